Background: an optimization exercise with open tools, aiming at small area. Do not read the settings as production practice. Where RTL was checked, it was by simulation tests only, not by an equivalence proof against the original. Runs are listed by start time; runs that overlapped did not see each other's results, and the first one shown may already differ from the original design. Some runs may be left out. An edit can pass the tests and still lose a function that they never use. For run 1, only the layout was checked, not whether the RTL still works.

==> design.v <==
module SPI_cmd(
    input wire       i_rst,
    input wire       i_clk,
    input wire [7:0] i_cmd,
    input wire       i_we,
    input wire       i_need_delay,
    output wire o_cmd,
    output wire o_cs,
    output wire o_done
);
    parameter CNT   = 8;
    parameter DELAY = 2_700_000; 
    reg [2:0]  r_state;
    reg [7:0]  r_cmd;
    reg        r_cs;
    reg [2:0]  r_cnt;
    reg [21:0] r_wait;
    reg r_done;
    wire [31:0] WAIT;
    assign o_cmd = r_cmd[7];
    assign o_cs   = r_cs;
    assign o_done = r_done;
    assign WAIT = i_need_delay ? DELAY : 10;
    always @(posedge i_clk or posedge i_rst) begin
        if (i_rst == 1'b1) begin
            r_state <= 0;
            r_cmd <= 0;
            r_cs <= 1;
            r_cnt <= 0;
            r_wait <= 0;
            r_done <= 0;
            r_state <= 0;
            r_cmd  <= 0;
            r_cnt   <= 0;
            r_wait  <= 0;
            r_cs    <= 1;
            r_done <= 0;
        end else begin
            r_done <= 0;
            case (r_state)
                0: begin
                    if (i_we == 1) begin
                        r_cs <= 0;
                        r_cmd <= i_cmd;
                        r_cnt <= 0;
                        r_wait <= 0;
                        r_state <= 1;
                    end
                end
                1: begin
                    if (r_cnt == CNT-1) begin
                        r_cmd <= {r_cmd[6:0], 1'b0};
                        r_cnt <= 0;
                        r_cs <= 1;
                        r_state <= 2;
                    end else begin
                        r_cnt <= r_cnt + 1'b1;
                        r_cmd <= {r_cmd[6:0], 1'b0};
                    end
                end
                2: begin
                    if (r_wait == WAIT-1) begin
                        r_wait <= 0;
                        r_state <= 3;
                    end else begin
                        r_wait <= r_wait + 1'b1;
                    end
                end
                3: begin
                    r_state <= 0;
                    r_done <= 1;
                end
            endcase
        end
    end
endmodule
module SPI_data(
    input wire        i_rst,
    input wire        i_clk,
    input wire [15:0] i_data,
    input wire        i_we,
    output wire o_data,
    output wire o_cs,
    output wire o_done
);
    parameter CNT  = 16;
    parameter WAIT = 10;
    reg [2:0]   r_state;
    reg [15:0]  r_data;
    reg         r_cs;
    reg [3:0]   r_cnt;
    reg [18:0]  r_wait;
    reg r_done;
    assign o_data  = r_data[15];
    assign o_cs    = r_cs;
    assign o_done = r_done;
    always @(posedge i_clk or posedge i_rst) begin
        if (i_rst == 1'b1) begin
            r_state <= 0;
            r_data <= 0;
            r_cs <= 1;
            r_cnt <= 0;
            r_wait <= 0;
            r_done <= 0;
            r_state <= 0;
            r_data  <= 0;
            r_cnt   <= 0;
            r_wait  <= 0;
            r_cs    <= 1;
            r_done <= 0;
        end else begin
            r_done <= 0;
            case (r_state)
                0: begin
                    if (i_we == 1) begin
                        r_cs <= 0;
                        r_data <= i_data;
                        r_cnt  <= 0;
                        r_wait <= 0;
                        r_state <= 1;
                    end
                end
                1: begin
                    if (r_cnt == CNT-1) begin
                        r_data <= {r_data[14:0], 1'b0};
                        r_cnt <= 0;
                        r_cs <= 1;
                        r_state <= 2;
                    end else begin
                        r_cnt <= r_cnt + 1'b1;
                        r_data <= {r_data[14:0], 1'b0};
                    end
                end
                2: begin
                    if (r_wait == WAIT-1) begin
                        r_wait <= 0;
                        r_state <= 3;
                    end else begin
                        r_wait <= r_wait + 1'b1;
                    end
                end
                3: begin
                    r_state <= 0;
                    r_done <= 1;
                end
            endcase
        end
    end
endmodule
module SPI_data_8(
    input wire        i_rst,
    input wire        i_clk,
    input wire [7:0] i_data,
    input wire        i_we,
    output wire o_data,
    output wire o_cs,
    output wire o_done
);
    parameter CNT  = 8;
    parameter WAIT = 10;
    reg [2:0]   r_state;
    reg [7:0]  r_data;
    reg         r_cs;
    reg [2:0]   r_cnt;
    reg [18:0]  r_wait;
    reg r_done;
    assign o_data  = r_data[7];
    assign o_cs    = r_cs;
    assign o_done = r_done;
    always @(posedge i_clk or posedge i_rst) begin
        if (i_rst == 1'b1) begin
            r_state <= 0;
            r_data <= 0;
            r_cs <= 1;
            r_cnt <= 0;
            r_wait <= 0;
            r_done <= 0;
            r_state <= 0;
            r_data  <= 0;
            r_cnt   <= 0;
            r_wait  <= 0;
            r_cs    <= 1;
            r_done <= 0;
        end else begin
            r_done <= 0;
            case (r_state)
                0: begin
                    if (i_we == 1) begin
                        r_cs <= 0;
                        r_data <= i_data;
                        r_cnt  <= 0;
                        r_wait <= 0;
                        r_state <= 1;
                    end
                end
                1: begin
                    if (r_cnt == CNT-1) begin
                        r_data <= {r_data[6:0], 1'b0};
                        r_cnt <= 0;
                        r_cs <= 1;
                        r_state <= 2;
                    end else begin
                        r_cnt <= r_cnt + 1'b1;
                        r_data <= {r_data[6:0], 1'b0};
                    end
                end
                2: begin
                    if (r_wait == WAIT-1) begin
                        r_wait <= 0;
                        r_state <= 3;
                    end else begin
                        r_wait <= r_wait + 1'b1;
                    end
                end
                3: begin
                    r_state <= 0;
                    r_done <= 1;
                end
            endcase
        end
    end
endmodule
module SPI_init (
    input wire i_rst,
    input wire i_clk,
    input wire i_start,
    output wire o_mosi,
    output wire o_dc,
    output wire o_cs,
    output wire o_done
);
    parameter SWREST     = 8'h01;
    parameter SLPOUT     = 8'h11;
    parameter DISPLAY_ON = 8'h29;
    parameter MADCTL     = 8'h36;
    parameter PIXFMT     = 8'h3A;
    parameter PWCTR1     = 8'hC0;
    parameter PWCTR2     = 8'hC1;
    parameter VMCTR1     = 8'hC5;
    parameter VMCTR2     = 8'hC7;
    reg [3:0]  r_state;
    reg        r_we_cmd;
    reg        r_we_data;
    reg [7:0]  r_cmd;
    reg [15:0] r_data;
    reg        r_dc;
    reg        r_done;
    reg        r_need_delay;
    wire w_done_cmd;
    wire w_done_data;
    wire o_cmd;
    wire o_data;
    wire o_cs_cmd;
    wire o_cs_data;
    parameter DELAY = 2_700_000; 
    SPI_cmd # (
        .DELAY (DELAY)
    ) spi_cmd (
        .i_rst          (i_rst       ),
        .i_clk          (i_clk       ),
        .i_cmd          (r_cmd       ),
        .i_we           (r_we_cmd    ),
        .i_need_delay   (r_need_delay),
        .o_cmd          (o_cmd       ),
        .o_cs           (o_cs_cmd    ),
        .o_done         (w_done_cmd  )
    );
    SPI_data spi_data (
        .i_rst          (i_rst      ),
        .i_clk          (i_clk      ),
        .i_data         (r_data     ),
        .i_we           (r_we_data  ),
        .o_data         (o_data     ),
        .o_cs           (o_cs_data  ),
        .o_done         (w_done_data)
    );
    assign o_dc = r_dc;
    assign o_done = r_done;
    assign o_mosi = r_dc ? o_data : o_cmd;
    assign o_cs   = r_dc ? o_cs_data : o_cs_cmd;
    always @(posedge i_clk or posedge i_rst) begin
        if (i_rst) begin
            r_state <= 0;
            r_we_cmd <= 0;
            r_we_data <= 0;
            r_dc <= 0;
            r_done <= 0;
            r_need_delay <= 0;
            r_state   <= 0;
            r_done    <= 0;
            r_we_cmd  <= 0;
            r_we_data <= 0;
            r_need_delay <= 0;
        end else begin
            case (r_state)
                0: begin
                    r_we_cmd     <= 0;
                    r_we_data    <= 0;
                    r_need_delay <= 0;
                    r_done       <= 0;
                    if (i_start) begin
                        r_dc         <= 0;
                        r_we_cmd     <= 1;
                        r_we_data    <= 0;
                        r_need_delay <= 1;
                        r_cmd        <= SWREST;
                        r_state      <= 1;
                    end
                end
                1: begin
                    r_we_cmd    <= 0;
                    r_we_data   <= 0;
                    if (w_done_cmd) begin
                        r_dc         <= 0;
                        r_we_cmd     <= 1;
                        r_we_data    <= 0;
                        r_need_delay <= 0;
                        r_cmd        <= PWCTR1;
                        r_state      <= 2;
                    end
                end
                2: begin
                    r_we_cmd    <= 0;
                    r_we_data   <= 0;
                    if (w_done_cmd) begin
                        r_dc        <= 1;
                        r_we_cmd    <= 0;
                        r_we_data   <= 1;
                        r_data      <= {8'b0, 8'h23};
                        r_state     <= 3;
                    end
                end
                3: begin
                    r_we_cmd    <= 0;
                    r_we_data   <= 0;
                    if (w_done_data) begin
                        r_dc         <= 0;
                        r_we_cmd     <= 1;
                        r_we_data    <= 0;
                        r_need_delay <= 0;
                        r_cmd        <= PWCTR2;
                        r_state      <= 4;
                    end
                end
                4: begin
                    r_we_cmd    <= 0;
                    r_we_data   <= 0;
                    if (w_done_cmd) begin
                        r_dc        <= 1;
                        r_we_cmd    <= 0;
                        r_we_data   <= 1;
                        r_data      <= {8'b0, 8'h10};
                        r_state     <= 5;
                    end
                end
                5: begin
                    r_we_cmd    <= 0;
                    r_we_data   <= 0;
                    if (w_done_data) begin
                        r_dc         <= 0;
                        r_we_cmd     <= 1;
                        r_we_data    <= 0;
                        r_need_delay <= 0;
                        r_cmd        <= VMCTR1;
                        r_state      <= 6;
                    end
                end
                6: begin
                    r_we_cmd    <= 0;
                    r_we_data   <= 0;
                    if (w_done_cmd) begin
                        r_dc        <= 1;    
                        r_we_cmd    <= 0;
                        r_we_data   <= 1;
                        r_data      <= {8'h3E, 8'h28};
                        r_state     <= 7;
                    end
                end
                7: begin
                    r_we_cmd    <= 0;
                    r_we_data   <= 0;
                    if (w_done_data) begin
                        r_dc         <= 0;
                        r_we_cmd     <= 1;
                        r_we_data    <= 0;
                        r_need_delay <= 0;
                        r_cmd        <= VMCTR2;
                        r_state      <= 8;
                    end
                end
                8: begin
                    r_we_cmd    <= 0;
                    r_we_data   <= 0;
                    if (w_done_cmd) begin
                        r_dc        <= 1;
                        r_we_cmd    <= 0;
                        r_we_data   <= 1;
                        r_data      <= {8'b0, 8'h86};
                        r_state     <= 9;
                    end
                end 
                9: begin
                    r_we_cmd    <= 0;
                    r_we_data   <= 0;
                    if (w_done_data) begin
                        r_dc         <= 0;
                        r_we_cmd     <= 1;
                        r_we_data    <= 0;
                        r_need_delay <= 0;
                        r_cmd        <= MADCTL;
                        r_state      <= 10;
                    end
                end
                10: begin
                    r_we_cmd    <= 0;
                    r_we_data   <= 0;
                    if (w_done_cmd) begin
                        r_dc        <= 1;
                        r_we_cmd    <= 0;
                        r_we_data   <= 1;
                        r_data      <= {8'b0, 8'h88};
                        r_state     <= 11;
                    end
                end
                11: begin
                    r_we_cmd    <= 0;
                    r_we_data   <= 0;
                    if (w_done_data) begin
                        r_dc         <= 0;
                        r_we_cmd     <= 1;
                        r_we_data    <= 0;
                        r_need_delay <= 0;
                        r_cmd        <= PIXFMT;
                        r_state      <= 12;
                    end
                end
                12: begin
                    r_we_cmd    <= 0;
                    r_we_data   <= 0;
                    if (w_done_cmd) begin
                        r_dc        <= 1;
                        r_we_cmd    <= 0;
                        r_we_data   <= 1;
                        r_data      <= {8'b0, 8'h55};
                        r_state     <= 13;
                    end
                end
                13: begin
                    r_we_cmd    <= 0;
                    r_we_data   <= 0;
                    if (w_done_data) begin
                        r_dc         <= 0;
                        r_we_cmd     <= 1;
                        r_we_data    <= 0;
                        r_need_delay <= 1;
                        r_cmd        <= SLPOUT;
                        r_state      <= 14;
                    end
                end
                14:  begin
                    r_we_cmd    <= 0;
                    r_we_data   <= 0;
                    if (w_done_cmd) begin
                        r_dc         <= 0;
                        r_we_cmd     <= 1;
                        r_we_data    <= 0;
                        r_need_delay <= 1;
                        r_cmd        <= DISPLAY_ON;
                        r_state      <= 15;
                    end
                end
                15: begin
                    r_we_cmd    <= 0;
                    r_we_data   <= 0;
                    if (w_done_cmd) begin
                        r_done  <= 1;
                        r_state <= 0;
                    end
                end
            endcase
        end
    end
endmodule
module SPI_clear (
    input wire i_rst,
    input wire i_clk,
    input wire i_start,
    output wire o_mosi,
    output wire o_dc,
    output wire o_cs,
    output wire o_done
);
    parameter WIDTH         = 240;
    parameter HEIGHT        = 320;
    parameter SET_COLUMN    = 8'h2A;
    parameter SET_PAGE      = 8'h2B;
    parameter WRITE_RAM     = 8'h2C;
    reg [3:0]  r_state;
    reg        r_we_cmd;
    reg        r_we_data;
    reg [7:0]  r_cmd;
    reg [7:0]  r_data;
    reg        r_dc;
    reg        r_done;
    reg        r_need_delay; 
    reg [8:0]  r_ycnt;
    reg [12:0] r_rcnt;
    reg [2:0]  r_state_column;
    reg [2:0]  r_state_page;
    wire w_done_cmd;
    wire w_done_data;
    wire o_cmd;
    wire o_data;
    wire o_cs_cmd;
    wire o_cs_data;
    parameter DELAY = 2_700_000; 
    SPI_cmd # (
        .DELAY (DELAY)
    ) spi_cmd (
        .i_rst          (i_rst       ),
        .i_clk          (i_clk       ),
        .i_cmd          (r_cmd       ),
        .i_we           (r_we_cmd    ),
        .i_need_delay   (r_need_delay),
        .o_cmd          (o_cmd       ),
        .o_cs           (o_cs_cmd    ),
        .o_done         (w_done_cmd  )
    );
    SPI_data_8 spi_data_8 (
        .i_rst          (i_rst      ),
        .i_clk          (i_clk      ),
        .i_data         (r_data     ),
        .i_we           (r_we_data  ),
        .o_data         (o_data     ),
        .o_cs           (o_cs_data  ),
        .o_done         (w_done_data)
    );
    assign o_dc = r_dc;
    assign o_done = r_done;
    assign o_mosi = r_dc ? o_data : o_cmd;
    assign o_cs   = r_dc ? o_cs_data : o_cs_cmd;
    always @(posedge i_clk or posedge i_rst) begin
        if (i_rst) begin
            r_state <= 0;
            r_we_cmd <= 0;
            r_we_data <= 0;
            r_dc <= 0;
            r_done <= 0;
            r_need_delay <= 0;
            r_ycnt <= 0;
            r_rcnt <= 0;
            r_state_column <= 0;
            r_state_page <= 0;
            r_state   <= 0;
            r_dc <= 0;
            r_done    <= 0;
            r_rcnt    <= 0;
            r_ycnt    <= 0;
            r_we_cmd  <= 0;
            r_we_data <= 0;
            r_state_column <= 0;
            r_state_page <= 0;
            r_need_delay = 0; 
        end else begin
                r_done    <= 0;
                if (r_ycnt == HEIGHT) begin
                    r_state <= 0;
                    r_done <= 1;
                    r_ycnt <= 0;
                    r_dc <= 0;
                end else begin
                    case (r_state)
                        0: begin
                            r_we_cmd     <= 0;
                            r_we_data    <= 0;
                            r_done       <= 0;
                            if (i_start) begin
                                r_dc         <= 0;
                                r_we_cmd     <= 1;
                                r_we_data    <= 0;
                                r_cmd        <= SET_COLUMN;
                                r_state      <= 1;
                            end
                        end
                        1: begin
                            r_we_cmd    <= 0;
                            r_we_data   <= 0;
                            case (r_state_column)
                                0: begin
                                    if (w_done_cmd) begin
                                        r_dc        <= 1;
                                        r_state_column <= 1;
                                    end
                                end
                                1: begin
                                    r_we_cmd        <= 0;
                                    r_we_data       <= 1;
                                    r_data          <= 0 >> 8;
                                    r_state_column  <= 2;
                                end
                                2: begin
                                    r_we_cmd  <= 0;
                                    r_we_data <= 0;
                                    if (w_done_data) begin
                                        r_we_cmd        <= 0;
                                        r_we_data       <= 1;
                                        r_data          <= 0 & 8'hff;
                                        r_state_column  <= 3;
                                    end
                                end
                                3: begin 
                                    r_we_cmd  <= 0;
                                    r_we_data <= 0;
                                    if (w_done_data) begin
                                        r_we_cmd        <= 0;
                                        r_we_data       <= 1;
                                        r_data          <= (WIDTH-1) >> 8;
                                        r_state_column  <= 4;
                                    end
                                end
                                4: begin
                                    r_we_cmd  <= 0;
                                    r_we_data <= 0;
                                    if (w_done_data) begin
                                        r_we_cmd        <= 0;
                                        r_we_data       <= 1;
                                        r_data          <= (WIDTH-1) & 8'hff;
                                        r_state_column  <= 5;
                                    end
                                end
                                5: begin
                                    r_we_cmd    <= 0;
                                    r_we_data   <= 0;
                                    if (w_done_data) begin
                                        r_state_column <= 0;
                                        r_state <= 2;
                                    end
                                end
                            endcase
                        end
                        2: begin
                            r_dc        <= 0;
                            r_we_cmd    <= 1;
                            r_we_data   <= 0;
                            r_cmd       <= SET_PAGE;
                            r_state     <= 3;
                        end
                        3: begin
                            r_we_cmd    <= 0;
                            r_we_data   <= 0;
                            case (r_state_page)
                                0: begin
                                    if (w_done_cmd) begin
                                        r_dc        <= 1;
                                        r_state_page <= 1;
                                    end
                                end
                                1: begin
                                    r_we_cmd      <= 0;
                                    r_we_data     <= 1;
                                    r_data        <= r_ycnt >> 8;
                                    r_state_page  <= 2;
                                end
                                2: begin
                                    r_we_cmd  <= 0;
                                    r_we_data <= 0;
                                    if (w_done_data) begin
                                        r_we_cmd      <= 0;
                                        r_we_data     <= 1;
                                        r_data        <= r_ycnt & 8'hff;
                                        r_state_page  <= 3;
                                    end
                                end
                                3: begin 
                                    r_we_cmd  <= 0;
                                    r_we_data <= 0;
                                    if (w_done_data) begin
                                        r_we_cmd      <= 0;
                                        r_we_data     <= 1;
                                        r_data        <= (r_ycnt + 8) >> 8;
                                        r_state_page  <= 4;
                                    end
                                end
                                4: begin
                                    r_we_cmd  <= 0;
                                    r_we_data <= 0;
                                    if (w_done_data) begin
                                        r_we_cmd      <= 0;
                                        r_we_data     <= 1;
                                        r_data        <= (r_ycnt + 8) & 8'hff;
                                        r_state_page  <= 5;
                                    end
                                end
                                5: begin
                                    r_we_cmd    <= 0;
                                    r_we_data   <= 0;
                                    if (w_done_data) begin
                                        r_state_page <= 0;
                                        r_state <= 4;
                                    end
                                end
                        endcase
                    end
                    4: begin
                        r_dc        <= 0;
                        r_we_cmd    <= 1;
                        r_we_data   <= 0;
                        r_cmd       <= WRITE_RAM;
                        r_state     <= 5;
                    end
                    5: begin
                        r_we_cmd    <= 0;
                        r_we_data   <= 0;
                        if (w_done_cmd) begin
                            r_dc          <= 1;
                            r_we_cmd      <= 0;
                            r_we_data     <= 1;
                            r_data        <= 8'b00000000;
                            r_rcnt        <= r_rcnt + 1'b1;
                            r_state       <= 6;
                        end
                    end
                    6: begin
                        r_we_cmd    <= 0;
                        r_we_data   <= 0;
                        if (r_rcnt == (WIDTH*2*13) - 1) begin
                            if (w_done_data) begin
                                r_we_cmd    <= 0;
                                r_we_data   <= 0;
                                r_rcnt      <= 0;
                                r_state     <= 7;
                            end
                        end else begin
                            if (w_done_data) begin
                                r_dc          <= 1;
                                r_we_cmd      <= 0;
                                r_we_data     <= 1;
                                r_data        <= 8'b00000000;
                                r_rcnt        <= r_rcnt + 1'b1;
                            end
                        end
                    end
                    7: begin
                        r_state <= 8;
                        r_ycnt <= r_ycnt + 9'd8;
                    end
                    8: begin
                            r_dc         <= 0;
                            r_we_cmd     <= 1;
                            r_we_data    <= 0;
                            r_cmd        <= SET_COLUMN;
                            r_state      <= 1;
                    end
                    endcase
                end
        end
    end
endmodule
module SPI_horizontal (
    input wire i_rst,
    input wire i_clk,
    input wire i_start,
    input wire [8:0] i_x1,
    input wire [8:0] i_x2,
    input wire [8:0] i_y,
    output wire o_mosi,
    output wire o_dc,
    output wire o_cs,
    output wire o_done
);
    parameter SET_COLUMN    = 8'h2A;
    parameter SET_PAGE      = 8'h2B;
    parameter WRITE_RAM     = 8'h2C;
    reg [3:0]  r_state;
    reg        r_we_cmd;
    reg        r_we_data;
    reg [7:0]  r_cmd;
    reg [7:0]  r_data;
    reg        r_dc;
    reg        r_done;
    reg        r_need_delay; 
    reg [11:0] r_rcnt;
    reg [2:0]  r_state_column;
    reg [2:0]  r_state_page;
    reg [8:0]  r_x1;
    reg [8:0]  r_x2;
    reg [8:0]  r_y; 
    wire w_done_cmd;
    wire w_done_data;
    wire o_cmd;
    wire o_data;
    wire o_cs_cmd;
    wire o_cs_data;
    parameter DELAY = 2_700_000; 
    SPI_cmd # (
        .DELAY (DELAY)
    ) spi_cmd (
        .i_rst          (i_rst       ),
        .i_clk          (i_clk       ),
        .i_cmd          (r_cmd       ),
        .i_we           (r_we_cmd    ),
        .i_need_delay   (r_need_delay),
        .o_cmd          (o_cmd       ),
        .o_cs           (o_cs_cmd    ),
        .o_done         (w_done_cmd  )
    );
    SPI_data_8 spi_data_8 (
        .i_rst          (i_rst      ),
        .i_clk          (i_clk      ),
        .i_data         (r_data     ),
        .i_we           (r_we_data  ),
        .o_data         (o_data     ),
        .o_cs           (o_cs_data  ),
        .o_done         (w_done_data)
    );
    assign o_dc = r_dc;
    assign o_done = r_done;
    assign o_mosi = r_dc ? o_data : o_cmd;
    assign o_cs   = r_dc ? o_cs_data : o_cs_cmd;
    always @(posedge i_clk or posedge i_rst) begin
        if (i_rst) begin
            r_state <= 0;
            r_we_cmd <= 0;
            r_we_data <= 0;
            r_dc <= 0;
            r_done <= 0;
            r_need_delay <= 0;
            r_rcnt <= 0;
            r_state_column <= 0;
            r_state_page <= 0;
            r_state   <= 0;
            r_dc <= 0;
            r_done    <= 0;
            r_rcnt    <= 0;
            r_we_cmd  <= 0;
            r_we_data <= 0;
            r_state_column <= 0;
            r_state_page <= 0;
            r_need_delay = 0; 
            r_x1 <= 0;
            r_x2 <= 0;
            r_y  <= 0; 
        end else begin
            r_done    <= 0;
            case (r_state)
                0: begin
                    r_we_cmd     <= 0;
                    r_we_data    <= 0;
                    r_done       <= 0;
                    if (i_start) begin
                        r_dc         <= 0;
                        r_we_cmd     <= 1;
                        r_we_data    <= 0;
                        r_cmd        <= SET_COLUMN;
                        r_state      <= 1;
                        r_x1 <= i_x1;
                        r_x2 <= i_x2;
                        r_y  <= i_y;
                    end
                end
                1: begin
                    r_we_cmd    <= 0;
                    r_we_data   <= 0;
                    case (r_state_column)
                        0: begin
                            if (w_done_cmd) begin
                                r_dc        <= 1;
                                r_state_column <= 1;
                            end
                        end
                        1: begin
                            r_we_cmd        <= 0;
                            r_we_data       <= 1;
                            r_data          <= r_x1 >> 8;
                            r_state_column  <= 2;
                        end
                        2: begin
                            r_we_cmd  <= 0;
                            r_we_data <= 0;
                            if (w_done_data) begin
                                r_we_cmd        <= 0;
                                r_we_data       <= 1;
                                r_data          <= r_x1 & 8'hff;
                                r_state_column  <= 3;
                            end
                        end
                        3: begin 
                            r_we_cmd  <= 0;
                            r_we_data <= 0;
                            if (w_done_data) begin
                                r_we_cmd        <= 0;
                                r_we_data       <= 1;
                                r_data          <= r_x2 >> 8;
                                r_state_column  <= 4;
                            end
                        end
                        4: begin
                            r_we_cmd  <= 0;
                            r_we_data <= 0;
                            if (w_done_data) begin
                                r_we_cmd        <= 0;
                                r_we_data       <= 1;
                                r_data          <= r_x2 & 8'hff;
                                r_state_column  <= 5;
                            end
                        end
                        5: begin
                            r_we_cmd    <= 0;
                            r_we_data   <= 0;
                            if (w_done_data) begin
                                r_state_column <= 0;
                                r_state <= 2;
                            end
                        end
                    endcase
                end
                2: begin
                    r_dc        <= 0;
                    r_we_cmd    <= 1;
                    r_we_data   <= 0;
                    r_cmd       <= SET_PAGE;
                    r_state     <= 3;
                end
                3: begin
                    r_we_cmd    <= 0;
                    r_we_data   <= 0;
                    case (r_state_page)
                        0: begin
                            if (w_done_cmd) begin
                                r_dc        <= 1;
                                r_state_page <= 1;
                            end
                        end
                        1: begin
                            r_we_cmd      <= 0;
                            r_we_data     <= 1;
                            r_data        <= r_y >> 8;
                            r_state_page  <= 2;
                        end
                        2: begin
                            r_we_cmd  <= 0;
                            r_we_data <= 0;
                            if (w_done_data) begin
                                r_we_cmd      <= 0;
                                r_we_data     <= 1;
                                r_data        <= r_y & 8'hff;
                                r_state_page  <= 3;
                            end
                        end
                        3: begin 
                            r_we_cmd  <= 0;
                            r_we_data <= 0;
                            if (w_done_data) begin
                                r_we_cmd      <= 0;
                                r_we_data     <= 1;
                                r_data        <= r_y >> 8;
                                r_state_page  <= 4;
                            end
                        end
                        4: begin
                            r_we_cmd  <= 0;
                            r_we_data <= 0;
                            if (w_done_data) begin
                                r_we_cmd      <= 0;
                                r_we_data     <= 1;
                                r_data        <= r_y & 8'hff;
                                r_state_page  <= 5;
                            end
                        end
                        5: begin
                            r_we_cmd    <= 0;
                            r_we_data   <= 0;
                            if (w_done_data) begin
                                r_state_page <= 0;
                                r_state <= 4;
                            end
                        end
                    endcase
                end
                4: begin
                    r_dc        <= 0;
                    r_we_cmd    <= 1;
                    r_we_data   <= 0;
                    r_cmd       <= WRITE_RAM;
                    r_state     <= 5;
                end
                5: begin
                    r_we_cmd    <= 0;
                    r_we_data   <= 0;
                    if (w_done_cmd) begin
                        r_dc          <= 1;
                        r_we_cmd      <= 0;
                        r_we_data     <= 1;
                        r_data        <= 8'b11111111;
                        r_rcnt        <= r_rcnt + 1'b1;
                        r_state       <= 6;
                    end
                end
                6: begin
                    r_we_cmd    <= 0;
                    r_we_data   <= 0;
                    if (r_rcnt == 8*2*(r_x2 - r_x1 + 1) - 1) begin
                        if (w_done_data) begin
                            r_we_cmd    <= 0;
                            r_we_data   <= 0;
                            r_rcnt      <= 0;
                            r_state     <= 7;
                        end
                    end else begin
                        if (w_done_data) begin
                            r_dc          <= 1;
                            r_we_cmd      <= 0;
                            r_we_data     <= 1;
                            r_data        <= 8'b11111111;
                            r_rcnt        <= r_rcnt + 1'b1;
                        end
                    end
                end
                7: begin
                    r_state <= 0;
                    r_done <= 1;
                    r_dc <= 0;
                end
            endcase
        end
    end
endmodule
module SPI_vertical (
    input wire i_rst,
    input wire i_clk,
    input wire i_start,
    input wire [8:0] i_x,
    input wire [8:0] i_y1,
    input wire [8:0] i_y2,
    output wire o_mosi,
    output wire o_dc,
    output wire o_cs,
    output wire o_done
);
    parameter SET_COLUMN    = 8'h2A;
    parameter SET_PAGE      = 8'h2B;
    parameter WRITE_RAM     = 8'h2C;
    reg [3:0]  r_state;
    reg        r_we_cmd;
    reg        r_we_data;
    reg [7:0]  r_cmd;
    reg [7:0]  r_data;
    reg        r_dc;
    reg        r_done;
    reg        r_need_delay; 
    reg [11:0] r_rcnt;
    reg [2:0]  r_state_column;
    reg [2:0]  r_state_page;
    reg [8:0]  r_x;
    reg [8:0]  r_y1;
    reg [8:0]  r_y2; 
    wire w_done_cmd;
    wire w_done_data;
    wire o_cmd;
    wire o_data;
    wire o_cs_cmd;
    wire o_cs_data;
    parameter DELAY = 2_700_000; 
    SPI_cmd # (
        .DELAY (DELAY)
    ) spi_cmd (
        .i_rst          (i_rst       ),
        .i_clk          (i_clk       ),
        .i_cmd          (r_cmd       ),
        .i_we           (r_we_cmd    ),
        .i_need_delay   (r_need_delay),
        .o_cmd          (o_cmd       ),
        .o_cs           (o_cs_cmd    ),
        .o_done         (w_done_cmd  )
    );
    SPI_data_8 spi_data_8 (
        .i_rst          (i_rst      ),
        .i_clk          (i_clk      ),
        .i_data         (r_data     ),
        .i_we           (r_we_data  ),
        .o_data         (o_data     ),
        .o_cs           (o_cs_data  ),
        .o_done         (w_done_data)
    );
    assign o_dc = r_dc;
    assign o_done = r_done;
    assign o_mosi = r_dc ? o_data : o_cmd;
    assign o_cs   = r_dc ? o_cs_data : o_cs_cmd;
    always @(posedge i_clk or posedge i_rst) begin
        if (i_rst) begin
            r_state <= 0;
            r_we_cmd <= 0;
            r_we_data <= 0;
            r_dc <= 0;
            r_done <= 0;
            r_need_delay <= 0;
            r_rcnt <= 0;
            r_state_column <= 0;
            r_state_page <= 0;
            r_state   <= 0;
            r_dc <= 0;
            r_done    <= 0;
            r_rcnt    <= 0;
            r_we_cmd  <= 0;
            r_we_data <= 0;
            r_state_column <= 0;
            r_state_page <= 0;
            r_need_delay = 0; 
            r_x   <= 0;
            r_y1  <= 0;
            r_y2  <= 0; 
        end else begin
            r_done    <= 0;
            case (r_state)
                0: begin
                    r_we_cmd     <= 0;
                    r_we_data    <= 0;
                    r_done       <= 0;
                    if (i_start) begin
                        r_dc         <= 0;
                        r_we_cmd     <= 1;
                        r_we_data    <= 0;
                        r_cmd        <= SET_COLUMN;
                        r_state      <= 1;
                        r_x   <= i_x;
                        r_y1  <= i_y1;
                        r_y2  <= i_y2; 
                    end
                end
                1: begin
                    r_we_cmd    <= 0;
                    r_we_data   <= 0;
                    case (r_state_column)
                        0: begin
                            if (w_done_cmd) begin
                                r_dc        <= 1;
                                r_state_column <= 1;
                            end
                        end
                        1: begin
                            r_we_cmd        <= 0;
                            r_we_data       <= 1;
                            r_data          <= r_x >> 8;
                            r_state_column  <= 2;
                        end
                        2: begin
                            r_we_cmd  <= 0;
                            r_we_data <= 0;
                            if (w_done_data) begin
                                r_we_cmd        <= 0;
                                r_we_data       <= 1;
                                r_data          <= r_x & 8'hff;
                                r_state_column  <= 3;
                            end
                        end
                        3: begin 
                            r_we_cmd  <= 0;
                            r_we_data <= 0;
                            if (w_done_data) begin
                                r_we_cmd        <= 0;
                                r_we_data       <= 1;
                                r_data          <= r_x >> 8;
                                r_state_column  <= 4;
                            end
                        end
                        4: begin
                            r_we_cmd  <= 0;
                            r_we_data <= 0;
                            if (w_done_data) begin
                                r_we_cmd        <= 0;
                                r_we_data       <= 1;
                                r_data          <= r_x & 8'hff;
                                r_state_column  <= 5;
                            end
                        end
                        5: begin
                            r_we_cmd    <= 0;
                            r_we_data   <= 0;
                            if (w_done_data) begin
                                r_state_column <= 0;
                                r_state <= 2;
                            end
                        end
                    endcase
                end
                2: begin
                    r_dc        <= 0;
                    r_we_cmd    <= 1;
                    r_we_data   <= 0;
                    r_cmd       <= SET_PAGE;
                    r_state     <= 3;
                end
                3: begin
                    r_we_cmd    <= 0;
                    r_we_data   <= 0;
                    case (r_state_page)
                        0: begin
                            if (w_done_cmd) begin
                                r_dc        <= 1;
                                r_state_page <= 1;
                            end
                        end
                        1: begin
                            r_we_cmd      <= 0;
                            r_we_data     <= 1;
                            r_data        <= r_y1 >> 8;
                            r_state_page  <= 2;
                        end
                        2: begin
                            r_we_cmd  <= 0;
                            r_we_data <= 0;
                            if (w_done_data) begin
                                r_we_cmd      <= 0;
                                r_we_data     <= 1;
                                r_data        <= r_y1 & 8'hff;
                                r_state_page  <= 3;
                            end
                        end
                        3: begin 
                            r_we_cmd  <= 0;
                            r_we_data <= 0;
                            if (w_done_data) begin
                                r_we_cmd      <= 0;
                                r_we_data     <= 1;
                                r_data        <= r_y2 >> 8;
                                r_state_page  <= 4;
                            end
                        end
                        4: begin
                            r_we_cmd  <= 0;
                            r_we_data <= 0;
                            if (w_done_data) begin
                                r_we_cmd      <= 0;
                                r_we_data     <= 1;
                                r_data        <= r_y2 & 8'hff;
                                r_state_page  <= 5;
                            end
                        end
                        5: begin
                            r_we_cmd    <= 0;
                            r_we_data   <= 0;
                            if (w_done_data) begin
                                r_state_page <= 0;
                                r_state <= 4;
                            end
                        end
                    endcase
                end
                4: begin
                    r_dc        <= 0;
                    r_we_cmd    <= 1;
                    r_we_data   <= 0;
                    r_cmd       <= WRITE_RAM;
                    r_state     <= 5;
                end
                5: begin
                    r_we_cmd    <= 0;
                    r_we_data   <= 0;
                    if (w_done_cmd) begin
                        r_dc          <= 1;
                        r_we_cmd      <= 0;
                        r_we_data     <= 1;
                        r_data        <= 8'b11111111;
                        r_rcnt        <= r_rcnt + 1'b1;
                        r_state       <= 6;
                    end
                end
                6: begin
                    r_we_cmd    <= 0;
                    r_we_data   <= 0;
                    if (r_rcnt == 8*2*(r_y2 - r_y1 + 1) - 1) begin
                        if (w_done_data) begin
                            r_we_cmd    <= 0;
                            r_we_data   <= 0;
                            r_rcnt      <= 0;
                            r_state     <= 7;
                        end
                    end else begin
                        if (w_done_data) begin
                            r_dc          <= 1;
                            r_we_cmd      <= 0;
                            r_we_data     <= 1;
                            r_data        <= 8'b11111111;
                            r_rcnt        <= r_rcnt + 1'b1;
                        end
                    end
                end
                7: begin
                    r_state <= 0;
                    r_done <= 1;
                    r_dc <= 0;
                end
            endcase
        end
    end
endmodule
module SPI_line (
    input wire i_rst,
    input wire i_clk,
    input wire i_start,
    input wire [8:0] i_x1,
    input wire [8:0] i_x2,
    input wire [8:0] i_y1,
    input wire [8:0] i_y2,
    output wire o_mosi,
    output wire o_dc,
    output wire o_cs,
    output wire o_done
);
    parameter SET_COLUMN    = 8'h2A;
    parameter SET_PAGE      = 8'h2B;
    parameter WRITE_RAM     = 8'h2C;
    parameter DELAY = 2_700_000; 
    parameter RST_X1 = 9'd120;
    parameter RST_Y1 = 9'd46;
    parameter RST_X2 = 9'd225;
    parameter RST_Y2 = 9'd122;
    wire [8:0] w_rst_dx = RST_X2 - RST_X1;
    wire [8:0] w_rst_dy = RST_Y2 - RST_Y1;
    reg [3:0]  r_state;
    reg        r_we_cmd;
    reg        r_we_data;
    reg [7:0]  r_cmd;
    reg [7:0]  r_data;
    reg        r_dc;
    reg        r_done;
    reg        r_need_delay; 
    reg [8:0]  r_xcnt;
    reg [8:0]  r_ycnt;
    reg [12:0] r_rcnt;
    reg [2:0]  r_state_column;
    reg [2:0]  r_state_page;
    reg [8:0]  r_dx;
    reg signed [8:0]  r_dy;
    reg signed [9:0]  r_error;
    reg r_a;
    reg [8:0] r_x1;
    reg [8:0] r_x2;
    reg [8:0] r_y1;
    reg [8:0] r_y2;
    wire w_done_cmd;
    wire w_done_data;
    wire o_cmd;
    wire o_data;
    wire o_cs_cmd;
    wire o_cs_data; 
    SPI_cmd # (
        .DELAY (DELAY)
    ) spi_cmd (
        .i_rst          (i_rst       ),
        .i_clk          (i_clk       ),
        .i_cmd          (r_cmd       ),
        .i_we           (r_we_cmd    ),
        .i_need_delay   (r_need_delay),
        .o_cmd          (o_cmd       ),
        .o_cs           (o_cs_cmd    ),
        .o_done         (w_done_cmd  )
    );
    SPI_data_8 spi_data_8 (
        .i_rst          (i_rst      ),
        .i_clk          (i_clk      ),
        .i_data         (r_data     ),
        .i_we           (r_we_data  ),
        .o_data         (o_data     ),
        .o_cs           (o_cs_data  ),
        .o_done         (w_done_data)
    );
    assign o_dc = r_dc;
    assign o_done = r_done;
    assign o_mosi = r_dc ? o_data : o_cmd;
    assign o_cs   = r_dc ? o_cs_data : o_cs_cmd;
    always @(posedge i_clk or posedge i_rst) begin
        if (i_rst) begin
            r_state <= 0;
            r_we_cmd <= 0;
            r_we_data <= 0;
            r_dc <= 0;
            r_done <= 0;
            r_need_delay <= 0;
            r_rcnt <= 0;
            r_state_column <= 0;
            r_state_page <= 0;
            r_a <= 0;
            r_state   <= 0;
            r_dc <= 0;
            r_done    <= 0;
            r_rcnt    <= 0;
            r_we_cmd  <= 0;
            r_we_data <= 0;
            r_state_column <= 0;
            r_state_page <= 0;
            r_need_delay <= 0; 
            r_error <= w_rst_dx >> 1;
            r_dx <= w_rst_dx;
            r_dy <= w_rst_dy;
            r_xcnt <= RST_X1;
            r_ycnt <= RST_Y1;
            r_x1   <= RST_X1;
            r_x2   <= RST_X2;
            r_y1   <= RST_Y1;
            r_y2   <= RST_Y2;
        end else begin
                r_dx <= r_x2 - r_x1;
                r_dy <= r_y2 - r_y1;
                r_done    <= 0;
                if (r_xcnt == r_x2 + 1) begin
                    r_state <= 0;
                    r_done <= 1;
                    r_xcnt <= r_x1;
                    r_ycnt <= r_y1;
                    r_dc <= 0;
                    r_error <= r_dx >> 1;
                end else begin
                    case (r_state)
                        0: begin
                            r_we_cmd     <= 0;
                            r_we_data    <= 0;
                            r_done       <= 0;
                            r_error <= r_dx >> 1;
                            if (i_start) begin
                                r_dc         <= 0;
                                r_we_cmd     <= 1;
                                r_we_data    <= 0;
                                r_cmd        <= SET_COLUMN;
                                r_state      <= 1;
                                r_xcnt <= i_x1;
                                r_ycnt <= i_y1;
                                r_x1   <= i_x1;
                                r_x2   <= i_x2;
                                r_y1   <= i_y1;
                                r_y2   <= i_y2;
                            end
                        end
                        1: begin
                            r_we_cmd    <= 0;
                            r_we_data   <= 0;
                            case (r_state_column)
                                0: begin
                                    if (w_done_cmd) begin
                                        r_dc        <= 1;
                                        r_state_column <= 1;
                                    end
                                end
                                1: begin
                                    r_we_cmd        <= 0;
                                    r_we_data       <= 1;
                                    r_data          <= r_xcnt >> 8;
                                    r_state_column  <= 2;
                                end
                                2: begin
                                    r_we_cmd  <= 0;
                                    r_we_data <= 0;
                                    if (w_done_data) begin
                                        r_we_cmd        <= 0;
                                        r_we_data       <= 1;
                                        r_data          <= r_xcnt & 8'hff;
                                        r_state_column  <= 3;
                                    end
                                end
                                3: begin 
                                    r_we_cmd  <= 0;
                                    r_we_data <= 0;
                                    if (w_done_data) begin
                                        r_we_cmd        <= 0;
                                        r_we_data       <= 1;
                                        r_data          <= r_xcnt >> 8;
                                        r_state_column  <= 4;
                                    end
                                end
                                4: begin
                                    r_we_cmd  <= 0;
                                    r_we_data <= 0;
                                    if (w_done_data) begin
                                        r_we_cmd        <= 0;
                                        r_we_data       <= 1;
                                        r_data          <= r_xcnt & 8'hff;
                                        r_state_column  <= 5;
                                    end
                                end
                                5: begin
                                    r_we_cmd    <= 0;
                                    r_we_data   <= 0;
                                    if (w_done_data) begin
                                        r_state_column <= 0;
                                        r_state <= 2;
                                    end
                                end
                            endcase
                        end
                        2: begin
                            r_dc        <= 0;
                            r_we_cmd    <= 1;
                            r_we_data   <= 0;
                            r_cmd       <= SET_PAGE;
                            r_state     <= 3;
                        end
                        3: begin
                            r_we_cmd    <= 0;
                            r_we_data   <= 0;
                            case (r_state_page)
                                0: begin
                                    if (w_done_cmd) begin
                                        r_dc        <= 1;
                                        r_state_page <= 1;
                                    end
                                end
                                1: begin
                                    r_we_cmd      <= 0;
                                    r_we_data     <= 1;
                                    r_data        <= r_ycnt >> 8;
                                    r_state_page  <= 2;
                                end
                                2: begin
                                    r_we_cmd  <= 0;
                                    r_we_data <= 0;
                                    if (w_done_data) begin
                                        r_we_cmd      <= 0;
                                        r_we_data     <= 1;
                                        r_data        <= r_ycnt & 8'hff;
                                        r_state_page  <= 3;
                                    end
                                end
                                3: begin 
                                    r_we_cmd  <= 0;
                                    r_we_data <= 0;
                                    if (w_done_data) begin
                                        r_we_cmd      <= 0;
                                        r_we_data     <= 1;
                                        r_data        <= r_ycnt >> 8;
                                        r_state_page  <= 4;
                                    end
                                end
                                4: begin
                                    r_we_cmd  <= 0;
                                    r_we_data <= 0;
                                    if (w_done_data) begin
                                        r_we_cmd      <= 0;
                                        r_we_data     <= 1;
                                        r_data        <= r_ycnt & 8'hff;
                                        r_state_page  <= 5;
                                    end
                                end
                                5: begin
                                    r_we_cmd    <= 0;
                                    r_we_data   <= 0;
                                    if (w_done_data) begin
                                        r_state_page <= 0;
                                        r_state <= 4;
                                    end
                                end
                        endcase
                    end
                    4: begin
                        r_dc        <= 0;
                        r_we_cmd    <= 1;
                        r_we_data   <= 0;
                        r_cmd       <= WRITE_RAM;
                        r_state     <= 5;
                    end
                    5: begin
                        r_we_cmd    <= 0;
                        r_we_data   <= 0;
                        if (w_done_cmd) begin
                            r_dc          <= 1;
                            r_we_cmd      <= 0;
                            r_we_data     <= 1;
                            r_data        <= 8'b11111111;
                            r_rcnt        <= r_rcnt + 1'b1;
                            r_state       <= 6;
                        end
                    end
                    6: begin
                        r_we_cmd    <= 0;
                        r_we_data   <= 0;
                        if (r_rcnt == 16) begin
                            if (w_done_data) begin
                                r_we_cmd    <= 0;
                                r_we_data   <= 0;
                                r_rcnt      <= 0;
                                r_state     <= 7;
                            end
                        end else begin
                            if (w_done_data) begin
                                r_dc          <= 1;
                                r_we_cmd      <= 0;
                                r_we_data     <= 1;
                                r_data        <= 8'b11111111;
                                r_rcnt        <= r_rcnt + 1'b1;
                            end
                        end
                    end
                    7: begin
                        r_state <= 8;
                        r_xcnt <= r_xcnt + 1'b1;
                        r_error <= r_error - (r_dy[8] ? -r_dy : r_dy);
                    end
                    8: begin
                        if (r_error[9] == 1) begin
                            if (r_y1 < r_y2) begin
                                r_ycnt <= r_ycnt + 1'b1;
                            end else if (r_y1 > r_y2) begin
                               r_ycnt <= r_ycnt - 1'b1;
                            end
                            r_error <= r_error + r_dx;
                        end
                        r_state <= 9;
                    end
                    9: begin
                        r_dc         <= 0;
                        r_we_cmd     <= 1;
                        r_we_data    <= 0;
                        r_cmd        <= SET_COLUMN;
                        r_state      <= 1;
                    end
                    endcase
                end
        end
    end
endmodule
module SPI_line2 (
    input wire i_rst,
    input wire i_clk,
    input wire i_start,
    input wire [8:0] i_x1,
    input wire [8:0] i_x2,
    input wire [8:0] i_y1,
    input wire [8:0] i_y2,
    output wire o_mosi,
    output wire o_dc,
    output wire o_cs,
    output wire o_done
);
    parameter SET_COLUMN    = 8'h2A;
    parameter SET_PAGE      = 8'h2B;
    parameter WRITE_RAM     = 8'h2C;
    parameter DELAY = 2_700_000; 
    parameter RST_X1 = 9'd120;
    parameter RST_Y1 = 9'd46;
    parameter RST_X2 = 9'd225;
    parameter RST_Y2 = 9'd122;
    wire [8:0] w_rst_dx = RST_X2 - RST_X1;
    wire [8:0] w_rst_dy = RST_Y2 - RST_Y1;
    reg [3:0]  r_state;
    reg        r_we_cmd;
    reg        r_we_data;
    reg [7:0]  r_cmd;
    reg [7:0]  r_data;
    reg        r_dc;
    reg        r_done;
    reg        r_need_delay; 
    reg [8:0]  r_xcnt;
    reg [8:0]  r_ycnt;
    reg [12:0] r_rcnt;
    reg [2:0]  r_state_column;
    reg [2:0]  r_state_page;
    reg signed [8:0]  r_dx;
    reg [8:0]  r_dy;
    reg signed [9:0]  r_error;
    reg r_a;
    reg [8:0] r_x1;
    reg [8:0] r_x2;
    reg [8:0] r_y1;
    reg [8:0] r_y2;
    wire w_done_cmd;
    wire w_done_data;
    wire o_cmd;
    wire o_data;
    wire o_cs_cmd;
    wire o_cs_data; 
    SPI_cmd # (
        .DELAY (DELAY)
    ) spi_cmd (
        .i_rst          (i_rst       ),
        .i_clk          (i_clk       ),
        .i_cmd          (r_cmd       ),
        .i_we           (r_we_cmd    ),
        .i_need_delay   (r_need_delay),
        .o_cmd          (o_cmd       ),
        .o_cs           (o_cs_cmd    ),
        .o_done         (w_done_cmd  )
    );
    SPI_data_8 spi_data_8 (
        .i_rst          (i_rst      ),
        .i_clk          (i_clk      ),
        .i_data         (r_data     ),
        .i_we           (r_we_data  ),
        .o_data         (o_data     ),
        .o_cs           (o_cs_data  ),
        .o_done         (w_done_data)
    );
    assign o_dc = r_dc;
    assign o_done = r_done;
    assign o_mosi = r_dc ? o_data : o_cmd;
    assign o_cs   = r_dc ? o_cs_data : o_cs_cmd;
    always @(posedge i_clk or posedge i_rst) begin
        if (i_rst) begin
            r_state <= 0;
            r_we_cmd <= 0;
            r_we_data <= 0;
            r_dc <= 0;
            r_done <= 0;
            r_need_delay <= 0;
            r_rcnt <= 0;
            r_state_column <= 0;
            r_state_page <= 0;
            r_a <= 0;
            r_state   <= 0;
            r_dc <= 0;
            r_done    <= 0;
            r_rcnt    <= 0;
            r_we_cmd  <= 0;
            r_we_data <= 0;
            r_state_column <= 0;
            r_state_page <= 0;
            r_need_delay <= 0; 
            r_error <= w_rst_dy >> 1;
            r_dx <= w_rst_dx;
            r_dy <= w_rst_dy;
            r_xcnt <= RST_X1;
            r_ycnt <= RST_Y1;
            r_x1   <= RST_X1;
            r_x2   <= RST_X2;
            r_y1   <= RST_Y1;
            r_y2   <= RST_Y2;
        end else begin
                r_dx <= r_x2 - r_x1;
                r_dy <= r_y2 - r_y1;
                r_done    <= 0;
                if (r_ycnt == r_y2 + 1) begin
                    r_state <= 0;
                    r_done <= 1;
                    r_xcnt <= r_x1;
                    r_ycnt <= r_y1;
                    r_dc <= 0;
                    r_error <= r_dy >> 1;
                end else begin
                    case (r_state)
                        0: begin
                            r_we_cmd     <= 0;
                            r_we_data    <= 0;
                            r_done       <= 0;
                            r_error <= r_dy >> 1;
                            if (i_start) begin
                                r_dc         <= 0;
                                r_we_cmd     <= 1;
                                r_we_data    <= 0;
                                r_cmd        <= SET_COLUMN;
                                r_state      <= 1;
                                r_xcnt <= i_x1;
                                r_ycnt <= i_y1;
                                r_x1   <= i_x1;
                                r_x2   <= i_x2;
                                r_y1   <= i_y1;
                                r_y2   <= i_y2;
                            end
                        end
                        1: begin
                            r_we_cmd    <= 0;
                            r_we_data   <= 0;
                            case (r_state_column)
                                0: begin
                                    if (w_done_cmd) begin
                                        r_dc        <= 1;
                                        r_state_column <= 1;
                                    end
                                end
                                1: begin
                                    r_we_cmd        <= 0;
                                    r_we_data       <= 1;
                                    r_data          <= r_xcnt >> 8;
                                    r_state_column  <= 2;
                                end
                                2: begin
                                    r_we_cmd  <= 0;
                                    r_we_data <= 0;
                                    if (w_done_data) begin
                                        r_we_cmd        <= 0;
                                        r_we_data       <= 1;
                                        r_data          <= r_xcnt & 8'hff;
                                        r_state_column  <= 3;
                                    end
                                end
                                3: begin 
                                    r_we_cmd  <= 0;
                                    r_we_data <= 0;
                                    if (w_done_data) begin
                                        r_we_cmd        <= 0;
                                        r_we_data       <= 1;
                                        r_data          <= r_xcnt >> 8;
                                        r_state_column  <= 4;
                                    end
                                end
                                4: begin
                                    r_we_cmd  <= 0;
                                    r_we_data <= 0;
                                    if (w_done_data) begin
                                        r_we_cmd        <= 0;
                                        r_we_data       <= 1;
                                        r_data          <= r_xcnt & 8'hff;
                                        r_state_column  <= 5;
                                    end
                                end
                                5: begin
                                    r_we_cmd    <= 0;
                                    r_we_data   <= 0;
                                    if (w_done_data) begin
                                        r_state_column <= 0;
                                        r_state <= 2;
                                    end
                                end
                            endcase
                        end
                        2: begin
                            r_dc        <= 0;
                            r_we_cmd    <= 1;
                            r_we_data   <= 0;
                            r_cmd       <= SET_PAGE;
                            r_state     <= 3;
                        end
                        3: begin
                            r_we_cmd    <= 0;
                            r_we_data   <= 0;
                            case (r_state_page)
                                0: begin
                                    if (w_done_cmd) begin
                                        r_dc        <= 1;
                                        r_state_page <= 1;
                                    end
                                end
                                1: begin
                                    r_we_cmd      <= 0;
                                    r_we_data     <= 1;
                                    r_data        <= r_ycnt >> 8;
                                    r_state_page  <= 2;
                                end
                                2: begin
                                    r_we_cmd  <= 0;
                                    r_we_data <= 0;
                                    if (w_done_data) begin
                                        r_we_cmd      <= 0;
                                        r_we_data     <= 1;
                                        r_data        <= r_ycnt & 8'hff;
                                        r_state_page  <= 3;
                                    end
                                end
                                3: begin 
                                    r_we_cmd  <= 0;
                                    r_we_data <= 0;
                                    if (w_done_data) begin
                                        r_we_cmd      <= 0;
                                        r_we_data     <= 1;
                                        r_data        <= r_ycnt >> 8;
                                        r_state_page  <= 4;
                                    end
                                end
                                4: begin
                                    r_we_cmd  <= 0;
                                    r_we_data <= 0;
                                    if (w_done_data) begin
                                        r_we_cmd      <= 0;
                                        r_we_data     <= 1;
                                        r_data        <= r_ycnt & 8'hff;
                                        r_state_page  <= 5;
                                    end
                                end
                                5: begin
                                    r_we_cmd    <= 0;
                                    r_we_data   <= 0;
                                    if (w_done_data) begin
                                        r_state_page <= 0;
                                        r_state <= 4;
                                    end
                                end
                        endcase
                    end
                    4: begin
                        r_dc        <= 0;
                        r_we_cmd    <= 1;
                        r_we_data   <= 0;
                        r_cmd       <= WRITE_RAM;
                        r_state     <= 5;
                    end
                    5: begin
                        r_we_cmd    <= 0;
                        r_we_data   <= 0;
                        if (w_done_cmd) begin
                            r_dc          <= 1;
                            r_we_cmd      <= 0;
                            r_we_data     <= 1;
                            r_data        <= 8'b11111111;
                            r_rcnt        <= r_rcnt + 1'b1;
                            r_state       <= 6;
                        end
                    end
                    6: begin
                        r_we_cmd    <= 0;
                        r_we_data   <= 0;
                        if (r_rcnt == 16) begin
                            if (w_done_data) begin
                                r_we_cmd    <= 0;
                                r_we_data   <= 0;
                                r_rcnt      <= 0;
                                r_state     <= 7;
                            end
                        end else begin
                            if (w_done_data) begin
                                r_dc          <= 1;
                                r_we_cmd      <= 0;
                                r_we_data     <= 1;
                                r_data        <= 8'b11111111;
                                r_rcnt        <= r_rcnt + 1'b1;
                            end
                        end
                    end
                    7: begin
                        r_state <= 8;
                        r_ycnt <= r_ycnt + 1'b1;
                        r_error <= r_error - (r_dx[8] ? -r_dx : r_dx);
                    end
                    8: begin
                        if (r_error[9] == 1) begin
                            if (r_x1 < r_x2) begin
                                r_xcnt <= r_xcnt + 1'b1;
                            end else if (r_x1 > r_x2) begin
                               r_xcnt <= r_xcnt - 1'b1;
                            end
                            r_error <= r_error + r_dy;
                        end
                        r_state <= 9;
                    end
                    9: begin
                        r_dc         <= 0;
                        r_we_cmd     <= 1;
                        r_we_data    <= 0;
                        r_cmd        <= SET_COLUMN;
                        r_state      <= 1;
                    end
                    endcase
                end
        end
    end
endmodule
module SPI_pentagon(
    input wire i_rst,
    input wire i_clk,
    input wire i_start,
    output wire o_mosi,
    output wire o_dc,
    output wire o_cs,
    output wire o_done
);
    parameter DELAY  = 2_700_000; 
    parameter X1 = 9'd120;
    parameter Y1 = 9'd46;
    parameter X2 = 9'd225;
    parameter Y2 = 9'd122;
    parameter X3 = 9'd185;
    parameter Y3 = 9'd245;
    parameter X4 = 9'd55;
    parameter Y4 = 9'd245;
    parameter X5 = 9'd15;
    parameter Y5 = 9'd122;
    reg [2:0] r_state;
    reg       r_line_start;
    reg       r_line2_start;
    reg       r_horizontal_start;
    reg r_done;
    reg [8:0] r_x1;
    reg [8:0] r_y1;
    reg [8:0] r_x2;
    reg [8:0] r_y2;
    reg [8:0] r_x1_2;
    reg [8:0] r_y1_2;
    reg [8:0] r_x2_2;
    reg [8:0] r_y2_2;
    wire w_line_done;
    wire w_line_mosi;
    wire w_line_dc;
    wire w_line_cs;
    wire w_line2_done;
    wire w_line2_mosi;
    wire w_line2_dc;
    wire w_line2_cs;
    wire w_horizontal_done;
    wire w_horizontal_mosi;
    wire w_horizontal_dc;
    wire w_horizontal_cs;
    assign o_mosi = (r_state == 3) ? w_horizontal_mosi :
                    (r_state == 1  || r_state == 5) ? w_line_mosi :
                    (r_state == 2 || r_state == 4) ? w_line2_mosi : 0; 
    assign o_dc =   (r_state == 3) ? w_horizontal_dc :
                    (r_state == 1 || r_state == 5) ? w_line_dc :
                    (r_state == 2 || r_state == 4) ? w_line2_dc : 0; 
    assign o_cs =   (r_state == 3) ? w_horizontal_cs :
                    (r_state == 1 || r_state == 5) ? w_line_cs :
                    (r_state == 2 || r_state == 4) ? w_line2_cs : 1; 
    assign o_done = r_done;
    SPI_horizontal # (
        .DELAY (DELAY)
    ) spi_horizontal (
        .i_rst      (i_rst),
        .i_clk      (i_clk),
        .i_start    (r_horizontal_start),
        .i_x1       (r_x1),
        .i_x2       (r_x2),
        .i_y        (r_y1),
        .o_mosi     (w_horizontal_mosi),
        .o_dc       (w_horizontal_dc),
        .o_cs       (w_horizontal_cs),
        .o_done     (w_horizontal_done)
    );
    SPI_line # (
        .DELAY (DELAY)
    ) spi_line (
        .i_rst      (i_rst),
        .i_clk      (i_clk),
        .i_start    (r_line_start),
        .i_x1 (r_x1),
        .i_x2 (r_x2),
        .i_y1 (r_y1),
        .i_y2 (r_y2),
        .o_mosi     (w_line_mosi),
        .o_dc       (w_line_dc),
        .o_cs       (w_line_cs),
        .o_done     (w_line_done)
    );
    SPI_line2 # (
        .DELAY (DELAY)
    ) spi_line2 (
        .i_rst      (i_rst),
        .i_clk      (i_clk),
        .i_start    (r_line2_start),
        .i_x1 (r_x1_2),
        .i_x2 (r_x2_2),
        .i_y1 (r_y1_2),
        .i_y2 (r_y2_2),
        .o_mosi     (w_line2_mosi),
        .o_dc       (w_line2_dc),
        .o_cs       (w_line2_cs),
        .o_done     (w_line2_done)
    );
    always @(posedge i_clk or posedge i_rst) begin
        if (i_rst) begin
            r_state <= 0;
            r_line_start <= 0;
            r_line2_start <= 0;
            r_horizontal_start <= 0;
            r_done <= 0;
            r_state <= 0;
            r_line_start <= 0;
            r_horizontal_start <= 0;
            r_done <= 0;
            r_x1 <= X1;
            r_y1 <= Y1;
            r_x2 <= X2;
            r_y2 <= Y2;
            r_x1_2 <= X1;
            r_y1_2 <= Y1;
            r_x2_2 <= X2;
            r_y2_2 <= Y2;
        end else begin
            case (r_state)
                0: begin
                    r_done <= 0;
                    if (i_start) begin
                        r_state <= 1;
                        r_line_start <= 1;
                        r_x1 <= X1;
                        r_y1 <= Y1;
                        r_x2 <= X2;
                        r_y2 <= Y2;
                    end
                end
                1: begin
                    r_line_start <= 0;
                    if (w_line_done) begin
                        r_state <= 2;
                        r_line2_start <= 1;
                        r_x1_2 <= X2;
                        r_y1_2 <= Y2;
                        r_x2_2 <= X3;
                        r_y2_2 <= Y3;
                    end 
                end
                2: begin
                    r_line2_start <= 0;
                    if (w_line2_done) begin
                        r_state <= 3;
                        r_horizontal_start <= 1;
                        r_x1 <= X4;
                        r_x2 <= X3;
                        r_y1 <= Y3;
                    end 
                end
                3: begin
                    r_horizontal_start <= 0;
                    if (w_horizontal_done) begin
                        r_state <= 4;
                        r_line2_start <= 1;
                        r_x1_2 <= X5;
                        r_y1_2 <= Y5;
                        r_x2_2 <= X4;
                        r_y2_2 <= Y4;
                    end 
                end
                4: begin
                    r_line2_start <= 0;
                    if (w_line2_done) begin
                        r_state <= 5;
                        r_line_start <= 1;
                        r_x1 <= X5;
                        r_y1 <= Y5;
                        r_x2 <= X1;
                        r_y2 <= Y1;
                    end 
                end
                5: begin
                    r_line_start <= 0;
                    if (w_line_done) begin
                        r_state <= 0;
                        r_done <= 1;
                    end 
                end
            endcase
        end
    end
endmodule
module SPI_star(
    input wire i_rst,
    input wire i_clk,
    input wire i_start,
    output wire o_mosi,
    output wire o_dc,
    output wire o_cs,
    output wire o_done
);
    parameter DELAY  = 2_700_000; 
    parameter X1 = 120;
    parameter Y1 = 90;
    parameter X2 = 177;
    parameter Y2 = 131;
    parameter X3 = 155;
    parameter Y3 = 198;
    parameter X4 = 84;
    parameter Y4 = 198;
    parameter X5 = 62;
    parameter Y5 = 131;
    reg [2:0] r_state;
    reg       r_line_start;
    reg       r_line2_start;
    reg       r_horizontal_start;
    reg r_done;
    reg [8:0] r_x1;
    reg [8:0] r_y1;
    reg [8:0] r_x2;
    reg [8:0] r_y2;
    reg [8:0] r_x1_2;
    reg [8:0] r_y1_2;
    reg [8:0] r_x2_2;
    reg [8:0] r_y2_2;
    wire w_line_done;
    wire w_line_mosi;
    wire w_line_dc;
    wire w_line_cs;
    wire w_line2_done;
    wire w_line2_mosi;
    wire w_line2_dc;
    wire w_line2_cs;
    wire w_horizontal_done;
    wire w_horizontal_mosi;
    wire w_horizontal_dc;
    wire w_horizontal_cs;
    assign o_mosi = (r_state == 3) ? w_horizontal_mosi :
                    (r_state == 2  || r_state == 4) ? w_line_mosi :
                    (r_state == 1 || r_state == 5) ? w_line2_mosi : 0; 
    assign o_dc =   (r_state == 3) ? w_horizontal_dc :
                    (r_state == 2 || r_state == 4) ? w_line_dc :
                    (r_state == 1 || r_state == 5) ? w_line2_dc : 0; 
    assign o_cs =   (r_state == 3) ? w_horizontal_cs :
                    (r_state == 2 || r_state == 4) ? w_line_cs :
                    (r_state == 1 || r_state == 5) ? w_line2_cs : 1; 
    assign o_done = r_done;
    SPI_horizontal # (
        .DELAY (DELAY)
    ) spi_horizontal (
        .i_rst      (i_rst),
        .i_clk      (i_clk),
        .i_start    (r_horizontal_start),
        .i_x1       (r_x1),
        .i_x2       (r_x2),
        .i_y        (r_y1),
        .o_mosi     (w_horizontal_mosi),
        .o_dc       (w_horizontal_dc),
        .o_cs       (w_horizontal_cs),
        .o_done     (w_horizontal_done)
    );
    SPI_line # (
        .DELAY (DELAY),
        .RST_X1 (X1),
        .RST_Y1 (Y1),
        .RST_X2 (X2),
        .RST_Y2 (Y2)
    ) spi_line (
        .i_rst      (i_rst),
        .i_clk      (i_clk),
        .i_start    (r_line_start),
        .i_x1 (r_x1),
        .i_x2 (r_x2),
        .i_y1 (r_y1),
        .i_y2 (r_y2),
        .o_mosi     (w_line_mosi),
        .o_dc       (w_line_dc),
        .o_cs       (w_line_cs),
        .o_done     (w_line_done)
    );
    SPI_line2 # (
        .DELAY (DELAY),
        .RST_X1 (X1),
        .RST_Y1 (Y1),
        .RST_X2 (X2),
        .RST_Y2 (Y2)
    ) spi_line2 (
        .i_rst      (i_rst),
        .i_clk      (i_clk),
        .i_start    (r_line2_start),
        .i_x1 (r_x1_2),
        .i_x2 (r_x2_2),
        .i_y1 (r_y1_2),
        .i_y2 (r_y2_2),
        .o_mosi     (w_line2_mosi),
        .o_dc       (w_line2_dc),
        .o_cs       (w_line2_cs),
        .o_done     (w_line2_done)
    );
    always @(posedge i_clk or posedge i_rst) begin
        if (i_rst) begin
            r_state <= 0;
            r_line_start <= 0;
            r_line2_start <= 0;
            r_horizontal_start <= 0;
            r_done <= 0;
            r_state <= 0;
            r_line_start <= 0;
            r_horizontal_start <= 0;
            r_done <= 0;
            r_x1 <= X1;
            r_y1 <= Y1;
            r_x2 <= X2;
            r_y2 <= Y2;
            r_x1_2 <= X1;
            r_y1_2 <= Y1;
            r_x2_2 <= X2;
            r_y2_2 <= Y2;
        end else begin
            case (r_state)
                0: begin
                    r_done <= 0;
                    if (i_start) begin
                        r_state <= 1;
                        r_line2_start <= 1;
                        r_x1_2 <= X1;
                        r_y1_2 <= Y1;
                        r_x2_2 <= X3;
                        r_y2_2 <= Y3;
                    end
                end
                1: begin
                    r_line2_start <= 0;
                    if (w_line2_done) begin
                        r_state <= 2;
                        r_line_start <= 1;
                        r_x1 <= X5;
                        r_y1 <= Y5;
                        r_x2 <= X3;
                        r_y2 <= Y3;
                    end 
                end
                2: begin
                    r_line_start <= 0;
                    if (w_line_done) begin
                        r_state <= 3;
                        r_horizontal_start <= 1;
                        r_x1 <= X5;
                        r_x2 <= X2;
                        r_y1 <= Y5;
                    end 
                end
                3: begin
                    r_horizontal_start <= 0;
                    if (w_horizontal_done) begin
                        r_state <= 4;
                        r_line_start <= 1;
                        r_x1 <= X4;
                        r_y1 <= Y4;
                        r_x2 <= X2;
                        r_y2 <= Y2;
                    end 
                end
                4: begin
                    r_line_start <= 0;
                    if (w_line_done) begin
                        r_state <= 5;
                        r_line2_start <= 1;
                        r_x1_2 <= X1;
                        r_y1_2 <= Y1;
                        r_x2_2 <= X4;
                        r_y2_2 <= Y4;
                    end 
                end
                5: begin
                    r_line2_start <= 0;
                    if (w_line2_done) begin
                        r_state <= 0;
                        r_done <= 1;
                    end 
                end
            endcase
        end
    end
endmodule
module SPI_connect(
    input wire i_rst,
    input wire i_clk,
    input wire i_start,
    output wire o_mosi,
    output wire o_dc,
    output wire o_cs,
    output wire o_done
);
    parameter DELAY  = 2_700_000; 
    parameter X1 = 120;
    parameter Y1 = 46;
    parameter X1_2 = 120;
    parameter Y1_2 = 90;
    parameter X2 = 225;
    parameter Y2 = 122;
    parameter X2_2 = 177;
    parameter Y2_2 = 131;
    parameter X3 = 185;
    parameter Y3 = 245;
    parameter X3_2 = 155;
    parameter Y3_2 = 198;
    parameter X4 = 55;
    parameter Y4 = 245;
    parameter X4_2 = 84;
    parameter Y4_2 = 198;
    parameter X5 = 15;
    parameter Y5 = 122;
    parameter X5_2 = 62;
    parameter Y5_2 = 131;
    reg [2:0] r_state;
    reg       r_line_start;
    reg       r_line2_start;
    reg       r_vertical_start;
    reg r_done;
    reg [8:0] r_x1;
    reg [8:0] r_y1;
    reg [8:0] r_x2;
    reg [8:0] r_y2;
    reg [8:0] r_x1_2;
    reg [8:0] r_y1_2;
    reg [8:0] r_x2_2;
    reg [8:0] r_y2_2;
    reg [8:0] r_x1_3;
    reg [8:0] r_y1_3;
    reg [8:0] r_x2_3;
    reg [8:0] r_y2_3;
    wire w_line_done;
    wire w_line_mosi;
    wire w_line_dc;
    wire w_line_cs;
    wire w_line2_done;
    wire w_line2_mosi;
    wire w_line2_dc;
    wire w_line2_cs;
    wire w_vertical_done;
    wire w_vertical_mosi;
    wire w_vertical_dc;
    wire w_vertical_cs;
    assign o_mosi = (r_state == 1) ? w_vertical_mosi :
                    (r_state == 2  || r_state == 5) ? w_line_mosi :
                    (r_state == 3 || r_state == 4) ? w_line2_mosi : 0; 
    assign o_dc =   (r_state == 1) ? w_vertical_dc :
                    (r_state == 2 || r_state == 5) ? w_line_dc :
                    (r_state == 3 || r_state == 4) ? w_line2_dc : 0; 
    assign o_cs =   (r_state == 1) ? w_vertical_cs :
                    (r_state == 2 || r_state == 5) ? w_line_cs :
                    (r_state == 3 || r_state == 4) ? w_line2_cs : 1; 
    assign o_done = r_done;
    SPI_vertical # (
        .DELAY (DELAY)
    ) spi_vertical (
        .i_rst      (i_rst),
        .i_clk      (i_clk),
        .i_start    (r_vertical_start),
        .i_x        (r_x1_3),
        .i_y1       (r_y1_3),
        .i_y2       (r_y2_3),
        .o_mosi     (w_vertical_mosi),
        .o_dc       (w_vertical_dc),
        .o_cs       (w_vertical_cs),
        .o_done     (w_vertical_done)
    );
    SPI_line # (
        .DELAY (DELAY)
    ) spi_line (
        .i_rst      (i_rst),
        .i_clk      (i_clk),
        .i_start    (r_line_start),
        .i_x1 (r_x1),
        .i_x2 (r_x2),
        .i_y1 (r_y1),
        .i_y2 (r_y2),
        .o_mosi     (w_line_mosi),
        .o_dc       (w_line_dc),
        .o_cs       (w_line_cs),
        .o_done     (w_line_done)
    );
    SPI_line2 # (
        .DELAY (DELAY)
    ) spi_line2 (
        .i_rst      (i_rst),
        .i_clk      (i_clk),
        .i_start    (r_line2_start),
        .i_x1 (r_x1_2),
        .i_x2 (r_x2_2),
        .i_y1 (r_y1_2),
        .i_y2 (r_y2_2),
        .o_mosi     (w_line2_mosi),
        .o_dc       (w_line2_dc),
        .o_cs       (w_line2_cs),
        .o_done     (w_line2_done)
    );
    always @(posedge i_clk or posedge i_rst) begin
        if (i_rst) begin
            r_state <= 0;
            r_line_start <= 0;
            r_line2_start <= 0;
            r_vertical_start <= 0;
            r_done <= 0;
            r_state <= 0;
            r_line_start <= 0;
            r_vertical_start <= 0;
            r_done <= 0;
            r_x1 <= X1;
            r_y1 <= Y1;
            r_x2 <= X2;
            r_y2 <= Y2;
            r_x1_2 <= X1;
            r_y1_2 <= Y1;
            r_x2_2 <= X2;
            r_y2_2 <= Y2;
        end else begin
            case (r_state)
                0: begin
                    r_done <= 0;
                    r_x1 <= X1;
                    r_y1 <= Y1;
                    r_x2 <= X2;
                    r_y2 <= Y2;
                    if (i_start) begin
                        r_state <= 1;
                        r_vertical_start <= 1;
                        r_x1_3 <= X1;
                        r_y1_3 <= Y1;
                        r_y2_3 <= Y1_2;
                    end
                end
                1: begin
                    r_vertical_start <= 0;
                    if (w_vertical_done) begin
                        r_state <= 2;
                        r_line_start <= 1;
                        r_x1 <= X2_2;
                        r_y1 <= Y2_2;
                        r_x2 <= X2;
                        r_y2 <= Y2;
                    end 
                end
                2: begin
                    r_line_start <= 0;
                    if (w_line_done) begin
                        r_state <= 3;
                        r_line2_start <= 1;
                        r_x1_2 <= X3_2;
                        r_y1_2 <= Y3_2;
                        r_x2_2 <= X3;
                        r_y2_2 <= Y3;
                    end 
                end
                3: begin
                    r_line2_start <= 0;
                    if (w_line2_done) begin
                        r_state <= 4;
                        r_line2_start <= 1;
                        r_x1_2 <= X4_2;
                        r_y1_2 <= Y4_2;
                        r_x2_2 <= X4;
                        r_y2_2 <= Y4;
                    end 
                end
                4: begin
                    r_line2_start <= 0;
                    if (w_line2_done) begin
                        r_state <= 5;
                        r_line_start <= 1;
                        r_x1 <= X5;
                        r_y1 <= Y5;
                        r_x2 <= X5_2;
                        r_y2 <= Y5_2;
                    end 
                end
                5: begin
                    r_line_start <= 0;
                    if (w_line_done) begin
                        r_state <= 0;
                        r_done <= 1;
                    end 
                end
            endcase
        end
    end
endmodule
module SPI_top(
    input wire i_clk,
    input wire i_rst,
    output wire o_mosi,
    output wire o_cs,
    output wire o_dc,
    output wire o_rst
);
    parameter DELAY  = 27_000; 
    parameter WIDTH  = 240;
    parameter HEIGHT = 320;
    reg [2:0] r_state;
    wire      w_rst;
    reg       r_init_start;
    reg       r_clear_start;
    reg       r_pentagon_start;
    reg       r_star_start;
    reg       r_connect_start;
    wire w_init_done;
    wire w_init_mosi;
    wire w_init_dc;
    wire w_init_cs;
    wire w_clear_done;
    wire w_clear_mosi;
    wire w_clear_dc;
    wire w_clear_cs;
    wire w_pentagon_done;
    wire w_pentagon_mosi;
    wire w_pentagon_dc;
    wire w_pentagon_cs;
    wire w_star_done;
    wire w_star_mosi;
    wire w_star_dc;
    wire w_star_cs;
    wire w_connect_done;
    wire w_connect_mosi;
    wire w_connect_dc;
    wire w_connect_cs;
    assign w_rst = ~i_rst;
    assign o_rst = i_rst;
    assign o_mosi = (r_state == 1) ? w_init_mosi :
                    (r_state == 2) ? w_clear_mosi :
                    (r_state == 3) ? w_pentagon_mosi :
                    (r_state == 4) ? w_star_mosi :
                    (r_state == 5) ? w_connect_mosi : 0; 
    assign o_dc =   (r_state == 1) ? w_init_dc :
                    (r_state == 2) ? w_clear_dc :
                    (r_state == 3) ? w_pentagon_dc : 
                    (r_state == 4) ? w_star_dc : 
                    (r_state == 5) ? w_connect_dc : 0; 
    assign o_cs =   (r_state == 1) ? w_init_cs :
                    (r_state == 2) ? w_clear_cs :
                    (r_state == 3) ? w_pentagon_cs :  
                    (r_state == 4) ? w_star_cs :  
                    (r_state == 5) ? w_connect_cs : 1; 
    SPI_init # (
        .DELAY (DELAY)
    )spi_init(
        .i_rst      (w_rst),
        .i_clk      (i_clk),
        .i_start    (r_init_start),
        .o_mosi     (w_init_mosi),
        .o_dc       (w_init_dc),
        .o_cs       (w_init_cs),
        .o_done     (w_init_done)
    );
    SPI_clear # (
        .DELAY  (DELAY),
        .WIDTH  (WIDTH),
        .HEIGHT (HEIGHT)
    ) spi_clear(
        .i_rst      (w_rst),
        .i_clk      (i_clk),
        .i_start    (r_clear_start),
        .o_mosi     (w_clear_mosi),
        .o_dc       (w_clear_dc),
        .o_cs       (w_clear_cs),
        .o_done     (w_clear_done)
    );
    SPI_pentagon # (
        .DELAY (DELAY)
    ) SPI_pentagon (
        .i_rst      (w_rst),
        .i_clk      (i_clk),
        .i_start    (r_pentagon_start),
        .o_mosi     (w_pentagon_mosi),
        .o_dc       (w_pentagon_dc),
        .o_cs       (w_pentagon_cs),
        .o_done     (w_pentagon_done)
    );
    SPI_star # (
        .DELAY (DELAY)
    ) SPI_star (
        .i_rst      (w_rst),
        .i_clk      (i_clk),
        .i_start    (r_star_start),
        .o_mosi     (w_star_mosi),
        .o_dc       (w_star_dc),
        .o_cs       (w_star_cs),
        .o_done     (w_star_done)
    );
    SPI_connect # (
        .DELAY (DELAY)
    ) SPI_connect (
        .i_rst      (w_rst),
        .i_clk      (i_clk),
        .i_start    (r_connect_start),
        .o_mosi     (w_connect_mosi),
        .o_dc       (w_connect_dc),
        .o_cs       (w_connect_cs),
        .o_done     (w_connect_done)
    );
    always @(posedge i_clk or posedge w_rst) begin
        if (w_rst) begin
            r_state <= 0;
            r_init_start <= 0;
            r_clear_start <= 0;
            r_pentagon_start <= 0;
            r_star_start <= 0;
            r_connect_start <= 0;
        end else begin
            case (r_state)
                0:begin
                    r_init_start <= 1;
                    r_state <= 1;
                end
                1: begin
                    r_init_start <= 0;
                    if (w_init_done) begin
                        r_state <= 2;
                        r_clear_start <= 1;
                    end
                end
                2: begin
                    r_clear_start <= 0;
                    if (w_clear_done) begin
                        r_state <= 3;
                        r_pentagon_start <= 1;
                    end 
                end
                3: begin
                    r_pentagon_start <= 0;
                    if (w_pentagon_done) begin
                        r_state <= 4;
                        r_star_start <= 1;
                    end 
                end
                4: begin
                    r_star_start <= 0;
                    if (w_star_done) begin
                        r_state <= 5;
                        r_connect_start <= 1;
                    end 
                end
                5: begin
                    r_connect_start <= 0;
                    if (w_connect_done) begin
                        r_state <= 6;
                    end 
                end
                6: begin
                end
            endcase
        end
    end
endmodule
==> run.sh <==
#!/bin/bash
# synth_recipe.tcl (not shown) runs the flow's synth.tcl, then flattens the netlist and writes it again
# the make line also repeats each setting of config.mk as NAME=value (left out here)
make -C /OpenROAD-flow-scripts/flow DESIGN_CONFIG=/design/flow/config.mk WORK_HOME=/design/flow/orfs CLKGATE_MAP_FILE= SYNTH_SCRIPT=/design/flow/synth_recipe.tcl finish
==> config.mk <==
export PLATFORM = sky130hd
export DESIGN_NAME = SPI_top
export DESIGN_NICKNAME = SPI_top
export VERILOG_FILES = /design/flow/design.v
export SDC_FILE = /design/flow/constraint.sdc
export NUM_CORES = 4
export LEC_CHECK = 0
export CAP_MARGIN = 20
export CORE_MARGIN = 2
export CORE_UTILIZATION = 40
export SLEW_MARGIN = 20
==> constraint.sdc <==
create_clock -name core_clock -period 10.0 [get_ports {i_clk}]
set_input_delay 2.0000 -clock core_clock [delete_from_list [all_inputs] [get_ports {i_clk}]]
set_output_delay 2.0000 -clock core_clock [all_outputs]
set_load 0.01 [all_outputs]
==> results by group, run 1 <==
Status
  – Status: timing/DRC/antenna clean

Routing
  – Drt drc: 0
  – Pre-antenna DRT Iters: 8
  – Drt total wl: 207000 um
  – Vias per cell: 5.57
  – Detail Route Antenna Nets: 0
  – WL per Instance: 16.2 um
  – DR vias: 71100
  – Starting DRT DRC Count: 5095

Clocking
  – TritonCTS Buffers: 181
  – Post-CTS Hold Buffers: 0
  – Later-pin clock latency in the skew report: 0.84 ns
  – CTS resizes: 0
  – CTS tree: built
  – H-Tree Level Count: 4
  – Clk buf depth: 3
  – CTS Sinks: 1579
  – CTS root buf: clkbuf_16
  – Setup Fix Bufs, Post-CTS: 0
  – Reg clk slew, reported paths: 0.06 ns

Logic synthesis
  – EDFF count, synth: 124
  – Asr flop ratio synth: 0.921
  – Syn nets: 10200
  – Cells after Synth: 9806
  – Synthesized flop and latch total: 1579
  – Area share of the largest cell type after synthesis: 0.358
  – Area contributors post-synth: dfrtp_1 36%, ha_1 5.7%, dfstp_2 4.9%
  – Avg Cell Area, Syn: 9.19 sq um
  – YS warnings: 15
  – Top cell type by total area after synthesis: dfrtp_1
  – Register area share after synthesis: 0.448
  – Most common library cells after synthesis: 1288 x dfrtp_1, 1041 x nor2_1, 897 x nand2_1, 813 x o21ai_0, 666 x a21oi_1
  – Mapped cell area: 90100 sq um
  – Top FF cell, synth: dfrtp_1
  – Netlist cell types: 98
  – Top-count cell post-synth: dfrtp_1

Worst setup path
  – CP max stage cell: a2111oi_0
  – Bufs and invs on worst path: 2
  – Worst R2R Path Depth: 11
  – Setup crit end kind: output pin
  – Worst flop-to-flop path endpoint: SPI_pentagon.spi_horizontal.r_data[1]
  – Top fanout value on the critical path: 13
  – Most common cell on crit path: o21ai_0
  – Worst Setup EP: o_mosi
  – Reg2Reg Setup Slack: 5.26 ns
  – CP max stage delay: 0.80 ns
  – Startpoint Class: flop
  – Worst EP arrival: 4.47 ns
  – Worst setup path startpoint: r_state[2]
  – Family with the most delay on the worst path: compound AO/OA/AOI/OAI gates
  – Setup CP Type: reg2out
  – Critical path, cell by cell: inv_1, a2111oi_0, o21ai_0, a21oi_1, o21ai_0, o21ai_0, a31oi_1, a32oi_1, clkdlybuf4s50_1
  – Levels on crit path: 9
  – Critical path data required time: 8.00 ns
  – Critical R2R Launch: SPI_pentagon.spi_horizontal.r_y[2]

Finish
  – Non-filler cells, final: 12800
  – Layout Nets: 10100
  – Share of cells above drive strength 1: 0.0762
  – Area delta synth->final: 10.1%
  – Final instance area: 99200 sq um

Global route
  – First-pass GRT wire length: 351000 um
  – Gr usage total: 0.178
  – Antenna violations before repair: 1
  – Largest net degree at the start of global routing: 149
  – Remaining Overflow, GRT: 0
  – Vias in the first global route: 69400

Timing
  – Setup TNS: 0 ns
  – Slew of the pin with the lowest slew margin: 1.06 ns
  – Final Critical Period: 6.47 ns
  – Max transition margin: 0.287
  – Hold Worst Slack: 0.393 ns
  – Final-report hold violation count: 0
  – Fmax: 155 MHz
  – Unrepaired setup endpoints after global routing: false
  – Worst-case clock skew: 0.0314 ns
  – Slew Limit Fails: 0
  – Fin crit share: 0.647
  – Final setup violation count: 0

Placed design
  – Post-DP HPWL: 143000 um
  – Dpl cells: 12400
  – Final Wtd Congestion: 0.876
  – Number of buffers added on ports: 5
  – DP Area: 92900 sq um

Die
  – Top Ports: 6
  – Die Wd: 479 um
  – Die Area: 229000 sq um
  – Core Footprint: 224000 sq um
  – Vert. Die Dim: 479 um
  – Num rows: 174
  – Initial Util: 0.401

Worst hold path
  – Worst min path class: reg2reg
  – Hold path startpoint: SPI_star.spi_line2.r_x2[0]

Flow run
  – Max Cap Viol: 0
how the worst min path moves through the flow:
stage	to	slack, ns	depth (start not counted)
floorplan	SPI_star.spi_line2.r_dx[0]	0.38	0
global placement	SPI_star.spi_line2.r_dx[0]	0.39	0
detailed placement	SPI_star.spi_line2.r_dx[0]	0.39	0
CTS	SPI_star.spi_line2.r_dx[0]	0.38	0
global route	SPI_star.spi_line2.r_dx[0]	0.39	0
finish	SPI_star.spi_line2.r_dx[0]	0.39	0
cells in the final DEF (no fill, tap or decap), types with 155 or more instances in the layout:
cell	count
nand2_1	897
o22ai_1	233
nand3_1	311
xnor2_1	273
inv_1	406
nor2b_1	167
and3_1	155
ha_1	413
dfrtp_1	1288
o21ai_0	812
clkbuf_16	187
xor2_1	355
dfstp_2	167
nor3_1	169
nor2_1	1037
a21oi_1	665
area by class of cell:
cell class / instances / area, sq um
multi-input combinational: 7399 / 46800
clock inverter: 74 / 958
inverter: 410 / 1540
sequential: 1579 / 40300
clock buffer: 264 / 5310
tap: 2992 / 3740
fill: 21200 / 125000
antenna: 2 / 5.00
timing repair buffer: 58 / 528
kinds of logic after synthesis:
kind of cell / count (synthesis) / share of synthesized area
AOI/OAI and AO/OA: 2604 / 0.178
xor gates and xnor gates: 632 / 0.0621
adders and majority gates: 437 / 0.0627
buffers and inverters: 828 / 0.0347
DFF: 1579 / 0.448
muxes: 238 / 0.0284
and+or+nand+nor: 3488 / 0.186
stage by stage:
step / util / setup WS (ns)
after floorplan: - / 5.77
after global routing: 0.442 / 3.28
after detailed placement: 0.414 / 4.34
after CTS: 0.442 / 3.42
final: 0.442 / 3.53
after global placement: 0.414 / 4.35
sequential cells by signal, indices dropped and copies added (netlist names), 22 cells and up:
name,cells
SPI_connect.spi_line.spi_cmd.r_wait,22
SPI_connect.spi_line2.spi_cmd.r_wait,22
SPI_connect.spi_vertical.spi_cmd.r_wait,22
SPI_pentagon.spi_horizontal.spi_cmd.r_wait,22
SPI_pentagon.spi_line.spi_cmd.r_wait,22
SPI_pentagon.spi_line2.spi_cmd.r_wait,22
SPI_star.spi_horizontal.spi_cmd.r_wait,22
SPI_star.spi_line.spi_cmd.r_wait,22
SPI_star.spi_line2.spi_cmd.r_wait,22
spi_clear.spi_cmd.r_wait,22
spi_init.spi_cmd.r_wait,22
worst register-to-register path, cell delays in order, from the launching register on:
cell,delay [ns]
dfrtp_1,0.51
inv_1,0.38
ha_1,0.66
nor2b_1,0.14
or4b_2,0.65
a41oi_1,0.31
a311o_1,0.16
o21ai_1,0.10
xor2_1,0.19
mux2i_1,0.50
a2111oi_2,0.20
nor2b_1,0.57
layer usage:
metal | up-vias | track usage | wire, um
met1 | 34600 | 0.250 | 98700
met5 | - | 0 | 0
met2 | 1330 | 0.289 | 95900
met4 | 0 | 0.0450 | 4380
li1 | 34800 | - | -
met3 | 321 | 0.0237 | 8020
Power of run 1 is not shown: the default activity estimate is doubtful for this run.
==> inputs of run 2 (changes only) <==
==> design.v (replaced) <==
module SPI_top(
    input wire i_clk,
    input wire i_rst,
    output wire o_mosi,
    output wire o_cs,
    output wire o_dc,
    output wire o_rst
);
    localparam K_L  = 2'd0;    
    localparam K_L2 = 2'd1;    
    localparam K_H  = 2'd2;    
    localparam K_V  = 2'd3;    
    wire w_rst = ~i_rst;
    assign o_rst = i_rst;
    reg        r_cs;
    reg        r_dc;
    reg [4:0]  r_t;
    reg [4:0]  r_seg;    
    reg [3:0]  r_step;
    reg        r_new;
    reg [3:0]  r_bc;
    reg [8:0]  r_x;
    reg [8:0]  r_y;
    reg [7:0]  r_err;
    reg [1:0] s_kind;
    reg [7:0] s_xs;
    reg [7:0] s_ys;
    reg [7:0] s_end;
    reg [7:0] s_m;
    reg [7:0] s_d;
    reg [7:0] s_e0;
    reg s_dec;
    reg [4:0] s_gap;
    reg s_afthv;
    always @(*) begin
        s_kind = 0; s_xs = 0; s_ys = 0; s_end = 0; s_m = 0; s_d = 0; s_e0 = 0;
        s_dec = 0; s_gap = 17; s_afthv = 0;
        case (r_seg)
            5'd2: begin s_kind=0; s_xs=120; s_ys=46; s_end=225; s_m=34; s_d=47; s_e0=22; s_dec=0; s_gap=18; s_afthv=0; end
            5'd3: begin s_kind=1; s_xs=225; s_ys=122; s_end=245; s_m=27; s_d=83; s_e0=26; s_dec=1; s_gap=17; s_afthv=0; end
            5'd4: begin s_kind=2; s_xs=55; s_ys=245; s_end=185; s_m=0; s_d=0; s_e0=0; s_dec=0; s_gap=17; s_afthv=0; end
            5'd5: begin s_kind=1; s_xs=15; s_ys=122; s_end=245; s_m=13; s_d=40; s_e0=19; s_dec=0; s_gap=16; s_afthv=1; end
            5'd6: begin s_kind=0; s_xs=15; s_ys=122; s_end=120; s_m=34; s_d=47; s_e0=22; s_dec=1; s_gap=17; s_afthv=0; end
            5'd7: begin s_kind=1; s_xs=120; s_ys=90; s_end=198; s_m=12; s_d=37; s_e0=7; s_dec=0; s_gap=19; s_afthv=0; end
            5'd8: begin s_kind=0; s_xs=62; s_ys=131; s_end=155; s_m=49; s_d=68; s_e0=21; s_dec=0; s_gap=17; s_afthv=0; end
            5'd9: begin s_kind=2; s_xs=62; s_ys=131; s_end=177; s_m=0; s_d=0; s_e0=0; s_dec=0; s_gap=17; s_afthv=0; end
            5'd10: begin s_kind=0; s_xs=84; s_ys=198; s_end=177; s_m=31; s_d=43; s_e0=22; s_dec=1; s_gap=16; s_afthv=1; end
            5'd11: begin s_kind=1; s_xs=120; s_ys=90; s_end=198; s_m=1; s_d=3; s_e0=1; s_dec=1; s_gap=17; s_afthv=0; end
            5'd12: begin s_kind=3; s_xs=120; s_ys=46; s_end=90; s_m=0; s_d=0; s_e0=0; s_dec=0; s_gap=19; s_afthv=0; end
            5'd13: begin s_kind=0; s_xs=177; s_ys=131; s_end=225; s_m=3; s_d=16; s_e0=17; s_dec=1; s_gap=16; s_afthv=1; end
            5'd14: begin s_kind=1; s_xs=155; s_ys=198; s_end=245; s_m=7; s_d=11; s_e0=8; s_dec=0; s_gap=17; s_afthv=0; end
            5'd15: begin s_kind=1; s_xs=84; s_ys=198; s_end=245; s_m=13; s_d=21; s_e0=11; s_dec=1; s_gap=17; s_afthv=0; end
            5'd16: begin s_kind=0; s_xs=15; s_ys=122; s_end=62; s_m=4; s_d=21; s_e0=10; s_dec=0; s_gap=17; s_afthv=0; end
            default: ;
        endcase
    end
    wire w_init  = (r_seg == 5'd0);
    wire w_clear = (r_seg == 5'd1);
    wire w_done  = (r_seg == 5'd17);
    wire w_line  = !w_init && !w_clear && !w_done && (s_kind == K_L || s_kind == K_L2);
    wire w_h     = !w_init && !w_clear && !w_done && (s_kind == K_H);
    wire w_v     = !w_init && !w_clear && !w_done && (s_kind == K_V);
    wire w_xmaj  = (s_kind == K_L);
    reg [7:0] r_lo;
    reg [7:0] r_hi;
    reg       r_len16;
    always @(*) begin
        r_lo = 8'h00; r_hi = 8'h00; r_len16 = 1'b0;
        if (w_init) begin
            case (r_step)
                4'd0:  r_lo = 8'h01;
                4'd1:  r_lo = 8'hC0;
                4'd2:  begin r_lo = 8'h23; r_len16 = 1; end
                4'd3:  r_lo = 8'hC1;
                4'd4:  begin r_lo = 8'h10; r_len16 = 1; end
                4'd5:  r_lo = 8'hC5;
                4'd6:  begin r_lo = 8'h28; r_hi = 8'h3E; r_len16 = 1; end
                4'd7:  r_lo = 8'hC7;
                4'd8:  begin r_lo = 8'h86; r_len16 = 1; end
                4'd9:  r_lo = 8'h36;
                4'd10: begin r_lo = 8'h88; r_len16 = 1; end
                4'd11: r_lo = 8'h3A;
                4'd12: begin r_lo = 8'h55; r_len16 = 1; end
                4'd13: r_lo = 8'h11;
                default: r_lo = 8'h29;
            endcase
        end else begin
            case (r_step)
                4'd0:  r_lo = 8'h2A;
                4'd1:  r_lo = 8'h00;
                4'd2:  r_lo = r_x[7:0];
                4'd3:  r_lo = 8'h00;
                4'd4:  r_lo = w_clear ? 8'd239 : (w_h ? s_end : r_x[7:0]);
                4'd5:  r_lo = 8'h2B;
                4'd6:  r_lo = {7'd0, r_y[8]};
                4'd7:  r_lo = r_y[7:0];
                4'd8:  r_lo = {7'd0, w_v ? 1'b0 : r_y[8]};
                4'd9:  r_lo = w_v ? s_end : r_y[7:0];
                4'd10: r_lo = 8'h2C;
                default: r_lo = w_clear ? 8'h00 : 8'hFF;
            endcase
        end
    end
    wire [7:0] w_byte = (r_len16 && !r_t[3]) ? r_hi : r_lo;
    assign o_mosi = !r_cs && w_byte[~r_t[2:0]];
    assign o_cs   = r_cs;
    assign o_dc   = r_dc;
    wire w_next_data = w_init ? (!r_step[0] && r_step != 0 && r_step != 14)
                              : !(r_step == 0 || r_step == 5 || r_step == 10);
    reg [4:0] r_gap;      
    reg [4:0] r_fall;     
    always @(*) begin
        if (w_init) begin
            r_gap  = (r_step == 0) ? 5'd3 : 5'd13;
            r_fall = 5'd12;
        end else begin
            case (r_step)
                4'd0: begin
                    if (r_new) begin
                        r_gap  = w_clear ? 5'd15 : s_gap;
                        r_fall = s_afthv ? 5'd13 : 5'd14;
                    end else begin
                        r_gap  = w_clear ? 5'd15 : 5'd16;
                        r_fall = w_clear ? 5'd14 : 5'd15;
                    end
                end
                4'd1, 4'd5, 4'd6, 4'd10: begin r_gap = 5'd14; r_fall = 5'd13; end
                default: begin r_gap = 5'd13; r_fall = 5'd13; end
            endcase
        end
    end
    wire w_delay = r_cs && (r_t < 10) &&
                   ((w_init && (r_step == 1 || r_step == 14)) || (w_clear && r_new && r_step == 0));
    wire w_tick  = (r_x == 9'd168) && (r_bc == 4'd11);
    wire w_xend  = r_t == (r_len16 ? 5'd15 : 5'd7);
    wire w_burst_end = !r_cs && w_xend && !w_init && r_step == 11;
    wire [8:0] w_outer = w_v ? r_y : r_x;
    wire [8:0] w_end9  = w_clear ? 9'd389 : {1'b0, s_end};
    wire w_last  = w_line ? (r_bc == 15) : (r_bc == 14 && w_outer == w_end9);
    wire [7:0] w_major = w_xmaj ? r_x[7:0] : r_y[7:0];
    wire w_segend = w_line ? (w_major == s_end) : (w_clear ? (r_y == 9'd320) : 1'b1);
    wire w_load = r_cs && r_step == 0 && r_t == 12 && !w_init;
    always @(posedge i_clk or posedge w_rst) begin
        if (w_rst) begin
            r_cs   <= 1'b1;
            r_dc   <= 1'b0;
            r_t    <= 5'd0;
            r_seg  <= 5'd0;
            r_step <= 4'd0;
            r_new  <= 1'b0;
            r_bc   <= 4'd0;
            r_x    <= 9'd0;
            r_y    <= 9'd0;
            r_err  <= 8'd0;
        end else begin
            if (!r_cs) begin
                if (w_xend) begin
                    r_cs <= 1'b1;
                    r_t  <= 5'd0;
                    if (w_init) begin
                        if (r_step == 14) begin
                            r_seg  <= 5'd1;
                            r_step <= 4'd0;
                            r_new  <= 1'b1;
                        end else begin
                            r_step <= r_step + 1'b1;
                        end
                    end else if (r_step != 11) begin
                        r_step <= r_step + 1'b1;
                        if (w_clear && r_step == 7)
                            r_y <= r_y + 9'd8;
                    end else begin
                        r_bc <= w_last ? 4'd0 : r_bc + 1'b1;
                        if (r_bc == 15 && (w_clear || w_h)) r_x <= r_x + 1'b1;
                        if (r_bc == 15 && w_v) r_y <= r_y + 1'b1;
                        if (w_last) begin
                            r_step <= 4'd0;
                            if (w_segend) begin
                                r_seg <= r_seg + 1'b1;
                                r_new <= 1'b1;
                            end else if (w_line) begin
                                if (w_xmaj) r_x <= r_x + 1'b1;
                                else        r_y <= r_y + 1'b1;
                                r_err <= r_err - s_m;
                            end
                        end
                    end
                end else begin
                    r_t <= r_t + 1'b1;
                end
            end else begin
                if (w_delay) begin
                    if (w_tick) begin
                        r_x  <= 9'd0;
                        r_bc <= 4'd0;
                        r_t  <= r_t + 1'b1;
                    end else begin
                        r_bc <= r_bc + 1'b1;
                        if (r_bc == 15) r_x <= r_x + 1'b1;
                    end
                end else if (!w_done && r_t == r_gap - 1) begin
                    r_cs  <= 1'b0;
                    r_t   <= 5'd0;
                    r_new <= 1'b0;
                end else begin
                    r_t <= r_t + 1'b1;
                end
                if (r_t == 11 && w_next_data && !w_done) r_dc <= 1'b1;
                if (r_t == r_fall - 1 && !w_next_data) r_dc <= 1'b0;
                if (r_t == 0 && r_step == 0 && !r_new && w_line && r_err[7]) begin
                    if (w_xmaj) r_y <= s_dec ? r_y - 1'b1 : r_y + 1'b1;
                    else        r_x <= s_dec ? r_x - 1'b1 : r_x + 1'b1;
                    r_err <= r_err + s_d;
                end
                if (w_load && (r_new || w_clear)) r_x <= {1'b0, s_xs};
                if (w_load && r_new) begin
                    r_y   <= {1'b0, s_ys};
                    r_err <= s_e0;
                end
            end
        end
    end
endmodule
==> run 2 against run 1 <==
Highest routed layer unchanged. First-iteration DRC count fell by 79%. Critical path depth rose by 1. Global-route usage rose by 8.9 points. Clock-buffer cell count fell by 258. Utilization fell by 1.9 points. Setup slack got worse by 0.59 ns. Sequential cell count fell by 1532. Area after synthesis fell by 92%. Wire length fell by 87%. Maximum frequency fell by 8.4%.
==> results by group, run 2 <==
Logic synthesis
  – YS warnings: 1 (was 15)
  – Top-count cell post-synth: nand2_1 (was dfrtp_1)
  – Post-synthesis mux area share: 0.0567 (was 0.0284)
  – EDFF count, synth: 0 (was 124)
  – Post-synthesis adder-cell area fraction: 0.0831 (was 0.0627)
  – Cells after Synth: 1035 (was 9806)
  – Avg Cell Area, Syn: 7.16 sq um (was 9.19 sq um)
  – Top FF cell, synth: dfrtp_1 (unchanged)
  – Register area share after synthesis: 0.159 (was 0.448)
  – Most common library cells after synthesis: 110 x nand2_1, 83 x a21oi_1, 77 x o21ai_0, 71 x nor2_1, 64 x clkbuf_1 (was 1288 x dfrtp_1, 1041 x nor2_1, 897 x nand2_1, 813 x o21ai_0, 666 x a21oi_1)
  – Synthesized flop and latch total: 47 (was 1579)
  – Asr flop ratio synth: 1.00 (was 0.921)
  – Syn nets: 1085 (was 10200)
  – Main combinational cell family by area after synthesis: compound AO/OA/AOI/OAI gates (was simple AND/OR/NAND/NOR gates)
  – Top cell type by total area after synthesis: dfrtp_1 (unchanged)
  – Netlist cell types: 89 (was 98)
  – Synth Area in Simple Gates: 0.264 (was 0.186)
  – Area share of the largest cell type after synthesis: 0.155 (was 0.358)
  – Mapped cell area: 7410 sq um (was 90100 sq um)
  – Area contributors post-synth: dfrtp_1 16%, ha_1 7.8%, a21oi_1 5.6% (was dfrtp_1 36%, ha_1 5.7%, dfstp_2 4.9%)
  – Post-synthesis xor/xnor area fraction: 0.0567 (was 0.0621)
  – Synth Area in Compound Gates: 0.313 (was 0.178)

Worst setup path
  – Bufs and invs on worst path: 1 (was 2)
  – Family with the most delay on the worst path: compound AO/OA/AOI/OAI gates (unchanged)
  – Critical path, cell by cell: nor2b_1, a22oi_1, nand2_1, a31o_2, a2111oi_0, nor3_1, nor3_1, o22ai_1, a32o_1, clkdlybuf4s50_1 (was inv_1, a2111oi_0, o21ai_0, a21oi_1, o21ai_0, o21ai_0, a31oi_1, a32oi_1, clkdlybuf4s50_1)
  – CP max stage delay: 1.03 ns (was 0.80 ns)
  – Top fanout value on the critical path: 60 (was 13)
  – Setup crit end kind: output pin (unchanged)
  – Worst flop-to-flop path endpoint: r_y[1] (was SPI_pentagon.spi_horizontal.r_data[1])
  – Most common cell on crit path: nor3_1 (was o21ai_0)
  – Worst EP arrival: 5.07 ns (was 4.47 ns)
  – Startpoint Class: flop (unchanged)
  – Worst R2R Path Depth: 10 (was 11)
  – Critical path data required time: 8.00 ns (about the same)
  – Critical R2R Launch: r_seg[4] (was SPI_pentagon.spi_horizontal.r_y[2])
  – Reg2Reg Setup Slack: 4.67 ns (was 5.26 ns)
  – Setup CP Type: reg2out (unchanged)
  – CP max stage cell: dfrtp_2 (was a2111oi_0)

Finish
  – Diodes inserted: 0 (was 2)
  – Commonest non-fill, non-tap cell in the layout: nand2_1 (was dfrtp_1)
  – Top flop regs: r_x x9, r_y x9, r_err x8
  – Filler cell count: 1876 (was 21200)
  – Area delta synth->final: 3.16% (was 10.1%)
  – Commonest non-fill, non-tap cells in the layout: 110 x nand2_1, 83 x a21oi_1, 77 x o21ai_0, 71 x nor2_1, 46 x ha_1 (was 1288 x dfrtp_1, 1037 x nor2_1, 897 x nand2_1, 812 x o21ai_0, 665 x a21oi_1)
  – Share of cells above drive strength 1: 0.0617 (was 0.0762)
  – Layout Nets: 1021 (was 10100)

Worst hold path
  – Worst min path class: reg2reg (unchanged)
  – Hold Path Cell Cnt: 2 (was 0)
  – Worst Hold Path EP: r_dc (was SPI_star.spi_line2.r_dx[0])
  – Hold path startpoint: r_dc (was SPI_star.spi_line2.r_x2[0])

Placed design
  – Number of buffers added on ports: 5 (unchanged)
  – Post-DP HPWL: 18800 um (was 143000 um)
  – Final Wtd Congestion: 0.970 (was 0.876)
  – Setup WS pre-CTS: 3.45 ns (was 4.34 ns)

Routing
  – Vias per cell: 6.55 (was 5.57)
  – DR vias: 7868 (was 71100)
  – Detail Route Antenna Nets: 0 (unchanged)
  – WL per Instance: 21.9 um (was 16.2 um)
  – Pre-antenna DRT Iters: 17 (was 8)
  – Starting DRT DRC Count: 1046 (was 5095)
  – Drt drc: 0 (unchanged)
  – Drt total wl: 26300 um (was 207000 um)

Timing
  – Final-report hold violation count: 0 (unchanged)
  – Unrepaired setup endpoints after global routing: false (unchanged)
  – Final WS setup: 2.93 ns (was 3.53 ns)
  – Slew Limit Fails: 0 (unchanged)
  – Worst-case clock skew: 0.0127 ns (was 0.0314 ns)
  – Setup TNS: 0 ns (unchanged)
  – Fin crit share: 0.707 (was 0.647)
  – Final Critical Period: 7.07 ns (was 6.47 ns)
  – Max transition margin: 0.298 (was 0.287)
  – Slew of the pin with the lowest slew margin: 1.05 ns (was 1.06 ns)
  – Fmax: 142 MHz (was 155 MHz)
  – Final setup violation count: 0 (unchanged)

Die
  – Die Wd: 140 um (was 479 um)
  – Top Ports: 6 (unchanged)
  – Core Footprint: 18100 sq um (was 224000 sq um)
  – Initial Util: 0.410 (was 0.401)
  – Vert. Die Dim: 140 um (was 479 um)
  – Die Area: 19600 sq um (was 229000 sq um)
  – Num rows: 49 (was 174)

Clocking
  – H-Tree Level Count: 2 (was 4)
  – Reg clk slew, reported paths: 0.08 ns (was 0.06 ns)
  – Clk buf depth: 2 (was 3)
  – Later-pin clock latency in the skew report: 0.32 ns (was 0.84 ns)
  – CTS root buf: clkbuf_16 (unchanged)
  – Post-CTS Hold Buffers: 0 (unchanged)
  – CTS resizes: 0 (unchanged)
  – Setup Fix Bufs, Post-CTS: 0 (unchanged)
  – TritonCTS Buffers: 5 (was 181)
  – CTS tree: built (unchanged)
  – CTS Sinks: 47 (was 1579)

Global route
  – Vias in the first global route: 7221 (was 69400)
  – Antenna violations before repair: 0 (was 1)
  – Gr usage total: 0.267 (was 0.178)
  – Remaining Overflow, GRT: 0 (unchanged)
  – Largest net degree at the start of global routing: 74 (was 149)
  – First-pass GRT wire length: 41700 um (was 351000 um)

Flow run
  – Max Cap Viol: 0 (unchanged)

Status
  – Status: timing/DRC/antenna clean (unchanged)
==> run 2: changes by cell type in the layout (fill, tap and decap cells not counted), moves of 166 or more <==
| cell | previous run | this run |
|---|---|---|
| clkbuf_16 | 187 | 5 |
| ha_1 | 413 | 46 |
| dfrtp_1 | 1288 | 44 |
| nor2_1 | 1037 | 71 |
| xnor2_1 | 273 | 36 |
| inv_1 | 406 | 36 |
| o21ai_0 | 812 | 77 |
| a21oi_1 | 665 | 83 |
| o22ai_1 | 233 | 14 |
| xor2_1 | 355 | 12 |
| nand3_1 | 311 | 45 |
| dfstp_2 | 167 | 1 |
| nand2_1 | 897 | 110 |
==> run 2: metal layers <==
layer,part of all wire,vias to the layer above,global-route usage
li1,-,3699,-
met1,0.45,3716,0.379
met2,0.44,402,0.412
met3,0.089,51,0.0482
met4,0.027,0,0.0813
met5,0,-,0
==> run 2: worst max path at each step <==
stage	from	to	depth (start not counted)
floorplan	r_seg[0]	o_mosi	16
finish	r_seg[4]	o_mosi	10
detailed placement	r_seg[4]	o_mosi	10
global route	r_seg[4]	o_mosi	10
global placement	r_seg[4]	o_mosi	10
CTS	r_seg[4]	o_mosi	10
==> run 2: metrics by stage <==
| stage | utilization | hold slack [ns] | instance area [sq um] | std cells |
|---|---|---|---|---|
| CTS | 0.423 | 0.514 | 7640 | 1201 |
| global route | 0.423 | 0.564 | 7640 | 1201 |
| finish | 0.423 | 0.513 | 7640 | 1201 |
| floorplan | - | 0.501 | 7410 | 1035 |
| global placement | 0.413 | 0.489 | 7470 | 1193 |
| detailed placement | 0.413 | 0.495 | 7470 | 1193 |
==> run 2: tightest hold or removal path: cells and delay by family (launching register included) <==
family	cells	cell delay (ns)
DFF	1	0.35
AOI/OAI and AO/OA	2	0.13
==> run 2: logic make-up after synthesis <==
kind of cell / Yosys count
xor+xnor: 48
simple gates: 389
compound gates: 344
mux: 36
fa+ha+maj: 48
flops: 47
buf+inv: 123
==> run 2: cell type report <==
class,instances,area [sq um],share of cell area
Tap cell,229,287,0.0375
Inverter,37,139,0.0182
Clock inverter,2,35.0,0.00458
Clock buffer,6,139,0.0182
Multi-Input combinational cell,865,5740,0.751
Sequential cell,47,1180,0.154
Timing Repair Buffer,15,120,0.0157
Power of run 2 is not shown: the default activity estimate is doubtful for this run.
==> inputs of run 3 (changes only) <==
==> design.v (replaced) <==
module SPI_top(
    input wire i_clk,
    input wire i_rst,
    output wire o_mosi,
    output wire o_cs,
    output wire o_dc,
    output wire o_rst
);
    localparam K_L  = 2'd0;    
    localparam K_L2 = 2'd1;    
    localparam K_H  = 2'd2;    
    localparam K_V  = 2'd3;    
    wire w_rst = ~i_rst;
    assign o_rst = i_rst;
    reg        r_cs;
    reg        r_dc;
    reg [4:0]  r_t;       
    reg [4:0]  r_seg;     
    reg [3:0]  r_step;    
    reg        r_new;     
    reg [3:0]  r_bc;      
    reg [8:0]  r_a;       
    reg [8:0]  r_b;       
    reg [7:0]  r_err;     
    reg        r_c;       
    reg        r_neg;     
    reg [1:0] s_kind;
    reg [7:0] s_as, s_bs, s_m, s_d, s_e0;   
    reg [7:0] s_end;      
    reg       s_dec;      
    reg [4:0] s_gap;      
    reg       s_afthv;    
    always @(*) begin
        s_kind = K_H; s_as = 0; s_bs = 0; s_end = 0; s_m = 0; s_d = 0; s_e0 = 0;
        s_dec = 0; s_gap = 17; s_afthv = 0;
        case (r_seg)
            5'd2:  begin s_kind=K_L;  s_as=120; s_bs=46;  s_end=225; s_m=34; s_d=47; s_e0=22; s_dec=0; s_gap=18; end
            5'd3:  begin s_kind=K_L2; s_as=122; s_bs=225; s_end=245; s_m=27; s_d=83; s_e0=26; s_dec=1; end
            5'd4:  begin s_kind=K_H;  s_as=55; s_bs=245; s_end=185; end
            5'd5:  begin s_kind=K_L2; s_as=122; s_bs=15; s_end=245; s_m=13; s_d=40; s_e0=19; s_dec=0; s_gap=16; s_afthv=1; end
            5'd6:  begin s_kind=K_L;  s_as=15; s_bs=122; s_end=120; s_m=34; s_d=47; s_e0=22; s_dec=1; end
            5'd7:  begin s_kind=K_L2; s_as=90; s_bs=120;  s_end=198; s_m=12; s_d=37; s_e0=7;  s_dec=0; s_gap=19; end
            5'd8:  begin s_kind=K_L;  s_as=62; s_bs=131; s_end=155; s_m=49; s_d=68; s_e0=21; s_dec=0; end
            5'd9:  begin s_kind=K_H;  s_as=62; s_bs=131; s_end=177; end
            5'd10: begin s_kind=K_L;  s_as=84; s_bs=198; s_end=177; s_m=31; s_d=43; s_e0=22; s_dec=1; s_gap=16; s_afthv=1; end
            5'd11: begin s_kind=K_L2; s_as=90; s_bs=120;  s_end=198; s_m=1;  s_d=3;  s_e0=1;  s_dec=1; end
            5'd12: begin s_kind=K_V;  s_as=46; s_bs=120;  s_end=90;  s_gap=19; end
            5'd13: begin s_kind=K_L;  s_as=177; s_bs=131; s_end=225; s_m=3;  s_d=16; s_e0=17; s_dec=1; s_gap=16; s_afthv=1; end
            5'd14: begin s_kind=K_L2; s_as=198; s_bs=155; s_end=245; s_m=7;  s_d=11; s_e0=8;  s_dec=0; end
            5'd15: begin s_kind=K_L2; s_as=198; s_bs=84; s_end=245; s_m=13; s_d=21; s_e0=11; s_dec=1; end
            5'd16: begin s_kind=K_L;  s_as=15; s_bs=122; s_end=62;  s_m=4;  s_d=21; s_e0=10; s_dec=0; end
            default: ;
        endcase
    end
    wire w_init  = (r_seg == 5'd0);
    wire w_clear = (r_seg == 5'd1);
    wire w_done  = (r_seg == 5'd17);
    wire w_shape = !w_init && !w_clear && !w_done;
    wire w_line  = w_shape && !s_kind[1];
    wire w_h     = w_shape && (s_kind == K_H);
    wire w_v     = w_shape && (s_kind == K_V);
    wire w_ymaj  = s_kind[0];    
    reg [7:0] r_lo;
    reg [7:0] r_hi;
    reg       r_len16;
    always @(*) begin
        r_lo = 8'h00; r_hi = 8'h00; r_len16 = 1'b0;
        if (w_init) begin
            case (r_step)
                4'd0:  r_lo = 8'h01;
                4'd1:  r_lo = 8'hC0;
                4'd2:  begin r_lo = 8'h23; r_len16 = 1; end
                4'd3:  r_lo = 8'hC1;
                4'd4:  begin r_lo = 8'h10; r_len16 = 1; end
                4'd5:  r_lo = 8'hC5;
                4'd6:  begin r_lo = 8'h28; r_hi = 8'h3E; r_len16 = 1; end
                4'd7:  r_lo = 8'hC7;
                4'd8:  begin r_lo = 8'h86; r_len16 = 1; end
                4'd9:  r_lo = 8'h36;
                4'd10: begin r_lo = 8'h88; r_len16 = 1; end
                4'd11: r_lo = 8'h3A;
                4'd12: begin r_lo = 8'h55; r_len16 = 1; end
                4'd13: r_lo = 8'h11;
                default: r_lo = 8'h29;
            endcase
        end else begin
            case (r_step)
                4'd0:  r_lo = 8'h2A;
                4'd1:  r_lo = 8'h00;
                4'd2:  r_lo = w_ymaj ? r_b[7:0] : r_a[7:0];
                4'd3:  r_lo = 8'h00;
                4'd4:  r_lo = w_clear ? 8'd239 : w_h ? s_end : w_ymaj ? r_b[7:0] : r_a[7:0];
                4'd5:  r_lo = 8'h2B;
                4'd6:  r_lo = {7'd0, r_b[8]};
                4'd7:  r_lo = w_ymaj ? r_a[7:0] : r_b[7:0];
                4'd8:  r_lo = {7'd0, r_b[8]};
                4'd9:  r_lo = w_v ? s_end : w_ymaj ? r_a[7:0] : r_b[7:0];
                4'd10: r_lo = 8'h2C;
                default: r_lo = w_clear ? 8'h00 : 8'hFF;
            endcase
        end
    end
    wire [7:0] w_byte = (r_len16 && !r_t[3]) ? r_hi : r_lo;
    assign o_mosi = !r_cs && w_byte[~r_t[2:0]];
    assign o_cs   = r_cs;
    assign o_dc   = r_dc;
    wire w_next_data = w_init ? (!r_step[0] && r_step != 0 && r_step != 14)
                              : !(r_step == 0 || r_step == 5 || r_step == 10);
    reg [4:0] r_gap;      
    reg [4:0] r_fall;     
    always @(*) begin
        if (w_init) begin
            r_gap  = (r_step == 0) ? 5'd3 : 5'd13;
            r_fall = 5'd12;
        end else begin
            case (r_step)
                4'd0: begin
                    if (r_new) begin
                        r_gap  = w_clear ? 5'd15 : s_gap;
                        r_fall = s_afthv ? 5'd13 : 5'd14;
                    end else begin
                        r_gap  = w_clear ? 5'd15 : 5'd16;
                        r_fall = w_clear ? 5'd14 : 5'd15;
                    end
                end
                4'd1, 4'd5, 4'd6, 4'd10: begin r_gap = 5'd14; r_fall = 5'd13; end
                default: begin r_gap = 5'd13; r_fall = 5'd13; end
            endcase
        end
    end
    wire w_cmp   = w_clear ? (r_a[8] && r_a[7] && r_a[2] && r_a[0])    
                           : (r_a[7:0] == s_end);
    wire w_delay = r_cs && (r_t < 10) &&
                   ((w_init && (r_step == 1 || r_step == 14)) || (w_clear && r_new && r_step == 0));
    wire w_tick  = r_a[7] && r_a[5] && r_a[3] && (r_bc == 4'd11);    
    wire w_xend  = r_t == (r_len16 ? 5'd15 : 5'd7);
    wire w_last  = w_line ? (r_bc == 15) : (r_bc == 14 && w_cmp);
    wire w_segend = w_line ? w_cmp : (w_clear ? (r_b[8] && r_b[6]) : 1'b1);
    wire w_load  = r_cs && r_step == 0 && r_t == 12 && !w_init;
    wire w_eop   = r_cs && r_step == 0 && w_line && !r_t[4];
    wire w_eload = r_new && !r_t[3];
    wire [2:0] w_bi = r_t[2:0];
    wire w_opb   = r_t[3] ? s_d[w_bi] : !s_m[w_bi];
    wire w_cin   = (w_bi == 0) ? !r_t[3] : r_c;
    wire w_sum   = r_err[0] ^ w_opb ^ w_cin;
    wire w_cout  = (r_err[0] & w_opb) | (r_err[0] & w_cin) | (w_opb & w_cin);
    wire w_ebit  = w_eload ? s_e0[w_bi] :
                   (r_new || (r_t[3] && !r_neg)) ? r_err[0] : w_sum;
    always @(posedge i_clk) begin
        if (w_eop) begin
            r_err <= {w_ebit, r_err[7:1]};
            r_c   <= w_cout;
            if (r_t == 7) r_neg <= w_sum;
        end
    end
    always @(posedge i_clk or posedge w_rst) begin
        if (w_rst) begin
            r_cs   <= 1'b1;
            r_dc   <= 1'b0;
            r_t    <= 5'd0;
            r_seg  <= 5'd0;
            r_step <= 4'd0;
            r_new  <= 1'b0;
            r_bc   <= 4'd0;
            r_a    <= 9'd0;
        end else begin
            if (!r_cs) begin
                if (w_xend) begin
                    r_cs <= 1'b1;
                    r_t  <= 5'd0;
                    if (w_init) begin
                        if (r_step == 14) begin
                            r_seg  <= 5'd1;
                            r_step <= 4'd0;
                            r_new  <= 1'b1;
                        end else begin
                            r_step <= r_step + 1'b1;
                        end
                    end else if (r_step != 11) begin
                        r_step <= r_step + 1'b1;
                    end else begin
                        r_bc <= w_last ? 4'd0 : r_bc + 1'b1;
                        if (r_bc == 15) r_a <= r_a + 1'b1;    
                        if (w_last) begin
                            r_step <= 4'd0;
                            if (w_segend) begin
                                r_seg <= r_seg + 1'b1;
                                r_new <= 1'b1;
                            end
                        end
                    end
                end else begin
                    r_t <= r_t + 1'b1;
                end
            end else begin
                if (w_delay) begin
                    if (w_tick) begin
                        r_a  <= 9'd0;
                        r_bc <= 4'd0;
                        r_t  <= r_t + 1'b1;
                    end else begin
                        r_bc <= r_bc + 1'b1;
                        if (r_bc == 15) r_a <= r_a + 1'b1;
                    end
                end else if (!w_done && r_t == r_gap - 1) begin
                    r_cs  <= 1'b0;
                    r_t   <= 5'd0;
                    r_new <= 1'b0;
                end else begin
                    r_t <= r_t + 1'b1;
                end
                if (r_t == 11 && w_next_data && !w_done) r_dc <= 1'b1;
                if (r_t == r_fall - 1 && !w_next_data) r_dc <= 1'b0;
                if (w_load && (r_new || w_clear)) r_a <= {1'b0, s_as};
            end
        end
    end
    always @(posedge i_clk) begin
        if (!r_cs) begin
            if (w_xend && !w_init && r_step == 7 && w_clear)
                r_b <= r_b + 9'd8;
        end else begin
            if (r_t == 8 && r_step == 0 && !r_new && w_line && r_neg)
                r_b <= s_dec ? r_b - 1'b1 : r_b + 1'b1;
            if (w_load && r_new)
                r_b <= {1'b0, s_bs};
        end
    end
endmodule
==> flow/run.sh (new file) <==
#!/bin/bash
# Own layout flow: the standard ORFS layout, except that synthesis maps the
# logic with an area-oriented ABC script (flow/area.abc) instead of ORFS's
# speed script. Registers, their names and cell types are unchanged: ABC only
# remaps the combinational logic after dfflibmap.
set -euo pipefail
WORK=$(pwd)
# synthesis script: the standard flow's, with yosys's abc command redirected to area.abc
{
  head -n 1 synth_recipe.tcl
  cat <<TCL
proc abc {args} {
  set i [lsearch -exact \$args -script]
  if {\$i >= 0} { lset args [expr {\$i + 1}] {$WORK/flow/area.abc} }
  yosys abc {*}\$args
}
TCL
  tail -n +2 synth_recipe.tcl
} > area_synth.tcl
sed "s#$WORK/synth_recipe.tcl#$WORK/area_synth.tcl#" standard.sh > area_standard.sh
grep -q area_synth.tcl area_standard.sh
bash area_standard.sh > flow_make.log 2>&1
test -f out/final.def
==> flow/area.abc (new file) <==
strash
&get -n
&deepsyn -T 90
&put
strash
&get -n
&dch -f
&nf -R 1000
&put
==> standard.sh (new file) <==
#!/bin/bash
# synth_recipe.tcl (not shown) runs the flow's synth.tcl, then flattens the netlist and writes it again
# the make line also repeats each setting of config.mk as NAME=value (left out here)
make -C /OpenROAD-flow-scripts/flow DESIGN_CONFIG=/design/flow/config.mk WORK_HOME=/design/flow/orfs CLKGATE_MAP_FILE= SYNTH_SCRIPT=/design/flow/synth_recipe.tcl "${@:-finish}"
removed: run.sh
==> run 3 against run 2 <==
Clock-buffer cell count decreased by 1. Die area decreased by 37%. Via count decreased by 39%. Setup slack improved by 0.33 ns. Final cell count decreased by 39%. Maximum frequency increased by 4.9%. Clock skew decreased by 0.0061 ns. Critical path type unchanged. Largest cell class unchanged.
==> results by group, run 3 <==
Logic synthesis
  – Area contributors post-synth: dfrtp_1 16%, edfxtp_1 12%, ha_1 9.6% (was dfrtp_1 16%, ha_1 7.8%, a21oi_1 5.6%)
  – Main combinational cell family by area after synthesis: compound AO/OA/AOI/OAI gates (unchanged)
  – Top cell type by total area after synthesis: dfrtp_1 (unchanged)
  – Mapped cell area: 4580 sq um (was 7410 sq um)
  – Synthesized flop and latch total: 49 (was 47)
  – Post-synthesis adder-cell area fraction: 0.104 (was 0.0831)
  – YS warnings: 1 (unchanged)
  – Synth Area in Simple Gates: 0.229 (was 0.264)
  – Most common library cells after synthesis: 69 x nand2_1, 68 x a21oi_1, 63 x nor2_1, 43 x o21ai_0, 35 x ha_1 (was 110 x nand2_1, 83 x a21oi_1, 77 x o21ai_0, 71 x nor2_1, 64 x clkbuf_1)
  – Syn nets: 616 (was 1085)
  – Top-count cell post-synth: nand2_1 (unchanged)
  – Synth Area in Compound Gates: 0.298 (was 0.313)
  – Register area share after synthesis: 0.289 (was 0.159)
  – Asr flop ratio synth: 0.612 (was 1.00)
  – Avg Cell Area, Syn: 7.94 sq um (was 7.16 sq um)
  – Top FF cell, synth: dfrtp_1 (unchanged)
  – EDFF count, synth: 19 (was 0)
  – Cells after Synth: 577 (was 1035)
  – Post-synthesis xor/xnor area fraction: 0.0516 (was 0.0567)
  – Netlist cell types: 60 (was 89)
  – Area share of the largest cell type after synthesis: 0.158 (was 0.155)
  – Post-synthesis mux area share: 0.00901 (was 0.0567)

Timing
  – Slew Limit Fails: 0 (unchanged)
  – Final WS setup: 3.26 ns (was 2.93 ns)
  – Final-report hold violation count: 0 (unchanged)
  – Max transition margin: 0.370 (was 0.298)
  – Unrepaired setup endpoints after global routing: false (unchanged)
  – Setup TNS: 0 ns (unchanged)
  – Slew of the pin with the lowest slew margin: 0.937 ns (was 1.05 ns)
  – Final setup violation count: 0 (unchanged)
  – Worst-case clock skew: 0.00662 ns (was 0.0127 ns)
  – Fmax: 148 MHz (was 142 MHz)
  – Fin crit share: 0.674 (was 0.707)
  – Final Critical Period: 6.74 ns (was 7.07 ns)

Finish
  – Diodes inserted: 0 (unchanged)
  – Commonest non-fill, non-tap cells in the layout: 69 x nand2_1, 68 x a21oi_1, 63 x nor2_1, 43 x o21ai_0, 35 x ha_1 (was 110 x nand2_1, 83 x a21oi_1, 77 x o21ai_0, 71 x nor2_1, 46 x ha_1)
  – Fin util: 0.441 (was 0.423)
  – Share of cells above drive strength 1: 0.0236 (was 0.0617)
  – Top flop regs: r_a x9, r_b x9, r_err x8 (was r_x x9, r_y x9, r_err x8)
  – Commonest non-fill, non-tap cell in the layout: nand2_1 (unchanged)
  – Filler cell count: 1145 (was 1876)
  – Layout Nets: 632 (was 1021)
  – Area delta synth->final: 8.95% (was 3.16%)

Placed design
  – Final Wtd Congestion: 1.07 (was 0.970)
  – Post-DP HPWL: 12300 um (was 18800 um)
  – Setup WS pre-CTS: 3.69 ns (was 3.45 ns)
  – Number of buffers added on ports: 5 (unchanged)

Worst setup path
  – CP max stage delay: 0.67 ns (was 1.03 ns)
  – CP max stage cell: dfrtp_1 (was dfrtp_2)
  – Setup CP Type: reg2out (unchanged)
  – Startpoint Class: flop (unchanged)
  – Critical path data required time: 8.00 ns (about the same)
  – Top fanout value on the critical path: 23 (was 60)
  – Worst EP arrival: 4.74 ns (was 5.07 ns)
  – Critical path, cell by cell: nor2_1, nand2_1, nor2_1, nor2_1, o21a_1, and2_0, o211ai_1, a221oi_1, a2111oi_0, nor4_1, a21oi_1, nor2_1, nor3_1, clkdlybuf4s50_1 (was nor2b_1, a22oi_1, nand2_1, a31o_2, a2111oi_0, nor3_1, nor3_1, o22ai_1, a32o_1, clkdlybuf4s50_1)
  – Setup crit end kind: output pin (unchanged)
  – Most common cell on crit path: nor2_1 (was nor3_1)

Global route
  – Vias in the first global route: 4474 (was 7221)
  – Largest net degree at the start of global routing: 36 (was 74)
  – Gr usage total: 0.258 (was 0.267)
  – First-pass GRT wire length: 25100 um (was 41700 um)
  – Antenna violations before repair: 0 (unchanged)
  – Remaining Overflow, GRT: 0 (unchanged)

Routing
  – DR vias: 4831 (was 7868)
  – Vias per cell: 6.55 (about the same)
  – Drt drc: 0 (unchanged)
  – Drt total wl: 16100 um (was 26300 um)
  – Detail Route Antenna Nets: 0 (unchanged)
  – WL per Instance: 21.8 um (was 21.9 um)
  – Starting DRT DRC Count: 731 (was 1046)
  – Pre-antenna DRT Iters: 8 (was 17)

Worst hold path
  – Worst min path class: reg2reg (unchanged)

Clocking
  – CTS resizes: 0 (unchanged)
  – CTS tree: built (unchanged)
  – Later-pin clock latency in the skew report: 0.30 ns (was 0.32 ns)
  – TritonCTS Buffers: 5 (unchanged)
  – Post-CTS Hold Buffers: 0 (unchanged)
  – Setup Fix Bufs, Post-CTS: 0 (unchanged)
  – Clk buf depth: 2 (unchanged)
  – CTS Sinks: 49 (was 47)
  – H-Tree Level Count: 2 (unchanged)
  – CTS root buf: clkbuf_16 (unchanged)
  – Reg clk slew, reported paths: 0.07 ns (was 0.08 ns)

Die
  – Top Ports: 6 (unchanged)
  – Num rows: 39 (was 49)
  – Vert. Die Dim: 111 um (was 140 um)
  – Die Area: 12300 sq um (was 19600 sq um)
  – Core Footprint: 11300 sq um (was 18100 sq um)
  – Initial Util: 0.405 (was 0.410)
  – Die Wd: 111 um (was 140 um)

Status
  – Status: timing/DRC/antenna clean (unchanged)

Flow run
  – Max Cap Viol: 0 (unchanged)
run 3: cell types whose count changed in the layout (fill, tap and decap cells not counted), moves of 17 or more:
cell and delta:
nand2_1 -41, xnor2_1 -17, and3_1 -18, inv_1 -36, nand3_1 -27, edfxtp_1 +19, clkinv_1 +22, nor3_1 -17
o21ai_0 -34
run 3: cells by family after synthesis:
logic type / Yosys count
buffers and inverters: 24
adder cells (fa/ha/maj): 37
AND/OR/NAND/NOR: 223
XOR/XNOR: 27
AO/OA/AOI/OAI: 213
flip-flops: 49
multiplexers: 4
run 3: metal layers:
layer | GRT usage | part of all wire | wire length, um
met5 | 0 | 0 | 0
met4 | 0.0840 | 0.029 | 470
met3 | 0.0323 | 0.084 | 1340
met2 | 0.402 | 0.45 | 7190
met1 | 0.372 | 0.44 | 7070
run 3: final timing paths:
kind / start / endpoint / depth (start not counted) / slack (ns)
max in group asynchronous: i_rst / r_cs / 2 / 7.60
worst max-delay path: r_seg[2] / o_mosi / 14 / 3.26
min in group asynchronous: i_rst / r_step[3] / 2 / 2.08
worst max register to register: r_seg[2] / r_t[0] / 21 / 4.65
worst min-delay path: r_err[5] / r_err[4] / 0 / 0.42
worst min register to register: r_err[5] / r_err[4] / 0 / 0.42
run 3: layout make-up:
| type | instances | area [sq um] | share of cell area |
|---|---|---|---|
| multi-input combinational | 504 | 3170 | 0.634 |
| sequential | 49 | 1320 | 0.265 |
| clock buffer | 5 | 125 | 0.0251 |
| inverter | 23 | 86.3 | 0.0173 |
| clock inverter | 3 | 26.3 | 0.00526 |
| timing repair buffer | 10 | 87.6 | 0.0175 |
| tap | 143 | 179 | 0.0358 |
run 3: per-stage QoR:
stage,hold WS (ns),instance area [sq um],std cells
2_1_floorplan,0.400,4580,577
3_3_place_gp,0.403,4840,729
3_5_place_dp,0.406,4840,729
4_1_cts,0.424,4990,737
5_1_grt,0.432,4990,737
6_report,0.421,4990,737
run 3: critical path: cells and delay by family (launching register included):
family / cells / cell delay (ns)
and+or+nand+nor: 8 / 2.30
DFF: 1 / 0.67
buffers and inverters: 1 / 0.56
AOI/OAI and AO/OA: 5 / 0.90
Power of run 3 is not shown: the default activity estimate is doubtful for this run.
==> inputs of run 4 (changes only) <==
--- a/design.v
+++ b/design.v
@@ -23,32 +23,32 @@
     reg [8:0]  r_b;       
     reg [7:0]  r_err;     
     reg        r_c;       
-    reg        r_neg;     
     reg [1:0] s_kind;
-    reg [7:0] s_as, s_bs, s_m, s_d, s_e0;   
+    reg [7:0] s_as, s_bs;   
+    reg [7:0] s_p, s_n, s_e;   
     reg [7:0] s_end;      
     reg       s_dec;      
     reg [4:0] s_gap;      
     reg       s_afthv;    
     always @(*) begin
-        s_kind = K_H; s_as = 0; s_bs = 0; s_end = 0; s_m = 0; s_d = 0; s_e0 = 0;
+        s_kind = K_H; s_as = 0; s_bs = 0; s_end = 0; s_p = 0; s_n = 0; s_e = 0;
         s_dec = 0; s_gap = 17; s_afthv = 0;
         case (r_seg)
-            5'd2:  begin s_kind=K_L;  s_as=120; s_bs=46;  s_end=225; s_m=34; s_d=47; s_e0=22; s_dec=0; s_gap=18; end
-            5'd3:  begin s_kind=K_L2; s_as=122; s_bs=225; s_end=245; s_m=27; s_d=83; s_e0=26; s_dec=1; end
+            5'd2:  begin s_kind=K_L;  s_as=120; s_bs=46;  s_end=225; s_p=13; s_n=222; s_e=244; s_dec=0; s_gap=18; end
+            5'd3:  begin s_kind=K_L2; s_as=122; s_bs=225; s_end=245; s_p=83; s_n=216; s_e=254; s_dec=1; end
             5'd4:  begin s_kind=K_H;  s_as=55; s_bs=245; s_end=185; end
-            5'd5:  begin s_kind=K_L2; s_as=122; s_bs=15; s_end=245; s_m=13; s_d=40; s_e0=19; s_dec=0; s_gap=16; s_afthv=1; end
-            5'd6:  begin s_kind=K_L;  s_as=15; s_bs=122; s_end=120; s_m=34; s_d=47; s_e0=22; s_dec=1; end
-            5'd7:  begin s_kind=K_L2; s_as=90; s_bs=120;  s_end=198; s_m=12; s_d=37; s_e0=7;  s_dec=0; s_gap=19; end
-            5'd8:  begin s_kind=K_L;  s_as=62; s_bs=131; s_end=155; s_m=49; s_d=68; s_e0=21; s_dec=0; end
+            5'd5:  begin s_kind=K_L2; s_as=122; s_bs=15; s_end=245; s_p=83; s_n=216; s_e=21; s_dec=0; s_gap=16; s_afthv=1; end
+            5'd6:  begin s_kind=K_L;  s_as=15; s_bs=122; s_end=120; s_p=13; s_n=222; s_e=244; s_dec=1; end
+            5'd7:  begin s_kind=K_L2; s_as=90; s_bs=120;  s_end=198; s_p=25; s_n=244; s_e=251;  s_dec=0; s_gap=19; end
+            5'd8:  begin s_kind=K_L;  s_as=62; s_bs=131; s_end=155; s_p=19; s_n=207; s_e=228; s_dec=0; end
             5'd9:  begin s_kind=K_H;  s_as=62; s_bs=131; s_end=177; end
-            5'd10: begin s_kind=K_L;  s_as=84; s_bs=198; s_end=177; s_m=31; s_d=43; s_e0=22; s_dec=1; s_gap=16; s_afthv=1; end
-            5'd11: begin s_kind=K_L2; s_as=90; s_bs=120;  s_end=198; s_m=1;  s_d=3;  s_e0=1;  s_dec=1; end
+            5'd10: begin s_kind=K_L;  s_as=84; s_bs=198; s_end=177; s_p=19; s_n=207; s_e=241; s_dec=1; s_gap=16; s_afthv=1; end
+            5'd11: begin s_kind=K_L2; s_as=90; s_bs=120;  s_end=198; s_p=2; s_n=255; s_e=0;  s_dec=1; end
             5'd12: begin s_kind=K_V;  s_as=46; s_bs=120;  s_end=90;  s_gap=19; end
-            5'd13: begin s_kind=K_L;  s_as=177; s_bs=131; s_end=225; s_m=3;  s_d=16; s_e0=17; s_dec=1; s_gap=16; s_afthv=1; end
-            5'd14: begin s_kind=K_L2; s_as=198; s_bs=155; s_end=245; s_m=7;  s_d=11; s_e0=8;  s_dec=0; end
-            5'd15: begin s_kind=K_L2; s_as=198; s_bs=84; s_end=245; s_m=13; s_d=21; s_e0=11; s_dec=1; end
-            5'd16: begin s_kind=K_L;  s_as=15; s_bs=122; s_end=62;  s_m=4;  s_d=21; s_e0=10; s_dec=0; end
+            5'd13: begin s_kind=K_L;  s_as=177; s_bs=131; s_end=225; s_p=43; s_n=246; s_e=49; s_dec=1; s_gap=16; s_afthv=1; end
+            5'd14: begin s_kind=K_L2; s_as=198; s_bs=155; s_end=245; s_p=4; s_n=249; s_e=1;  s_dec=0; end
+            5'd15: begin s_kind=K_L2; s_as=198; s_bs=84; s_end=245; s_p=8; s_n=243; s_e=254; s_dec=1; end
+            5'd16: begin s_kind=K_L;  s_as=15; s_bs=122; s_end=62;  s_p=43; s_n=246; s_e=14; s_dec=0; end
             default: ;
         endcase
     end
@@ -60,48 +60,60 @@
     wire w_h     = w_shape && (s_kind == K_H);
     wire w_v     = w_shape && (s_kind == K_V);
     wire w_ymaj  = s_kind[0];    
-    reg [7:0] r_lo;
+    reg [7:0] r_k;        
     reg [7:0] r_hi;
     reg       r_len16;
-    always @(*) begin
-        r_lo = 8'h00; r_hi = 8'h00; r_len16 = 1'b0;
+    reg [2:0] r_src;      
+    always @(*) begin
+        r_k = 8'h00; r_hi = 8'h00; r_len16 = 1'b0; r_src = 3'd0;
         if (w_init) begin
             case (r_step)
-                4'd0:  r_lo = 8'h01;
-                4'd1:  r_lo = 8'hC0;
-                4'd2:  begin r_lo = 8'h23; r_len16 = 1; end
-                4'd3:  r_lo = 8'hC1;
-                4'd4:  begin r_lo = 8'h10; r_len16 = 1; end
-                4'd5:  r_lo = 8'hC5;
-                4'd6:  begin r_lo = 8'h28; r_hi = 8'h3E; r_len16 = 1; end
-                4'd7:  r_lo = 8'hC7;
-                4'd8:  begin r_lo = 8'h86; r_len16 = 1; end
-                4'd9:  r_lo = 8'h36;
-                4'd10: begin r_lo = 8'h88; r_len16 = 1; end
-                4'd11: r_lo = 8'h3A;
-                4'd12: begin r_lo = 8'h55; r_len16 = 1; end
-                4'd13: r_lo = 8'h11;
-                default: r_lo = 8'h29;
+                4'd0:  r_k = 8'h01;
+                4'd1:  r_k = 8'hC0;
+                4'd2:  begin r_k = 8'h23; r_len16 = 1; end
+                4'd3:  r_k = 8'hC1;
+                4'd4:  begin r_k = 8'h10; r_len16 = 1; end
+                4'd5:  r_k = 8'hC5;
+                4'd6:  begin r_k = 8'h28; r_hi = 8'h3E; r_len16 = 1; end
+                4'd7:  r_k = 8'hC7;
+                4'd8:  begin r_k = 8'h86; r_len16 = 1; end
+                4'd9:  r_k = 8'h36;
+                4'd10: begin r_k = 8'h88; r_len16 = 1; end
+                4'd11: r_k = 8'h3A;
+                4'd12: begin r_k = 8'h55; r_len16 = 1; end
+                4'd13: r_k = 8'h11;
+                default: r_k = 8'h29;
             endcase
         end else begin
             case (r_step)
-                4'd0:  r_lo = 8'h2A;
-                4'd1:  r_lo = 8'h00;
-                4'd2:  r_lo = w_ymaj ? r_b[7:0] : r_a[7:0];
-                4'd3:  r_lo = 8'h00;
-                4'd4:  r_lo = w_clear ? 8'd239 : w_h ? s_end : w_ymaj ? r_b[7:0] : r_a[7:0];
-                4'd5:  r_lo = 8'h2B;
-                4'd6:  r_lo = {7'd0, r_b[8]};
-                4'd7:  r_lo = w_ymaj ? r_a[7:0] : r_b[7:0];
-                4'd8:  r_lo = {7'd0, r_b[8]};
-                4'd9:  r_lo = w_v ? s_end : w_ymaj ? r_a[7:0] : r_b[7:0];
-                4'd10: r_lo = 8'h2C;
-                default: r_lo = w_clear ? 8'h00 : 8'hFF;
+                4'd0:  r_k = 8'h2A;
+                4'd2:  r_src = w_ymaj ? 3'd2 : 3'd1;
+                4'd4:  if (w_clear) r_k = 8'd239;
+                       else r_src = w_h ? 3'd3 : w_ymaj ? 3'd2 : 3'd1;
+                4'd5:  r_k = 8'h2B;
+                4'd6:  r_src = 3'd4;
+                4'd7:  r_src = w_ymaj ? 3'd1 : 3'd2;
+                4'd8:  r_src = 3'd4;
+                4'd9:  r_src = w_v ? 3'd3 : w_ymaj ? 3'd1 : 3'd2;
+                4'd10: r_k = 8'h2C;
+                4'd11: r_k = w_clear ? 8'h00 : 8'hFF;
+                default: ;
             endcase
         end
     end
-    wire [7:0] w_byte = (r_len16 && !r_t[3]) ? r_hi : r_lo;
-    assign o_mosi = !r_cs && w_byte[~r_t[2:0]];
+    wire [2:0] w_bsel = ~r_t[2:0];
+    wire [7:0] w_kbyte = (r_len16 && !r_t[3]) ? r_hi : r_k;
+    reg r_bit;
+    always @(*) begin
+        case (r_src)
+            3'd1:    r_bit = r_a[w_bsel];
+            3'd2:    r_bit = r_b[w_bsel] ^ s_dec;
+            3'd3:    r_bit = s_end[w_bsel];
+            3'd4:    r_bit = (w_bsel == 0) && (r_b[8] ^ s_dec);
+            default: r_bit = w_kbyte[w_bsel];
+        endcase
+    end
+    assign o_mosi = !r_cs && r_bit;
     assign o_cs   = r_cs;
     assign o_dc   = r_dc;
     wire w_next_data = w_init ? (!r_step[0] && r_step != 0 && r_step != 14)
@@ -137,20 +149,19 @@
     wire w_last  = w_line ? (r_bc == 15) : (r_bc == 14 && w_cmp);
     wire w_segend = w_line ? w_cmp : (w_clear ? (r_b[8] && r_b[6]) : 1'b1);
     wire w_load  = r_cs && r_step == 0 && r_t == 12 && !w_init;
-    wire w_eop   = r_cs && r_step == 0 && w_line && !r_t[4];
-    wire w_eload = r_new && !r_t[3];
+    wire w_eop   = r_cs && r_step == 0 && w_line && r_t[4:3] == 2'b00;
     wire [2:0] w_bi = r_t[2:0];
-    wire w_opb   = r_t[3] ? s_d[w_bi] : !s_m[w_bi];
-    wire w_cin   = (w_bi == 0) ? !r_t[3] : r_c;
-    wire w_sum   = r_err[0] ^ w_opb ^ w_cin;
-    wire w_cout  = (r_err[0] & w_opb) | (r_err[0] & w_cin) | (w_opb & w_cin);
-    wire w_ebit  = w_eload ? s_e0[w_bi] :
-                   (r_new || (r_t[3] && !r_neg)) ? r_err[0] : w_sum;
+    wire w_opb   = r_err[7] ? s_p[w_bi] : s_n[w_bi];
+    wire w_cin   = (w_bi != 0) && r_c;
+    wire w_abit  = (w_bi == 7) ? r_err[7] : r_err[0];
+    wire w_sum   = w_abit ^ w_opb ^ w_cin;
+    wire w_cout  = (w_abit & w_opb) | (w_abit & w_cin) | (w_opb & w_cin);
+    wire w_ebit  = r_new ? s_e[w_bi] : w_sum;
     always @(posedge i_clk) begin
+        r_c <= w_cout;
         if (w_eop) begin
-            r_err <= {w_ebit, r_err[7:1]};
-            r_c   <= w_cout;
-            if (r_t == 7) r_neg <= w_sum;
+            if (w_bi == 7) r_err[7]   <= w_ebit;
+            else           r_err[6:0] <= {w_ebit, r_err[6:1]};
         end
     end
     always @(posedge i_clk or posedge w_rst) begin
@@ -220,10 +231,10 @@
             if (w_xend && !w_init && r_step == 7 && w_clear)
                 r_b <= r_b + 9'd8;
         end else begin
-            if (r_t == 8 && r_step == 0 && !r_new && w_line && r_neg)
-                r_b <= s_dec ? r_b - 1'b1 : r_b + 1'b1;
+            if (r_t == 0 && r_step == 0 && !r_new && w_line && r_err[7])
+                r_b <= r_b + 1'b1;
             if (w_load && r_new)
-                r_b <= {1'b0, s_bs};
+                r_b <= {s_dec, s_bs ^ {8{s_dec}}};
         end
     end
 endmodule
==> flow/run.sh (replaced) <==
#!/bin/bash
# Own layout flow: the standard ORFS layout (standard.sh), with changes
# that only affect cell area:
#  - synthesis maps the logic with an area-oriented ABC script (area.abc.in:
#    deep logic synthesis, then area-recovering mapping) instead of ORFS's
#    speed script, and adders are left to ABC as plain logic instead of being
#    mapped to the library's half/full adder cells first (ADDER_MAP_FILE
#    empty), so ABC optimises them with the logic around them. Synthesis runs
#    NSEED times with different random seeds, in parallel, and the layout
#    continues from the smallest netlist. Registers,
#    their names and cell types are the standard synthesis's: ABC only remaps
#    the combinational logic after dfflibmap;
#  - port buffers use the smallest buffer cell (every port still gets one);
#  - CTS builds its usual H-tree from clkbuf_8 cells and adds no dummy loads.
# Each tool's output goes to a log file in the work folder: synth_N.log for
# each synthesis run, flow_make.log for the rest of the layout.
set -euo pipefail
WORK=$(pwd)
NSEED=${NSEED:-4}
ABC_TIME=${ABC_TIME:-900}
export BUFFER_PORTS_ARGS="-buffer_cell sky130_fd_sc_hd__buf_1"
export CTS_ARGS="-sink_clustering_enable -repair_clock_nets -buf_list sky130_fd_sc_hd__clkbuf_8 -dont_use_dummy_load"

grep -q "WORK_HOME=$WORK/orfs " standard.sh
grep -q "$WORK/synth_recipe.tcl" standard.sh
grep -q " CLKGATE_MAP_FILE= " standard.sh
sed -e "s# CLKGATE_MAP_FILE= # CLKGATE_MAP_FILE= ADDER_MAP_FILE= #" standard.sh > standard_area.sh
grep -q " ADDER_MAP_FILE= " standard_area.sh
for s in $(seq 1 "$NSEED"); do
  sed -e "s/@SEED@/$s/" -e "s/@TIME@/$ABC_TIME/" flow/area.abc.in > "area_$s.abc"
  # The standard flow's synthesis script, with yosys's abc command redirected to area_$s.abc
  {
    head -n 1 synth_recipe.tcl
    cat <<TCL
proc abc {args} {
  set i [lsearch -exact \$args -script]
  if {\$i >= 0} { lset args [expr {\$i + 1}] {$WORK/area_$s.abc} }
  yosys abc {*}\$args
}
TCL
    tail -n +2 synth_recipe.tcl
  } > "area_synth_$s.tcl"
  sed -e "s#$WORK/synth_recipe.tcl#$WORK/area_synth_$s.tcl#" \
      -e "s#WORK_HOME=$WORK/orfs #WORK_HOME=$WORK/orfs_$s #" standard_area.sh > "standard_$s.sh"
  bash "standard_$s.sh" synth > "synth_$s.log" 2>&1 &
done
wait

best=""; best_area=""
for s in $(seq 1 "$NSEED"); do
  stat="orfs_$s/reports/$FLOW_PLATFORM/SPI_top/base/synth_stat.txt"
  [[ -f $stat ]] || continue
  a=$(grep "Chip area" "$stat" | tail -n 1 | awk '{print $NF}')
  echo "synthesis seed $s: area $a" >> synth_pick.log
  if [[ -z $best ]] || awk -v a="$a" -v b="$best_area" 'BEGIN { exit !(a < b) }'; then
    best=$s; best_area=$a
  fi
done
[[ -n $best ]]
echo "picked seed $best" >> synth_pick.log
rm -rf orfs
mv "orfs_$best" orfs
for s in $(seq 1 "$NSEED"); do rm -rf "orfs_$s"; done

# the rest of the layout, from the picked synthesis
sed -e "s#$WORK/synth_recipe.tcl#$WORK/area_synth_$best.tcl#" standard_area.sh > area_standard.sh
bash area_standard.sh > flow_make.log 2>&1
test -f out/final.def
==> flow/area.abc.in (new file) <==
strash
&get -n
&deepsyn -T @TIME@ -S @SEED@
&put
strash
&get -n
&dch -f
&nf -p -R 1000 -F 16 -A 4 -C 32 -a
&put
--- a/config.mk
+++ b/config.mk
@@ -8,4 +8,5 @@
 export CAP_MARGIN = 20
 export CORE_MARGIN = 2
 export CORE_UTILIZATION = 40
+export GPL_TIMING_DRIVEN = 0
 export SLEW_MARGIN = 20
removed: flow/area.abc
==> run 4 against run 3 <==
Still clean. Sequential share of layout area up 6.8 points. Clock skew is 0.011 ns higher. Sequential cell count is 1 lower. Final cell count shrank 22%. Non-clock buffer count down 2. Design area is 23% lower. Area after synthesis fell by 22%. Clock-buffer cell count unchanged. Worst hold slack improved by 0.011 ns. Wire length decreased by 30%. Setup slack worse by 0.33 ns. Critical path depth rose by 1. Critical endpoint unchanged.
==> results by group, run 4 <==
Status
  – Status: timing/DRC/antenna clean (unchanged)

Clocking
  – Reg clk slew, reported paths: 0.09 ns (was 0.07 ns)
  – CTS resizes: 0 (unchanged)
  – H-Tree Level Count: 2 (unchanged)
  – Setup Fix Bufs, Post-CTS: 0 (unchanged)
  – Clk buf depth: 2 (unchanged)
  – Later-pin clock latency in the skew report: 0.31 ns (was 0.30 ns)
  – TritonCTS Buffers: 5 (unchanged)
  – CTS tree: built (unchanged)
  – CTS Sinks: 48 (was 49)
  – Post-CTS Hold Buffers: 0 (unchanged)
  – CTS root buf: clkbuf_8 (was clkbuf_16)

Routing
  – DR vias: 3736 (was 4831)
  – WL per Instance: 19.6 um (was 21.8 um)
  – Drt total wl: 11200 um (was 16100 um)
  – Starting DRT DRC Count: 425 (was 731)
  – Vias per cell: 6.50 (was 6.55)
  – Drt drc: 0 (unchanged)
  – Detail Route Antenna Nets: 0 (unchanged)
  – Pre-antenna DRT Iters: 5 (was 8)

Global route
  – Remaining Overflow, GRT: 0 (unchanged)
  – Largest net degree at the start of global routing: 26 (was 36)
  – Gr usage total: 0.230 (was 0.258)
  – Antenna violations before repair: 0 (unchanged)
  – Vias in the first global route: 3393 (was 4474)
  – First-pass GRT wire length: 17800 um (was 25100 um)

Timing
  – Fmax: 142 MHz (was 148 MHz)
  – Setup TNS: 0 ns (unchanged)
  – Max transition margin: 0.296 (was 0.370)
  – Worst-case clock skew: 0.0173 ns (was 0.00662 ns)
  – Slew of the pin with the lowest slew margin: 1.05 ns (was 0.937 ns)
  – Slew Limit Fails: 0 (unchanged)
  – Final Critical Period: 7.06 ns (was 6.74 ns)
  – Fin crit share: 0.706 (was 0.674)
  – Final-report hold violation count: 0 (unchanged)
  – Final setup violation count: 0 (unchanged)
  – Unrepaired setup endpoints after global routing: false (unchanged)

Logic synthesis
  – Area share of the largest cell type after synthesis: 0.203 (was 0.158)
  – Area contributors post-synth: dfrtp_1 20%, edfxtp_1 14%, o21ai_0 6.4% (was dfrtp_1 16%, edfxtp_1 12%, ha_1 9.6%)
  – Avg Cell Area, Syn: 7.86 sq um (was 7.94 sq um)
  – Top cell type by total area after synthesis: dfrtp_1 (unchanged)
  – YS warnings: 1 (unchanged)
  – Asr flop ratio synth: 0.625 (was 0.612)
  – EDFF count, synth: 17 (was 19)
  – Cells after Synth: 455 (was 577)
  – Syn nets: 457 (was 616)
  – Synthesized flop and latch total: 48 (was 49)
  – Top FF cell, synth: dfrtp_1 (unchanged)
  – Netlist cell types: 57 (was 60)
  – Mapped cell area: 3570 sq um (was 4580 sq um)
  – Register area share after synthesis: 0.359 (was 0.289)
  – Most common library cells after synthesis: 57 x nand2_1, 56 x nor2_1, 46 x o21ai_0, 39 x a21oi_1, 29 x dfrtp_1 (was 69 x nand2_1, 68 x a21oi_1, 63 x nor2_1, 43 x o21ai_0, 35 x ha_1)
  – Top-count cell post-synth: nand2_1 (unchanged)

Finish
  – Diodes inserted: 0 (unchanged)
  – Share of cells above drive strength 1: 0.0257 (was 0.0236)
  – Top flop regs: r_a x9, r_b x9, r_err x8 (unchanged)
  – Commonest non-fill, non-tap cell in the layout: nand2_1 (unchanged)
  – Commonest non-fill, non-tap cells in the layout: 57 x nand2_1, 56 x nor2_1, 46 x o21ai_0, 39 x a21oi_1, 29 x dfrtp_1 (was 69 x nand2_1, 68 x a21oi_1, 63 x nor2_1, 43 x o21ai_0, 35 x ha_1)
  – Layout Nets: 471 (was 632)
  – Area delta synth->final: 7.63% (was 8.95%)

Worst setup path
  – Worst flop-to-flop path endpoint: r_seg[4] (was r_t[0])
  – Critical R2R Launch: r_seg[0] (was r_seg[2])
  – Critical path data required time: 8.00 ns (about the same)
  – Setup CP Type: reg2out (unchanged)
  – Worst Setup EP: o_mosi (unchanged)
  – Worst setup path startpoint: r_seg[0] (was r_seg[2])
  – Worst R2R Path Depth: 24 (was 21)
  – Worst EP arrival: 5.06 ns (was 4.74 ns)
  – Top fanout value on the critical path: 25 (was 23)
  – Startpoint Class: flop (unchanged)
  – Setup crit end kind: output pin (unchanged)
  – Reg2Reg Setup Slack: 3.73 ns (was 4.65 ns)

Die
  – Num rows: 34 (was 39)
  – Top Ports: 6 (unchanged)
  – Core Footprint: 8680 sq um (was 11300 sq um)
  – Die Area: 9710 sq um (was 12300 sq um)
  – Vert. Die Dim: 98.5 um (was 111 um)
  – Die Wd: 98.5 um (was 111 um)
  – Initial Util: 0.412 (was 0.405)

Placed design
  – Post-DP HPWL: 8070 um (was 12300 um)
  – Number of buffers added on ports: 5 (unchanged)
  – Final Wtd Congestion: 1.01 (was 1.07)

Worst hold path
  – Hold path startpoint: r_err[2] (was r_err[5])
  – Worst min path class: reg2reg (unchanged)

Flow run
  – Max Cap Viol: 0 (unchanged)
## run 4: worst min path at each step
stage                     endpoint  slack [ns]  cells past startpoint
after detailed placement  r_err[0]        0.41                      0
final                     r_err[1]        0.43                      0
after global placement    r_err[4]        0.41                      0
after CTS                 r_err[1]        0.44                      0
after floorplan           r_err[0]        0.40                      0
after global routing      r_err[1]        0.45                      0
## run 4: worst max-delay path, cell delays in order (launching register included)
cell and delay [ns]:
dfrtp_1 0.89, nand2_1 0.35, nand3_1 0.19, nand2_1 0.12, o21ai_0 0.25, a41oi_1 0.17, o21ai_0 0.92, nand2b_1 0.35
nor2_1 0.11, nor2_1 0.36, o22ai_1 0.15, a21oi_1 0.16, a311oi_1 0.06, a221o_1 0.28, a21oi_1 0.21, buf_1 0.18
## run 4: cell type report
cell class              instances  area (sq um)
well taps                     108           135
multi-input cells             390          2240
flip-flops and latches         48          1280
inverters                      16          60.1
repair buffers                  7          55.1
clock buffers                   5          68.8
plain buffers                   1          7.51
fillers                       899          4830
## run 4: metal layers
metal | up-vias | global-route usage | part of all wire
li1 | 1744 | - | -
met1 | 1751 | 0.335 | 0.46
met2 | 197 | 0.339 | 0.42
met3 | 44 | 0.0433 | 0.079
met4 | 0 | 0.0906 | 0.038
met5 | - | 0 | 0
## run 4: cells by family after synthesis
logic type / count (synthesis) / synth area share
XOR/XNOR: 19 / 0.0466
adder cells (fa/ha/maj): 1 / 0.00280
AO/OA/AOI/OAI: 169 / 0.303
flip-flops: 48 / 0.359
AND/OR/NAND/NOR: 198 / 0.262
multiplexers: 3 / 0.00840
buffers and inverters: 17 / 0.0189
## run 4: stage by stage
stage          hold WS, ns   util  cell area [sq um]  setup WS [ns]  instances
6_report             0.432  0.443               3850           2.94        575
5_1_grt              0.449  0.443               3850           2.64        575
4_1_cts              0.438  0.443               3840           3.08        575
3_5_place_dp         0.414  0.435               3770           3.43        570
3_3_place_gp         0.406  0.430               3730           3.45        568
2_1_floorplan        0.400      -               3570           4.65        455
Power of run 4 is not shown: the default activity estimate is doubtful for this run.
==> inputs of run 5 (changes only) <==
--- a/design.v
+++ b/design.v
@@ -172,8 +172,6 @@
             r_seg  <= 5'd0;
             r_step <= 4'd0;
             r_new  <= 1'b0;
-            r_bc   <= 4'd0;
-            r_a    <= 9'd0;
         end else begin
             if (!r_cs) begin
                 if (w_xend) begin
@@ -190,8 +188,6 @@
                     end else if (r_step != 11) begin
                         r_step <= r_step + 1'b1;
                     end else begin
-                        r_bc <= w_last ? 4'd0 : r_bc + 1'b1;
-                        if (r_bc == 15) r_a <= r_a + 1'b1;    
                         if (w_last) begin
                             r_step <= 4'd0;
                             if (w_segend) begin
@@ -205,14 +201,8 @@
                 end
             end else begin
                 if (w_delay) begin
-                    if (w_tick) begin
-                        r_a  <= 9'd0;
-                        r_bc <= 4'd0;
+                    if (w_tick)
                         r_t  <= r_t + 1'b1;
-                    end else begin
-                        r_bc <= r_bc + 1'b1;
-                        if (r_bc == 15) r_a <= r_a + 1'b1;
-                    end
                 end else if (!w_done && r_t == r_gap - 1) begin
                     r_cs  <= 1'b0;
                     r_t   <= 5'd0;
@@ -222,19 +212,23 @@
                 end
                 if (r_t == 11 && w_next_data && !w_done) r_dc <= 1'b1;
                 if (r_t == r_fall - 1 && !w_next_data) r_dc <= 1'b0;
-                if (w_load && (r_new || w_clear)) r_a <= {1'b0, s_as};
             end
         end
     end
+    wire w_bbyte = !r_cs && w_xend && !w_init && r_step == 11;    
+    wire w_dcnt  = w_delay && !w_tick;
+    wire w_clr   = (w_delay && w_tick) || (!r_cs && w_init && r_step == 0);
+    wire w_bcinc = (w_bbyte && !w_last) || w_dcnt;
+    wire w_ainc  = (w_bbyte || w_dcnt) && r_bc == 4'd15;    
+    wire w_aload = w_load && (r_new || w_clear);
     always @(posedge i_clk) begin
-        if (!r_cs) begin
-            if (w_xend && !w_init && r_step == 7 && w_clear)
-                r_b <= r_b + 9'd8;
-        end else begin
-            if (r_t == 0 && r_step == 0 && !r_new && w_line && r_err[7])
-                r_b <= r_b + 1'b1;
-            if (w_load && r_new)
-                r_b <= {s_dec, s_bs ^ {8{s_dec}}};
-        end
-    end
+        r_bc <= (w_clr || (w_bbyte && w_last)) ? 4'd0 : r_bc + {3'd0, w_bcinc};
+        r_a  <= w_clr ? 9'd0 : w_aload ? {1'b0, s_as} : r_a + {8'd0, w_ainc};
+    end
+    wire w_b8  = !r_cs && w_xend && !w_init && r_step == 7 && w_clear;
+    wire w_b1  = r_cs && r_t == 0 && r_step == 0 && !r_new && w_line && r_err[7];
+    wire w_bld = w_load && r_new;
+    wire [8:0] w_bnext = r_b + {5'd0, w_b8, 2'd0, w_b1};
+    always @(posedge i_clk)
+        r_b <= w_bld ? {s_dec, s_bs ^ {8{s_dec}}} : w_bnext;
 endmodule
==> run 5 against run 4 <==
Still clean. Die area decreased by 4.1%. Worst hold slack got worse by 0.0069 ns. Global-route usage up 2.2 points.
==> results by group, run 5 <==
Routing
  – Vias per cell: 6.44 (was 6.50)
  – Drt total wl: 11100 um (was 11200 um)
  – Pre-antenna DRT Iters: 6 (was 5)
  – DR vias: 3649 (was 3736)
  – WL per Instance: 19.5 um (was 19.6 um)
  – Drt drc: 0 (unchanged)
  – Starting DRT DRC Count: 461 (was 425)
  – Detail Route Antenna Nets: 0 (unchanged)

Worst setup path
  – Setup CP Type: reg2reg (was reg2out)
  – CP max stage cell: o41ai_1 (was o21ai_0)
  – Worst EP arrival: 6.63 ns (was 5.06 ns)
  – Bufs and invs on worst path: 0 (was 1)
  – Critical path data required time: 10.19 ns (was 8.00 ns)
  – CP max stage delay: 0.79 ns (was 0.92 ns)
  – Critical path, cell by cell: or3_1, nor2_1, nand3_1, nor2_1, xor2_1, nor4_1, nand2_1, nor3_1, nand2b_1, or2_0, nand2_1, a21o_1, a21boi_0, o41ai_1, and2_0, nand4_1, nand2b_1, xnor2_1, mux2_1 (was nand2_1, nand3_1, nand2_1, o21ai_0, a41oi_1, o21ai_0, nand2b_1, nor2_1, nor2_1, o22ai_1, a21oi_1, a311oi_1, a221o_1, a21oi_1, buf_1)
  – Setup crit end kind: flop (was output pin)
  – Startpoint Class: flop (unchanged)
  – Family with the most delay on the worst path: simple AND/OR/NAND/NOR gates (was compound AO/OA/AOI/OAI gates)
  – Top fanout value on the critical path: 22 (was 25)

Timing
  – Slew of the pin with the lowest slew margin: 0.961 ns (was 1.05 ns)
  – Final setup violation count: 0 (unchanged)
  – Unrepaired setup endpoints after global routing: false (unchanged)
  – Slew Limit Fails: 0 (unchanged)
  – Final Critical Period: 6.44 ns (was 7.06 ns)
  – Final-report hold violation count: 0 (unchanged)
  – Max transition margin: 0.360 (was 0.296)
  – Fin crit share: 0.644 (was 0.706)
  – Setup TNS: 0 ns (unchanged)
  – Worst-case clock skew: 0.0112 ns (was 0.0173 ns)
  – Fmax: 155 MHz (was 142 MHz)

Clocking
  – CTS Sinks: 48 (unchanged)
  – Post-CTS Hold Buffers: 0 (unchanged)
  – CTS tree: built (unchanged)
  – Clk buf depth: 2 (unchanged)
  – Reg clk slew, reported paths: 0.09 ns (about the same)
  – Later-pin clock latency in the skew report: 0.30 ns (was 0.31 ns)
  – Setup Fix Bufs, Post-CTS: 0 (unchanged)
  – TritonCTS Buffers: 5 (unchanged)
  – CTS root buf: clkbuf_8 (unchanged)
  – CTS resizes: 0 (unchanged)
  – H-Tree Level Count: 2 (unchanged)

Logic synthesis
  – Top FF cell, synth: dfxtp_1 (was dfrtp_1)
  – Area share of the largest cell type after synthesis: 0.135 (was 0.203)
  – Area contributors post-synth: dfxtp_1 13%, dfrtp_1 12%, edfxtp_1 7.0% (was dfrtp_1 20%, edfxtp_1 14%, o21ai_0 6.4%)
  – EDFF count, synth: 8 (was 17)
  – Avg Cell Area, Syn: 7.57 sq um (was 7.86 sq um)
  – Top cell type by total area after synthesis: dfxtp_1 (was dfrtp_1)
  – YS warnings: 1 (unchanged)
  – Cells after Synth: 452 (was 455)
  – Most common library cells after synthesis: 55 x nor2_1, 52 x nand2_1, 45 x a21oi_1, 31 x o21ai_0, 23 x dfxtp_1 (was 57 x nand2_1, 56 x nor2_1, 46 x o21ai_0, 39 x a21oi_1, 29 x dfrtp_1)
  – Mapped cell area: 3420 sq um (was 3570 sq um)
  – Top-count cell post-synth: nor2_1 (was nand2_1)
  – Register area share after synthesis: 0.329 (was 0.359)
  – Netlist cell types: 58 (was 57)
  – Syn nets: 454 (was 457)
  – Synthesized flop and latch total: 48 (unchanged)
  – Asr flop ratio synth: 0.354 (was 0.625)

Global route
  – Largest net degree at the start of global routing: 27 (was 26)
  – Grt met1 use: 0.354 (was 0.335)
  – Global routing's busiest layer: met2 (unchanged)
  – First-pass GRT wire length: 18100 um (was 17800 um)
  – Remaining Overflow, GRT: 0 (unchanged)
  – Global Route met3 Usage: 0.0419 (was 0.0433)
  – Antenna violations before repair: 0 (unchanged)
  – Vias in the first global route: 3367 (was 3393)
  – Gr usage total: 0.253 (was 0.230)
  – Met2 Use GR: 0.394 (was 0.339)

Die
  – Die Wd: 96.5 um (was 98.5 um)
  – Core Footprint: 8260 sq um (was 8680 sq um)
  – Top Ports: 6 (unchanged)
  – Num rows: 33 (was 34)
  – Die Area: 9310 sq um (was 9710 sq um)
  – Initial Util: 0.414 (was 0.412)
  – Vert. Die Dim: 96.5 um (was 98.5 um)

Finish
  – Top flop regs: r_a x9, r_b x9, r_err x8 (unchanged)
  – Non-filler cells, final: 567 (was 575)
  – Diodes inserted: 0 (unchanged)
  – Area delta synth->final: 6.76% (was 7.63%)
  – Share of cells above drive strength 1: 0.0195 (was 0.0257)
  – Commonest non-fill, non-tap cells in the layout: 55 x nor2_1, 52 x nand2_1, 45 x a21oi_1, 31 x o21ai_0, 23 x dfxtp_1 (was 57 x nand2_1, 56 x nor2_1, 46 x o21ai_0, 39 x a21oi_1, 29 x dfrtp_1)
  – Layout Nets: 466 (was 471)
  – Commonest non-fill, non-tap cell in the layout: nor2_1 (was nand2_1)
  – Fin util: 0.442 (was 0.443)

Placed design
  – Number of buffers added on ports: 5 (unchanged)
  – Final Wtd Congestion: 0.929 (was 1.01)
  – Dpl cells: 562 (was 570)
  – Post-DP HPWL: 8040 um (was 8070 um)

Flow run
  – Max Cap Viol: 0 (unchanged)

Status
  – Status: timing/DRC/antenna clean (unchanged)

Worst hold path
  – Worst min path class: reg2reg (unchanged)
## run 5: cell count changes after synthesis, moves of 6 or more
cell      before  now
nor3_1        12   21
nand4_1        2   12
o21ai_0       46   31
dfxtp_1        1   23
dfrtp_1       29   16
edfxtp_1      17    8
a21oi_1       39   45
## run 5: kinds of logic after synthesis
| logic type | count (synthesis) | share of synthesized area |
|---|---|---|
| AO/OA/AOI/OAI | 144 | 0.265 |
| XOR/XNOR | 24 | 0.0614 |
| adder cells (fa/ha/maj) | 1 | 0.00293 |
| buffers and inverters | 13 | 0.0154 |
| flip-flops | 48 | 0.329 |
| multiplexers | 3 | 0.00914 |
| AND/OR/NAND/NOR | 219 | 0.317 |
## run 5: through the flow
stage	setup slack, ns	cell area [sq um]	hold slack, ns
2_1_floorplan	5.14	3420	0.400
4_1_cts	3.65	3650	0.425
5_1_grt	2.98	3650	0.432
3_3_place_gp	3.65	3570	0.404
3_5_place_dp	3.68	3580	0.406
6_report	3.56	3650	0.425
## run 5: cell type report
cell class	instances	area (sq um)
Buffer	1	7.51
Multi-Input combinational cell	391	2250
Fill cell	855	4600
Tap cell	105	131
Clock buffer	5	68.8
Sequential cell	48	1130
Inverter	12	45.0
Timing Repair Buffer	5	18.8
## run 5: final timing paths
kind,startpoint,endpoint,cells past startpoint,slack (ns)
max,r_seg[1],r_b[8],19,3.56
min,r_err[6],r_err[5],0,0.43
max reg2reg,r_seg[1],r_b[8],19,3.56
min reg2reg,r_err[6],r_err[5],0,0.43
max in group asynchronous,i_rst,r_seg[3],1,7.65
min in group asynchronous,i_rst,r_t[3],1,1.80
## run 5: metal layers
layer | wire length [um] | part of all wire
met1 | 5090 | 0.46
met2 | 4910 | 0.44
met3 | 799 | 0.072
met4 | 245 | 0.022
met5 | 0 | 0
Power of run 5 is not shown: the default activity estimate is doubtful for this run.
==> inputs of run 6 (changes only) <==
--- a/flow/run.sh
+++ b/flow/run.sh
@@ -17,7 +17,7 @@
 set -euo pipefail
 WORK=$(pwd)
 NSEED=${NSEED:-4}
-ABC_TIME=${ABC_TIME:-900}
+ABC_TIME=${ABC_TIME:-1800}
 export BUFFER_PORTS_ARGS="-buffer_cell sky130_fd_sc_hd__buf_1"
 export CTS_ARGS="-sink_clustering_enable -repair_clock_nets -buf_list sky130_fd_sc_hd__clkbuf_8 -dont_use_dummy_load"
 
==> run 6 against run 5 <==
Still clean on timing, DRC and antenna. Setup slack better by 0.30 ns. Synthesized cell count is 1.8% higher. Die area decreased by 0.67%.
==> results by group, run 6 <==
Status
  – Status: timing/DRC/antenna clean (unchanged)

Logic synthesis
  – Most common library cells after synthesis: 63 x nor2_1, 61 x nand2_1, 44 x a21oi_1, 39 x o21ai_0 (was 55 x nor2_1, 52 x nand2_1, 45 x a21oi_1, 31 x o21ai_0, 23 x dfxtp_1)
  – Syn nets: 462 (was 454)
  – EDFF count, synth: 8 (unchanged)
  – YS warnings: 1 (unchanged)
  – Top cell type by total area after synthesis: dfxtp_1 (unchanged)
  – Top-count cell post-synth: nor2_1 (unchanged)
  – Area contributors post-synth: dfxtp_1 14%, dfrtp_1 12%, edfxtp_1 7.1% (was dfxtp_1 13%, dfrtp_1 12%, edfxtp_1 7.0%)
  – Area share of the largest cell type after synthesis: 0.135 (about the same)
  – Asr flop ratio synth: 0.354 (unchanged)
  – Register area share after synthesis: 0.332 (was 0.329)
  – Avg Cell Area, Syn: 7.39 sq um (was 7.57 sq um)
  – Cells after Synth: 460 (was 452)
  – Top FF cell, synth: dfxtp_1 (unchanged)
  – Netlist cell types: 51 (was 58)
  – Synthesized flop and latch total: 48 (unchanged)
  – Mapped cell area: 3400 sq um (was 3420 sq um)

Clocking
  – CTS tree: built (unchanged)
  – Post-CTS Hold Buffers: 0 (unchanged)
  – TritonCTS Buffers: 5 (unchanged)
  – Reg clk slew, reported paths: 0.10 ns (was 0.09 ns)
  – H-Tree Level Count: 2 (unchanged)
  – CTS root buf: clkbuf_8 (unchanged)
  – Clk buf depth: 2 (unchanged)
  – CTS resizes: 0 (unchanged)
  – Later-pin clock latency in the skew report: 0.32 ns (was 0.30 ns)
  – CTS Sinks: 48 (unchanged)
  – Setup Fix Bufs, Post-CTS: 0 (unchanged)

Die
  – Top Ports: 6 (unchanged)
  – Core Footprint: 8220 sq um (was 8260 sq um)
  – Vert. Die Dim: 96.2 um (was 96.5 um)
  – Initial Util: 0.414 (about the same)
  – Die Wd: 96.2 um (was 96.5 um)
  – Die Area: 9250 sq um (was 9310 sq um)
  – Num rows: 33 (unchanged)

Worst hold path
  – Worst min path class: reg2reg (unchanged)

Finish
  – Top flop regs: r_a x9, r_b x9, r_err x8 (unchanged)
  – Commonest non-fill, non-tap cell in the layout: nor2_1 (unchanged)
  – Diodes inserted: 0 (unchanged)
  – Multi-input logic area: 2240 sq um (was 2250 sq um)
  – Layout Nets: 475 (was 466)
  – Register Area: 1130 sq um (unchanged)
  – Filler cell count: 869 (was 855)
  – Share of cells above drive strength 1: 0.0255 (was 0.0195)
  – Commonest non-fill, non-tap cells in the layout: 63 x nor2_1, 61 x nand2_1, 44 x a21oi_1, 39 x o21ai_0, 23 x dfxtp_1 (was 55 x nor2_1, 52 x nand2_1, 45 x a21oi_1, 31 x o21ai_0, 23 x dfxtp_1)
  – Area delta synth->final: 7.18% (was 6.76%)

Worst setup path
  – Startpoint Class: flop (unchanged)
  – Critical path data required time: 8.00 ns (was 10.19 ns)
  – Setup CP Type: reg2out (was reg2reg)
  – Setup crit end kind: output pin (was flop)
  – Top fanout value on the critical path: 25 (was 22)
  – Worst EP arrival: 4.14 ns (was 6.63 ns)
  – Reg2Reg Setup Slack: 4.00 ns (was 3.56 ns)

Timing
  – Worst-case clock skew: 0.0269 ns (was 0.0112 ns)
  – Unrepaired setup endpoints after global routing: false (unchanged)
  – Slew of the pin with the lowest slew margin: 0.916 ns (was 0.961 ns)
  – Fin crit share: 0.614 (was 0.644)
  – Final setup violation count: 0 (unchanged)
  – Max transition margin: 0.383 (was 0.360)
  – Setup TNS: 0 ns (unchanged)
  – Fmax: 163 MHz (was 155 MHz)
  – Slew Limit Fails: 0 (unchanged)
  – Final-report hold violation count: 0 (unchanged)
  – Final Critical Period: 6.14 ns (was 6.44 ns)

Global route
  – Remaining Overflow, GRT: 0 (unchanged)
  – Gr usage total: 0.248 (was 0.253)
  – First-pass GRT wire length: 17600 um (was 18100 um)
  – Antenna violations before repair: 0 (unchanged)
  – Largest net degree at the start of global routing: 26 (was 27)
  – Vias in the first global route: 3378 (was 3367)

Routing
  – DR vias: 3675 (was 3649)
  – WL per Instance: 18.9 um (was 19.5 um)
  – Detail Route Antenna Nets: 0 (unchanged)
  – Starting DRT DRC Count: 485 (was 461)
  – Drt drc: 0 (unchanged)
  – Pre-antenna DRT Iters: 5 (was 6)
  – Drt total wl: 10900 um (was 11100 um)
  – Vias per cell: 6.38 (was 6.44)

Placed design
  – Post-DP HPWL: 7920 um (was 8040 um)
  – Final Wtd Congestion: 0.968 (was 0.929)
  – Number of buffers added on ports: 5 (unchanged)

Flow run
  – Max Cap Viol: 0 (unchanged)
[run 6: critical path: stages, from the launching register on]
cell	delay (ns)
dfrtp_1	0.92
clkinv_1	0.47
nand2_1	0.23
nand2_1	0.15
nand2_1	0.14
o21ai_0	0.34
nor2_1	0.21
a21oi_1	0.07
nand2b_1	0.25
nor2_1	0.21
a31oi_1	0.07
nor2_1	0.12
a21oi_1	0.05
o32ai_1	0.34
a21oi_1	0.11
buf_1	0.13
[run 6: kinds of logic (layout without fill, tap and decap cells)]
group / count (synthesis) / after routing / synth area share
compound gates: 157 / 157 / 0.294
xor+xnor: 18 / 18 / 0.0464
buf+inv: 13 / 24 / 0.0155
flops: 48 / 48 / 0.332
mux: 5 / 5 / 0.0147
simple gates: 219 / 219 / 0.298
[run 6: path summary, 6_finish.rpt]
check / startpoint / end / cells after the start
hold reg to reg: r_err[1] / r_err[0] / 0
min in group asynchronous: i_rst / r_seg[3] / 1
setup reg to reg: r_seg[1] / r_a[8] / 19
setup / recovery: r_seg[0] / o_mosi / 15
hold / removal: r_err[1] / r_err[0] / 0
max in group asynchronous: i_rst / r_cs / 1
[run 6: cell type report]
type / count / area share
repair buffers: 6 / 0.00687
plain buffers: 1 / 0.00206
flip-flops and latches: 48 / 0.310
clock buffers: 5 / 0.0189
well taps: 105 / 0.0361
inverters: 12 / 0.0124
multi-input cells: 399 / 0.614
[run 6: routing by layer]
layer,up-vias,wire length (um),GRT usage,part of all wire
li1,1759,-,-,-
met1,1686,5040,0.351,0.46
met2,196,4590,0.382,0.42
met3,34,893,0.0384,0.082
met4,0,378,0.0857,0.035
met5,-,0,0,0
[run 6: stage by stage]
stage	std cells	setup WS (ns)	cell area [sq um]	hold slack (ns)	utilization
after floorplan	460	5.11	3400	0.400	-
after global placement	570	3.29	3550	0.409	0.432
after detailed placement	571	4.19	3560	0.405	0.433
after CTS	576	3.94	3630	0.434	0.441
after global routing	576	3.44	3640	0.444	0.443
final	576	3.86	3640	0.431	0.443
Power of run 6 is not shown: the default activity estimate is doubtful for this run.

==> afterwards: timing with drivers on the ports <==
No port has a modelled driver above. Below, the same layouts with a new extraction and two added sets of constraints.
Step 1 (the two cells are an assumption about what drives the block):
set clk [get_ports {i_clk}]
set_driving_cell -lib_cell sky130_fd_sc_hd__clkbuf_16 $clk
set_driving_cell -lib_cell sky130_fd_sc_hd__buf_2 [delete_from_list [all_inputs] $clk]
Step 2 moves the port delays by t, midway between the first and last clock arrival at a register: inputs arrive t later, outputs are due t later. That takes back most of the time a late clock gives input paths.
a / b / c = ideal ports / drivers / drivers and shift; a / b = the first two.
| run | shift t [ns] | slack for setup (ns) | worst hold slack (ns) |
|---|---|---|---|
| run 1 | 0.902 | 3.528 / 3.442 / 4.344 | 0.393 / 0.393 / 0.393 |
| run 2 | 0.354 | 2.935 / 2.891 / 3.245 | 0.513 / 0.513 / 0.513 |
| run 3 | 0.336 | 3.264 / 3.226 / 3.562 | 0.421 / 0.421 / 0.421 |
| run 4 | 0.334 | 2.938 / 2.905 / 3.239 | 0.432 / 0.432 / 0.432 |
| run 5 | 0.332 | 3.560 / 3.560 / 3.560 | 0.425 / 0.425 / 0.425 |
| run 6 | 0.335 | 3.863 / 3.831 / 3.997 | 0.431 / 0.431 / 0.431 |
After both steps setup and hold are still met in every run listed.
